This is an optimization exercise on Yosys and OpenROAD, whose aim is small area, a short achievable clock period and few clock cycles, not a production implementation.
RTL that was checked went through simulation tests only; none was proved equivalent to the original.
The runs stand in the order in which they began. Some may have run side by side, so a run need not build on the results above it, and the first need not be the original design.
Some runs may be left out. An edit can pass the tests and still lose a function that they never use.
Function not checked in runs 1 to 7, 18, 21, 25 and 28: the RTL went through the layout flow alone.

[design/flow/config.mk]
export PLATFORM = sky130hd
export DESIGN_NAME = DMA_AHB_Master
export DESIGN_NICKNAME = DMA_AHB_Master
export VERILOG_FILES = /design/flow/design.v
export SDC_FILE = /design/flow/constraint.sdc
export NUM_CORES = 4
export LEC_CHECK = 0
export CAP_MARGIN = 20
export CORE_MARGIN = 2
export CORE_UTILIZATION = 40
export PLACE_DENSITY = 0.6
export SLEW_MARGIN = 20
[design/flow/constraint.sdc]
create_clock -name core_clock -period 6.0 [get_ports {HCLK}]
set_input_delay 1.2000 -clock core_clock [delete_from_list [all_inputs] [get_ports {HCLK}]]
set_output_delay 1.2000 -clock core_clock [all_outputs]
set_load 0.01 [all_outputs]
[design/flow/design.v]
module DMA_AHB_Master #(
    parameter ADDR_WIDTH = 32,
    parameter DATA_WIDTH = 32,
    parameter BASE_ADDR  = 32'h0000_0000
)(
    input wire HCLK,
    input wire HRESETn,
    input wire [ADDR_WIDTH-1:0] HADDR,
    input wire [1:0] HTRANS,
    input wire HWRITE,
    input wire [DATA_WIDTH-1:0] HWDATA,
    output reg [DATA_WIDTH-1:0] HRDATA,
    output reg [ADDR_WIDTH-1:0] master_HADDR,
    output reg [2:0] master_HBURST,
    output reg master_HMASTLOCK,
    output reg [3:0] master_HPROT,
    output reg [2:0] master_HSIZE,
    output reg [1:0] master_HTRANS,
    output reg [DATA_WIDTH-1:0] master_HWDATA,
    output reg master_HWRITE,
    input wire [DATA_WIDTH-1:0] master_HRDATA,
    input wire master_HREADY,
    input wire master_HRESP
);
    reg [31:2] src_q;
    reg [31:2] dst_q;
    reg [31:0] size_q;
    reg        busy;
    reg        done;
    reg        wr_q;       
    reg [31:2] addr_q;
    reg [31:2] alt_q;
    reg [28:0] left_q;     
    reg [31:0] data_q;
    wire acc   = HTRANS[1];
    wire a_start = (HADDR == BASE_ADDR);
    wire a_src   = (HADDR == BASE_ADDR + 4);
    wire a_dst   = (HADDR == BASE_ADDR + 8);
    wire a_size  = (HADDR == BASE_ADDR + 12);
    wire a_done  = (HADDR == BASE_ADDR + 16);
    wire st    = acc & HWRITE & a_start & HWDATA[0];
    wire frac  = |size_q[1:0];
    wire last  = (left_q == 29'd0) | ((left_q == 29'd1) & ~frac);
    wire fin   = busy & wr_q & master_HREADY & last;
    wire busy_d = st | (busy & ~fin);
    always @(posedge HCLK or negedge HRESETn) begin
        if (!HRESETn) begin
            src_q  <= 30'd0;
            dst_q  <= 30'd0;
            size_q <= 32'd0;
            busy   <= 1'b0;
            done   <= 1'b0;
        end else begin
            if (acc & HWRITE & a_src)  src_q  <= HWDATA[31:2];
            if (acc & HWRITE & a_dst)  dst_q  <= HWDATA[31:2];
            if (acc & HWRITE & a_size) size_q <= HWDATA;
            busy <= busy_d;
            done <= (done & ~st) | fin;
        end
    end
    always @(posedge HCLK) begin
        if (st) begin
            wr_q   <= 1'b0;
            addr_q <= src_q;
            alt_q  <= dst_q;
            left_q <= size_q[30:2];
        end else if (master_HREADY) begin
            wr_q   <= ~wr_q;
            addr_q <= alt_q;
            alt_q  <= addr_q + 30'd1;
            if (wr_q) left_q <= left_q - 29'd1;
        end
        if (~wr_q) data_q <= master_HRDATA;
        HRDATA <= ({32{a_start}} & {31'd0, busy_d})
                | ({32{a_src}}   & {src_q, 2'b00})
                | ({32{a_dst}}   & {dst_q, 2'b00})
                | ({32{a_size}}  & size_q)
                | ({32{a_done}}  & {31'd0, done});
    end
    always @(*) begin
        master_HADDR     = {addr_q, 2'b00};
        master_HBURST    = 3'b000;
        master_HMASTLOCK = 1'b0;
        master_HPROT     = 4'b0000;
        master_HSIZE     = 3'b010;
        master_HTRANS    = {busy, 1'b0};
        master_HWDATA    = data_q;
        master_HWRITE    = wr_q;
    end
endmodule
[design/flow/run.sh]
#!/bin/bash
# synth_recipe.tcl (not shown) runs the flow's synth.tcl, then flattens the netlist and writes it again
# the make line also repeats each setting of config.mk as NAME=value (left out here)
make -C /OpenROAD-flow-scripts/flow DESIGN_CONFIG=/design/flow/config.mk WORK_HOME=/design/flow/orfs CLKGATE_MAP_FILE= SYNTH_SCRIPT=/design/flow/synth_recipe.tcl finish
==> summary.txt, run 1 <==
status=complete, no violations; # Post-CTS Setup Buffers=0; Synth area leaders=edfxtp_1, dfrtp_1, mux2_2; met2 Use GR=between 20% and 30%; htree depth=1; total core area=~26000 sq um; Cell variety after synth=46; Worst Hold Class=register to register; Synth Cell Area=10740 sq um; final hold vios=0; ys async rst share=37.90%; routability cong.=0.7549; CTS tree=yes; Tmin final=approximately 4 ns; fin cells=roughly 1.4k; Synth Flop Type=edfxtp_1; latest clock arrival within the worst-skew pair=between 0.5 and 0.6 ns; Initial DRT Pass Iterations=7; Max-Cap Viols=0; count of final setup violators=0; final core occ=between 50% and 60%; commonest non-fill, non-tap cells in the layout=clkdlybuf4s50_1, edfxtp_1, dfrtp_1; final WL=26490 microns; dpl hpwl=about 17000 microns; port bufs=just under 200; FF+latch count, synth=between 200 and 250; via/cell ratio=about 5.3; first-pass GRT wire length=40410 microns; DRC Markers=0; Layout Skew=~0.012 ns; DIE AREA=~28000 sq um; Period Utilization, post-route=67.52%; GR Util met1=about a quarter; vias in the first global route=around 7.1k; CTS Sinks=about 250; Post-synth EDFFs=121; Mapped Avg Cell Area=13.32 sq um; RSZ-0062 raised after global routing=no; initial antenna violation count=0; critical path launch point type=input pin; CP top delay family=simple AND/OR/NAND/NOR gates; Peak Freq=between 0.2 and 0.25 GHz; vias=7219; clock buffer depth=3; post-synth top area share=between 30 and 40%; Synth warnings=1; Sum Neg Setup Slack=0 ns; Clock transition at path regs=approximately 0.060 ns; Crit. End Element=register; sequential cell area=6646 sq um; Final ANT Viol Nets=0; gr usage total=18.28%; pin count of the biggest net entering global routing=between 90 and 100; Worst Max-Slew Pin Slew=0.8806 ns; met3 Resource Use GR=2.844%; placed instance count=around 1.3k; Seq/Total Area, Yosys=between 60 and 70%; WL per Instance=between 15 and 20 microns; Layout fillers=roughly 2.2k; hold_buf cts=0; Crit path required time=between 6 and 7 ns; WHS=0.4809 ns; total grt overflow=0; multi-input combinational cell area=approximately 3700 sq um; Max stage delay on crit path=approximately 0.85 ns; Slowest cell on crit path=or4_4; NumNets Final=1110; post-synthesis cell count=~800; Cell Chain, Critical Path=clkdlybuf4s50_1, nor4_1, nand4_1, or4_4, nand2b_2, buf_4; area leader, netlist=edfxtp_1; crit-path max FO=60; critical path data arrival time=roughly 4.2 ns; most common cell after layout, fill and taps aside=clkdlybuf4s50_1; root buffer cell=clkbuf_16; die extent in y=roughly 170 microns; IO Count=between 200 and 250; post_cts resized=0; P&R area growth vs syn=28.90%; cts bufs inserted=27; Die Wd=between 150 and 200 microns; ANT cells=0; GRT busiest layer=met2; layout cells sized above 1=17.97%; max_slew headroom=about two fifths; Crit Path Category=input pin to register; fin. max-slew vios=0; First DRT Iteration DRCs=between 600 and 700; row count=59; WP buf/inv=2; Starting Density=about two fifths
[per-stage QoR]
stage               setup slack, ns  area, sq um
global placement              1.460        12990
floorplan                     1.734        10780
global route                  1.736        13840
finish                        1.949        13840
detailed placement            1.340        12990
CTS                           1.919        13840
[synthesized netlist by cell type, drive strengths merged, types with 2 or more instances]
master	count
nand4	15
nand2b	3
a21oi	58
dfxtp	33
and3	6
or4	2
conb	2
or3	2
ha	4
nand3	19
o21ai	2
clkbuf	10
dfrtp	94
nor2	74
nor3b	2
edfxtp	121
a222oi	30
nand2	18
xnor2	28
buf	42
nor4	26
and2	3
nor3	14
mux2	122
inv	36
xor2	27
[sequential cells by signal, summed over array words and instances (netlist names)]
register / flops
dst_q: 30
busy: 1
src_q: 30
data_q: 32
alt_q: 30
done: 1
left_q: 29
HRDATA: 32
wr_q: 1
addr_q: 30
size_q: 32
[kinds of logic after synthesis]
group	synth area share [%]
xor+xnor	4.486
compound gates	5.954
flops	61.90
fa+ha+maj	0.4661
simple gates	9.135
buf+inv	4.253
mux	13.74
other cells	0.06994
[per-layer routing]
metal / vias up / wire (microns) / share of wire, %
met2: 254 / 12140 / 46
met5: - / 0 / 0
met3: 36 / 1643 / 6.2
met1: 3587 / 12140 / 46
met4: 0 / 565 / 2.1
li1: 3342 / - / -
[layout make-up]
type,instances,share of cell area (%)
Sequential cell,248,48.02
Multi-Input combinational cell,482,26.94
Timing Repair Buffer,208,14.90
Clock buffer,39,5.496
Tap cell,335,3.028
Inverter,36,0.9763
Clock inverter,11,0.6418
[worst paths after layout]
kind | to | cells past startpoint | slack, ns | start
max in group asynchronous | size_q[28] | 2 | 4.21 | HRESETn
min reg2reg | done | 1 | 0.48 | done
max reg2reg | left_q[28] | 7 | 3.18 | left_q[0]
max | addr_q[2] | 6 | 1.95 | HADDR[26]
min in group asynchronous | dst_q[18] | 1 | 0.66 | HRESETn
min | done | 1 | 0.48 | done
Power of run 1 is not shown: the default activity estimate is doubtful for this run.
==> run 2, diff against run 1 <==
--- a/design/flow/design.v
+++ b/design/flow/design.v
@@ -59,7 +59,7 @@
         end
     end
     always @(posedge HCLK) begin
-        if (st) begin
+        if (~busy) begin
             wr_q   <= 1'b0;
             addr_q <= src_q;
             alt_q  <= dst_q;
--- a/design/flow/config.mk
+++ b/design/flow/config.mk
@@ -9,4 +9,5 @@
 export CORE_MARGIN = 2
 export CORE_UTILIZATION = 40
 export PLACE_DENSITY = 0.6
+export SETUP_SLACK_MARGIN = 3.0
 export SLEW_MARGIN = 20
==> run 2 against run 1 <==
Net effect:
- maximum frequency grew 24%
- hold slack gained 0.030 ns
- critical path type unchanged
- setup slack gained 0.77 ns
- die area grew 2.0%
- area after synthesis grew 2.1%
- global-route usage grew 3.0 points
- still clean
==> summary.txt, run 2 <==
status=complete, no violations; Peak Freq=about 0.3 GHz; DIE AREA=28740 sq um; post-synthesis cell count=849; root buffer cell=clkbuf_16; count of final setup violators=0; Sum Neg Setup Slack=0 ns; total core area=26950 sq um; htree depth=1; vias=7672; row count=60; Synth Cell Area=~11000 sq um; ys async rst share=a little under two fifths; dpl hpwl=between 15000 and 20000 microns; Die Wd=169.5 microns; Clock transition at path regs=0.06 ns; Crit Path Category=input pin to register; clock buffer depth=3; Layout fillers=roughly 2.2k; RSZ-0062 raised after global routing=yes; max_slew headroom=42.68%; area leader, netlist=edfxtp_1; die extent in y=between 150 and 200 microns; total grt overflow=0; NumNets Final=1181; vias in the first global route=roughly 7.9k; routability cong.=0.7985; fin. max-slew vios=0; final WL=between 30000 and 40000 microns; Post-synth EDFFs=around 120; Max-Cap Viols=0; Synth area leaders=edfxtp_1, dfrtp_1, mux2_2; P&R area growth vs syn=36.98%; pin count of the biggest net entering global routing=a little over 60; critical path launch point type=input pin; final hold vios=0; IO Count=around 210; Seq/Total Area, Yosys=around 61%; CTS tree=yes; first-pass GRT wire length=roughly 47000 microns; Worst Max-Slew Pin Slew=roughly 0.86 ns; latest clock arrival within the worst-skew pair=about 0.54 ns; WL per Instance=approximately 21 microns; final core occ=55.70%; initial antenna violation count=0; crit-path max FO=8; ANT cells=0; layout cells sized above 1=about a quarter; Tmin final=between 3 and 4 ns; Mapped Avg Cell Area=12.91 sq um; commonest non-fill, non-tap cells in the layout=clkdlybuf4s50_1, edfxtp_1, nor2_1; DRC Markers=0; Period Utilization, post-route=54.64%; hold_buf cts=0; top-count cell post-synth=mux2_2; gr usage total=a little over a fifth; port bufs=a little under 200; Initial DRT Pass Iterations=5; CTS Sinks=around 250; Final ANT Viol Nets=0; via/cell ratio=5.339; top cells by count, synth=mux2_2, edfxtp_1, nor2_1; pre-CTS WS=around 1.3 ns; Crit. End Element=register; Cell variety after synth=between 40 and 50; Layout Skew=around 0.015 ns; Worst Hold Class=register to register; Synth warnings=1; Crit path required time=between 6 and 7 ns; cts bufs inserted=28; Starting Density=between 40% and 50%; critical path data arrival time=3.70 ns; FF+latch count, synth=~250; First DRT Iteration DRCs=520; Top Registers=HRDATA (32), data_q (32), size_q (32); most common cell after layout, fill and taps aside=clkdlybuf4s50_1; worst setup margin=around 2.7 ns; Synth Flop Type=edfxtp_1; post-synth top area share=33.15%
## run 2: kinds of logic (layout without fill, tap and decap cells)
logic type | after synthesis | count (layout) | synth area share, %
and+or+nand+nor | 221 | 221 | 9.990
adders and majority gates | 4 | 4 | 0.4567
muxes | 155 | 155 | 15.90
other | 2 | 14 | 0.06853
buffers and inverters | 71 | 306 | 3.493
AOI/OAI and AO/OA | 93 | 93 | 5.046
xor gates and xnor gates | 55 | 55 | 4.395
DFF | 248 | 248 | 60.65
## run 2: worst max-delay path: stages
cell and delay, ns:
buf_6 0.09, or4_4 0.54, nor3_4 0.13, or4b_4 0.53
buf_6 0.15, nor4b_4 0.28, buf_4 0.17, buf_8 0.13
buf_12 0.16, mux2_4 0.31
## run 2: timing repair
action	4_1_cts	5_1_grt
hold endpoints to repair	0	0
setup endpoints to repair	126	92
setup buffers	19	4
resized for setup	132	42
pin swaps	8	10
gates cloned	9	1
## run 2: area by class of cell
| class | count | area, sq um | share of cell area, % |
|---|---|---|---|
| flip-flops and latches | 248 | 6650 | 44.30 |
| clock buffers | 41 | 769.5 | 5.126 |
| repair buffers | 243 | 2639 | 17.58 |
| inverters | 11 | 41.29 | 0.2750 |
| multi-input cells | 542 | 4395 | 29.28 |
| well taps | 341 | 426.7 | 2.842 |
| clock inverters | 11 | 90.09 | 0.6001 |
## run 2: worst paths after layout
check,slack (ns),endpoint,startpoint,cells after the start
setup / recovery,2.72,dst_q[12],HADDR[0],10
min in group asynchronous,0.77,dst_q[7],HRESETn,1
hold / removal,0.51,dst_q[2],dst_q[2],1
hold reg to reg,0.51,dst_q[2],dst_q[2],1
max in group asynchronous,4.19,size_q[12],HRESETn,2
setup reg to reg,3.30,alt_q[31],addr_q[8],5
## run 2: metal layers
| metal | vias up | global-route usage, % | part of all wire [%] |
|---|---|---|---|
| met5 | - | 0 | 0 |
| met4 | 0 | 4.868 | 2.0 |
| met3 | 36 | 2.985 | 5.5 |
| met2 | 276 | 35.47 | 47 |
| met1 | 3838 | 29.53 | 45 |
| li1 | 3522 | - | - |
## run 2: per-stage QoR
stage,hold WS (ns),cell area [sq um],instances
3_3_place_gp,0.4711,13220,1352
5_1_grt,0.5349,15010,1437
6_report,0.5106,15010,1437
3_5_place_dp,0.4754,13220,1352
2_1_floorplan,0.4581,11060,861
4_1_cts,0.5104,14820,1432
Power of run 2 is not shown: the default activity estimate is doubtful for this run.
==> run 3, diff against run 2 <==
--- a/design/flow/config.mk
+++ b/design/flow/config.mk
@@ -5,9 +5,10 @@
 export SDC_FILE = /design/flow/constraint.sdc
 export NUM_CORES = 4
 export LEC_CHECK = 0
+export ABC_CLOCK_PERIOD_IN_PS = 2400
 export CAP_MARGIN = 20
 export CORE_MARGIN = 2
 export CORE_UTILIZATION = 40
 export PLACE_DENSITY = 0.6
-export SETUP_SLACK_MARGIN = 3.0
+export SETUP_SLACK_MARGIN = 3.6
 export SLEW_MARGIN = 20
==> run 3 against run 2 <==
Net effect:
- synthesized cell count unchanged
- first-iteration DRC count increased by 10%
- setup slack improved by 0.045 ns
- critical endpoint is now dst_q[28]
- cell count increased by 4.3%
- sequential cell count unchanged
- clock skew about the same
- via count increased by 4.2%
- sequential share of layout area decreased by 1.4 points
- maximum frequency increased by 1.4%
- design area increased by 3.4%
- critical path type unchanged
- hold slack got worse by 0.018 ns
- clock-buffer cell count increased by 3
==> summary.txt, run 3 <==
row count=60; Starting Density=40.66%; critical path data arrival time=3.65 ns; P&R area growth vs syn=41.65%; count of final setup violators=0; ANT cells=0; NumNets Final=1243; gr usage total=a little over a fifth; Hold Startpoint=dst_q[2]; Crit path required time=roughly 6.4 ns; Peak Freq=a little over 0.3 GHz; port bufs=196; Worst Setup SP=HADDR[0]; Worst Max-Slew Pin Slew=~0.93 ns; WL per Instance=around 22 microns; total grt overflow=0; CTS Sinks=between 200 and 250; Period Utilization, post-route=between 50% and 60%; critical path launch point type=input pin; Tmin final=about 3.2 ns; vias=about 8k; DIE AREA=28740 sq um; cts bufs inserted=28; Layout Skew=between 0.015 and 0.02 ns; DRC Markers=0; post-synthesis cell count=around 850; Sum Neg Setup Slack=0 ns; ys async rst share=around 38%; CTS tree=yes; Die Wd=169.5 microns; reg2reg start=busy; multi-input combinational cell area=roughly 4600 sq um; sequential cell area=6654 sq um; via/cell ratio=~5.3; final WL=33420 microns; max_slew headroom=38.05%; IO Count=about 210; crit-path max FO=7; htree depth=1; Final ANT Viol Nets=0; layout cells sized above 1=a little over a third; final hold vios=0; commonest non-fill, non-tap cells in the layout=edfxtp_1, dfrtp_1, mux2_2; first-pass GRT wire length=approximately 47000 microns; Max-Cap Viols=0; Clock transition at path regs=0.06 ns; dpl hpwl=approximately 18000 microns; Synth warnings=1; RSZ-0062 raised after global routing=yes; latest clock arrival within the worst-skew pair=~0.54 ns; vias in the first global route=~8k; routability cong.=roughly 0.77; Seq/Total Area, Yosys=between 60% and 70%; status=complete, no violations; root buffer cell=clkbuf_16; area leader, netlist=edfxtp_1; die extent in y=about 170 microns; First DRT Iteration DRCs=~570; Cell variety after synth=46; total core area=26950 sq um; Layout fillers=~2.2k; Initial DRT Pass Iterations=4; pin count of the biggest net entering global routing=between 60 and 70; top-count cell post-synth=mux2_2; top cells by count, synth=mux2_2, edfxtp_1, nor2_1; Mapped Avg Cell Area=around 13 sq um; fin. max-slew vios=0; FF+latch count, synth=around 250; Synth Flop Type=edfxtp_1; clock buffer depth=3; Crit Path Category=input pin to register; hold_buf cts=0; Worst Hold Class=register to register; post-synth top area share=around a third; Synth Cell Area=between 10000 and 15000 sq um; Top Registers=HRDATA (32), data_q (32), size_q (32); initial antenna violation count=0; Synth area leaders=edfxtp_1, dfrtp_1, mux2_2; Post-synth EDFFs=121; Crit. End Element=register; most common cell after layout, fill and taps aside=edfxtp_1
-- run 3: cell counts after synthesis --
No cell type changed its count.
-- run 3: cell type report --
cell class | instances | share of cell area [%]
Tap cell | 341 | 2.748
Inverter | 11 | 0.2660
Clock inverter | 8 | 0.3063
Sequential cell | 248 | 42.86
Multi-Input combinational cell | 544 | 29.57
Clock buffer | 44 | 5.424
Timing Repair Buffer | 303 | 18.82
-- run 3: cells by family after synthesis --
logic type,synth area share [%]
AOI/OAI and AO/OA,5.046
muxes,15.90
DFF,60.65
buffers and inverters,3.493
xor gates and xnor gates,4.395
other,0.06853
adders and majority gates,0.4567
and+or+nand+nor,9.990
-- run 3: through the flow --
| stage | setup slack (ns) | hold slack [ns] | util (%) | instance area (sq um) | cells |
|---|---|---|---|---|---|
| 2_1_floorplan | 2.623 | 0.4581 | - | 11080 | 861 |
| 6_report | 2.766 | 0.4925 | 57.60 | 15520 | 1499 |
| 3_3_place_gp | 1.614 | 0.4696 | 48.99 | 13200 | 1349 |
| 5_1_grt | 2.747 | 0.4957 | 57.60 | 15520 | 1499 |
| 4_1_cts | 2.837 | 0.4904 | 55.45 | 14940 | 1473 |
| 3_5_place_dp | 1.573 | 0.4779 | 48.99 | 13200 | 1349 |
-- run 3: metal layers --
layer	GRT usage, %	routed length, microns
met1	29.26	14850
met3	3.498	1977
met5	0	0
met2	36.82	16090
met4	4.794	498
-- run 3: final timing paths --
check | to | slack, ns | depth (start not counted)
max | dst_q[28] | 2.77 | 10
min | dst_q[2] | 0.49 | 1
max reg2reg | HRDATA[0] | 3.29 | 7
min reg2reg | dst_q[2] | 0.49 | 1
max in group asynchronous | busy | 4.16 | 2
min in group asynchronous | src_q[27] | 0.78 | 1
-- run 3: timing repair --
item | in CTS | in global routing
buffers inserted | 66 | 18
pin swaps | 14 | 16
hold endpoints to repair | 0 | 0
endpoints found under the setup margin | 294 | 212
gates cloned | 6 | 8
gates resized for setup | 366 | 115
-- run 3: critical path, cell delays in order --
cell	delay, ns
buf_6	0.09
or4_4	0.53
nor3_4	0.13
or4b_4	0.52
buf_16	0.17
nor4b_4	0.23
buf_6	0.17
buf_4	0.13
buf_12	0.14
mux2_2	0.34
Power of run 3 is not shown: the default activity estimate is doubtful for this run.
==> run 4, diff against run 3 <==
==> design/flow/config.mk (replaced) <==
export PLATFORM = sky130hd
export DESIGN_NAME = DMA_AHB_Master
export DESIGN_NICKNAME = DMA_AHB_Master
export VERILOG_FILES = /design/flow/design.v
export SDC_FILE = /design/flow/constraint.sdc
export NUM_CORES = 4
export LEC_CHECK = 0
export CAP_MARGIN = 20
export CORE_MARGIN = 2
export CORE_UTILIZATION = 40
export PLACE_DENSITY = 0.6
export SETUP_SLACK_MARGIN = 3.8
export SLEW_MARGIN = 20
==> run 4 against run 3 <==
Net effect:
- critical endpoint is now src_q[27]
- largest cell class unchanged
- design area is 2.2% higher
- global-route usage increased by 0.56 points
- first-iteration DRC count decreased by 9.2%
- non-clock buffer count grew 15
- sequential share of layout area decreased by 0.84 points
- routed wire length shrank 0.90%
- via count rose by 0.75%
- still clean
==> summary.txt, run 4 <==
latest clock arrival within the worst-skew pair=0.55 ns; placed cell area=roughly 13000 sq um; Initial DRT Pass Iterations=5; Mapped Avg Cell Area=about 13 sq um; total core area=between 20000 and 30000 sq um; max_slew headroom=45.20%; die extent in y=about 170 microns; Post-synth EDFFs=between 100 and 150; Seq/Total Area, Yosys=just over 60%; met2 Use GR=between 30% and 40%; gr usage total=22.20%; Synth Cell Area=around 11000 sq um; ys async rst share=between 30% and 40%; Starting Density=approximately 41%; fin. max-slew vios=0; pin count of the biggest net entering global routing=57; status=complete, no violations; critical path launch point type=input pin; GR Util met1=approximately 31%; GRT busiest layer=met2; Synth area leaders=edfxtp_1, dfrtp_1, mux2_2; dpl hpwl=17710 microns; area leader, netlist=edfxtp_1; routability cong.=0.8038; met3 Resource Use GR=around 3.7%; post-route cell area=15870 sq um; FF+latch count, synth=~250; P&R area growth vs syn=44.83%; Top Registers=HRDATA (32), data_q (32), size_q (32); commonest non-fill, non-tap cells in the layout=edfxtp_1, dfrtp_1, nor2_1; layout cells sized above 1=between 40 and 50%; clock buffer depth=3; count of final setup violators=0; Layout fillers=around 2.2k; Peak Freq=about 0.30 GHz; total grt overflow=0; Synth Flop Type=edfxtp_1; Tmin final=3.293 ns; htree depth=1; vias in the first global route=8110; Die Wd=roughly 170 microns; Layout Skew=around 0.014 ns; final WL=33120 microns; post-synthesis cell count=849; via/cell ratio=around 5.3; most common cell after layout, fill and taps aside=edfxtp_1; CTS tree=yes; cts bufs inserted=28; Worst Max-Slew Pin Slew=a little over 0.8 ns; IO Count=213; ANT cells=0; Crit Path Category=input pin to register; crit-path max FO=5; top-count cell post-synth=mux2_2; NumNets Final=between 1k and 1.5k; row count=60; Final ANT Viol Nets=0; critical path data arrival time=between 3 and 4 ns; DRC Markers=0; port bufs=around 200; Max-Cap Viols=0; final hold vios=0; vias=8052; CTS Sinks=248; WL per Instance=approximately 22 microns; initial antenna violation count=0; first-pass GRT wire length=about 48000 microns; DIE AREA=approximately 29000 sq um; Crit. End Element=register; Period Utilization, post-route=between 50% and 60%; Clock transition at path regs=0.06 ns; RSZ-0062 raised after global routing=yes; Cell variety after synth=46; top cells by count, synth=mux2_2, edfxtp_1, nor2_1; Synth warnings=1; post-synth top area share=around a third; Sum Neg Setup Slack=0 ns; Worst Hold Class=register to register; Crit path required time=~6.4 ns; hold_buf cts=0; First DRT Iteration DRCs=~520; root buffer cell=clkbuf_16
## run 4: cell counts after synthesis
Identical to the previous run, type by type.
## run 4: worst paths after layout
path,start,to,slack [ns],depth (start not counted)
worst max-delay path,HADDR[27],src_q[27],2.71,11
worst min register to register,dst_q[2],dst_q[2],0.49,1
min in group asynchronous,HRESETn,src_q[25],0.62,1
max in group asynchronous,HRESETn,src_q[7],4.19,2
worst max register to register,busy,HRDATA[0],3.61,7
worst min-delay path,dst_q[2],dst_q[2],0.49,1
## run 4: critical path: stages
cell and delay, ns:
clkdlybuf4s15_1 0.19, nor4_2 0.30, nand4_1 0.20, or4b_4 0.58, buf_12 0.15, buf_4 0.15
nor3_4 0.19, buf_6 0.16, buf_12 0.13, buf_12 0.13, mux2_2 0.33
## run 4: what timing repair did
| item | CTS | global route |
|---|---|---|
| buffers inserted | 80 | 18 |
| pin swaps | 42 | 33 |
| setup endpoints to repair | 338 | 327 |
| gates cloned | 11 | 4 |
| resized for setup | 572 | 100 |
## run 4: through the flow
stage	util [%]	worst slack, ns	hold WS, ns	instances
after floorplan	-	2.623	0.4581	861
after detailed placement	49.10	1.367	0.4799	1350
after global placement	49.10	1.372	0.4680	1350
final	58.90	2.707	0.4885	1515
after global routing	58.90	2.627	0.5128	1515
after CTS	56.72	2.673	0.4936	1493
## run 4: layer usage
layer	wire length, microns	vias up
met1	14680	4068
met4	716	0
met5	0	-
met3	1824	36
li1	-	3690
met2	15900	258
## run 4: logic make-up (layout without fill, tap and decap cells)
kind of cell / Yosys count / count (layout) / share of synthesized area [%]
adders and majority gates: 4 / 4 / 0.4567
other: 2 / 14 / 0.06853
and+or+nand+nor: 221 / 224 / 9.990
buffers and inverters: 71 / 381 / 3.493
xor gates and xnor gates: 55 / 55 / 4.395
DFF: 248 / 248 / 60.65
AOI/OAI and AO/OA: 93 / 93 / 5.046
muxes: 155 / 155 / 15.90
## run 4: final cells by class
class	instances	area, sq um	share of cell area (%)
clock buffer	44	822.0	5.179
multi-input combinational	545	4767	30.03
inverter	11	41.29	0.2601
clock inverter	8	72.57	0.4572
tap	341	426.7	2.688
sequential	248	6670	42.02
timing repair buffer	318	3073	19.36
Power of run 4 is not shown: the default activity estimate is doubtful for this run.
==> run 5, diff against run 4 <==
==> design/flow/flow/run.sh (new file) <==
#!/bin/bash
# Standard ORFS layout, with plain buffers on the ports instead of the
# delay cells buffer_ports picks by default. Synthesis is the standard one.
set -euo pipefail
bash standard.sh synth > synth.log 2>&1
export BUFFER_PORTS_ARGS="-buffer_cell sky130_fd_sc_hd__buf_1"
bash standard.sh > layout.log 2>&1
==> design/flow/standard.sh (new file) <==
#!/bin/bash
# synth_recipe.tcl (not shown) runs the flow's synth.tcl, then flattens the netlist and writes it again
# the make line also repeats each setting of config.mk as NAME=value (left out here)
make -C /OpenROAD-flow-scripts/flow DESIGN_CONFIG=/design/flow/config.mk WORK_HOME=/design/flow/orfs CLKGATE_MAP_FILE= SYNTH_SCRIPT=/design/flow/synth_recipe.tcl "${@:-finish}"
--- a/design/flow/config.mk
+++ b/design/flow/config.mk
@@ -9,5 +9,5 @@
 export CORE_MARGIN = 2
 export CORE_UTILIZATION = 40
 export PLACE_DENSITY = 0.6
-export SETUP_SLACK_MARGIN = 3.8
+export SETUP_SLACK_MARGIN = 3.6
 export SLEW_MARGIN = 20
removed: design/flow/run.sh
==> run 5 against run 4 <==
Net effect:
- synthesized cell count is the same
- hold slack improved by 0.0084 ns
- global-route usage decreased by 1.9 points
- clock-buffer cell count down 13
- register-to-register slack better by 0.11 ns
- still clean
- non-clock buffer count shrank 67
==> summary.txt, run 5 <==
status=complete, no violations; hold path depth=1; fin. max-slew vios=0; gr usage total=approximately a fifth; die extent in y=between 150 and 200 microns; multi-input combinational cell area=approximately 4400 sq um; WL per Instance=around 21 microns; first-pass GRT wire length=around 44000 microns; Reg-to-Reg End=alt_q[31]; Die Wd=169.5 microns; Seq/Total Area, Yosys=60.65%; reg2reg start=addr_q[8]; Layout fillers=approximately 2.3k; RSZ-0062 raised after global routing=yes; hold worst-path end=dst_q[2]; latest clock arrival within the worst-skew pair=approximately 0.55 ns; post-synthesis cell count=849; CTS Sinks=approximately 250; most common cell after layout, fill and taps aside=buf_1; Worst Max-Slew Pin Slew=just under 1 ns; First DRT Iteration DRCs=440; Crit path required time=6.42 ns; Final ANT Viol Nets=0; Initial DRT Pass Iterations=7; Mapped Avg Cell Area=~13 sq um; pin count of the biggest net entering global routing=between 80 and 90; Sum Neg Setup Slack=0 ns; Tmin final=a little over 3 ns; port bufs=about 200; sequential cell area=approximately 6700 sq um; FF+latch count, synth=roughly 250; Synth warnings=1; CP top delay family=simple AND/OR/NAND/NOR gates; Top Registers=HRDATA (32), data_q (32), size_q (32); commonest non-fill, non-tap cells in the layout=buf_1, edfxtp_1, nor2_1; Synth area leaders=edfxtp_1, dfrtp_1, mux2_2; total grt overflow=0; CTS tree=yes; Worst Hold Class=register to register; WP buf/inv=3; IO Count=~210; final hold vios=0; Crit. End Element=register; htree depth=1; initial antenna violation count=1; Slowest cell on crit path=or4b_4; post-synth top area share=around a third; layout cells sized above 1=a little over a quarter; total core area=26950 sq um; top-count cell post-synth=mux2_2; ys async rst share=between 30 and 40%; top cells by count, synth=mux2_2, edfxtp_1, nor2_1; count of final setup violators=0; vias=~7.7k; critical path launch point type=input pin; Max stage delay on crit path=about 0.57 ns; DIE AREA=28740 sq um; cts bufs inserted=28; WHS=around 0.50 ns; clock buffer depth=3; vias in the first global route=around 7.5k; Worst R2R Setup Slack=3.72 ns; critical path data arrival time=about 3.5 ns; Hold Startpoint=dst_q[2]; Peak Freq=about 0.32 GHz; Max-Cap Viols=0; Starting Density=roughly two fifths; root buffer cell=clkbuf_16; Synth Flop Type=edfxtp_1; Worst Setup SP=HADDR[0]; Cell Chain, Critical Path=buf_1, or4_4, nor3_4, or4b_4, nor4b_4, buf_6, buf_12, mux2_2; via/cell ratio=between 5 and 6; Clock transition at path regs=approximately 0.060 ns; Cell variety after synth=between 40 and 50; Worst R2R Path Depth=5; final WL=roughly 30000 microns; P&R area growth vs syn=27.13%; Period Utilization, post-route=51.70%; row count=60; Layout Skew=0.01185 ns; DRC Markers=0; max_slew headroom=between 30% and 40%; routability cong.=0.7806; Post-synth EDFFs=around 120; Synth Cell Area=around 11000 sq um; Crit Path Category=input pin to register; crit-path max FO=15; NumNets Final=between 1k and 1.5k; area leader, netlist=edfxtp_1; dpl hpwl=between 15000 and 20000 microns
-- run 5: cell type report --
class | instances | area share (%)
multi-input cells | 542 | 31.23
clock inverters | 21 | 1.886
clock buffers | 31 | 5.110
inverters | 11 | 0.2964
flip-flops and latches | 248 | 47.74
diodes | 1 | 0.01796
repair buffers | 251 | 10.66
well taps | 341 | 3.062
-- run 5: cell families (layout without fill, tap and decap cells) --
kind of cell,Yosys count,in the layout,share of synthesized area (%)
AND/OR/NAND/NOR,221,221,9.990
multiplexers,155,155,15.90
XOR/XNOR,55,55,4.395
other,2,15,0.06853
flip-flops,248,248,60.65
AO/OA/AOI/OAI,93,93,5.046
adder cells (fa/ha/maj),4,4,0.4567
buffers and inverters,71,314,3.493
-- run 5: through the flow --
| stage | worst slack (ns) | instances | util (%) | area [sq um] |
|---|---|---|---|---|
| finish | 2.898 | 1446 | 51.69 | 13930 |
| global route | 2.821 | 1446 | 51.69 | 13930 |
| CTS | 2.903 | 1430 | 49.99 | 13470 |
| detailed placement | 1.635 | 1348 | 44.46 | 11980 |
| global placement | 1.620 | 1348 | 44.46 | 11980 |
| floorplan | 2.623 | 861 | - | 11080 |
-- run 5: what timing repair did --
item,in CTS,in global routing
hold buffers,0,0
hold endpoints to repair,0,0
endpoints found under the setup margin,175,146
pin swaps,1,2
gates cloned,4,5
resized for setup,45,66
setup buffers,26,9
-- run 5: worst max-delay path by stage --
stage | end | slack, ns | cells past startpoint
after global routing | dst_q[12] | 2.82 | 8
after detailed placement | dst_q[20] | 1.63 | 7
after CTS | dst_q[20] | 2.90 | 8
after global placement | dst_q[18] | 1.62 | 7
final | dst_q[20] | 2.90 | 8
after floorplan | dst_q[10] | 2.62 | 7
-- run 5: metal layers --
metal	global-route usage, %	up-vias	wire [microns]
met5	0	-	0
met4	6.800	0	917
met3	3.382	48	1874
met2	34.43	310	14560
met1	26.59	3808	13190
li1	-	3542	-
Power of run 5 is not shown: the default activity estimate is doubtful for this run.
==> run 6, diff against run 5 <==
--- a/design/flow/design.v
+++ b/design/flow/design.v
@@ -27,18 +27,24 @@
     reg [31:0] size_q;
     reg        busy;
     reg        done;
+    reg [31:0] wdata_q;
+    reg        w_src, w_dst, w_size;
     reg        wr_q;       
     reg [31:2] addr_q;
     reg [31:2] alt_q;
     reg [28:0] left_q;     
     reg [31:0] data_q;
-    wire acc   = HTRANS[1];
-    wire a_start = (HADDR == BASE_ADDR);
-    wire a_src   = (HADDR == BASE_ADDR + 4);
-    wire a_dst   = (HADDR == BASE_ADDR + 8);
-    wire a_size  = (HADDR == BASE_ADDR + 12);
-    wire a_done  = (HADDR == BASE_ADDR + 16);
-    wire st    = acc & HWRITE & a_start & HWDATA[0];
+    wire hit     = ~|HADDR[31:5] & ~|HADDR[1:0];
+    wire a_start = hit & (HADDR[4:2] == 3'd0);
+    wire a_src   = hit & (HADDR[4:2] == 3'd1);
+    wire a_dst   = hit & (HADDR[4:2] == 3'd2);
+    wire a_size  = hit & (HADDR[4:2] == 3'd3);
+    wire a_done  = hit & (HADDR[4:2] == 3'd4);
+    wire wacc    = HTRANS[1] & HWRITE;
+    wire [31:2] src_d  = w_src  ? wdata_q[31:2] : src_q;
+    wire [31:2] dst_d  = w_dst  ? wdata_q[31:2] : dst_q;
+    wire [31:0] size_d = w_size ? wdata_q : size_q;
+    wire st    = wacc & a_start & HWDATA[0];
     wire frac  = |size_q[1:0];
     wire last  = (left_q == 29'd0) | ((left_q == 29'd1) & ~frac);
     wire fin   = busy & wr_q & master_HREADY & last;
@@ -48,22 +54,29 @@
             src_q  <= 30'd0;
             dst_q  <= 30'd0;
             size_q <= 32'd0;
+            w_src  <= 1'b0;
+            w_dst  <= 1'b0;
+            w_size <= 1'b0;
             busy   <= 1'b0;
             done   <= 1'b0;
         end else begin
-            if (acc & HWRITE & a_src)  src_q  <= HWDATA[31:2];
-            if (acc & HWRITE & a_dst)  dst_q  <= HWDATA[31:2];
-            if (acc & HWRITE & a_size) size_q <= HWDATA;
-            busy <= busy_d;
-            done <= (done & ~st) | fin;
+            src_q  <= src_d;
+            dst_q  <= dst_d;
+            size_q <= size_d;
+            w_src  <= wacc & a_src;
+            w_dst  <= wacc & a_dst;
+            w_size <= wacc & a_size;
+            busy   <= busy_d;
+            done   <= (done & ~st) | fin;
         end
     end
     always @(posedge HCLK) begin
+        wdata_q <= HWDATA;
         if (~busy) begin
             wr_q   <= 1'b0;
-            addr_q <= src_q;
-            alt_q  <= dst_q;
-            left_q <= size_q[30:2];
+            addr_q <= src_d;
+            alt_q  <= dst_d;
+            left_q <= size_d[30:2];
         end else if (master_HREADY) begin
             wr_q   <= ~wr_q;
             addr_q <= alt_q;
@@ -72,9 +85,9 @@
         end
         if (~wr_q) data_q <= master_HRDATA;
         HRDATA <= ({32{a_start}} & {31'd0, busy_d})
-                | ({32{a_src}}   & {src_q, 2'b00})
-                | ({32{a_dst}}   & {dst_q, 2'b00})
-                | ({32{a_size}}  & size_q)
+                | ({32{a_src}}   & {src_d, 2'b00})
+                | ({32{a_dst}}   & {dst_d, 2'b00})
+                | ({32{a_size}}  & size_d)
                 | ({32{a_done}}  & {31'd0, done});
     end
     always @(*) begin
--- a/design/flow/config.mk
+++ b/design/flow/config.mk
@@ -7,7 +7,7 @@
 export LEC_CHECK = 0
 export CAP_MARGIN = 20
 export CORE_MARGIN = 2
-export CORE_UTILIZATION = 40
-export PLACE_DENSITY = 0.6
+export CORE_UTILIZATION = 55
+export PLACE_DENSITY = 0.7
 export SETUP_SLACK_MARGIN = 3.6
 export SLEW_MARGIN = 20
==> run 6 against run 5 <==
Net effect:
- first-iteration DRC count is 26% higher
- sequential cell count is 35 higher
- sequential share of layout area is 4.0 points higher
- global-route usage is 5.0 points higher
- clock-buffer cell count is 15 higher
- area after synthesis is 7.5% higher
- maximum frequency is 31% higher
- non-clock buffer count is 1 higher
- via count is 11% higher
- largest cell class unchanged
==> summary.txt, run 6 <==
Tmin final=roughly 2.4 ns; fin. max-slew vios=0; Crit path required time=around 6.4 ns; Worst Hold Class=register to register; most common cell after layout, fill and taps aside=buf_1; Layout Skew=approximately 0.011 ns; CTS tree=yes; first-pass GRT wire length=44150 microns; ys async rst share=approximately 34%; Simple-Gate Fraction of Synth Area=between 10% and 20%; FF+latch count, synth=between 200 and 300; cts bufs inserted=29; gr usage total=25.34%; P&R area growth vs syn=20.77%; Mapped Avg Cell Area=approximately 12 sq um; Crit. End Element=register; hold worst-path end=size_q[1]; total grt overflow=0; Seq/Total Area, Yosys=62.48%; final WL=between 20000 and 30000 microns; Adder-Cell Fraction of Synth Area=less than 1%; die extent in y=between 150 and 200 microns; crit-path max FO=5; Final ANT Viol Nets=0; largest family of logic cells by synthesized area=multiplexers; WL per Instance=around 20 microns; Starting Density=56.06%; First DRT Iteration DRCs=~550; top sig layer=met4; wl on met1=12370 microns; Worst Max-Slew Pin Slew=about 0.96 ns; Synth Flop Type=edfxtp_1; XOR/XNOR Fraction of Synth Area=1.858%; vias=about 8.6k; CTS Sinks=approximately 280; NumNets Final=roughly 1.3k; pin count of the biggest net entering global routing=between 80 and 90; hold path depth=1; DIE AREA=about 23000 sq um; Crit Path Category=register to register; post-synthesis cell count=946; critical path data arrival time=2.77 ns; Sum Neg Setup Slack=0 ns; final hold vios=0; vias in the first global route=around 8.2k; top-count cell post-synth=mux2_2; Worst R2R Path Depth=5; status=complete, no violations; initial antenna violation count=0; row count=53; Synth area leaders=edfxtp_1, dfrtp_1, mux2_2; latest clock arrival within the worst-skew pair=0.54 ns; root buffer cell=clkbuf_16; Synth Cell Area=11780 sq um; multiplexer share of the synthesized area=between 10% and 20%; IO Count=about 210; total core area=21020 sq um; Max-Cap Viols=0; dpl hpwl=approximately 17000 microns; clock buffer depth=3; layout cells sized above 1=22.58%; Synth warnings=1; htree depth=1; Period Utilization, post-route=39.60%; routability cong.=0.8146; met2 WL=approximately 15000 microns; Cell variety after synth=50; max_slew headroom=36.20%; Die Wd=roughly 150 microns; count of final setup violators=0; Initial DRT Pass Iterations=5; Post-synth EDFFs=approximately 120; commonest non-fill, non-tap cells in the layout=buf_1, mux2_2, edfxtp_1; ANT cells=0; Worst R2R Setup Slack=roughly 3.6 ns; Reg-to-Reg End=left_q[27]; port bufs=a little under 200; top cells by count, synth=mux2_2, edfxtp_1, nor2_1; via/cell ratio=just under 6; critical path launch point type=register; met3 WL=about 1700 microns; area leader, netlist=edfxtp_1; complex-gate fraction of the synthesized area=between 7 and 8%; reg2reg start=left_q[9]; Hold Startpoint=wdata_q[1]; RSZ-0062 raised after global routing=yes; DRC Markers=0; Peak Freq=about 0.42 GHz; post-synth top area share=a little under a third; Clock transition at path regs=~0.06 ns
run 6: changes by cell type in the layout (fill, tap and decap cells not counted), moves of 18 or more:
cell,delta
a22oi_1,-27
mux2_2,+36
inv_1,+30
mux2_4,-60
a31oi_1,+18
a21oi_1,-21
buf_4,+20
xnor2_1,-29
dfxtp_1,+32
o32ai_1,+26
nor2_1,+22
run 6: how the worst max path moves through the flow:
stage,startpoint,cells after the start,slack (ns),end
floorplan,HADDR[13],5,3.57,HRDATA[25]
global placement,HADDR[2],5,2.47,HRDATA[18]
detailed placement,HADDR[2],5,2.36,HRDATA[18]
CTS,HADDR[2],5,3.52,HRDATA[17]
global route,left_q[15],4,3.54,left_q[28]
finish,left_q[9],5,3.62,left_q[27]
run 6: final cells by class:
type | instances | area (sq um)
inverter | 40 | 150.1
timing repair buffer | 252 | 1220
clock buffer | 46 | 870.8
multi-input combinational | 571 | 4212
tap | 275 | 344.1
clock inverter | 8 | 66.31
fill | 1561 | 6790
sequential | 283 | 7368
run 6: cells by family after synthesis:
family	Yosys count
AO/OA/AOI/OAI	122
XOR/XNOR	25
adder cells (fa/ha/maj)	4
buffers and inverters	107
flip-flops	283
multiplexers	127
other	2
AND/OR/NAND/NOR	276
run 6: worst max-delay path: stages, from the launching register on:
cell	delay [ns]
edfxtp_1	0.40
or4_4	0.56
buf_4	0.15
or4_4	0.52
or4_1	0.41
a31oi_1	0.16
run 6: stage by stage:
step | hold slack (ns) | utilization [%] | cells | worst slack, ns | cell area, sq um
2_1_floorplan | 0.4495 | - | 958 | 3.570 | 11860
3_3_place_gp | 0.4629 | 60.24 | 1367 | 2.467 | 12660
3_5_place_dp | 0.4657 | 60.31 | 1368 | 2.355 | 12680
4_1_cts | 0.4817 | 66.31 | 1451 | 3.516 | 13940
5_1_grt | 0.5086 | 67.70 | 1475 | 3.540 | 14230
6_report | 0.4794 | 67.70 | 1475 | 3.624 | 14230
run 6: repair_timing:
| item | in CTS | in global routing |
|---|---|---|
| cloned | 2 | 1 |
| setup endpoints to repair | 90 | 59 |
| hold buffers | 0 | 0 |
| setup buffers | 27 | 23 |
| resized for setup | 16 | 25 |
| pin swaps | 5 | 13 |
run 6: layer usage:
metal  GRT usage, %  up-vias
met1          33.86     4273
met3          3.242       69
met4          8.019        0
met5              0        -
met2          43.27      289
li1               -     3935
Power of run 6 is not shown: the default activity estimate is doubtful for this run.
==> run 7, diff against run 6 <==
--- a/design/flow/config.mk
+++ b/design/flow/config.mk
@@ -7,7 +7,7 @@
 export LEC_CHECK = 0
 export CAP_MARGIN = 20
 export CORE_MARGIN = 2
-export CORE_UTILIZATION = 55
-export PLACE_DENSITY = 0.7
+export CORE_UTILIZATION = 40
+export PLACE_DENSITY = 0.6
 export SETUP_SLACK_MARGIN = 3.6
 export SLEW_MARGIN = 20
==> run 7 against run 6 <==
Net effect:
- clock skew up 0.0081 ns
- sequential cell count is the same
- design area up 2.4%
- largest cell class unchanged
==> summary.txt, run 7 <==
vias in the first global route=slightly above 8k; hold_buf cts=0; initial antenna violation count=0; worst setup margin=roughly 3.5 ns; Reg-to-Reg End=left_q[19]; die extent in y=175.6 microns; clock buffer depth=3; Cell variety after synth=50; ys async rst share=approximately a third; cts bufs inserted=31; Worst R2R Path Depth=4; top-count cell post-synth=mux2_2; Clock transition at path regs=~0.06 ns; WL per Instance=19.47 microns; Hold Startpoint=wdata_q[1]; latest clock arrival within the worst-skew pair=0.56 ns; P&R area growth vs syn=23.70%; Synth Flop Type=edfxtp_1; vias=8513; root buffer cell=clkbuf_16; via/cell ratio=~5.4; layout cells sized above 1=between 20% and 30%; port bufs=around 200; first-pass GRT wire length=46840 microns; Mapped Avg Cell Area=roughly 12 sq um; CP top delay family=flip-flops; Layout Skew=~0.019 ns; count of final setup violators=0; Crit path required time=between 4 and 5 ns; reg2reg start=left_q[2]; Slowest cell on crit path=dfrtp_4; IO Count=~210; hold worst-path end=size_q[1]; Initial DRT Pass Iterations=7; final hold vios=0; critical path launch point type=register; total grt overflow=0; Crit Path Category=register to output port; Period Utilization, post-route=a little over two fifths; First DRT Iteration DRCs=about 580; pre-CTS WS=about 2.2 ns; FF+latch count, synth=about 280; top cells by count, synth=mux2_2, edfxtp_1, nor2_1; critical path data arrival time=about 1.3 ns; htree depth=1; DIE AREA=approximately 30000 sq um; most common cell after layout, fill and taps aside=buf_1; fin. max-slew vios=0; row count=62; Starting Density=about 41%; Cell Chain, Critical Path=buf_16, clkbuf_2; area leader, netlist=edfxtp_1; post-route cell area=between 10000 and 15000 sq um; Worst R2R Setup Slack=roughly 3.6 ns; commonest non-fill, non-tap cells in the layout=buf_1, mux2_2, edfxtp_1; Final ANT Viol Nets=0; max_slew headroom=about a third; Synth area leaders=edfxtp_1, dfrtp_1, mux2_2; Max-Cap Viols=0; DRC Markers=0; placed cell area=approximately 13000 sq um; Max stage delay on crit path=~0.5 ns; WP buf/inv=2; RSZ-0062 raised after global routing=yes; routability cong.=a little under 0.8; CTS tree=yes; pin count of the biggest net entering global routing=68; status=complete, no violations; hold path depth=1; crit-path max FO=6; Crit. End Element=output port; Sum Neg Setup Slack=0 ns; Synth warnings=1; Worst Hold Class=register to register; critical path depth in cells=2; final WL=between 30000 and 40000 microns; NumNets Final=between 1k and 1.5k; Die Wd=around 180 microns; Seq/Total Area, Yosys=62.48%; post-synth top area share=roughly 31%; Peak Freq=about 0.40 GHz; Post-synth EDFFs=about 120; Tmin final=about 2.5 ns; Synth Cell Area=about 12000 sq um; dpl hpwl=between 15000 and 20000 microns; CTS Sinks=roughly 280; total core area=between 20000 and 30000 sq um; Worst Max-Slew Pin Slew=about 1.0 ns; gr usage total=between 15 and 20%; post-synthesis cell count=946
[run 7: cell counts after synthesis]
Identical to the previous run, type by type.
[run 7: cell families (layout without fill, tap and decap cells)]
kind of cell	count (synthesis)	after routing	share of synthesized area, %
XOR/XNOR	25	25	1.858
AO/OA/AOI/OAI	122	122	7.220
flip-flops	283	283	62.48
other	2	15	0.06373
AND/OR/NAND/NOR	276	276	11.86
adder cells (fa/ha/maj)	4	4	0.4247
multiplexers	127	127	12.14
buffers and inverters	107	355	3.960
[run 7: layout make-up]
type                    instances  area, sq um
flip-flops and latches        283         7370
multi-input cells             568         4163
clock inverters                10        107.6
inverters                      40        150.1
fillers                      2613        14280
clock buffers                  48        983.4
repair buffers                257         1320
well taps                     384        480.5
diodes                          1        2.502
[run 7: worst max path at each step]
stage	from	endpoint	slack (ns)
final	busy	master_HTRANS[1]	3.49
after global routing	busy	master_HTRANS[1]	3.45
after CTS	busy	master_HTRANS[1]	3.40
after global placement	HADDR[2]	HRDATA[17]	2.19
after floorplan	HADDR[13]	HRDATA[25]	3.57
after detailed placement	HADDR[2]	HRDATA[6]	2.18
[run 7: routing by layer]
metal	vias up	part of all wire, %	track usage, %
li1	3936	-	-
met1	4253	43	26.05
met2	279	49	32.96
met3	45	5.8	3.074
met4	0	2.2	5.028
met5	-	0	0
[run 7: metrics by stage]
stage                     utilization, %  hold slack, ns  cells
final                              50.51          0.4931   1591
after global routing               50.50          0.5126   1590
after CTS                          49.56          0.4949   1571
after detailed placement           44.44          0.4657   1480
after global placement             44.44          0.4786   1480
after floorplan                        -          0.4495    958
[run 7: timing repair]
item / 4_1_cts / 5_1_grt
resized for setup: 24 / 32
setup endpoints to repair: 84 / 61
cloned: 2 / 0
buffers inserted: 31 / 19
pin swaps: 5 / 13
Power of run 7 is not shown: the default activity estimate is doubtful for this run.
==> run 8, diff against run 7 <==
--- a/design/flow/design.v
+++ b/design/flow/design.v
@@ -27,13 +27,12 @@
     reg [31:0] size_q;
     reg        busy;
     reg        done;
-    reg [31:0] wdata_q;
     reg        w_src, w_dst, w_size;
     reg        wr_q;       
     reg [31:2] addr_q;
     reg [31:2] alt_q;
     reg [28:0] left_q;     
-    reg [31:0] data_q;
+    reg [31:0] data_q;     
     wire hit     = ~|HADDR[31:5] & ~|HADDR[1:0];
     wire a_start = hit & (HADDR[4:2] == 3'd0);
     wire a_src   = hit & (HADDR[4:2] == 3'd1);
@@ -41,9 +40,9 @@
     wire a_size  = hit & (HADDR[4:2] == 3'd3);
     wire a_done  = hit & (HADDR[4:2] == 3'd4);
     wire wacc    = HTRANS[1] & HWRITE;
-    wire [31:2] src_d  = w_src  ? wdata_q[31:2] : src_q;
-    wire [31:2] dst_d  = w_dst  ? wdata_q[31:2] : dst_q;
-    wire [31:0] size_d = w_size ? wdata_q : size_q;
+    wire [31:2] src_d  = w_src  ? data_q[31:2] : src_q;
+    wire [31:2] dst_d  = w_dst  ? data_q[31:2] : dst_q;
+    wire [31:0] size_d = w_size ? data_q : size_q;
     wire st    = wacc & a_start & HWDATA[0];
     wire frac  = |size_q[1:0];
     wire last  = (left_q == 29'd0) | ((left_q == 29'd1) & ~frac);
@@ -51,18 +50,12 @@
     wire busy_d = st | (busy & ~fin);
     always @(posedge HCLK or negedge HRESETn) begin
         if (!HRESETn) begin
-            src_q  <= 30'd0;
-            dst_q  <= 30'd0;
-            size_q <= 32'd0;
-            w_src  <= 1'b0;
-            w_dst  <= 1'b0;
-            w_size <= 1'b0;
+            w_src  <= 1'b1;
+            w_dst  <= 1'b1;
+            w_size <= 1'b1;
             busy   <= 1'b0;
             done   <= 1'b0;
         end else begin
-            src_q  <= src_d;
-            dst_q  <= dst_d;
-            size_q <= size_d;
             w_src  <= wacc & a_src;
             w_dst  <= wacc & a_dst;
             w_size <= wacc & a_size;
@@ -70,8 +63,15 @@
             done   <= (done & ~st) | fin;
         end
     end
+    always @(posedge HCLK or negedge HRESETn) begin
+        if (!HRESETn) begin
+            data_q <= 32'd0;
+        end else begin
+            if (~busy) data_q <= HWDATA;
+            else if (~wr_q) data_q <= master_HRDATA;
+        end
+    end
     always @(posedge HCLK) begin
-        wdata_q <= HWDATA;
         if (~busy) begin
             wr_q   <= 1'b0;
             addr_q <= src_d;
@@ -83,7 +83,9 @@
             alt_q  <= addr_q + 30'd1;
             if (wr_q) left_q <= left_q - 29'd1;
         end
-        if (~wr_q) data_q <= master_HRDATA;
+        src_q  <= src_d;
+        dst_q  <= dst_d;
+        size_q <= size_d;
         HRDATA <= ({32{a_start}} & {31'd0, busy_d})
                 | ({32{a_src}}   & {src_d, 2'b00})
                 | ({32{a_dst}}   & {dst_d, 2'b00})
--- a/design/flow/config.mk
+++ b/design/flow/config.mk
@@ -7,7 +7,7 @@
 export LEC_CHECK = 0
 export CAP_MARGIN = 20
 export CORE_MARGIN = 2
-export CORE_UTILIZATION = 40
-export PLACE_DENSITY = 0.6
+export CORE_UTILIZATION = 55
+export PLACE_DENSITY = 0.7
 export SETUP_SLACK_MARGIN = 3.6
 export SLEW_MARGIN = 20
==> run 8 against run 7 <==
Net effect:
- hold slack worse by 0.0045 ns
- sequential share of layout area is 3.8 points lower
- area after synthesis is 7.8% lower
- sequential cell count is 32 lower
- global-route usage is 6.7 points higher
- design area is 10% lower
- cell count is 7.7% lower
- clock skew is 0.0012 ns lower
- die area is 32% lower
- register-to-register slack better by 0.09 ns
- synthesized cell count is 4.0% higher
- highest routed layer unchanged
==> summary.txt, run 8 <==
status=complete, no violations; Tmin final=roughly 2.4 ns; FF+latch count, synth=around 250; DRC Markers=0; routability cong.=approximately 0.8; most common cell after layout, fill and taps aside=buf_1; Cell Chain, Critical Path=buf_1; Initial DRT Pass Iterations=5; Crit. End Element=output port; dpl hpwl=between 15000 and 20000 microns; clock buffer depth=3; vias in the first global route=approximately 7.7k; CTS tree=yes; pre-CTS WS=about 2.9 ns; final WL=27830 microns; First DRT Iteration DRCs=560; vias=8160; DIE AREA=around 21000 sq um; latest clock arrival within the worst-skew pair=~0.54 ns; Worst Max-Slew Pin Slew=roughly 0.94 ns; Peak Freq=around 0.42 GHz; top cells by count, synth=nor2_1, dfxtp_1, mux2_2; NumNets Final=between 1k and 1.5k; Top Registers=HRDATA (32), data_q (32), size_q (32); port bufs=196; ANT cells=0; root buffer cell=clkbuf_16; Starting Density=56.04%; RSZ-0062 raised after global routing=yes; commonest non-fill, non-tap cells in the layout=buf_1, nor2_1, dfxtp_1; multi-input combinational cell area=4654 sq um; htree depth=1; cts bufs inserted=26; post-synthesis cell count=around 980; critical path data arrival time=approximately 1.2 ns; Crit Path Category=register to output port; initial antenna violation count=0; Sum Neg Setup Slack=0 ns; Seq/Total Area, Yosys=~56%; Period Utilization, post-route=roughly two fifths; P&R area growth vs syn=20.33%; Synth warnings=1; Synth Flop Type=dfxtp_1; first-pass GRT wire length=approximately 42000 microns; final hold vios=0; total grt overflow=0; Layout fillers=between 1.5k and 2k; critical path launch point type=register; via/cell ratio=approximately 5.6; Worst Hold Class=register to register; Synth area leaders=edfxtp_1, dfxtp_1, mux2_2; CTS Sinks=around 250; Final ANT Viol Nets=0; layout cells sized above 1=between 20 and 25%; post-synth top area share=between 20% and 30%; sequential cell area=slightly above 6000 sq um; count of final setup violators=0; WL per Instance=between 15 and 20 microns; ys async rst share=14.74%; gr usage total=a little over a quarter; Die Wd=between 100 and 150 microns; Layout Skew=0.01817 ns; worst setup margin=3.594 ns; row count=51; area leader, netlist=edfxtp_1; Slowest cell on crit path=dfxtp_4; Clock transition at path regs=about 0.060 ns; WP buf/inv=1; Post-synth EDFFs=approximately 90; fin. max-slew vios=0; IO Count=213; Crit path required time=roughly 4.8 ns; Synth Cell Area=approximately 11000 sq um; pin count of the biggest net entering global routing=around 100; total core area=19400 sq um; top-count cell post-synth=nor2_1; Cell variety after synth=47; crit-path max FO=11; CP top delay family=flip-flops; die extent in y=~140 microns; max_slew headroom=a little under two fifths; hold_buf cts=0; Max stage delay on crit path=around 0.49 ns; Max-Cap Viols=0; Mapped Avg Cell Area=approximately 11 sq um
-- run 8: per-layer routing --
layer / up-vias / wire length (microns) / global-route usage (%)
met5: - / 0 / 0
met4: 0 / 530 / 7.103
met3: 42 / 1611 / 3.808
met2: 273 / 13540 / 43.93
met1: 3971 / 12150 / 35.64
li1: 3874 / - / -
-- run 8: path summary, 6_finish.rpt --
check	from	to	slack, ns	depth (start not counted)
min reg2reg	src_q[11]	src_q[11]	0.49	1
min in group asynchronous	HRESETn	data_q[21]	0.75	2
max	wr_q	master_HWRITE	3.59	1
max in group asynchronous	HRESETn	busy	4.82	2
min	src_q[11]	src_q[11]	0.49	1
max reg2reg	addr_q[10]	alt_q[20]	3.69	7
-- run 8: logic make-up after synthesis --
family	after synthesis	share of synthesized area, %
AND/OR/NAND/NOR	286	12.14
other	2	0.06909
adder cells (fa/ha/maj)	4	0.4604
flip-flops	251	56.16
XOR/XNOR	49	3.948
multiplexers	155	15.69
AO/OA/AOI/OAI	134	7.355
buffers and inverters	103	4.178
-- run 8: final cells by class --
cell class,instances,area share (%)
tap,265,2.535
inverter,33,0.9470
multi-input combinational,643,35.58
sequential,251,46.74
timing repair buffer,229,8.102
clock inverter,2,0.07653
clock buffer,46,6.017
-- run 8: repair_timing --
| item | in CTS | in global routing |
|---|---|---|
| setup endpoints to repair | 129 | 31 |
| gates cloned | 2 | 0 |
| resized for setup | 12 | 21 |
| pin swaps | 1 | 0 |
| setup buffers | 15 | 9 |
-- run 8: metrics by stage --
step / cell area, sq um / instances / util, % / hold WS, ns
global route: 13080 / 1469 / 67.43 / 0.5029
floorplan: 11170 / 996 / - / 0.4516
global placement: 11920 / 1395 / 61.44 / 0.4578
CTS: 12910 / 1460 / 66.57 / 0.4911
finish: 13080 / 1469 / 67.43 / 0.4886
detailed placement: 11920 / 1395 / 61.44 / 0.4655
Testbench counts for the RTL of run 8, summed over its fixed seeds: cycles 9,069.
Power of run 8 is not shown: the default activity estimate is doubtful for this run.
==> run 9, diff against run 8 <==
--- a/design/flow/config.mk
+++ b/design/flow/config.mk
@@ -8,6 +8,7 @@
 export CAP_MARGIN = 20
 export CORE_MARGIN = 2
 export CORE_UTILIZATION = 55
+export CTS_BUF_LIST = sky130_fd_sc_hd__clkbuf_4 sky130_fd_sc_hd__clkbuf_8
 export PLACE_DENSITY = 0.7
 export SETUP_SLACK_MARGIN = 3.6
 export SLEW_MARGIN = 20
==> run 9 against run 8 <==
Net effect:
- core utilization up 0.72 points
- still clean on timing, DRC and antenna
- critical path depth unchanged
- die area unchanged
- area after synthesis unchanged
==> summary.txt, run 9 <==
final hold vios=0; Tmin final=roughly 2.4 ns; post-synthesis cell count=984; port bufs=between 150 and 200; status=complete, no violations; DIE AREA=20900 sq um; cts bufs inserted=42; Cell Chain, Critical Path=buf_1; pre-CTS WS=2.876 ns; Slowest cell on crit path=dfxtp_4; layout cells sized above 1=23.93%; total grt overflow=0; CTS tree=yes; P&R area growth vs syn=21.60%; Synth Cell Area=around 11000 sq um; Cell variety after synth=47; vias=between 8k and 9k; Post-synth EDFFs=89; Worst Max-Slew Pin Slew=roughly 0.96 ns; pin count of the biggest net entering global routing=~100; Mapped Avg Cell Area=approximately 11 sq um; root buffer cell=clkbuf_8; CP top delay family=flip-flops; final core occ=approximately 68%; ANT cells=0; FF+latch count, synth=between 200 and 300; post-synth top area share=about a quarter; CTS Sinks=251; IO Count=approximately 210; Period Utilization, post-route=39.98%; Crit. End Element=output port; htree depth=2; wl on met1=12220 microns; vias in the first global route=7769; fin. max-slew vios=0; Seq/Total Area, Yosys=between 50% and 60%; row count=around 50; Max-Cap Viols=0; Synth Flop Type=dfxtp_1; most common cell after layout, fill and taps aside=buf_1; WL per Instance=18.37 microns; Starting Density=approximately 56%; Max stage delay on crit path=about 0.48 ns; NumNets Final=around 1.3k; RSZ-0062 raised after global routing=yes; met3 WL=1566 microns; top sig layer=met4; Top Registers=HRDATA (32), data_q (32), size_q (32); clock buffer depth=3; Initial DRT Pass Iterations=4; first-pass GRT wire length=between 40000 and 50000 microns; worst setup margin=3.601 ns; Die Wd=roughly 140 microns; ys async rst share=approximately 15%; area leader, netlist=edfxtp_1; Worst Hold Class=register to register; max_slew headroom=a little over a third; WP buf/inv=1; die extent in y=144.6 microns; commonest non-fill, non-tap cells in the layout=buf_1, nor2_1, dfxtp_1; Synth area leaders=edfxtp_1, dfxtp_1, mux2_2; Clock transition at path regs=0.06 ns; Synth warnings=1; count of final setup violators=0; top-count cell post-synth=nor2_1; First DRT Iteration DRCs=a little under 500; Final ANT Viol Nets=0; Layout Skew=~0.012 ns; total core area=just under 20000 sq um; critical path launch point type=register; met2 WL=~13000 microns; dpl hpwl=between 15000 and 20000 microns; gr usage total=between 20% and 30%; top cells by count, synth=nor2_1, dfxtp_1, mux2_2; routability cong.=~0.80; Crit Path Category=register to output port; final WL=roughly 28000 microns; Sum Neg Setup Slack=0 ns; Peak Freq=roughly 0.42 GHz; via/cell ratio=roughly 5.5; Crit path required time=4.80 ns; critical path data arrival time=1.20 ns; DRC Markers=0; initial antenna violation count=1; latest clock arrival within the worst-skew pair=about 0.54 ns; crit-path max FO=11
run 9: worst paths after layout:
path / start / to / slack (ns) / depth (start not counted)
worst min register to register: size_q[31] / size_q[31] / 0.48 / 1
max in group asynchronous: HRESETn / busy / 4.84 / 2
worst min-delay path: size_q[31] / size_q[31] / 0.48 / 1
worst max-delay path: wr_q / master_HWRITE / 3.60 / 1
worst max register to register: addr_q[9] / alt_q[20] / 3.64 / 7
min in group asynchronous: HRESETn / data_q[28] / 0.73 / 2
run 9: layout make-up:
cell class / instances / area (sq um)
fillers: 1573 / 6180
multi-input cells: 643 / 4631
clock inverters: 2 / 12.51
repair buffers: 237 / 1114
clock buffers: 75 / 888.4
inverters: 33 / 123.9
flip-flops and latches: 251 / 6118
well taps: 265 / 331.6
run 9: kinds of logic after synthesis:
logic type	after synthesis	synth area share [%]
AOI/OAI and AO/OA	134	7.355
xor gates and xnor gates	49	3.948
adders and majority gates	4	0.4604
buffers and inverters	103	4.178
DFF	251	56.16
muxes	155	15.69
other	2	0.06909
and+or+nand+nor	286	12.14
run 9: timing repair:
action	in CTS	in global routing
pin swaps	1	1
setup endpoints to repair	135	35
hold buffers	0	0
buffers inserted	18	14
cloned	2	0
resized for setup	14	16
endpoints found under the hold margin	0	0
run 9: stage by stage:
step,instance area (sq um),hold slack (ns),instances
CTS,13040,0.4799,1492
finish,13220,0.4812,1506
global placement,11920,0.4578,1395
floorplan,11170,0.4516,996
global route,13220,0.4994,1506
detailed placement,11920,0.4655,1395
run 9: metal layers:
| metal | vias up | track usage, % |
|---|---|---|
| li1 | 3935 | - |
| met1 | 4029 | 35.26 |
| met2 | 250 | 42.93 |
| met3 | 42 | 5.132 |
| met4 | 0 | 8.431 |
| met5 | - | 0 |
Power of run 9 is not shown: the default activity estimate is doubtful for this run.
==> run 10, diff against run 9 <==
--- a/design/flow/config.mk
+++ b/design/flow/config.mk
@@ -8,7 +8,6 @@
 export CAP_MARGIN = 20
 export CORE_MARGIN = 2
 export CORE_UTILIZATION = 55
-export CTS_BUF_LIST = sky130_fd_sc_hd__clkbuf_4 sky130_fd_sc_hd__clkbuf_8
 export PLACE_DENSITY = 0.7
-export SETUP_SLACK_MARGIN = 3.6
+export SETUP_SLACK_MARGIN = 4.0
 export SLEW_MARGIN = 20
==> run 10 against run 9 <==
Net effect:
- hold slack worse by 0.0061 ns
- setup slack worse by 0.0024 ns
- die area unchanged
- maximum frequency about the same
- highest routed layer unchanged
==> summary.txt, run 10 <==
status=complete, no violations; Crit path required time=about 4.8 ns; layout cells sized above 1=between 40% and 50%; placed cell area=approximately 12000 sq um; sequential cell area=between 6000 and 7000 sq um; Slowest cell on crit path=edfxtp_1; critical path launch point type=register; XOR/XNOR Fraction of Synth Area=3.948%; top-count cell post-synth=nor2_1; via/cell ratio=between 5 and 6; commonest non-fill, non-tap cells in the layout=nor2_1, buf_4, mux2_2; Layout fillers=1126; reg2reg start=addr_q[12]; Adder-Cell Fraction of Synth Area=0.4604%; pin count of the biggest net entering global routing=74; First DRT Iteration DRCs=about 860; Die Wd=144.6 microns; post-synth top area share=24.59%; count of final setup violators=0; gr usage total=approximately 30%; root buffer cell=clkbuf_16; Worst Hold Class=register to register; Synth Cell Area=~11000 sq um; vias=around 9.5k; multiplexer share of the synthesized area=between 10% and 20%; htree depth=1; final hold vios=0; final core occ=79.84%; final WL=roughly 35000 microns; CTS tree=yes; port bufs=a little under 200; top cells by count, synth=nor2_1, dfxtp_1, mux2_2; die extent in y=144.6 microns; Initial DRT Pass Iterations=6; cts bufs inserted=27; Worst Setup SP=addr_q[5]; NumNets Final=between 1k and 1.5k; WL per Instance=approximately 22 microns; Mapped Avg Cell Area=roughly 11 sq um; FF+latch count, synth=251; RSZ-0062 raised after global routing=yes; first-pass GRT wire length=48010 microns; routability cong.=~0.8; Cell variety after synth=47; most common cell after layout, fill and taps aside=nor2_1; Hold Startpoint=size_q[31]; total core area=19400 sq um; Crit Path Category=register to output port; CTS Sinks=251; Clock transition at path regs=roughly 0.06 ns; Synth warnings=1; IO Count=~210; Worst Max-Slew Pin Slew=between 0.6 and 0.7 ns; Max-Cap Viols=0; P&R area growth vs syn=42.48%; Top Registers=HRDATA (32), data_q (32), size_q (32); critical path data arrival time=between 1 and 1.5 ns; latest clock arrival within the worst-skew pair=0.55 ns; initial antenna violation count=0; Period Utilization, post-route=about two fifths; ys async rst share=roughly 15%; DRC Markers=0; Synth area leaders=edfxtp_1, dfxtp_1, mux2_2; multi-input combinational cell area=around 5300 sq um; Final ANT Viol Nets=0; complex-gate fraction of the synthesized area=7.355%; max_slew headroom=between 50% and 60%; area leader, netlist=edfxtp_1; Simple-Gate Fraction of Synth Area=around an eighth; post-synthesis cell count=984; post-route cell area=around 15000 sq um; Cell Chain, Critical Path=buf_6; crit-path max FO=2; Tmin final=2.401 ns; total grt overflow=0; Crit. End Element=output port; Peak Freq=between 0.4 and 0.5 GHz; DIE AREA=~21000 sq um; dpl hpwl=16320 microns; Seq/Total Area, Yosys=between 50% and 60%; hold_buf cts=0; Starting Density=between 50 and 60%; Sum Neg Setup Slack=0 ns; ANT cells=0; fin. max-slew vios=0; CP top delay family=flip-flops; row count=51; Layout Skew=between 0.01 and 0.015 ns; WP buf/inv=1; Post-synth EDFFs=89; Max stage delay on crit path=0.48 ns; Synth Flop Type=dfxtp_1; largest family of logic cells by synthesized area=multiplexers; vias in the first global route=approximately 8.6k; clock buffer depth=3
==> run 10: cell counts after synthesis <==
No cell type changed its count.
==> run 10: worst paths after layout <==
path	end	slack, ns	cells after the start
worst max-delay path	master_HADDR[5]	3.60	1
worst min-delay path	size_q[31]	0.48	1
worst max register to register	alt_q[28]	3.62	7
worst min register to register	size_q[31]	0.48	1
max in group asynchronous	data_q[15]	4.82	2
min in group asynchronous	data_q[28]	0.73	2
==> run 10: area by class of cell <==
class	count	area share, %
clock buffers	36	4.968
clock inverters	14	0.8401
inverters	33	0.8078
multi-input cells	646	33.99
flip-flops and latches	251	39.72
well taps	265	2.141
repair buffers	377	17.53
==> run 10: cells by family (layout without fill, tap and decap cells) <==
logic type      after synthesis  after routing
fa+ha+maj                     4              4
simple gates                286            290
buf+inv                     103            460
xor+xnor                     49             49
mux                         155            155
compound gates              134            134
flops                       251            251
other cells                   2             14
==> run 10: timing repair <==
item / in CTS / in global routing
endpoints found under the setup margin: 308 / 165
gates cloned: 9 / 1
resized for setup: 187 / 118
buffers inserted: 107 / 60
pin swaps: 39 / 47
==> run 10: per-stage QoR <==
step	instances	hold WS, ns	setup WS [ns]
after floorplan	996	0.4516	3.433
after global placement	1395	0.4583	3.025
after detailed placement	1395	0.4616	3.003
after CTS	1561	0.4751	3.556
after global routing	1622	0.4944	3.593
final	1622	0.4751	3.599
==> run 10: routing by layer <==
metal	routed length, microns	vias up	part of all wire, %	GRT usage, %
met3	2684	131	7.7	5.861
met5	0	-	0	0
met2	16550	495	47	49.14
li1	-	4196	-	-
met1	14140	4685	40	40.92
met4	1672	0	4.8	11.09
Power of run 10 is not shown: the default activity estimate is doubtful for this run.
==> run 11, diff against run 10 <==
--- a/design/flow/config.mk
+++ b/design/flow/config.mk
@@ -8,6 +8,8 @@
 export CAP_MARGIN = 20
 export CORE_MARGIN = 2
 export CORE_UTILIZATION = 55
+export CTS_BUF_LIST = sky130_fd_sc_hd__clkbuf_8
+export CTS_CLUSTER_SIZE = 25
 export PLACE_DENSITY = 0.7
-export SETUP_SLACK_MARGIN = 4.0
+export SETUP_SLACK_MARGIN = 3.6
 export SLEW_MARGIN = 20
==> run 11 against run 10 <==
Net effect:
- design area is 15% lower
- global-route usage fell by 4.1 points
- critical endpoint is now master_HADDR[30]
- register-to-register slack gained 0.05 ns
- non-clock buffer count is 135 lower
- largest cell class unchanged
==> summary.txt, run 11 <==
multi-input combinational cell area=roughly 4600 sq um; Sum Neg Setup Slack=0 ns; DRC Markers=0; Synth Cell Area=approximately 11000 sq um; Synth warnings=1; Clock transition at path regs=roughly 0.060 ns; Mapped Avg Cell Area=11.05 sq um; layout cells sized above 1=22.23%; fin cells=between 1.5k and 2k; Initial DRT Pass Iterations=5; ANT cells=0; total grt overflow=0; wl on met1=between 10000 and 15000 microns; Worst Hold Class=register to register; clock buffer depth=3; Period Utilization, post-route=about two fifths; Final ANT Viol Nets=0; First DRT Iteration DRCs=roughly 530; Tmin final=2.367 ns; sequential cell area=6118 sq um; WP buf/inv=1; DIE AREA=between 20000 and 25000 sq um; met2 WL=between 10000 and 15000 microns; WL per Instance=between 15 and 20 microns; CP top delay family=flip-flops; Worst Max-Slew Pin Slew=roughly 1.0 ns; dpl hpwl=about 16000 microns; final hold vios=0; Crit Path Category=register to output port; final WL=27780 microns; post-synthesis cell count=between 900 and 1k; P&R area growth vs syn=21.02%; vias=8238; commonest non-fill, non-tap cells in the layout=buf_1, nor2_1, dfxtp_1; routability cong.=approximately 0.8; Max-Cap Viols=0; Layout Skew=about 0.015 ns; top-count cell post-synth=nor2_1; root buffer cell=clkbuf_8; top sig layer=met4; Top Registers=HRDATA (32), data_q (32), size_q (32); FF+latch count, synth=between 200 and 300; fin. max-slew vios=0; vias in the first global route=7762; ys async rst share=around 15%; max_slew headroom=around 33%; critical path launch point type=register; Synth Flop Type=dfxtp_1; Peak Freq=around 0.42 GHz; Cell Chain, Critical Path=buf_1; IO Count=approximately 210; Cell variety after synth=47; Crit path required time=4.80 ns; area leader, netlist=edfxtp_1; Die Wd=between 100 and 150 microns; critical path data arrival time=1.17 ns; WHS=~0.48 ns; Starting Density=a little under three fifths; crit-path max FO=3; status=complete, no violations; met3 WL=between 1500 and 2000 microns; cts bufs inserted=42; pin count of the biggest net entering global routing=104; initial antenna violation count=1; top cells by count, synth=nor2_1, dfxtp_1, mux2_2; post-synth top area share=approximately a quarter; Max stage delay on crit path=approximately 0.46 ns; first-pass GRT wire length=41790 microns; CTS tree=yes; placed instance count=1395; CTS Sinks=around 250; total core area=approximately 19000 sq um; port bufs=between 150 and 200; most common cell after layout, fill and taps aside=buf_1; Crit. End Element=output port; latest clock arrival within the worst-skew pair=approximately 0.54 ns; RSZ-0062 raised after global routing=no; Post-synth EDFFs=between 80 and 90; via/cell ratio=between 5 and 6; Slowest cell on crit path=edfxtp_1; gr usage total=between 20% and 30%; Seq/Total Area, Yosys=about 56%; Layout fillers=~1.6k; count of final setup violators=0; Synth area leaders=edfxtp_1, dfxtp_1, mux2_2; die extent in y=about 140 microns; row count=51; htree depth=2; NumNets Final=1320
==> run 11: final timing paths <==
kind,cells after the start,slack [ns],start,to
max,1,3.63,addr_q[30],master_HADDR[30]
min,1,0.48,size_q[31],size_q[31]
max reg2reg,7,3.67,addr_q[9],alt_q[20]
min reg2reg,1,0.48,size_q[31],size_q[31]
max in group asynchronous,2,4.84,HRESETn,busy
min in group asynchronous,2,0.73,HRESETn,data_q[28]
==> run 11: kinds of logic (layout without fill, tap and decap cells) <==
logic type               count (synthesis)  count (layout)  synth area share, %
AND/OR/NAND/NOR                        286             287                12.14
flip-flops                             251             251                56.16
multiplexers                           155             155                15.69
AO/OA/AOI/OAI                          134             134                7.355
buffers and inverters                  103             352                4.178
XOR/XNOR                                49              49                3.948
adder cells (fa/ha/maj)                  4               4               0.4604
other                                    2              14              0.06909
==> run 11: through the flow <==
stage | setup WS (ns) | util, % | cell area (sq um)
6_report | 3.633 | 67.81 | 13160
5_1_grt | 3.591 | 67.81 | 13160
4_1_cts | 3.570 | 66.89 | 12980
3_5_place_dp | 2.876 | 61.44 | 11920
3_3_place_gp | 2.874 | 61.44 | 11920
2_1_floorplan | 3.433 | - | 11170
==> run 11: repair_timing <==
action | in CTS | in global routing
resized for setup | 15 | 13
buffers inserted | 19 | 18
pin swaps | 1 | 1
endpoints found under the setup margin | 135 | 26
endpoints found under the hold margin | 0 | 0
hold buffers | 0 | 0
gates cloned | 2 | 0
==> run 11: final cells by class <==
type | instances | area share (%)
clock buffers | 52 | 5.440
clock inverters | 25 | 0.7514
inverters | 33 | 0.9416
multi-input cells | 643 | 35.09
flip-flops and latches | 251 | 46.51
well taps | 265 | 2.520
repair buffers | 242 | 8.750
==> run 11: routing by layer <==
layer,GRT usage [%],vias to the layer above
li1,-,3939
met1,35.55,3969
met2,42.93,280
met3,5.232,50
met4,8.431,0
met5,0,-
Power of run 11 is not shown: the default activity estimate is doubtful for this run.
==> run 12, diff against run 11 <==
--- a/design/flow/config.mk
+++ b/design/flow/config.mk
@@ -8,8 +8,6 @@
 export CAP_MARGIN = 20
 export CORE_MARGIN = 2
 export CORE_UTILIZATION = 55
-export CTS_BUF_LIST = sky130_fd_sc_hd__clkbuf_8
-export CTS_CLUSTER_SIZE = 25
 export PLACE_DENSITY = 0.7
-export SETUP_SLACK_MARGIN = 3.6
+export SETUP_SLACK_MARGIN = 3.4
 export SLEW_MARGIN = 20
==> run 12 against run 11 <==
Net effect:
- non-clock buffer count shrank 31
- maximum frequency fell by 6.5%
- via count is 2.1% lower
- first-iteration DRC count decreased by 5.9%
- critical endpoint is now master_HWRITE
- largest cell class unchanged
==> summary.txt, run 12 <==
Synth Cell Area=between 10000 and 15000 sq um; pin count of the biggest net entering global routing=around 150; fin. max-slew vios=0; First DRT Iteration DRCs=~500; Sum Neg Setup Slack=0 ns; vias=8064; most common cell after layout, fill and taps aside=buf_1; NumNets Final=about 1.3k; Worst Max-Slew Pin Slew=around 1.0 ns; Worst R2R Setup Slack=~3.6 ns; via/cell ratio=~5.6; latest clock arrival within the worst-skew pair=0.53 ns; critical path data arrival time=between 1 and 1.5 ns; Post-synth EDFFs=a little under 90; area leader, netlist=edfxtp_1; Layout Skew=a little under 0.009 ns; Starting Density=a little under three fifths; total grt overflow=0; crit-path max FO=20; P&R area growth vs syn=17.35%; Period Utilization, post-route=42.20%; vias in the first global route=around 7.6k; ys async rst share=between 10% and 20%; post-synthesis cell count=just under 1k; hold path depth=1; total core area=a little under 20000 sq um; first-pass GRT wire length=between 40000 and 50000 microns; DRC Markers=0; die extent in y=around 140 microns; RSZ-0062 raised after global routing=yes; cts bufs inserted=26; final WL=between 20000 and 30000 microns; WL per Instance=roughly 19 microns; CTS Sinks=251; hold_buf cts=0; port bufs=between 150 and 200; Final ANT Viol Nets=0; initial antenna violation count=0; top-count cell post-synth=nor2_1; Seq/Total Area, Yosys=between 50% and 60%; routability cong.=between 0.8 and 0.9; root buffer cell=clkbuf_16; Synth Flop Type=dfxtp_1; critical path launch point type=register; Mapped Avg Cell Area=11.05 sq um; reg2reg start=addr_q[2]; Initial DRT Pass Iterations=5; Peak Freq=0.3949 GHz; dpl hpwl=approximately 17000 microns; top cells by count, synth=nor2_1, dfxtp_1, mux2_2; max_slew headroom=between 30% and 40%; Die Wd=144.6 microns; layout cells sized above 1=between 10% and 20%; commonest non-fill, non-tap cells in the layout=buf_1, nor2_1, dfxtp_1; Synth area leaders=edfxtp_1, dfxtp_1, mux2_2; WHS=approximately 0.49 ns; sequential cell area=between 6000 and 7000 sq um; Crit Path Category=register to output port; Crit. End Element=output port; clock buffer depth=3; status=complete, no violations; count of final setup violators=0; Worst R2R Path Depth=7; hold worst-path end=src_q[12]; multi-input combinational cell area=4439 sq um; Hold Startpoint=src_q[12]; CTS tree=yes; Synth warnings=1; htree depth=1; row count=51; Crit path required time=approximately 4.8 ns; Layout fillers=around 1.6k; DIE AREA=20900 sq um; Top Registers=HRDATA (32), data_q (32), size_q (32); final hold vios=0; Tmin final=2.532 ns; Reg-to-Reg End=alt_q[20]; Clock transition at path regs=0.06 ns; Worst Hold Class=register to register; ANT cells=0; Cell variety after synth=47; post-synth top area share=about a quarter; FF+latch count, synth=roughly 250; IO Count=213; Max-Cap Viols=0; gr usage total=25.58%
==> run 12: changes by cell type in the layout (fill, tap and decap cells not counted), moves of 7 or more <==
| cell | previous run | this run |
|---|---|---|
| o32ai_2 | 15 | 0 |
| buf_4 | 41 | 10 |
| buf_1 | 188 | 195 |
| inv_1 | 55 | 32 |
| o32ai_1 | 11 | 26 |
| clkbuf_16 | 0 | 28 |
| clkbuf_1 | 0 | 8 |
| clkbuf_8 | 52 | 4 |
==> run 12: repair_timing <==
action                     4_1_cts  5_1_grt
resized for setup                2        4
setup endpoints to repair        4       38
pin swaps                        0        1
buffers inserted                 3        3
==> run 12: kinds of logic (layout without fill, tap and decap cells) <==
family                   Yosys count  after routing  share of synthesized area, %
AND/OR/NAND/NOR                  286            286                         12.14
flip-flops                       251            251                         56.16
multiplexers                     155            155                         15.69
AO/OA/AOI/OAI                    134            134                         7.355
buffers and inverters            103            292                         4.178
XOR/XNOR                          49             49                         3.948
adder cells (fa/ha/maj)            4              4                        0.4604
other                              2             14                       0.06909
==> run 12: cell type report <==
cell class,count,share of cell area [%]
Tap cell,265,2.599
Timing Repair Buffer,211,7.003
Multi-Input combinational cell,642,34.80
Clock inverter,8,0.5493
Inverter,33,0.9711
Sequential cell,251,47.92
Clock buffer,40,6.160
==> run 12: how the worst max path moves through the flow <==
stage,startpoint,endpoint,slack [ns]
2_1_floorplan,HADDR[13],HRDATA[14],3.40
3_3_place_gp,HADDR[2],HRDATA[27],2.96
3_5_place_dp,HADDR[2],HRDATA[20],2.92
4_1_cts,busy,master_HTRANS[1],3.41
5_1_grt,left_q[0],left_q[26],3.39
6_report,wr_q,master_HWRITE,3.47
==> run 12: stage by stage <==
stage | utilization, % | setup slack, ns | instances | area, sq um
after floorplan | - | 3.398 | 996 | 11020
after global placement | 60.87 | 2.962 | 1396 | 11810
after detailed placement | 60.87 | 2.916 | 1396 | 11810
after CTS | 65.54 | 3.412 | 1447 | 12710
after global routing | 65.76 | 3.394 | 1450 | 12760
final | 65.76 | 3.468 | 1450 | 12760
==> run 12: critical path, stage by stage (launching register included) <==
cell     delay, ns
dfxtp_4       0.38
buf_8         0.24
buf_1         0.18
==> run 12: metal layers <==
layer	vias up	part of all wire, %	global-route usage [%]
met5	-	0	0
met4	0	2.4	7.767
met3	47	6.5	4.172
met2	275	47	41.58
met1	3906	44	35.45
li1	3836	-	-
Power of run 12 is not shown: the default activity estimate is doubtful for this run.
==> run 13, diff against run 12 <==
--- a/design/flow/config.mk
+++ b/design/flow/config.mk
@@ -9,5 +9,5 @@
 export CORE_MARGIN = 2
 export CORE_UTILIZATION = 55
 export PLACE_DENSITY = 0.7
-export SETUP_SLACK_MARGIN = 3.4
+export SETUP_SLACK_MARGIN = 3.5
 export SLEW_MARGIN = 20
==> run 13 against run 12 <==
Net effect:
- synthesized cell count unchanged
- first-iteration DRC count up 7.3%
- critical path type unchanged
- area after synthesis unchanged
- cell count up 0.69%
- core utilization up 0.99 points
- global-route usage up 0.51 points
- hold slack better by 0.0023 ns
==> summary.txt, run 13 <==
status=complete, no violations; Crit Path Category=register to output port; gr usage total=26.09%; Cell variety after synth=47; htree depth=1; Slowest cell on crit path=edfxtp_1; Starting Density=a little under three fifths; die extent in y=144.6 microns; FF+latch count, synth=between 200 and 300; latest clock arrival within the worst-skew pair=around 0.54 ns; post-synth top area share=around a quarter; multiplexer share of the synthesized area=between 15 and 20%; post-route cell area=about 13000 sq um; final core occ=66.74%; post-synthesis cell count=984; P&R area growth vs syn=19.11%; Clock transition at path regs=0.06 ns; CP top delay family=flip-flops; Max-Cap Viols=0; pin count of the biggest net entering global routing=73; reg2reg start=addr_q[2]; Synth Cell Area=roughly 11000 sq um; ys async rst share=around 15%; DRC Markers=0; Seq/Total Area, Yosys=between 50% and 60%; first-pass GRT wire length=approximately 42000 microns; total grt overflow=0; First DRT Iteration DRCs=531; initial antenna violation count=0; Adder-Cell Fraction of Synth Area=less than 1%; Worst Hold Class=register to register; port bufs=between 150 and 200; placed instance count=1395; max_slew headroom=between 30 and 40%; WP buf/inv=1; Synth area leaders=edfxtp_1, dfxtp_1, mux2_2; Tmin final=approximately 2.5 ns; placed cell area=around 12000 sq um; Post-synth EDFFs=just under 90; Final ANT Viol Nets=0; top-count cell post-synth=nor2_1; XOR/XNOR Fraction of Synth Area=about 3.9%; Period Utilization, post-route=between 40% and 50%; layout cells sized above 1=17.91%; crit-path max FO=6; Top Registers=HRDATA (32), data_q (32), size_q (32); dpl hpwl=roughly 17000 microns; area leader, netlist=edfxtp_1; Mapped Avg Cell Area=11.05 sq um; commonest non-fill, non-tap cells in the layout=buf_1, nor2_1, dfxtp_1; cts bufs inserted=27; row count=51; Crit. End Element=output port; count of final setup violators=0; CTS Sinks=between 200 and 300; largest family of logic cells by synthesized area=multiplexers; clock buffer depth=3; Simple-Gate Fraction of Synth Area=~12%; NumNets Final=1281; most common cell after layout, fill and taps aside=buf_1; Die Wd=roughly 140 microns; Layout Skew=about 0.014 ns; top cells by count, synth=nor2_1, dfxtp_1, mux2_2; fin. max-slew vios=0; vias=just over 8k; IO Count=between 200 and 250; Synth warnings=1; Initial DRT Pass Iterations=5; ANT cells=0; WL per Instance=around 19 microns; DIE AREA=between 20000 and 25000 sq um; Synth Flop Type=dfxtp_1; Layout fillers=1592; Hold Startpoint=src_q[15]; routability cong.=about 0.84; fin cells=around 1.5k; CTS tree=yes; Cell Chain, Critical Path=buf_1; critical path launch point type=register; Worst Setup SP=addr_q[9]; Worst Max-Slew Pin Slew=about 1 ns; root buffer cell=clkbuf_16; vias in the first global route=7810; total core area=about 19000 sq um; Crit path required time=approximately 4.8 ns; Max stage delay on crit path=between 0.5 and 0.6 ns; Peak Freq=0.4075 GHz; critical path data arrival time=~1.3 ns; RSZ-0062 raised after global routing=yes; Sum Neg Setup Slack=0 ns; final hold vios=0; final WL=27160 microns; complex-gate fraction of the synthesized area=7.355%; via/cell ratio=approximately 5.5
run 13: cell counts after synthesis:
No cell type changed its count.
run 13: layout make-up:
type | instances | area (sq um) | area share (%)
inverters | 33 | 123.9 | 0.9567
well taps | 265 | 331.6 | 2.561
clock inverters | 11 | 86.33 | 0.6668
clock buffers | 39 | 783.3 | 6.049
repair buffers | 219 | 987.2 | 7.625
multi-input cells | 642 | 4523 | 34.93
flip-flops and latches | 251 | 6112 | 47.21
run 13: worst paths after layout:
| check | to | slack (ns) | cells past startpoint |
|---|---|---|---|
| hold reg to reg | src_q[15] | 0.49 | 1 |
| min in group asynchronous | data_q[29] | 0.72 | 2 |
| setup / recovery | master_HADDR[9] | 3.55 | 1 |
| setup reg to reg | alt_q[20] | 3.68 | 7 |
| max in group asynchronous | busy | 4.85 | 2 |
| hold / removal | src_q[15] | 0.49 | 1 |
run 13: cell families (layout without fill, tap and decap cells):
group | Yosys count | count (layout)
and+or+nand+nor | 286 | 286
buffers and inverters | 103 | 302
xor gates and xnor gates | 49 | 49
AOI/OAI and AO/OA | 134 | 134
adders and majority gates | 4 | 4
other | 2 | 14
DFF | 251 | 251
muxes | 155 | 155
run 13: repair_timing:
action / CTS / global route
gates resized for setup: 7 / 5
pin swaps: 1 / 0
setup buffers: 7 / 7
setup endpoints to repair: 64 / 71
hold buffers: 0 / 0
cloned: 1 / 0
run 13: routing by layer:
| layer | global-route usage, % | routed length (microns) | vias to the layer above | share of wire, % |
|---|---|---|---|---|
| met2 | 41.83 | 12580 | 257 | 46 |
| met3 | 3.742 | 1550 | 52 | 5.7 |
| met4 | 8.125 | 744 | 0 | 2.7 |
| met1 | 36.87 | 12290 | 3887 | 45 |
| li1 | - | - | 3852 | - |
| met5 | 0 | 0 | - | 0 |
run 13: worst reg2reg max path, cell delays in order, from the launching register on:
cell      delay [ns]
edfxtp_1        0.47
ha_1            0.27
nand3_1         0.20
nor3_4          0.35
buf_4           0.23
nand3_1         0.13
or3_1           0.37
a31oi_1         0.16
run 13: stage by stage:
| stage | worst slack (ns) | hold WS [ns] |
|---|---|---|
| after CTS | 3.393 | 0.4905 |
| after global routing | 3.478 | 0.4986 |
| after global placement | 2.651 | 0.4602 |
| after floorplan | 3.398 | 0.4516 |
| after detailed placement | 2.684 | 0.4762 |
| final | 3.546 | 0.4892 |
Power of run 13 is not shown: the default activity estimate is doubtful for this run.
==> run 14, diff against run 13 <==
--- a/design/flow/config.mk
+++ b/design/flow/config.mk
@@ -8,6 +8,9 @@
 export CAP_MARGIN = 20
 export CORE_MARGIN = 2
 export CORE_UTILIZATION = 55
+export CTS_BUF_LIST = sky130_fd_sc_hd__clkbuf_16
+export CTS_CLUSTER_DIAMETER = 80
+export CTS_CLUSTER_SIZE = 20
 export PLACE_DENSITY = 0.7
-export SETUP_SLACK_MARGIN = 3.5
+export SETUP_SLACK_MARGIN = 3.6
 export SLEW_MARGIN = 20
==> run 14 against run 13 <==
Net effect:
- setup slack gained 0.078 ns
- core utilization shrank 1.5 points
- design area shrank 2.2%
- clock-buffer cell count shrank 22
- largest cell class unchanged
- register-to-register slack lost 0.02 ns
- critical path type unchanged
- via count shrank 0.17%
- highest routed layer unchanged
- non-clock buffer count grew 2
- synthesized cell count is the same
- maximum frequency grew 3.3%
- die area is the same
- critical path depth is the same
==> summary.txt, run 14 <==
die extent in y=around 140 microns; port bufs=196; top cells by count, synth=nor2_1, dfxtp_1, mux2_2; DIE AREA=20900 sq um; via/cell ratio=~5.6; routability cong.=0.7975; Cell variety after synth=47; fin. max-slew vios=0; First DRT Iteration DRCs=480; final WL=between 20000 and 30000 microns; DRC Markers=0; fin cells=roughly 1.4k; critical path launch point type=register; CP top delay family=flip-flops; first-pass GRT wire length=just over 40000 microns; WHS=about 0.49 ns; count of final setup violators=0; P&R area growth vs syn=16.44%; commonest non-fill, non-tap cells in the layout=buf_1, nor2_1, dfxtp_1; pin count of the biggest net entering global routing=about 100; final core occ=between 60% and 70%; status=complete, no violations; Slowest cell on crit path=edfxtp_1; Synth Cell Area=10870 sq um; Top Registers=HRDATA (32), data_q (32), size_q (32); post-synth top area share=24.59%; Max-Cap Viols=0; NumNets Final=between 1k and 1.5k; Synth area leaders=edfxtp_1, dfxtp_1, mux2_2; CTS tree=yes; Clock transition at path regs=0.08 ns; Crit Path Category=register to output port; Sum Neg Setup Slack=0 ns; ANT cells=0; Initial DRT Pass Iterations=5; root buffer cell=clkbuf_16; layout cells sized above 1=between 10% and 20%; latest clock arrival within the worst-skew pair=a little under 0.5 ns; CTS Sinks=around 250; Period Utilization, post-route=between 30% and 40%; FF+latch count, synth=251; ys async rst share=approximately 15%; WL per Instance=between 15 and 20 microns; RSZ-0062 raised after global routing=yes; Seq/Total Area, Yosys=a little under three fifths; sequential cell area=between 6000 and 7000 sq um; total grt overflow=0; Synth Flop Type=dfxtp_1; Max stage delay on crit path=slightly above 0.5 ns; Starting Density=between 50% and 60%; Tmin final=between 2 and 2.5 ns; clock buffer depth=3; gr usage total=25.15%; max_slew headroom=between 30% and 40%; crit-path max FO=4; area leader, netlist=edfxtp_1; vias=about 8.0k; final hold vios=0; row count=between 50 and 60; Layout Skew=about 0.014 ns; vias in the first global route=approximately 7.4k; Crit. End Element=output port; initial antenna violation count=0; Post-synth EDFFs=just under 90; Final ANT Viol Nets=0; Synth warnings=1; Worst Max-Slew Pin Slew=approximately 0.97 ns; Cell Chain, Critical Path=clkbuf_2; cts bufs inserted=16; multi-input combinational cell area=4623 sq um; Layout fillers=about 1.6k; Worst R2R Setup Slack=between 3 and 4 ns; Peak Freq=between 0.4 and 0.5 GHz; Die Wd=roughly 140 microns; IO Count=roughly 210; Mapped Avg Cell Area=about 11 sq um; WP buf/inv=1; critical path data arrival time=approximately 1.2 ns; total core area=19400 sq um; Worst Hold Class=register to register; most common cell after layout, fill and taps aside=buf_1; placed instance count=1395; top-count cell post-synth=nor2_1; Crit path required time=approximately 4.8 ns; post-synthesis cell count=984; htree depth=1; dpl hpwl=approximately 16000 microns
[run 14: cell counts after synthesis]
Identical to the previous run, type by type.
[run 14: area by class of cell]
cell class / instances / share of cell area (%)
multi-input combinational: 643 / 36.53
tap: 265 / 2.620
clock inverter: 11 / 0.3855
inverter: 33 / 0.9787
clock buffer: 17 / 3.361
timing repair buffer: 221 / 7.829
sequential: 251 / 48.30
[run 14: kinds of logic (layout without fill, tap and decap cells)]
group                      Yosys count  in the layout  share of synthesized area (%)
AOI/OAI and AO/OA                  134            134                          7.355
xor gates and xnor gates            49             49                          3.948
adders and majority gates            4              4                         0.4604
DFF                                251            251                          56.16
and+or+nand+nor                    286            287                          12.14
buffers and inverters              103            282                          4.178
other                                2             14                        0.06909
muxes                              155            155                          15.69
[run 14: final timing paths]
| check | from | endpoint | cells after the start |
|---|---|---|---|
| min in group asynchronous | HRESETn | data_q[1] | 2 |
| worst max-delay path | addr_q[15] | master_HADDR[15] | 1 |
| worst max register to register | addr_q[2] | alt_q[20] | 7 |
| max in group asynchronous | HRESETn | busy | 2 |
| worst min-delay path | size_q[31] | size_q[31] | 1 |
| worst min register to register | size_q[31] | size_q[31] | 1 |
[run 14: metal layers]
metal	global-route usage, %	part of all wire, %	up-vias
met3	3.510	5.6	35
li1	-	-	3824
met4	5.161	1.6	0
met5	0	0	-
met2	41.96	48	253
met1	35.34	45	3922
[run 14: repair_timing]
item / CTS / global route
pin swaps: 1 / 1
buffers inserted: 6 / 10
resized for setup: 13 / 10
gates cloned: 2 / 0
hold buffers: 0 / 0
setup endpoints to repair: 123 / 19
[run 14: through the flow]
stage,setup slack [ns],area [sq um]
final,3.624,12660
after global placement,2.874,11920
after floorplan,3.433,11170
after global routing,3.567,12660
after detailed placement,2.876,11920
after CTS,3.492,12540
Power of run 14 is not shown: the default activity estimate is doubtful for this run.
==> run 15, diff against run 14 <==
--- a/design/flow/config.mk
+++ b/design/flow/config.mk
@@ -9,8 +9,8 @@
 export CORE_MARGIN = 2
 export CORE_UTILIZATION = 55
 export CTS_BUF_LIST = sky130_fd_sc_hd__clkbuf_16
-export CTS_CLUSTER_DIAMETER = 80
-export CTS_CLUSTER_SIZE = 20
+export CTS_CLUSTER_DIAMETER = 120
+export CTS_CLUSTER_SIZE = 30
 export PLACE_DENSITY = 0.7
 export SETUP_SLACK_MARGIN = 3.6
 export SLEW_MARGIN = 20
==> run 15 against run 14 <==
Net effect:
- sequential cell count stayed put
- hold slack better by 0.0030 ns
- global-route usage decreased by 0.23 points
- via count is 0.44% lower
- critical path depth unchanged
- largest cell class unchanged
- design area is 0.59% lower
- cell count shrank 0.49%
- core utilization fell by 0.39 points
- critical path type unchanged
- die area did not move
- first-iteration DRC count rose by 15%
==> summary.txt, run 15 <==
status=complete, no violations; Starting Density=56.04%; Initial DRT Pass Iterations=5; critical path launch point type=register; post-route cell area=approximately 13000 sq um; htree depth=1; Max stage delay on crit path=0.53 ns; gr usage total=between 20% and 30%; Worst R2R Setup Slack=3.67 ns; Clock transition at path regs=~0.12 ns; Sum Neg Setup Slack=0 ns; via/cell ratio=between 5 and 6; Synth area leaders=edfxtp_1, dfxtp_1, mux2_2; ANT cells=0; Top Registers=HRDATA (32), data_q (32), size_q (32); root buffer cell=clkbuf_16; WL per Instance=between 15 and 20 microns; Crit path required time=4.80 ns; final hold vios=0; Reg-to-Reg End=alt_q[28]; pre-CTS WS=between 2 and 3 ns; DIE AREA=20900 sq um; Crit Path Category=register to output port; crit-path max FO=4; total grt overflow=0; Period Utilization, post-route=39.85%; Mapped Avg Cell Area=around 11 sq um; Hold Startpoint=size_q[31]; CTS Sinks=between 200 and 300; latest clock arrival within the worst-skew pair=0.49 ns; commonest non-fill, non-tap cells in the layout=buf_1, nor2_1, dfxtp_1; top-count cell post-synth=nor2_1; RSZ-0062 raised after global routing=yes; port bufs=roughly 200; First DRT Iteration DRCs=550; NumNets Final=roughly 1.3k; worst setup margin=around 3.6 ns; reg2reg start=addr_q[15]; WP buf/inv=1; routability cong.=roughly 0.80; placed cell area=approximately 12000 sq um; P&R area growth vs syn=15.75%; fin. max-slew vios=0; Die Wd=approximately 140 microns; cts bufs inserted=12; Worst Max-Slew Pin Slew=0.9562 ns; row count=51; hold_buf cts=0; Seq/Total Area, Yosys=between 50 and 60%; dpl hpwl=between 15000 and 20000 microns; Final ANT Viol Nets=0; critical path data arrival time=about 1.2 ns; Worst R2R Path Depth=5; Post-synth EDFFs=just under 90; Synth Flop Type=dfxtp_1; Worst Hold Class=register to register; IO Count=between 200 and 250; die extent in y=roughly 140 microns; pin count of the biggest net entering global routing=between 100 and 150; WHS=between 0.4 and 0.5 ns; max_slew headroom=roughly 36%; clock buffer depth=3; CTS tree=yes; vias=~8k; Synth Cell Area=between 10000 and 15000 sq um; area leader, netlist=edfxtp_1; vias in the first global route=roughly 7.3k; critical path depth in cells=1; initial antenna violation count=0; hold worst-path end=size_q[31]; first-pass GRT wire length=between 30000 and 40000 microns; post-synth top area share=24.59%; CP top delay family=flip-flops; Layout Skew=approximately 0.028 ns; top cells by count, synth=nor2_1, dfxtp_1, mux2_2; Max-Cap Viols=0; post-synthesis cell count=around 1000; Slowest cell on crit path=edfxtp_1; total core area=19400 sq um; Peak Freq=0.4183 GHz; layout cells sized above 1=a little under a fifth; Crit. End Element=output port; DRC Markers=0; FF+latch count, synth=251; Synth warnings=1; ys async rst share=about 15%; hold path depth=1; final WL=approximately 27000 microns; Cell Chain, Critical Path=clkbuf_2; Tmin final=2.391 ns; count of final setup violators=0; most common cell after layout, fill and taps aside=buf_1; Cell variety after synth=47
-- run 15: cell counts after synthesis --
No cell type changed its count.
-- run 15: how the worst max path moves through the flow --
stage / start / end / slack, ns
after floorplan: HADDR[18] / HRDATA[14] / 3.43
after global placement: HADDR[2] / HRDATA[8] / 2.87
after detailed placement: HADDR[2] / HRDATA[8] / 2.88
after CTS: wr_q / master_HWRITE / 3.48
after global routing: wr_q / master_HWRITE / 3.57
final: addr_q[15] / master_HADDR[15] / 3.61
-- run 15: cells by family (layout without fill, tap and decap cells) --
group / count (synthesis) / count (layout) / synth area share (%)
simple gates: 286 / 287 / 12.14
flops: 251 / 251 / 56.16
mux: 155 / 155 / 15.69
compound gates: 134 / 134 / 7.355
buf+inv: 103 / 275 / 4.178
xor+xnor: 49 / 49 / 3.948
fa+ha+maj: 4 / 4 / 0.4604
other cells: 2 / 14 / 0.06909
-- run 15: per-layer routing --
metal	part of all wire (%)	global-route usage, %	vias to the layer above
met2	48	41.96	249
met5	0	0	-
met1	45	34.59	3905
met4	1.4	5.008	0
li1	-	-	3818
met3	5.4	3.675	27
-- run 15: area by class of cell --
type | instances | area (sq um)
clock buffer | 13 | 325.3
clock inverter | 7 | 42.54
fill | 1627 | 6817
inverter | 33 | 123.9
multi-input combinational | 643 | 4639
sequential | 251 | 6113
tap | 265 | 331.6
timing repair buffer | 222 | 1006
-- run 15: metrics by stage --
stage | util, % | std cells
after floorplan | - | 996
after CTS | 64.09 | 1424
after global routing | 64.86 | 1434
after detailed placement | 61.44 | 1395
final | 64.86 | 1434
after global placement | 61.44 | 1395
-- run 15: timing repair --
item / 4_1_cts / 5_1_grt
cloned: 2 / 0
endpoints found under the setup margin: 123 / 20
buffers inserted: 7 / 10
resized for setup: 13 / 17
pin swaps: 1 / 1
Power of run 15 is not shown: the default activity estimate is doubtful for this run.
==> run 16, diff against run 15 <==
--- a/design/flow/config.mk
+++ b/design/flow/config.mk
@@ -7,10 +7,10 @@
 export LEC_CHECK = 0
 export CAP_MARGIN = 20
 export CORE_MARGIN = 2
-export CORE_UTILIZATION = 55
+export CORE_UTILIZATION = 65
 export CTS_BUF_LIST = sky130_fd_sc_hd__clkbuf_16
-export CTS_CLUSTER_DIAMETER = 120
-export CTS_CLUSTER_SIZE = 30
-export PLACE_DENSITY = 0.7
+export CTS_CLUSTER_DIAMETER = 100
+export CTS_CLUSTER_SIZE = 25
+export PLACE_DENSITY = 0.8
 export SETUP_SLACK_MARGIN = 3.6
 export SLEW_MARGIN = 20
==> run 16 against run 15 <==
Net effect:
- critical path depth is 4 higher
- sequential cell count stayed put
- setup slack got worse by 0.0085 ns
- via count grew 2.2%
- synthesized cell count unchanged
- die area is 15% lower
- clock-buffer cell count grew 2
- sequential share of layout area fell by 0.077 points
- design area up 0.16%
- maximum frequency shrank 0.35%
==> summary.txt, run 16 <==
layout cells sized above 1=approximately 18%; crit-path max FO=6; Crit. End Element=register; Worst Hold Class=register to register; Synth warnings=1; port bufs=~200; RSZ-0062 raised after global routing=yes; hold path depth=1; Max-Cap Viols=0; ANT cells=0; Worst R2R Setup Slack=3.60 ns; Starting Density=between 60 and 70%; Initial DRT Pass Iterations=5; final core occ=roughly 77%; clock buffer depth=3; Mapped Avg Cell Area=about 11 sq um; Sum Neg Setup Slack=0 ns; post-synth top area share=around a quarter; Post-synth EDFFs=slightly below 90; Synth area leaders=edfxtp_1, dfxtp_1, mux2_2; post-synthesis cell count=between 900 and 1k; final hold vios=0; initial antenna violation count=0; Synth Cell Area=around 11000 sq um; CTS Sinks=251; worst setup margin=roughly 3.6 ns; vias in the first global route=7806; Final ANT Viol Nets=0; First DRT Iteration DRCs=about 560; area leader, netlist=edfxtp_1; pre-CTS WS=a little under 3 ns; Period Utilization, post-route=39.99%; pin count of the biggest net entering global routing=around 170; commonest non-fill, non-tap cells in the layout=buf_1, nor2_1, dfxtp_1; P&R area growth vs syn=15.93%; count of final setup violators=0; total grt overflow=0; Crit Path Category=register to register; max_slew headroom=approximately a third; ys async rst share=14.74%; Reg-to-Reg End=alt_q[26]; Seq/Total Area, Yosys=between 50 and 60%; row count=47; Tmin final=about 2.4 ns; Die Wd=133.3 microns; Synth Flop Type=dfxtp_1; cts bufs inserted=14; dpl hpwl=16120 microns; NumNets Final=about 1.3k; root buffer cell=clkbuf_16; Layout fillers=between 1k and 1.5k; routability cong.=~0.82; latest clock arrival within the worst-skew pair=0.49 ns; status=complete, no violations; hold worst-path end=size_q[31]; total core area=about 16000 sq um; fin. max-slew vios=0; die extent in y=approximately 130 microns; final WL=approximately 27000 microns; Top Registers=HRDATA (32), data_q (32), size_q (32); hold_buf cts=0; top-count cell post-synth=nor2_1; Cell variety after synth=47; DRC Markers=0; Hold Startpoint=size_q[31]; first-pass GRT wire length=41070 microns; reg2reg start=addr_q[9]; Layout Skew=between 0.03 and 0.04 ns; Worst Max-Slew Pin Slew=approximately 1 ns; Peak Freq=about 0.42 GHz; Clock transition at path regs=0.10 ns; Crit path required time=6.18 ns; critical path launch point type=register; IO Count=approximately 210; htree depth=1; DIE AREA=between 15000 and 20000 sq um; gr usage total=a little under 30%; most common cell after layout, fill and taps aside=buf_1; top cells by count, synth=nor2_1, dfxtp_1, mux2_2; CTS tree=yes; Worst R2R Path Depth=5; FF+latch count, synth=251; WL per Instance=around 19 microns; critical path data arrival time=between 2 and 3 ns; vias=8175; via/cell ratio=roughly 5.9
==> run 16: cell counts after synthesis <==
No cell type changed its count.
==> run 16: worst max-delay path by stage <==
| stage | start | endpoint | depth (start not counted) |
|---|---|---|---|
| after floorplan | HADDR[18] | HRDATA[14] | 8 |
| after global placement | HADDR[2] | HRDATA[7] | 6 |
| after detailed placement | HADDR[2] | HRDATA[7] | 6 |
| final | addr_q[9] | alt_q[26] | 5 |
| after CTS | wr_q | master_HWRITE | 2 |
| after global routing | wr_q | master_HWRITE | 2 |
==> run 16: kinds of logic after synthesis <==
group | Yosys count | share of synthesized area, %
AO/OA/AOI/OAI | 134 | 7.355
XOR/XNOR | 49 | 3.948
adder cells (fa/ha/maj) | 4 | 0.4604
buffers and inverters | 103 | 4.178
flip-flops | 251 | 56.16
multiplexers | 155 | 15.69
other | 2 | 0.06909
AND/OR/NAND/NOR | 286 | 12.14
==> run 16: final cells by class <==
cell class / count / area (sq um) / share of cell area, %
inverters: 33 / 123.9 / 0.9829
multi-input cells: 643 / 4664 / 37.01
clock buffers: 15 / 375.4 / 2.979
flip-flops and latches: 251 / 6113 / 48.51
clock inverters: 9 / 60.06 / 0.4766
well taps: 220 / 275.3 / 2.184
repair buffers: 221 / 989.7 / 7.853
==> run 16: what timing repair did <==
action / CTS / global route
setup buffers: 7 / 9
gates cloned: 1 / 1
hold endpoints to repair: 0 / 0
resized for setup: 10 / 20
endpoints found under the setup margin: 62 / 33
pin swaps: 1 / 1
==> run 16: metrics by stage <==
stage,instance area (sq um),hold slack (ns),std cells
2_1_floorplan,11170,0.4516,996
3_3_place_gp,11860,0.4589,1350
3_5_place_dp,11860,0.4659,1350
4_1_cts,12410,0.4899,1382
5_1_grt,12600,0.5151,1392
6_report,12600,0.4927,1392
==> run 16: layer usage <==
layer	up-vias	routed length, microns	track usage, %
met4	0	461	7.624
met5	-	0	0
met3	43	2019	4.833
met1	3988	11270	40.08
met2	330	12930	49.26
li1	3814	-	-
==> run 16: critical path: stages, from the launching register on <==
cell	delay (ns)
edfxtp_1	0.51
nand3_1	0.39
nor4_1	0.67
nand3_1	0.24
xor2_1	0.20
a21oi_1	0.08
Power of run 16 is not shown: the default activity estimate is doubtful for this run.
==> run 17, diff against run 16 <==
--- a/design/flow/config.mk
+++ b/design/flow/config.mk
@@ -7,10 +7,10 @@
 export LEC_CHECK = 0
 export CAP_MARGIN = 20
 export CORE_MARGIN = 2
-export CORE_UTILIZATION = 65
+export CORE_UTILIZATION = 55
 export CTS_BUF_LIST = sky130_fd_sc_hd__clkbuf_16
 export CTS_CLUSTER_DIAMETER = 100
 export CTS_CLUSTER_SIZE = 25
-export PLACE_DENSITY = 0.8
+export PLACE_DENSITY = 0.7
 export SETUP_SLACK_MARGIN = 3.6
 export SLEW_MARGIN = 20
==> run 17 against run 16 <==
Net effect:
- still clean on timing, DRC and antenna
- via count decreased by 1.9%
- clock-buffer cell count unchanged
- first-iteration DRC count decreased by 7.1%
- setup slack improved by 0.014 ns
- area after synthesis unchanged
- design area about the same
- core utilization decreased by 12 points
- critical path type is now register to output port
- highest routed layer unchanged
==> summary.txt, run 17 <==
Mapped Avg Cell Area=11.05 sq um; status=complete, no violations; Initial DRT Pass Iterations=5; hold path depth=1; latest clock arrival within the worst-skew pair=0.48 ns; port bufs=196; vias=8023; Top Registers=HRDATA (32), data_q (32), size_q (32); Worst Max-Slew Pin Slew=between 0.9 and 1 ns; Reg-to-Reg End=alt_q[28]; Sum Neg Setup Slack=0 ns; final hold vios=0; placed cell area=between 10000 and 15000 sq um; Synth warnings=1; Clock transition at path regs=roughly 0.10 ns; total grt overflow=0; NumNets Final=roughly 1.3k; Cell Chain, Critical Path=clkbuf_2; WL per Instance=about 19 microns; via/cell ratio=5.591; post-synthesis cell count=just under 1k; Final ANT Viol Nets=0; Slowest cell on crit path=edfxtp_1; Period Utilization, post-route=39.76%; top-count cell post-synth=nor2_1; total core area=roughly 19000 sq um; reg2reg start=addr_q[15]; max_slew headroom=34.57%; FF+latch count, synth=~250; dpl hpwl=16160 microns; Max stage delay on crit path=approximately 0.52 ns; Worst Hold Class=register to register; critical path data arrival time=between 1 and 1.5 ns; Starting Density=between 50% and 60%; Crit Path Category=register to output port; First DRT Iteration DRCs=roughly 520; vias in the first global route=7341; Seq/Total Area, Yosys=between 50% and 60%; Worst R2R Path Depth=5; Synth Cell Area=10870 sq um; Crit. End Element=output port; critical path depth in cells=1; IO Count=213; Max-Cap Viols=0; most common cell after layout, fill and taps aside=buf_1; crit-path max FO=4; gr usage total=between 20% and 30%; post-route cell area=roughly 13000 sq um; area leader, netlist=edfxtp_1; Hold Startpoint=size_q[31]; layout cells sized above 1=17.95%; Crit path required time=around 4.8 ns; Worst R2R Setup Slack=approximately 3.7 ns; htree depth=1; Die Wd=144.6 microns; critical path launch point type=register; Peak Freq=roughly 0.42 GHz; Synth Flop Type=dfxtp_1; clock buffer depth=3; commonest non-fill, non-tap cells in the layout=buf_1, nor2_1, dfxtp_1; count of final setup violators=0; final WL=approximately 27000 microns; root buffer cell=clkbuf_16; Layout Skew=0.02411 ns; CP top delay family=flip-flops; Synth area leaders=edfxtp_1, dfxtp_1, mux2_2; first-pass GRT wire length=40240 microns; CTS Sinks=~250; initial antenna violation count=0; CTS tree=yes; pin count of the biggest net entering global routing=between 100 and 150; RSZ-0062 raised after global routing=yes; cts bufs inserted=14; Cell variety after synth=47; DIE AREA=around 21000 sq um; ANT cells=0; Post-synth EDFFs=89; row count=between 50 and 60; ys async rst share=14.74%; post-synth top area share=between 20 and 25%; die extent in y=~140 microns; P&R area growth vs syn=15.92%; hold_buf cts=0; top cells by count, synth=nor2_1, dfxtp_1, mux2_2; Tmin final=roughly 2.4 ns; DRC Markers=0; fin. max-slew vios=0; WP buf/inv=1; hold worst-path end=size_q[31]; routability cong.=~0.80
run 17: cell counts after synthesis:
No cell type changed its count.
run 17: timing repair:
action | in CTS | in global routing
cloned | 2 | 0
gates resized for setup | 11 | 12
buffers inserted | 7 | 7
pin swaps | 1 | 0
endpoints found under the setup margin | 122 | 18
run 17: layer usage:
| metal | vias to the layer above | GRT usage, % | routed length [microns] |
|---|---|---|---|
| met3 | 34 | 3.675 | 1488 |
| met4 | 0 | 4.650 | 454 |
| li1 | 3817 | - | - |
| met1 | 3924 | 35.06 | 11900 |
| met2 | 248 | 42.21 | 12960 |
| met5 | - | 0 | 0 |
run 17: through the flow:
stage / std cells / hold slack [ns] / util [%] / worst slack [ns]
after floorplan: 996 / 0.4516 / - / 3.433
after global placement: 1395 / 0.4578 / 61.44 / 2.874
after detailed placement: 1395 / 0.4655 / 61.44 / 2.876
after CTS: 1428 / 0.4894 / 64.42 / 3.496
after global routing: 1435 / 0.5100 / 64.96 / 3.564
final: 1435 / 0.4904 / 64.96 / 3.615
run 17: worst max-delay path by stage:
stage | from | end | slack (ns)
after floorplan | HADDR[18] | HRDATA[14] | 3.43
after global placement | HADDR[2] | HRDATA[8] | 2.87
after detailed placement | HADDR[2] | HRDATA[8] | 2.88
after CTS | wr_q | master_HWRITE | 3.50
after global routing | HADDR[25] | HRDATA[8] | 3.56
final | addr_q[15] | master_HADDR[15] | 3.61
run 17: area by class of cell:
cell class,instances,area [sq um]
sequential,251,6113
tap,265,331.6
timing repair buffer,219,975.9
multi-input combinational,643,4621
inverter,33,123.9
fill,1631,6798
clock buffer,15,375.4
clock inverter,9,60.06
run 17: cell families after synthesis:
| family | count (synthesis) | synth area share (%) |
|---|---|---|
| compound gates | 134 | 7.355 |
| xor+xnor | 49 | 3.948 |
| fa+ha+maj | 4 | 0.4604 |
| buf+inv | 103 | 4.178 |
| flops | 251 | 56.16 |
| mux | 155 | 15.69 |
| other cells | 2 | 0.06909 |
| simple gates | 286 | 12.14 |
Power of run 17 is not shown: the default activity estimate is doubtful for this run.
==> run 18, diff against run 17 <==
--- a/design/flow/design.v
+++ b/design/flow/design.v
@@ -29,6 +29,8 @@
     reg        done;
     reg        w_src, w_dst, w_size;
     reg        wr_q;       
+    reg        wr_o;       
+    reg        busy_o;     
     reg [31:2] addr_q;
     reg [31:2] alt_q;
     reg [28:0] left_q;     
@@ -48,18 +50,31 @@
     wire last  = (left_q == 29'd0) | ((left_q == 29'd1) & ~frac);
     wire fin   = busy & wr_q & master_HREADY & last;
     wire busy_d = st | (busy & ~fin);
+    reg [31:0] rd_word;
+    always @(*) begin
+        case (HADDR[4:2])
+            3'd0:    rd_word = {31'd0, busy_d};
+            3'd1:    rd_word = {src_d, 2'b00};
+            3'd2:    rd_word = {dst_d, 2'b00};
+            3'd3:    rd_word = size_d;
+            3'd4:    rd_word = {31'd0, done};
+            default: rd_word = 32'd0;
+        endcase
+    end
     always @(posedge HCLK or negedge HRESETn) begin
         if (!HRESETn) begin
             w_src  <= 1'b1;
             w_dst  <= 1'b1;
             w_size <= 1'b1;
             busy   <= 1'b0;
+            busy_o <= 1'b0;
             done   <= 1'b0;
         end else begin
             w_src  <= wacc & a_src;
             w_dst  <= wacc & a_dst;
             w_size <= wacc & a_size;
             busy   <= busy_d;
+            busy_o <= st | (busy_o & ~fin);
             done   <= (done & ~st) | fin;
         end
     end
@@ -74,11 +89,13 @@
     always @(posedge HCLK) begin
         if (~busy) begin
             wr_q   <= 1'b0;
+            wr_o   <= 1'b0;
             addr_q <= src_d;
             alt_q  <= dst_d;
             left_q <= size_d[30:2];
         end else if (master_HREADY) begin
             wr_q   <= ~wr_q;
+            wr_o   <= ~wr_o;
             addr_q <= alt_q;
             alt_q  <= addr_q + 30'd1;
             if (wr_q) left_q <= left_q - 29'd1;
@@ -86,11 +103,7 @@
         src_q  <= src_d;
         dst_q  <= dst_d;
         size_q <= size_d;
-        HRDATA <= ({32{a_start}} & {31'd0, busy_d})
-                | ({32{a_src}}   & {src_d, 2'b00})
-                | ({32{a_dst}}   & {dst_d, 2'b00})
-                | ({32{a_size}}  & size_d)
-                | ({32{a_done}}  & {31'd0, done});
+        HRDATA <= hit ? rd_word : 32'd0;
     end
     always @(*) begin
         master_HADDR     = {addr_q, 2'b00};
@@ -98,8 +111,8 @@
         master_HMASTLOCK = 1'b0;
         master_HPROT     = 4'b0000;
         master_HSIZE     = 3'b010;
-        master_HTRANS    = {busy, 1'b0};
+        master_HTRANS    = {busy_o, 1'b0};
         master_HWDATA    = data_q;
-        master_HWRITE    = wr_q;
+        master_HWRITE    = wr_o;
     end
 endmodule
==> run 18 against run 17 <==
Net effect:
- still clean
- core utilization down 1.2 points
- area after synthesis rose by 1.0%
- non-clock buffer count fell by 6
- largest cell class unchanged
==> summary.txt, run 18 <==
Layout fillers=~1.6k; gr usage total=about a quarter; Final ANT Viol Nets=0; Worst R2R Path Depth=6; Hold Startpoint=size_q[31]; initial antenna violation count=0; Crit. End Element=register; Post-synth EDFFs=89; sequential cell area=~6000 sq um; Clock transition at path regs=approximately 0.090 ns; top-count cell post-synth=dfxtp_1; ANT cells=0; routability cong.=0.7851; reg2reg start=busy; max_slew headroom=between 30% and 40%; hold path depth=1; multi-input combinational cell area=approximately 4600 sq um; Starting Density=56.25%; vias in the first global route=7611; NumNets Final=between 1k and 1.5k; Mapped Avg Cell Area=11.56 sq um; post-synth top area share=between 20% and 30%; total grt overflow=0; vias=between 7k and 8k; CTS tree=yes; First DRT Iteration DRCs=429; top cells by count, synth=dfxtp_1, mux2_2, nor2_1; row count=51; dpl hpwl=between 15000 and 20000 microns; Reg-to-Reg End=HRDATA[0]; clock buffer depth=3; area leader, netlist=edfxtp_1; FF+latch count, synth=around 250; pin count of the biggest net entering global routing=91; final hold vios=0; P&R area growth vs syn=13.29%; Period Utilization, post-route=between 40 and 50%; Synth area leaders=edfxtp_1, dfxtp_1, mux2_2; cts bufs inserted=14; final WL=25740 microns; DRC Markers=0; Tmin final=approximately 2.6 ns; worst setup margin=around 3.4 ns; Peak Freq=between 0.3 and 0.4 GHz; Synth warnings=1; layout cells sized above 1=approximately a fifth; crit-path max FO=31; Seq/Total Area, Yosys=a little under three fifths; critical path data arrival time=3.01 ns; Max-Cap Viols=0; Top Registers=HRDATA (32), data_q (32), size_q (32); via/cell ratio=5.592; Crit Path Category=input pin to register; IO Count=around 210; CTS Sinks=roughly 250; total core area=19530 sq um; Synth Flop Type=dfxtp_1; first-pass GRT wire length=between 40000 and 50000 microns; ys async rst share=15.02%; post-synthesis cell count=950; Layout Skew=0.02429 ns; status=complete, no violations; htree depth=1; latest clock arrival within the worst-skew pair=0.49 ns; Cell variety after synth=55; Sum Neg Setup Slack=0 ns; Worst R2R Setup Slack=~3.6 ns; most common cell after layout, fill and taps aside=buf_1; pre-CTS WS=approximately 2.7 ns; count of final setup violators=0; Synth Cell Area=~11000 sq um; die extent in y=between 100 and 150 microns; hold_buf cts=0; DIE AREA=roughly 21000 sq um; RSZ-0062 raised after global routing=yes; port bufs=approximately 200; fin. max-slew vios=0; hold worst-path end=size_q[31]; Worst Hold Class=register to register; WL per Instance=roughly 18 microns; Initial DRT Pass Iterations=5; root buffer cell=clkbuf_16; Worst Max-Slew Pin Slew=~1.0 ns; Crit path required time=around 6.4 ns; commonest non-fill, non-tap cells in the layout=buf_1, dfxtp_1, mux2_2; Die Wd=between 100 and 150 microns; critical path launch point type=input pin
[run 18: changes by cell type after synthesis, sizes merged, moves of 11 or more]
| cell | delta |
|---|---|
| a21oi | +28 |
| xor2 | +14 |
| inv | -29 |
| nor2 | -68 |
| nand2 | +31 |
| xnor2 | -11 |
| o32ai | -26 |
| a22oi | +30 |
[run 18: per-stage QoR]
step           utilization, %  cell area (sq um)  cells  hold WS, ns
3_3_place_gp            60.79              11870   1361       0.4410
3_5_place_dp            60.79              11870   1361       0.4454
4_1_cts                 63.47              12390   1388       0.4679
2_1_floorplan               -              11050    962       0.4336
6_report                63.73              12440   1393       0.4672
5_1_grt                 63.73              12440   1393       0.5039
[run 18: cell type report]
cell class	instances	area share, %
Clock inverter	8	0.3720
Multi-Input combinational cell	635	36.76
Clock buffer	16	3.217
Timing Repair Buffer	213	7.430
Inverter	3	0.09049
Tap cell	265	2.664
Sequential cell	253	49.47
[run 18: routing by layer]
layer	GRT usage, %	up-vias	share of wire [%]
li1	-	3736	-
met1	32.84	3819	45
met2	39.86	202	48
met3	2.987	32	5.0
met4	5.686	0	1.7
met5	0	-	0
[run 18: logic make-up after synthesis]
logic type | count (synthesis) | synth area share, %
AOI/OAI and AO/OA | 161 | 9.261
xor gates and xnor gates | 52 | 4.146
other | 2 | 0.06837
DFF | 253 | 55.99
adders and majority gates | 4 | 0.4557
buffers and inverters | 74 | 3.258
and+or+nand+nor | 249 | 11.30
muxes | 155 | 15.53
[run 18: timing repair]
item	CTS	global route
gates cloned	1	0
resized for setup	8	5
endpoints found under the setup margin	62	47
pin swaps	0	1
buffers inserted	2	5
[run 18: worst max-delay path by stage]
stage / cells after the start / endpoint / from / slack, ns
CTS: 7 / HRDATA[0] / HADDR[15] / 3.41
global placement: 7 / HRDATA[0] / HADDR[15] / 2.78
global route: 7 / HRDATA[0] / HADDR[15] / 3.35
floorplan: 5 / done / HADDR[15] / 3.13
finish: 7 / HRDATA[0] / HADDR[15] / 3.40
detailed placement: 7 / HRDATA[0] / HADDR[15] / 2.74
[run 18: worst max-delay path: stages]
cell	delay [ns]
buf_1	0.08
or4_4	0.52
or4b_4	0.59
nor3_4	0.15
nand2_2	0.09
buf_12	0.21
a31oi_1	0.17
Power of run 18 is not shown: the default activity estimate is doubtful for this run.
==> run 19, diff against run 18 <==
--- a/design/flow/design.v
+++ b/design/flow/design.v
@@ -29,8 +29,6 @@
     reg        done;
     reg        w_src, w_dst, w_size;
     reg        wr_q;       
-    reg        wr_o;       
-    reg        busy_o;     
     reg [31:2] addr_q;
     reg [31:2] alt_q;
     reg [28:0] left_q;     
@@ -67,14 +65,12 @@
             w_dst  <= 1'b1;
             w_size <= 1'b1;
             busy   <= 1'b0;
-            busy_o <= 1'b0;
             done   <= 1'b0;
         end else begin
             w_src  <= wacc & a_src;
             w_dst  <= wacc & a_dst;
             w_size <= wacc & a_size;
             busy   <= busy_d;
-            busy_o <= st | (busy_o & ~fin);
             done   <= (done & ~st) | fin;
         end
     end
@@ -89,13 +85,11 @@
     always @(posedge HCLK) begin
         if (~busy) begin
             wr_q   <= 1'b0;
-            wr_o   <= 1'b0;
             addr_q <= src_d;
             alt_q  <= dst_d;
             left_q <= size_d[30:2];
         end else if (master_HREADY) begin
             wr_q   <= ~wr_q;
-            wr_o   <= ~wr_o;
             addr_q <= alt_q;
             alt_q  <= addr_q + 30'd1;
             if (wr_q) left_q <= left_q - 29'd1;
@@ -111,8 +105,8 @@
         master_HMASTLOCK = 1'b0;
         master_HPROT     = 4'b0000;
         master_HSIZE     = 3'b010;
-        master_HTRANS    = {busy_o, 1'b0};
+        master_HTRANS    = {busy, 1'b0};
         master_HWDATA    = data_q;
-        master_HWRITE    = wr_o;
+        master_HWRITE    = wr_q;
     end
 endmodule
--- a/design/flow/config.mk
+++ b/design/flow/config.mk
@@ -12,5 +12,5 @@
 export CTS_CLUSTER_DIAMETER = 100
 export CTS_CLUSTER_SIZE = 25
 export PLACE_DENSITY = 0.7
-export SETUP_SLACK_MARGIN = 3.6
+export SETUP_SLACK_MARGIN = 3.7
 export SLEW_MARGIN = 20
==> run 19 against run 18 <==
Net effect:
- critical path depth shrank 6
- die area decreased by 1.6%
- area after synthesis decreased by 1.6%
- design area increased by 4.8%
- sequential share of layout area is 2.5 points lower
- largest cell class unchanged
==> summary.txt, run 19 <==
FF+latch count, synth=between 200 and 300; WL per Instance=about 19 microns; Final ANT Viol Nets=0; critical path launch point type=register; die extent in y=between 100 and 150 microns; P&R area growth vs syn=20.68%; IO Count=between 200 and 250; Cell Chain, Critical Path=buf_1; sequential cell area=around 6100 sq um; Worst Hold Class=register to register; dpl hpwl=16710 microns; Layout Skew=0.02974 ns; Worst Setup SP=addr_q[2]; total grt overflow=0; top cells by count, synth=dfxtp_1, mux2_2, a21oi_1; WP buf/inv=1; vias in the first global route=around 8k; first-pass GRT wire length=between 40000 and 50000 microns; Hold Startpoint=size_q[31]; DIE AREA=20780 sq um; CP top delay family=flip-flops; latest clock arrival within the worst-skew pair=between 0.4 and 0.5 ns; max_slew headroom=36.00%; total core area=19400 sq um; Die Wd=about 140 microns; via/cell ratio=about 5.6; Crit path required time=roughly 4.8 ns; Synth warnings=1; count of final setup violators=0; routability cong.=between 0.7 and 0.8; Initial DRT Pass Iterations=5; CTS Sinks=between 200 and 300; ys async rst share=14.74%; post-synth top area share=around a quarter; Synth Cell Area=10800 sq um; Post-synth EDFFs=89; vias=8223; fin. max-slew vios=0; Top Registers=HRDATA (32), data_q (32), size_q (32); NumNets Final=about 1.3k; Max-Cap Viols=0; Starting Density=55.70%; Tmin final=about 2.4 ns; fin cells=approximately 1.5k; CTS tree=yes; Crit. End Element=output port; status=complete, no violations; Peak Freq=~0.42 GHz; root buffer cell=clkbuf_16; final WL=about 28000 microns; Mapped Avg Cell Area=between 10 and 15 sq um; Layout fillers=~1.5k; gr usage total=between 20% and 30%; Slowest cell on crit path=edfxtp_1; pin count of the biggest net entering global routing=84; Worst Max-Slew Pin Slew=roughly 0.96 ns; hold_buf cts=0; Seq/Total Area, Yosys=between 50% and 60%; Max stage delay on crit path=between 0.5 and 0.6 ns; top-count cell post-synth=dfxtp_1; port bufs=~200; crit-path max FO=4; commonest non-fill, non-tap cells in the layout=buf_1, dfxtp_1, mux2_2; post-synthesis cell count=between 900 and 1k; Synth Flop Type=dfxtp_1; critical path data arrival time=about 1.2 ns; Cell variety after synth=47; ANT cells=0; most common cell after layout, fill and taps aside=buf_1; multi-input combinational cell area=about 4500 sq um; Synth area leaders=edfxtp_1, dfxtp_1, mux2_2; placed instance count=approximately 1.4k; Crit Path Category=register to output port; area leader, netlist=edfxtp_1; RSZ-0062 raised after global routing=yes; First DRT Iteration DRCs=576; clock buffer depth=3; initial antenna violation count=2; row count=51; layout cells sized above 1=24.59%; DRC Markers=0; final hold vios=0; reg2reg start=addr_q[4]; Sum Neg Setup Slack=0 ns; htree depth=1; Clock transition at path regs=roughly 0.09 ns; cts bufs inserted=14; Period Utilization, post-route=roughly 40%
[run 19: changes by cell type after synthesis, moves of 4 or more]
cell	delta
a21oi_1	+33
a21oi_2	-30
xnor2_1	+18
xor2_1	-17
nor4_1	+14
a31oi_1	-4
inv_1	+4
nand3_1	-4
nor3_1	+4
or3_1	-4
[run 19: logic make-up (layout without fill, tap and decap cells)]
kind of cell,Yosys count,after routing,share of synthesized area (%)
adder cells (fa/ha/maj),4,4,0.4632
AO/OA/AOI/OAI,158,158,8.211
AND/OR/NAND/NOR,246,247,11.26
multiplexers,156,156,15.89
XOR/XNOR,54,54,4.447
other,2,14,0.06951
buffers and inverters,76,328,3.162
flip-flops,251,251,56.50
[run 19: what timing repair did]
item                                    in CTS  in global routing
setup buffers                               51                 42
gates resized for setup                     25                 34
gates cloned                                 1                  0
endpoints found under the setup margin     108                 58
pin swaps                                    3                  3
[run 19: layout make-up]
type                       count  area share, %
inverter                       7         0.2015
clock buffer                  15          2.879
clock inverter                 9         0.4702
sequential                   251          46.93
tap                          265          2.543
timing repair buffer         297          12.12
multi-input combinational    633          34.85
[run 19: metal layers]
metal  wire length [microns]  global-route usage (%)  part of all wire (%)
met1                   11980                   36.45                    43
met4                     677                   8.329                   2.4
met3                    2156                   4.570                   7.7
met5                      23                       0                 0.082
met2                   13140                   42.33                    47
[run 19: worst paths after layout]
path                            slack (ns)  cells past startpoint         endpoint
worst max register to register        3.68                      6        alt_q[28]
max in group asynchronous             4.78                      2             busy
min in group asynchronous             0.79                      2        data_q[8]
worst min register to register        0.48                      1       size_q[31]
worst min-delay path                  0.48                      1       size_q[31]
worst max-delay path                  3.61                      1  master_HADDR[2]
[run 19: per-stage QoR]
stage	utilization (%)	hold WS (ns)	cell area [sq um]	worst slack [ns]
global route	67.21	0.5060	13040	3.572
floorplan	-	0.4502	10860	3.710
global placement	60.26	0.4605	11690	2.984
detailed placement	60.26	0.4639	11690	2.877
CTS	65.10	0.4875	12630	3.598
finish	67.21	0.4842	13040	3.611
Testbench counts for the RTL of run 19, summed over its fixed seeds: cycles 9,069.
Power of run 19 is not shown: the default activity estimate is doubtful for this run.
==> run 20, diff against run 19 <==
--- a/design/flow/config.mk
+++ b/design/flow/config.mk
@@ -12,5 +12,5 @@
 export CTS_CLUSTER_DIAMETER = 100
 export CTS_CLUSTER_SIZE = 25
 export PLACE_DENSITY = 0.7
-export SETUP_SLACK_MARGIN = 3.7
+export SETUP_SLACK_MARGIN = 3.6
 export SLEW_MARGIN = 20
==> run 20 against run 19 <==
Net effect:
- area after synthesis did not move
- non-clock buffer count down 63
- register-to-register slack better by 0.02 ns
- via count down 4.5%
- hold slack improved by 0.00091 ns
- core utilization shrank 3.1 points
- setup slack improved by 0.0033 ns
- highest routed layer unchanged
- die area unchanged
- critical path depth did not move
- global-route usage decreased by 1.1 points
- sequential share of layout area up 2.2 points
==> summary.txt, run 20 <==
P&R area growth vs syn=15.21%; htree depth=1; post-synthesis cell count=between 900 and 1k; port bufs=196; vias=7851; Crit Path Category=register to output port; wl on met1=11930 microns; post-synth top area share=24.74%; via/cell ratio=roughly 5.6; crit-path max FO=4; Initial DRT Pass Iterations=5; Tmin final=about 2.4 ns; critical path data arrival time=1.19 ns; Post-synth EDFFs=89; FF+latch count, synth=around 250; cts bufs inserted=14; Seq/Total Area, Yosys=around 57%; First DRT Iteration DRCs=a little under 600; worst setup margin=3.614 ns; DIE AREA=between 20000 and 25000 sq um; Worst R2R Path Depth=6; most common cell after layout, fill and taps aside=buf_1; final hold vios=0; hold path depth=1; Starting Density=a little under three fifths; WL per Instance=between 15 and 20 microns; Clock transition at path regs=0.09 ns; NumNets Final=around 1.2k; CTS tree=yes; Peak Freq=0.4191 GHz; Synth warnings=1; Worst Max-Slew Pin Slew=approximately 0.98 ns; Sum Neg Setup Slack=0 ns; ANT cells=0; root buffer cell=clkbuf_16; latest clock arrival within the worst-skew pair=around 0.49 ns; status=complete, no violations; met2 WL=about 12000 microns; max_slew headroom=34.96%; Final ANT Viol Nets=0; pre-CTS WS=around 2.9 ns; Crit. End Element=output port; met3 WL=about 1800 microns; DRC Markers=0; Max stage delay on crit path=0.53 ns; final WL=~27000 microns; Synth Flop Type=dfxtp_1; Synth Cell Area=10800 sq um; first-pass GRT wire length=about 40000 microns; fin. max-slew vios=0; layout cells sized above 1=roughly 18%; total grt overflow=0; WP buf/inv=1; top sig layer=met5; RSZ-0062 raised after global routing=yes; Period Utilization, post-route=39.77%; Crit path required time=roughly 4.8 ns; Mapped Avg Cell Area=about 11 sq um; dpl hpwl=~17000 microns; Synth area leaders=edfxtp_1, dfxtp_1, mux2_2; CP top delay family=flip-flops; Layout Skew=~0.032 ns; Top Registers=HRDATA (32), data_q (32), size_q (32); row count=between 50 and 60; vias in the first global route=roughly 7.5k; CTS Sinks=approximately 250; commonest non-fill, non-tap cells in the layout=buf_1, dfxtp_1, mux2_2; gr usage total=approximately 25%; initial antenna violation count=1; ys async rst share=~15%; routability cong.=slightly below 0.8; top cells by count, synth=dfxtp_1, mux2_2, a21oi_1; clock buffer depth=3; die extent in y=~140 microns; Worst Hold Class=register to register; IO Count=213; pin count of the biggest net entering global routing=84; Slowest cell on crit path=edfxtp_1; Max-Cap Viols=0; total core area=19400 sq um; Cell variety after synth=between 40 and 50; count of final setup violators=0; area leader, netlist=edfxtp_1; Die Wd=~140 microns; top-count cell post-synth=dfxtp_1; critical path depth in cells=1; Cell Chain, Critical Path=buf_1; critical path launch point type=register
run 20: final timing paths:
path | end | slack [ns] | from
max | master_HADDR[2] | 3.61 | addr_q[2]
min | size_q[31] | 0.49 | size_q[31]
max reg2reg | left_q[21] | 3.70 | left_q[6]
min reg2reg | size_q[31] | 0.49 | size_q[31]
max in group asynchronous | busy | 4.79 | HRESETn
min in group asynchronous | data_q[8] | 0.78 | HRESETn
run 20: logic make-up (layout without fill, tap and decap cells):
| kind of cell | Yosys count | after routing | share of synthesized area [%] |
|---|---|---|---|
| muxes | 156 | 156 | 15.89 |
| buffers and inverters | 76 | 265 | 3.162 |
| other | 2 | 14 | 0.06951 |
| AOI/OAI and AO/OA | 158 | 158 | 8.211 |
| adders and majority gates | 4 | 4 | 0.4632 |
| and+or+nand+nor | 246 | 246 | 11.26 |
| DFF | 251 | 251 | 56.50 |
| xor gates and xnor gates | 54 | 54 | 4.447 |
run 20: per-stage QoR:
| step | hold slack, ns | std cells | instance area [sq um] | utilization [%] |
|---|---|---|---|---|
| after global placement | 0.4605 | 1359 | 11690 | 60.26 |
| after CTS | 0.4875 | 1393 | 12250 | 63.16 |
| after floorplan | 0.4502 | 959 | 10860 | - |
| after global routing | 0.5060 | 1413 | 12450 | 64.16 |
| final | 0.4851 | 1413 | 12450 | 64.16 |
| after detailed placement | 0.4639 | 1359 | 11690 | 60.26 |
run 20: repair_timing:
action / 4_1_cts / 5_1_grt
setup buffers: 10 / 20
endpoints found under the setup margin: 50 / 48
hold buffers: 0 / 0
hold endpoints to repair: 0 / 0
gates resized for setup: 6 / 8
pin swaps: 1 / 2
run 20: area by class of cell:
class / count / area [sq um]
fillers: 1561 / 6952
inverters: 7 / 26.28
multi-input cells: 632 / 4493
flip-flops and latches: 251 / 6113
clock buffers: 15 / 375.4
repair buffers: 234 / 1046
well taps: 265 / 331.6
clock inverters: 9 / 61.31
run 20: routing by layer:
layer	track usage, %	up-vias
li1	-	3763
met1	35.72	3751
met2	40.48	290
met3	3.907	45
met4	7.001	2
met5	0	-
Power of run 20 is not shown: the default activity estimate is doubtful for this run.
==> run 21, diff against run 20 <==
--- a/design/flow/design.v
+++ b/design/flow/design.v
@@ -29,6 +29,7 @@
     reg        done;
     reg        w_src, w_dst, w_size;
     reg        wr_q;       
+    reg        first_q;    
     reg [31:2] addr_q;
     reg [31:2] alt_q;
     reg [28:0] left_q;     
@@ -84,14 +85,16 @@
     end
     always @(posedge HCLK) begin
         if (~busy) begin
-            wr_q   <= 1'b0;
-            addr_q <= src_d;
-            alt_q  <= dst_d;
-            left_q <= size_d[30:2];
+            wr_q    <= 1'b0;
+            first_q <= 1'b1;
+            addr_q  <= src_d;
+            alt_q   <= dst_d;
+            left_q  <= size_d[30:2];
         end else if (master_HREADY) begin
-            wr_q   <= ~wr_q;
-            addr_q <= alt_q;
-            alt_q  <= addr_q + 30'd1;
+            wr_q    <= ~wr_q;
+            first_q <= 1'b0;
+            addr_q  <= alt_q + {29'd0, ~first_q};
+            alt_q   <= addr_q;
             if (wr_q) left_q <= left_q - 29'd1;
         end
         src_q  <= src_d;
==> run 21 against run 20 <==
Net effect:
- still clean
- clock skew is 0.0053 ns lower
- cell count is 1.9% lower
- design area is 1.9% lower
- non-clock buffer count is 23 lower
- hold slack better by 0.0099 ns
- maximum frequency is 3.8% lower
- core utilization is 1.0 points lower
- first-iteration DRC count is 26% lower
- clock-buffer cell count stayed put
==> summary.txt, run 21 <==
Worst R2R Setup Slack=roughly 3.5 ns; dpl hpwl=16080 microns; total grt overflow=0; CTS Sinks=approximately 250; top-count cell post-synth=dfxtp_1; IO Count=about 210; critical path launch point type=register; CTS tree=yes; Top Registers=HRDATA (32), data_q (32), size_q (32); hold path depth=1; P&R area growth vs syn=13.46%; NumNets Final=between 1k and 1.5k; post-synth top area share=around a quarter; port bufs=196; Mapped Avg Cell Area=between 10 and 15 sq um; initial antenna violation count=0; Final ANT Viol Nets=0; area leader, netlist=edfxtp_1; First DRT Iteration DRCs=around 440; count of final setup violators=0; Crit path required time=slightly above 6 ns; WL per Instance=around 19 microns; vias=a little under 8k; Max-Cap Viols=0; most common cell after layout, fill and taps aside=buf_1; Synth Flop Type=dfxtp_1; status=complete, no violations; total core area=between 15000 and 20000 sq um; layout cells sized above 1=roughly 17%; htree depth=1; Post-synth EDFFs=slightly below 90; ANT cells=0; reg2reg start=left_q[12]; first-pass GRT wire length=around 40000 microns; hold_buf cts=0; DRC Markers=0; critical path data arrival time=~2.7 ns; pin count of the biggest net entering global routing=approximately 110; Tmin final=about 2.5 ns; Worst R2R Path Depth=6; max_slew headroom=32.24%; commonest non-fill, non-tap cells in the layout=buf_1, dfxtp_1, mux2_2; hold worst-path end=dst_q[5]; final hold vios=0; Hold Startpoint=dst_q[5]; FF+latch count, synth=~250; final WL=25910 microns; Peak Freq=roughly 0.4 GHz; Sum Neg Setup Slack=0 ns; Synth warnings=1; Worst Max-Slew Pin Slew=1.016 ns; Synth Cell Area=between 10000 and 15000 sq um; row count=just over 50; Period Utilization, post-route=41.34%; Initial DRT Pass Iterations=5; die extent in y=roughly 140 microns; post-synthesis cell count=~940; Cell variety after synth=between 40 and 50; Seq/Total Area, Yosys=around 57%; Layout Skew=approximately 0.027 ns; WHS=between 0.4 and 0.5 ns; Worst Setup SP=left_q[12]; crit-path max FO=6; DIE AREA=around 21000 sq um; Crit Path Category=register to register; Reg-to-Reg End=left_q[25]; root buffer cell=clkbuf_16; Starting Density=about 56%; vias in the first global route=7514; cts bufs inserted=14; Worst Hold Class=register to register; via/cell ratio=around 5.6; clock buffer depth=3; Synth area leaders=edfxtp_1, dfxtp_1, mux2_2; RSZ-0062 raised after global routing=yes; fin. max-slew vios=0; routability cong.=0.8117; latest clock arrival within the worst-skew pair=0.48 ns; Clock transition at path regs=0.10 ns; Crit. End Element=register; Die Wd=about 140 microns; top cells by count, synth=dfxtp_1, mux2_2, a21oi_1; ys async rst share=between 10% and 20%; gr usage total=around a quarter
==> run 21: cell count changes after synthesis, moves of 2 or more <==
| cell | previous run | this run |
|---|---|---|
| xor2_1 | 14 | 34 |
| xnor2_1 | 39 | 21 |
| nor4_1 | 26 | 10 |
| nand3_1 | 13 | 23 |
| and3_1 | 7 | 15 |
| inv_1 | 7 | 3 |
| nand4_1 | 10 | 6 |
| nor2_1 | 100 | 104 |
| nor3_1 | 16 | 13 |
| and2_1 | 2 | 0 |
| or3_1 | 1 | 3 |
| or4_1 | 2 | 0 |
==> run 21: worst max path at each step <==
stage               depth (start not counted)         end
finish                                      6  left_q[25]
global placement                            6   HRDATA[4]
CTS                                         6  left_q[25]
floorplan                                   7  left_q[25]
global route                                6  left_q[21]
detailed placement                          6   HRDATA[4]
==> run 21: layout make-up <==
class | count | area [sq um]
repair buffers | 211 | 853.3
well taps | 265 | 331.6
multi-input cells | 630 | 4442
inverters | 4 | 17.52
flip-flops and latches | 252 | 6131
clock inverters | 9 | 60.06
fillers | 1595 | 7124
clock buffers | 15 | 375.4
==> run 21: routing by layer <==
layer	up-vias	wire length, microns	GRT usage (%)
met5	-	0	0
met3	33	1216	3.532
met1	3795	11850	34.96
li1	3670	-	-
met4	0	435	5.779
met2	201	12410	40.83
==> run 21: cell families after synthesis <==
group / count (synthesis) / synth area share, %
compound gates: 158 / 8.139
xor+xnor: 55 / 4.476
fa+ha+maj: 5 / 0.5813
buf+inv: 74 / 3.174
flops: 252 / 56.91
mux: 156 / 15.95
other cells: 2 / 0.06979
simple gates: 241 / 10.70
==> run 21: critical path: stages, from the launching register on <==
cell and delay, ns:
edfxtp_1 0.42, or4_4 0.55, or3_4 0.38, or3_4 0.44
nor3b_4 0.19, xnor2_1 0.15, a21oi_1 0.09
==> run 21: timing repair <==
item	CTS	global route
gates resized for setup	12	12
setup endpoints to repair	108	82
setup buffers	4	3
hold endpoints to repair	0	0
gates cloned	1	0
pin swaps	8	1
==> run 21: through the flow <==
| stage | util, % | setup slack (ns) | instance area [sq um] | cells |
|---|---|---|---|---|
| final | 63.15 | 3.519 | 12210 | 1386 |
| after global placement | 60.18 | 2.883 | 11630 | 1354 |
| after floorplan | - | 3.599 | 10810 | 955 |
| after detailed placement | 60.18 | 2.796 | 11630 | 1354 |
| after CTS | 62.82 | 3.533 | 12150 | 1383 |
| after global routing | 63.15 | 3.472 | 12210 | 1386 |
Power of run 21 is not shown: the default activity estimate is doubtful for this run.
==> run 22, diff against run 21 <==
--- a/design/flow/design.v
+++ b/design/flow/design.v
@@ -30,6 +30,8 @@
     reg        w_src, w_dst, w_size;
     reg        wr_q;       
     reg        first_q;    
+    reg        wr_o;       
+    reg        busy_o;     
     reg [31:2] addr_q;
     reg [31:2] alt_q;
     reg [28:0] left_q;     
@@ -66,12 +68,14 @@
             w_dst  <= 1'b1;
             w_size <= 1'b1;
             busy   <= 1'b0;
+            busy_o <= 1'b0;
             done   <= 1'b0;
         end else begin
             w_src  <= wacc & a_src;
             w_dst  <= wacc & a_dst;
             w_size <= wacc & a_size;
             busy   <= busy_d;
+            busy_o <= st | (busy_o & ~fin);
             done   <= (done & ~st) | fin;
         end
     end
@@ -86,12 +90,14 @@
     always @(posedge HCLK) begin
         if (~busy) begin
             wr_q    <= 1'b0;
+            wr_o    <= 1'b0;
             first_q <= 1'b1;
             addr_q  <= src_d;
             alt_q   <= dst_d;
             left_q  <= size_d[30:2];
         end else if (master_HREADY) begin
             wr_q    <= ~wr_q;
+            wr_o    <= ~wr_o;
             first_q <= 1'b0;
             addr_q  <= alt_q + {29'd0, ~first_q};
             alt_q   <= addr_q;
@@ -108,8 +114,8 @@
         master_HMASTLOCK = 1'b0;
         master_HPROT     = 4'b0000;
         master_HSIZE     = 3'b010;
-        master_HTRANS    = {busy, 1'b0};
+        master_HTRANS    = {busy_o, 1'b0};
         master_HWDATA    = data_q;
-        master_HWRITE    = wr_q;
+        master_HWRITE    = wr_o;
     end
 endmodule
--- a/design/flow/config.mk
+++ b/design/flow/config.mk
@@ -12,5 +12,5 @@
 export CTS_CLUSTER_DIAMETER = 100
 export CTS_CLUSTER_SIZE = 25
 export PLACE_DENSITY = 0.7
-export SETUP_SLACK_MARGIN = 3.6
+export SETUP_SLACK_MARGIN = 3.7
 export SLEW_MARGIN = 20
==> run 22 against run 21 <==
Net effect:
- sequential cell count rose by 2
- die area rose by 2.3%
- synthesized cell count rose by 1.9%
- critical path depth fell by 5
- setup slack improved by 0.17 ns
- core utilization rose by 2.1 points
- global-route usage fell by 0.80 points
- design area rose by 4.7%
==> summary.txt, run 22 <==
status=complete, no violations; complex-gate fraction of the synthesized area=under 10%; max_slew headroom=35.70%; Synth warnings=1; latest clock arrival within the worst-skew pair=~0.5 ns; post-synth top area share=between 20% and 30%; XOR/XNOR Fraction of Synth Area=under 10%; total grt overflow=0; Cell Chain, Critical Path=clkbuf_2; critical path data arrival time=between 1 and 1.5 ns; Worst Hold Class=register to register; Final ANT Viol Nets=0; DIE AREA=about 21000 sq um; multi-input combinational cell area=4705 sq um; Synth area leaders=edfxtp_1, dfxtp_1, mux2_2; post-synthesis cell count=between 900 and 1k; IO Count=213; via/cell ratio=approximately 5.5; commonest non-fill, non-tap cells in the layout=buf_1, dfxtp_1, mux2_2; dpl hpwl=16710 microns; top cells by count, synth=dfxtp_1, mux2_2, a21oi_1; Clock transition at path regs=around 0.1 ns; DRC Markers=0; Post-synth EDFFs=just under 90; Layout fillers=1595; crit-path max FO=2; RSZ-0062 raised after global routing=yes; First DRT Iteration DRCs=about 550; P&R area growth vs syn=16.07%; Starting Density=between 50% and 60%; ANT cells=0; Layout Skew=around 0.027 ns; met3 Resource Use GR=around 3.2%; Initial DRT Pass Iterations=5; die extent in y=about 150 microns; final hold vios=0; critical path launch point type=register; final WL=~26000 microns; Crit path required time=4.80 ns; placed instance count=approximately 1.4k; Die Wd=around 150 microns; Synth Cell Area=about 11000 sq um; Simple-Gate Fraction of Synth Area=a little under an eighth; Slowest cell on crit path=edfxtp_1; Worst Max-Slew Pin Slew=~0.96 ns; Sum Neg Setup Slack=0 ns; row count=51; fin cells=roughly 1.4k; initial antenna violation count=0; met2 Use GR=just under 40%; Seq/Total Area, Yosys=roughly 56%; htree depth=1; vias=~7.9k; Max stage delay on crit path=0.46 ns; fin. max-slew vios=0; Cell variety after synth=54; sequential cell area=6178 sq um; cts bufs inserted=14; Period Utilization, post-route=between 30% and 40%; CTS Sinks=roughly 250; routability cong.=just over 0.8; largest family of logic cells by synthesized area=multiplexers; multiplexer share of the synthesized area=between 10% and 20%; Worst Setup SP=addr_q[14]; CTS tree=yes; port bufs=196; Hold Startpoint=first_q; layout cells sized above 1=between 20% and 30%; WL per Instance=between 15 and 20 microns; Synth Flop Type=dfxtp_1; Crit. End Element=output port; clock buffer depth=3; first-pass GRT wire length=about 40000 microns; GR Util met1=between 30% and 40%; Adder-Cell Fraction of Synth Area=0.5679%; FF+latch count, synth=around 250; gr usage total=24.01%; Mapped Avg Cell Area=roughly 11 sq um; WP buf/inv=1; ys async rst share=between 10% and 20%; GRT busiest layer=met2; Peak Freq=~0.43 GHz; Max-Cap Viols=0; most common cell after layout, fill and taps aside=buf_1; Crit Path Category=register to output port; final core occ=65.27%; pin count of the biggest net entering global routing=81; area leader, netlist=edfxtp_1; Tmin final=2.313 ns; count of final setup violators=0; root buffer cell=clkbuf_16; Top Registers=HRDATA (32), data_q (32), size_q (32); NumNets Final=about 1.3k; top-count cell post-synth=dfxtp_1; total core area=between 15000 and 20000 sq um; reg2reg start=w_size; CP top delay family=flip-flops; vias in the first global route=~7.6k
## run 22: cell count changes after synthesis, sizes merged, moves of 5 or more
cell	before	now
and3	15	3
xor2	34	21
and2	1	6
nand3	23	17
xnor2	21	33
nand4	6	14
a21oi	120	115
nor4	12	21
nand2	49	54
## run 22: timing repair
action                                  4_1_cts  5_1_grt
endpoints found under the hold margin         0        0
endpoints found under the setup margin       93      110
buffers inserted                             14       20
pin swaps                                     0        0
hold buffers                                  0        0
resized for setup                             9       30
## run 22: final cells by class
| cell class | instances | share of cell area [%] |
|---|---|---|
| timing repair buffer | 238 | 8.748 |
| inverter | 5 | 0.1468 |
| clock inverter | 9 | 0.4697 |
| clock buffer | 15 | 2.935 |
| multi-input combinational | 645 | 36.79 |
| sequential | 254 | 48.32 |
| tap | 265 | 2.593 |
## run 22: stage by stage
step                      hold slack, ns  instance area [sq um]  worst slack (ns)
after floorplan                   0.4416                  11190             3.617
after global placement            0.4529                  11950             2.643
after detailed placement          0.4639                  11960             2.925
after CTS                         0.4849                  12520             3.683
after global routing              0.5070                  12790             3.660
final                             0.4826                  12790             3.687
## run 22: kinds of logic (layout without fill, tap and decap cells)
kind of cell               Yosys count  after routing
muxes                              157            157
adders and majority gates            5              5
and+or+nand+nor                    257            257
DFF                                254            254
AOI/OAI and AO/OA                  158            158
other                                2             14
xor gates and xnor gates            54             54
buffers and inverters               74            267
## run 22: final timing paths
check,to,slack (ns),cells past startpoint
worst min-delay path,first_q,0.48,2
max in group asynchronous,busy,4.79,2
worst max-delay path,master_HADDR[14],3.69,1
worst max register to register,left_q[15],3.82,3
worst min register to register,first_q,0.48,2
min in group asynchronous,data_q[3],0.77,2
## run 22: metal layers
metal,up-vias,routed length (microns)
met5,-,0
met4,0,333
met3,22,1229
met2,203,12510
met1,3863,12080
li1,3817,-
Testbench counts for the RTL of run 22, summed over its fixed seeds: cycles 9,069.
Power of run 22 is not shown: the default activity estimate is doubtful for this run.
==> run 23, diff against run 22 <==
--- a/design/flow/config.mk
+++ b/design/flow/config.mk
@@ -12,5 +12,5 @@
 export CTS_CLUSTER_DIAMETER = 100
 export CTS_CLUSTER_SIZE = 25
 export PLACE_DENSITY = 0.7
-export SETUP_SLACK_MARGIN = 3.7
+export SETUP_SLACK_MARGIN = 3.8
 export SLEW_MARGIN = 20
==> run 23 against run 22 <==
Net effect:
- highest routed layer unchanged
- routed wire length increased by 5.3%
- sequential share of layout area is 1.5 points lower
- sequential cell count is the same
- critical path depth did not move
==> summary.txt, run 23 <==
fin cells=about 1.5k; Synth Cell Area=11020 sq um; die extent in y=around 150 microns; Post-synth EDFFs=between 80 and 90; placed instance count=1373; most common cell after layout, fill and taps aside=buf_1; fin. max-slew vios=0; routability cong.=just under 0.8; Worst Setup SP=addr_q[26]; CTS tree=yes; Crit. End Element=output port; post-synthesis cell count=961; Slowest cell on crit path=edfxtp_1; gr usage total=between 20 and 25%; DRC Markers=0; Max-Cap Viols=0; layout cells sized above 1=around 30%; final WL=about 28000 microns; sequential cell area=just over 6000 sq um; Synth area leaders=edfxtp_1, dfxtp_1, mux2_2; Seq/Total Area, Yosys=between 50% and 60%; Layout fillers=between 1.5k and 2k; Synth Flop Type=dfxtp_1; ys async rst share=14.96%; crit-path max FO=2; Cell variety after synth=54; top cells by count, synth=dfxtp_1, mux2_2, a21oi_1; pin count of the biggest net entering global routing=97; Die Wd=145.5 microns; First DRT Iteration DRCs=about 520; first-pass GRT wire length=41550 microns; Initial DRT Pass Iterations=5; Cell Chain, Critical Path=clkbuf_2; area leader, netlist=edfxtp_1; row count=between 50 and 60; initial antenna violation count=0; Top Registers=HRDATA (32), data_q (32), size_q (32); total core area=just under 20000 sq um; Reg-to-Reg End=left_q[25]; Peak Freq=roughly 0.43 GHz; placed cell area=around 12000 sq um; post-synth top area share=around a quarter; Max stage delay on crit path=about 0.45 ns; Worst Max-Slew Pin Slew=1.003 ns; Clock transition at path regs=roughly 0.1 ns; Mapped Avg Cell Area=about 11 sq um; WP buf/inv=1; Starting Density=56.24%; Worst R2R Setup Slack=approximately 3.8 ns; Synth warnings=1; CP top delay family=flip-flops; Tmin final=roughly 2.3 ns; htree depth=1; max_slew headroom=about a third; Crit path required time=between 4 and 5 ns; CTS Sinks=between 200 and 300; port bufs=slightly below 200; post-route cell area=roughly 13000 sq um; critical path launch point type=register; count of final setup violators=0; ANT cells=0; critical path data arrival time=approximately 1.1 ns; hold_buf cts=0; root buffer cell=clkbuf_16; Crit Path Category=register to output port; reg2reg start=left_q[5]; Worst Hold Class=register to register; DIE AREA=about 21000 sq um; WL per Instance=~19 microns; cts bufs inserted=14; dpl hpwl=approximately 17000 microns; critical path depth in cells=1; Period Utilization, post-route=38.38%; vias in the first global route=7703; final core occ=a little under 70%; Final ANT Viol Nets=0; Layout Skew=about 0.022 ns; total grt overflow=0; final hold vios=0; via/cell ratio=~5.5; FF+latch count, synth=about 250; worst setup path end=master_HADDR[26]; vias=~8k; P&R area growth vs syn=19.98%; latest clock arrival within the worst-skew pair=around 0.5 ns; Worst R2R Path Depth=5; Sum Neg Setup Slack=0 ns; commonest non-fill, non-tap cells in the layout=buf_1, mux2_2, dfxtp_1; top-count cell post-synth=dfxtp_1; NumNets Final=about 1.3k; clock buffer depth=3; multi-input combinational cell area=around 4800 sq um; IO Count=213; RSZ-0062 raised after global routing=yes; status=complete, no violations
==> run 23: cell count changes in the layout (fill, tap and decap cells not counted), moves of 3 or more <==
cell      previous run  this run
a21oi_2             19        28
clkbuf_2            10        51
buf_1              181       127
buf_2                1         8
buf_4               38        58
buf_6                7        11
a21oi_1             96        85
nand2_1             54        51
dfxtp_2              1         4
dfxtp_1            126       123
==> run 23: cell families (layout without fill, tap and decap cells) <==
family	after synthesis	count (layout)	share of synthesized area, %
and+or+nand+nor	257	258	11.86
DFF	254	254	56.00
xor gates and xnor gates	54	54	4.293
buffers and inverters	74	289	3.407
muxes	157	157	15.68
AOI/OAI and AO/OA	158	158	8.120
adders and majority gates	5	5	0.5679
other	2	14	0.06817
==> run 23: per-stage QoR <==
step	setup slack (ns)	hold WS, ns
after floorplan	3.618	0.4416
after global placement	2.984	0.4540
after detailed placement	2.954	0.4648
after CTS	3.678	0.4896
after global routing	3.663	0.4999
final	3.697	0.4884
==> run 23: metal layers <==
metal  wire, microns  part of all wire, %  GRT usage [%]  vias to the layer above
met5               0                    0              0                        -
met4             392                  1.4          5.000                        0
met3            1166                  4.2          2.257                       27
met2           13480                   49          40.28                      195
met1           12510                   45          35.02                     3958
li1                -                    -              -                     3866
==> run 23: final cells by class <==
class	instances	share of cell area, %
clock buffers	15	2.840
clock inverters	9	0.4544
inverters	5	0.1420
multi-input cells	646	36.37
flip-flops and latches	254	46.82
well taps	265	2.509
repair buffers	260	10.87
==> run 23: what timing repair did <==
action                     in CTS  in global routing
setup buffers                  37                 16
pin swaps                       0                  7
gates cloned                    1                  3
setup endpoints to repair     136                188
gates resized for setup        34                 96
==> run 23: worst min path at each step <==
stage / from / endpoint / slack [ns] / cells after the start
2_1_floorplan: first_q / first_q / 0.44 / 2
4_1_cts: size_q[31] / size_q[31] / 0.49 / 1
3_5_place_dp: size_q[31] / size_q[31] / 0.46 / 1
5_1_grt: size_q[31] / size_q[31] / 0.50 / 1
3_3_place_gp: first_q / first_q / 0.45 / 2
6_report: first_q / first_q / 0.49 / 2
Power of run 23 is not shown: the default activity estimate is doubtful for this run.
==> run 24, diff against run 23 <==
--- a/design/flow/config.mk
+++ b/design/flow/config.mk
@@ -12,5 +12,5 @@
 export CTS_CLUSTER_DIAMETER = 100
 export CTS_CLUSTER_SIZE = 25
 export PLACE_DENSITY = 0.7
-export SETUP_SLACK_MARGIN = 3.8
+export SETUP_SLACK_MARGIN = 3.6
 export SLEW_MARGIN = 20
==> run 24 against run 23 <==
Net effect:
- core utilization decreased by 4.2 points
- via count decreased by 2.1%
- first-iteration DRC count decreased by 8.4%
- synthesized cell count unchanged
- register-to-register slack got worse by 0.03 ns
- area after synthesis unchanged
- highest routed layer unchanged
==> summary.txt, run 24 <==
status=complete, no violations; Layout Skew=about 0.028 ns; P&R area growth vs syn=12.45%; IO Count=approximately 210; vias in the first global route=7767; total core area=about 20000 sq um; Die Wd=roughly 150 microns; Tmin final=roughly 2.3 ns; Starting Density=about 56%; Clock transition at path regs=about 0.10 ns; via/cell ratio=5.637; vias=between 7k and 8k; Initial DRT Pass Iterations=5; htree depth=1; DIE AREA=21180 sq um; post-route cell area=approximately 12000 sq um; placed instance count=roughly 1.4k; root buffer cell=clkbuf_16; commonest non-fill, non-tap cells in the layout=buf_1, dfxtp_1, mux2_2; Slowest cell on crit path=dfrtp_1; row count=approximately 50; total grt overflow=0; critical path data arrival time=1.14 ns; post-synthesis cell count=961; Worst Max-Slew Pin Slew=approximately 1.0 ns; CTS Sinks=254; latest clock arrival within the worst-skew pair=0.49 ns; RSZ-0062 raised after global routing=no; area leader, netlist=edfxtp_1; top cells by count, synth=dfxtp_1, mux2_2, a21oi_1; clock buffer depth=3; port bufs=approximately 200; initial antenna violation count=0; layout cells sized above 1=16.33%; fin cells=1398; die extent in y=approximately 150 microns; crit-path max FO=5; Synth Cell Area=about 11000 sq um; Top Registers=HRDATA (32), data_q (32), size_q (32); Cell Chain, Critical Path=buf_1; WP buf/inv=1; first-pass GRT wire length=between 40000 and 50000 microns; CP top delay family=flip-flops; Crit Path Category=register to output port; FF+latch count, synth=254; Mapped Avg Cell Area=11.46 sq um; Final ANT Viol Nets=0; Max-Cap Viols=0; dpl hpwl=16840 microns; ys async rst share=14.96%; top-count cell post-synth=dfxtp_1; NumNets Final=1233; WL per Instance=approximately 19 microns; Synth warnings=1; First DRT Iteration DRCs=480; ANT cells=0; Synth area leaders=edfxtp_1, dfxtp_1, mux2_2; pin count of the biggest net entering global routing=between 200 and 250; placed cell area=approximately 12000 sq um; critical path launch point type=register; count of final setup violators=0; DRC Markers=0; Cell variety after synth=between 50 and 60; Seq/Total Area, Yosys=between 50 and 60%; cts bufs inserted=14; final WL=between 20000 and 30000 microns; Period Utilization, post-route=a little under 40%; Peak Freq=~0.43 GHz; most common cell after layout, fill and taps aside=buf_1; Max stage delay on crit path=approximately 0.48 ns; Worst Hold Class=register to register; routability cong.=a little under 0.8; hold_buf cts=0; Crit. End Element=output port; Synth Flop Type=dfxtp_1; CTS tree=yes; Crit path required time=around 4.8 ns; final hold vios=0; Post-synth EDFFs=89; gr usage total=24.84%; post-synth top area share=roughly a quarter; fin. max-slew vios=0; max_slew headroom=around a third; Sum Neg Setup Slack=0 ns
==> run 24: cell counts after synthesis <==
Identical to the previous run, type by type.
==> run 24: final timing paths <==
check | from | end | slack [ns] | cells past startpoint
max | data_q[5] | master_HWDATA[5] | 3.66 | 1
min | first_q | first_q | 0.48 | 2
max reg2reg | left_q[0] | left_q[24] | 3.79 | 7
min reg2reg | first_q | first_q | 0.48 | 2
max in group asynchronous | HRESETn | busy | 4.79 | 2
min in group asynchronous | HRESETn | data_q[3] | 0.77 | 2
==> run 24: what timing repair did <==
action	4_1_cts	5_1_grt
buffers inserted	1	0
pin swaps	2	0
cloned	1	0
resized for setup	5	7
setup endpoints to repair	37	34
==> run 24: cells by family (layout without fill, tap and decap cells) <==
kind of cell	count (synthesis)	in the layout	share of synthesized area, %
simple gates	257	258	11.86
flops	254	254	56.00
buf+inv	74	233	3.407
mux	157	157	15.68
compound gates	158	158	8.120
xor+xnor	54	54	4.293
other cells	2	14	0.06817
fa+ha+maj	5	5	0.5679
==> run 24: stage by stage <==
stage | worst slack, ns | utilization, % | hold slack [ns]
2_1_floorplan | 3.601 | - | 0.4416
3_3_place_gp | 2.900 | 60.60 | 0.4530
3_5_place_dp | 2.855 | 60.60 | 0.4646
4_1_cts | 3.623 | 63.03 | 0.4807
5_1_grt | 3.601 | 63.24 | 0.5018
6_report | 3.655 | 63.24 | 0.4764
==> run 24: layout make-up <==
| class | instances | area [sq um] |
|---|---|---|
| Fill cell | 1658 | 7202 |
| Clock buffer | 15 | 375.4 |
| Multi-Input combinational cell | 646 | 4617 |
| Tap cell | 265 | 331.6 |
| Clock inverter | 9 | 60.06 |
| Timing Repair Buffer | 204 | 809.5 |
| Inverter | 5 | 18.77 |
| Sequential cell | 254 | 6176 |
==> run 24: per-layer routing <==
metal / global-route usage [%] / part of all wire [%] / vias to the layer above
met5: 0 / 0 / -
met4: 4.951 / 1.3 / 0
met3: 2.665 / 4.1 / 28
met2: 42.32 / 49 / 198
met1: 34.78 / 46 / 3905
li1: - / - / 3749
==> run 24: worst register-to-register path, delay by kind of cell (launching register included) <==
kind,cells,cell delay (ns)
flops,1,0.49
simple gates,3,0.89
compound gates,1,0.08
buf+inv,1,0.12
xor+xnor,1,0.16
fa+ha+maj,1,0.20
Power of run 24 is not shown: the default activity estimate is doubtful for this run.
==> run 25, diff against run 24 <==
--- a/design/flow/design.v
+++ b/design/flow/design.v
@@ -43,9 +43,9 @@
     wire a_size  = hit & (HADDR[4:2] == 3'd3);
     wire a_done  = hit & (HADDR[4:2] == 3'd4);
     wire wacc    = HTRANS[1] & HWRITE;
-    wire [31:2] src_d  = w_src  ? data_q[31:2] : src_q;
-    wire [31:2] dst_d  = w_dst  ? data_q[31:2] : dst_q;
-    wire [31:0] size_d = w_size ? data_q : size_q;
+    wire [31:2] src_d  = w_src  ? HRDATA[31:2] : src_q;
+    wire [31:2] dst_d  = w_dst  ? HRDATA[31:2] : dst_q;
+    wire [31:0] size_d = w_size ? HRDATA : size_q;
     wire st    = wacc & a_start & HWDATA[0];
     wire frac  = |size_q[1:0];
     wire last  = (left_q == 29'd0) | ((left_q == 29'd1) & ~frac);
@@ -81,10 +81,9 @@
     end
     always @(posedge HCLK or negedge HRESETn) begin
         if (!HRESETn) begin
-            data_q <= 32'd0;
+            HRDATA <= 32'd0;
         end else begin
-            if (~busy) data_q <= HWDATA;
-            else if (~wr_q) data_q <= master_HRDATA;
+            HRDATA <= HWRITE ? HWDATA : hit ? rd_word : 32'd0;
         end
     end
     always @(posedge HCLK) begin
@@ -106,7 +105,7 @@
         src_q  <= src_d;
         dst_q  <= dst_d;
         size_q <= size_d;
-        HRDATA <= hit ? rd_word : 32'd0;
+        if (busy & ~wr_q) data_q <= master_HRDATA;
     end
     always @(*) begin
         master_HADDR     = {addr_q, 2'b00};
==> run 25 against run 24 <==
Net effect:
- sequential cell count unchanged
- design area up 0.76%
- via count up 0.82%
- maximum frequency down 0.53%
- first-iteration DRC count up 18%
- register-to-register slack worse by 0.13 ns
- critical path depth unchanged
- critical endpoint is now master_HADDR[30]
- synthesized cell count down 4.0%
- clock skew up 0.0011 ns
- still clean
- setup slack worse by 0.013 ns
- highest routed layer unchanged
- clock-buffer cell count unchanged
==> summary.txt, run 25 <==
critical path depth in cells=1; Layout fillers=~1.7k; commonest non-fill, non-tap cells in the layout=buf_1, mux2_2, edfxtp_1; via/cell ratio=between 5 and 6; port bufs=about 200; Crit. End Element=output port; DRC Markers=0; NumNets Final=around 1.2k; total core area=19590 sq um; Slowest cell on crit path=edfxtp_1; Die Wd=145.9 microns; layout cells sized above 1=16.67%; Crit path required time=4.80 ns; Peak Freq=0.4243 GHz; area leader, netlist=edfxtp_1; crit-path max FO=2; final hold vios=0; Layout Skew=roughly 0.029 ns; vias=7945; Worst R2R Path Depth=4; fin cells=1369; clock buffer depth=3; reg2reg start=left_q[22]; Sum Neg Setup Slack=0 ns; ANT cells=0; Max stage delay on crit path=roughly 0.5 ns; critical path launch point type=register; count of final setup violators=0; Cell variety after synth=roughly 60; latest clock arrival within the worst-skew pair=roughly 0.5 ns; Seq/Total Area, Yosys=between 50% and 60%; Synth warnings=1; status=complete, no violations; IO Count=between 200 and 250; top cells by count, synth=mux2_2, edfxtp_1, dfxtp_1; pin count of the biggest net entering global routing=76; Top Registers=HRDATA (32), data_q (32), size_q (32); post-route cell area=12480 sq um; cts bufs inserted=14; top-count cell post-synth=mux2_2; Worst Hold Class=register to register; dpl hpwl=~17000 microns; Worst Max-Slew Pin Slew=around 1 ns; Max-Cap Viols=0; RSZ-0062 raised after global routing=yes; WL per Instance=19.50 microns; die extent in y=between 100 and 150 microns; Worst R2R Setup Slack=3.66 ns; Final ANT Viol Nets=0; post-synthesis cell count=between 900 and 1k; DIE AREA=21280 sq um; fin. max-slew vios=0; placed cell area=around 12000 sq um; WP buf/inv=1; Initial DRT Pass Iterations=8; Hold Startpoint=first_q; row count=slightly above 50; critical path data arrival time=between 1 and 1.5 ns; gr usage total=around a quarter; Synth area leaders=edfxtp_1, dfxtp_1, mux2_2; max_slew headroom=approximately a third; Mapped Avg Cell Area=12.00 sq um; FF+latch count, synth=254; first-pass GRT wire length=around 41000 microns; final WL=roughly 27000 microns; Clock transition at path regs=approximately 0.10 ns; P&R area growth vs syn=12.74%; Tmin final=between 2 and 2.5 ns; final core occ=between 60% and 70%; Synth Flop Type=edfxtp_1; CTS Sinks=around 250; ys async rst share=about 15%; First DRT Iteration DRCs=~570; post-synth top area share=between 30% and 40%; CP top delay family=flip-flops; CTS tree=yes; Cell Chain, Critical Path=buf_1; Synth Cell Area=between 10000 and 15000 sq um; most common cell after layout, fill and taps aside=buf_1; Period Utilization, post-route=39.29%; Reg-to-Reg End=busy; htree depth=1; vias in the first global route=7711; placed instance count=1338; routability cong.=0.7939; worst setup path end=master_HADDR[30]; Starting Density=roughly 57%; initial antenna violation count=0; Post-synth EDFFs=around 120; root buffer cell=clkbuf_16; Worst Setup SP=addr_q[30]; Crit Path Category=register to output port; total grt overflow=0
## run 25: how the worst min path moves through the flow
stage / endpoint / slack [ns] / cells after the start
final: first_q / 0.48 / 2
after global routing: dst_q[3] / 0.51 / 1
after CTS: first_q / 0.48 / 2
after detailed placement: done / 0.46 / 1
after global placement: first_q / 0.45 / 2
after floorplan: first_q / 0.44 / 2
## run 25: worst reg2reg max path: stages (launching register included)
cell and delay [ns]:
edfxtp_1 0.45, or4_1 0.61, or3_1 0.40, or4_1 0.59, o2bb2ai_1 0.16
## run 25: cells by family (layout without fill, tap and decap cells)
kind of cell / after synthesis / count (layout) / share of synthesized area, %
other: 2 / 14 / 0.06783
DFF: 254 / 254 / 58.62
adders and majority gates: 5 / 5 / 0.5650
buffers and inverters: 79 / 247 / 3.266
muxes: 124 / 124 / 12.60
and+or+nand+nor: 278 / 279 / 13.49
xor gates and xnor gates: 22 / 22 / 1.740
AOI/OAI and AO/OA: 159 / 159 / 9.651
## run 25: final cells by class
class / instances / area, sq um / share of cell area (%)
flip-flops and latches: 254 / 6497 / 52.05
multi-input cells: 603 / 4319 / 34.60
repair buffers: 212 / 862.1 / 6.907
inverters: 11 / 45.04 / 0.3609
clock buffers: 15 / 375.4 / 3.007
clock inverters: 9 / 51.30 / 0.4110
well taps: 265 / 331.6 / 2.656
## run 25: routing by layer
metal	global-route usage, %	wire length, microns
met3	3.072	1310
met2	41.77	12980
met4	5.637	559
met5	0	0
met1	32.97	11850
## run 25: stage by stage
step / hold WS, ns / setup slack (ns)
final: 0.4773 / 3.643
after global routing: 0.5051 / 3.550
after CTS: 0.4828 / 3.626
after detailed placement: 0.4650 / 2.822
after global placement: 0.4521 / 2.888
after floorplan: 0.4416 / 3.763
## run 25: repair_timing
item / in CTS / in global routing
setup endpoints to repair: 49 / 44
setup buffers: 3 / 3
gates resized for setup: 3 / 4
hold buffers: 0 / 0
endpoints found under the hold margin: 0 / 0
cloned: 1 / 0
pin swaps: 2 / 0
Power of run 25 is not shown: the default activity estimate is doubtful for this run.
==> run 26, diff against run 25 <==
--- a/design/flow/design.v
+++ b/design/flow/design.v
@@ -43,9 +43,9 @@
     wire a_size  = hit & (HADDR[4:2] == 3'd3);
     wire a_done  = hit & (HADDR[4:2] == 3'd4);
     wire wacc    = HTRANS[1] & HWRITE;
-    wire [31:2] src_d  = w_src  ? HRDATA[31:2] : src_q;
-    wire [31:2] dst_d  = w_dst  ? HRDATA[31:2] : dst_q;
-    wire [31:0] size_d = w_size ? HRDATA : size_q;
+    wire [31:2] src_d  = w_src  ? data_q[31:2] : src_q;
+    wire [31:2] dst_d  = w_dst  ? data_q[31:2] : dst_q;
+    wire [31:0] size_d = w_size ? data_q : size_q;
     wire st    = wacc & a_start & HWDATA[0];
     wire frac  = |size_q[1:0];
     wire last  = (left_q == 29'd0) | ((left_q == 29'd1) & ~frac);
@@ -81,9 +81,10 @@
     end
     always @(posedge HCLK or negedge HRESETn) begin
         if (!HRESETn) begin
-            HRDATA <= 32'd0;
+            data_q <= 32'd0;
         end else begin
-            HRDATA <= HWRITE ? HWDATA : hit ? rd_word : 32'd0;
+            if (~busy) data_q <= HWDATA;
+            else if (~wr_q) data_q <= master_HRDATA;
         end
     end
     always @(posedge HCLK) begin
@@ -105,7 +106,7 @@
         src_q  <= src_d;
         dst_q  <= dst_d;
         size_q <= size_d;
-        if (busy & ~wr_q) data_q <= master_HRDATA;
+        HRDATA <= hit ? rd_word : 32'd0;
     end
     always @(*) begin
         master_HADDR     = {addr_q, 2'b00};
--- a/design/flow/config.mk
+++ b/design/flow/config.mk
@@ -11,6 +11,6 @@
 export CTS_BUF_LIST = sky130_fd_sc_hd__clkbuf_16
 export CTS_CLUSTER_DIAMETER = 100
 export CTS_CLUSTER_SIZE = 25
-export PLACE_DENSITY = 0.7
+export PLACE_DENSITY = 0.6
 export SETUP_SLACK_MARGIN = 3.6
 export SLEW_MARGIN = 20
==> run 26 against run 25 <==
Net effect:
- setup slack improved by 0.019 ns
- register-to-register slack improved by 0.03 ns
- maximum frequency rose by 0.81%
==> summary.txt, run 26 <==
DIE AREA=21180 sq um; NumNets Final=1234; Synth area leaders=edfxtp_1, dfxtp_1, mux2_2; Tmin final=approximately 2.3 ns; reg2reg start=first_q; ANT cells=0; hold path depth=2; routability cong.=~0.75; post-synthesis cell count=roughly 960; vias=approximately 7.9k; Synth Cell Area=between 10000 and 15000 sq um; root buffer cell=clkbuf_16; fin. max-slew vios=0; Max-Cap Viols=0; Simple-Gate Fraction of Synth Area=around an eighth; pin count of the biggest net entering global routing=90; CP top delay family=simple AND/OR/NAND/NOR gates; WP buf/inv=2; area leader, netlist=edfxtp_1; largest family of logic cells by synthesized area=multiplexers; Hold Startpoint=busy_o; total core area=between 15000 and 20000 sq um; initial antenna violation count=0; WL per Instance=19.16 microns; commonest non-fill, non-tap cells in the layout=buf_1, dfxtp_1, mux2_2; Clock transition at path regs=~0.10 ns; top-count cell post-synth=dfxtp_1; crit-path max FO=4; complex-gate fraction of the synthesized area=approximately 8.1%; layout cells sized above 1=~16%; Layout Skew=between 0.02 and 0.03 ns; Seq/Total Area, Yosys=roughly 56%; latest clock arrival within the worst-skew pair=between 0.4 and 0.5 ns; multiplexer share of the synthesized area=15.68%; htree depth=1; max_slew headroom=around 32%; Worst R2R Setup Slack=around 3.7 ns; Crit Path Category=input pin to register; Slowest cell on crit path=nor4_2; Mapped Avg Cell Area=11.46 sq um; die extent in y=~150 microns; IO Count=213; Worst Max-Slew Pin Slew=approximately 1 ns; status=complete, no violations; total grt overflow=0; RSZ-0062 raised after global routing=no; hold worst-path end=busy_o; dpl hpwl=~17000 microns; Top Registers=HRDATA (32), data_q (32), size_q (32); Worst R2R Path Depth=7; Cell Chain, Critical Path=buf_1, nor4_2, nand2_1, nor4_4, buf_4, nand4_1, a21bo_2; post-synth top area share=between 20% and 30%; Die Wd=145.5 microns; Layout fillers=about 1.7k; DRC Markers=0; critical path launch point type=input pin; Final ANT Viol Nets=0; count of final setup violators=0; Crit path required time=~6.4 ns; clock buffer depth=3; Worst Hold Class=register to register; Starting Density=a little under three fifths; critical path data arrival time=2.72 ns; final WL=about 27000 microns; most common cell after layout, fill and taps aside=buf_1; Cell variety after synth=54; CTS tree=yes; Adder-Cell Fraction of Synth Area=less than 1%; XOR/XNOR Fraction of Synth Area=under 10%; row count=51; port bufs=around 200; First DRT Iteration DRCs=approximately 540; Post-synth EDFFs=89; first-pass GRT wire length=41970 microns; Peak Freq=about 0.43 GHz; Crit. End Element=register; vias in the first global route=~7.6k; top cells by count, synth=dfxtp_1, mux2_2, a21oi_1; FF+latch count, synth=254; Period Utilization, post-route=approximately 40%; cts bufs inserted=14; Synth warnings=1; Initial DRT Pass Iterations=5; Sum Neg Setup Slack=0 ns; CTS Sinks=about 250; via/cell ratio=between 5 and 6; hold_buf cts=0; Max stage delay on crit path=about 0.33 ns; ys async rst share=14.96%; gr usage total=24.69%; Synth Flop Type=dfxtp_1; final hold vios=0; P&R area growth vs syn=12.15%; Reg-to-Reg End=addr_q[16]
run 26: cell types whose count changed in the layout (fill, tap and decap cells not counted), moves of 26 or more:
cell	previous run	this run
xnor2_1	7	33
dfxtp_1	95	126
mux2i_1	1	32
edfxtp_1	121	89
o21ai_0	36	2
a21oi_1	24	114
nor2_1	65	101
a22oi_1	0	30
nor2b_1	31	3
a221oi_1	30	0
run 26: cell families (layout without fill, tap and decap cells):
family,count (synthesis),count (layout)
and+or+nand+nor,257,258
other,2,14
DFF,254,254
buffers and inverters,74,234
xor gates and xnor gates,54,54
AOI/OAI and AO/OA,158,158
muxes,157,157
adders and majority gates,5,5
run 26: layout make-up:
type | instances | area, sq um | area share (%)
Inverter | 5 | 18.77 | 0.1519
Clock inverter | 9 | 60.06 | 0.4861
Tap cell | 265 | 331.6 | 2.684
Sequential cell | 254 | 6176 | 49.98
Multi-Input combinational cell | 646 | 4586 | 37.11
Clock buffer | 15 | 375.4 | 3.038
Timing Repair Buffer | 205 | 808.3 | 6.542
run 26: what timing repair did:
| action | CTS | global route |
|---|---|---|
| endpoints found under the setup margin | 31 | 37 |
| buffers inserted | 1 | 0 |
| resized for setup | 4 | 5 |
| gates cloned | 1 | 0 |
| pin swaps | 2 | 0 |
run 26: how the worst max path moves through the flow:
stage / start / endpoint / cells past startpoint / slack, ns
6_report: HADDR[5] / done / 7 / 3.66
5_1_grt: HADDR[5] / done / 7 / 3.59
4_1_cts: data_q[11] / master_HWDATA[11] / 1 / 3.64
3_5_place_dp: HADDR[9] / HRDATA[24] / 6 / 2.82
3_3_place_gp: HADDR[14] / HRDATA[0] / 6 / 2.85
2_1_floorplan: HADDR[27] / done / 5 / 3.60
run 26: stage by stage:
step,hold slack [ns],instances,area [sq um],setup WS (ns),utilization [%]
global placement,0.4576,1373,11870,2.854,60.57
floorplan,0.4416,973,11080,3.601,-
global route,0.5104,1399,12360,3.590,63.07
detailed placement,0.4622,1373,11870,2.821,60.57
finish,0.4876,1399,12360,3.662,63.07
CTS,0.4863,1399,12330,3.637,62.96
run 26: worst min-delay path, stage by stage (launching register included):
cell and delay (ns):
dfrtp_1 0.36, nand2_1 0.05, nand2_1 0.05
run 26: layer usage:
layer	vias up	global-route usage (%)	share of wire, %
met5	-	0	0
met4	0	4.608	1.9
met3	33	2.727	4.0
met2	217	40.21	46
met1	3857	36.25	48
li1	3743	-	-
Testbench counts for the RTL of run 26, summed over its fixed seeds: cycles 9,069.
Power of run 26 is not shown: the default activity estimate is doubtful for this run.
==> run 27, diff against run 26 <==
--- a/design/flow/config.mk
+++ b/design/flow/config.mk
@@ -11,6 +11,6 @@
 export CTS_BUF_LIST = sky130_fd_sc_hd__clkbuf_16
 export CTS_CLUSTER_DIAMETER = 100
 export CTS_CLUSTER_SIZE = 25
-export PLACE_DENSITY = 0.6
+export PLACE_DENSITY = 0.8
 export SETUP_SLACK_MARGIN = 3.6
 export SLEW_MARGIN = 20
==> run 27 against run 26 <==
Net effect:
- still clean
- die area is the same
- via count about the same
- clock skew increased by 0.00062 ns
- global-route usage decreased by 0.73 points
- non-clock buffer count stayed put
- sequential share of layout area grew 0.10 points
- area after synthesis stayed put
- critical path depth shrank 6
- first-iteration DRC count grew 1.1%
- setup slack worse by 0.027 ns
- synthesized cell count stayed put
- critical endpoint is now master_HWDATA[6]
- largest cell class unchanged
- highest routed layer unchanged
==> summary.txt, run 27 <==
met2 Use GR=between 40% and 50%; Peak Freq=approximately 0.42 GHz; pin count of the biggest net entering global routing=65; Seq/Total Area, Yosys=a little under three fifths; count of final setup violators=0; RSZ-0062 raised after global routing=no; die extent in y=145.5 microns; Sum Neg Setup Slack=0 ns; top-count cell post-synth=dfxtp_1; Synth warnings=1; CTS Sinks=approximately 250; hold_buf cts=0; CTS tree=yes; ys async rst share=between 10 and 15%; final WL=between 20000 and 30000 microns; area leader, netlist=edfxtp_1; GRT busiest layer=met2; vias in the first global route=slightly below 8k; Post-synth EDFFs=between 80 and 90; Period Utilization, post-route=39.42%; DIE AREA=21180 sq um; Synth area leaders=edfxtp_1, dfxtp_1, mux2_2; Die Wd=between 100 and 150 microns; met3 Resource Use GR=about 3.5%; initial antenna violation count=0; ANT cells=0; clock buffer depth=3; first-pass GRT wire length=around 41000 microns; critical path data arrival time=around 1.2 ns; Slowest cell on crit path=dfrtp_1; Synth Flop Type=dfxtp_1; Crit path required time=4.80 ns; layout cells sized above 1=between 10% and 20%; Cell variety after synth=54; Crit. End Element=output port; Clock transition at path regs=0.10 ns; IO Count=approximately 210; htree depth=1; gr usage total=a little under a quarter; routability cong.=about 0.84; Tmin final=between 2 and 2.5 ns; row count=51; GR Util met1=31.88%; First DRT Iteration DRCs=542; NumNets Final=about 1.2k; total core area=approximately 20000 sq um; FF+latch count, synth=around 250; WL per Instance=between 15 and 20 microns; crit-path max FO=5; Starting Density=56.24%; Max stage delay on crit path=~0.47 ns; Synth Cell Area=around 11000 sq um; Mapped Avg Cell Area=roughly 11 sq um; Crit Path Category=register to output port; Worst Max-Slew Pin Slew=a little under 1 ns; vias=just under 8k; latest clock arrival within the worst-skew pair=between 0.5 and 0.6 ns; critical path launch point type=register; port bufs=roughly 200; DRC Markers=0; root buffer cell=clkbuf_16; via/cell ratio=between 5 and 6; cts bufs inserted=14; WP buf/inv=1; dpl hpwl=about 17000 microns; Worst Hold Class=register to register; most common cell after layout, fill and taps aside=buf_1; P&R area growth vs syn=11.93%; top cells by count, synth=dfxtp_1, mux2_2, a21oi_1; commonest non-fill, non-tap cells in the layout=buf_1, dfxtp_1, mux2_2; CP top delay family=flip-flops; status=complete, no violations; max_slew headroom=about a third; Top Registers=HRDATA (32), data_q (32), size_q (32); Cell Chain, Critical Path=buf_1; final hold vios=0; post-synthesis cell count=961; Max-Cap Viols=0; Layout Skew=0.02653 ns; Final ANT Viol Nets=0; total grt overflow=0; Initial DRT Pass Iterations=5; fin. max-slew vios=0; post-synth top area share=around 24%
-- run 27: kinds of logic (layout without fill, tap and decap cells) --
family	count (synthesis)	after routing	synth area share, %
flip-flops	254	254	56.00
AND/OR/NAND/NOR	257	257	11.86
multiplexers	157	157	15.68
AO/OA/AOI/OAI	158	158	8.120
adder cells (fa/ha/maj)	5	5	0.5679
XOR/XNOR	54	54	4.293
other	2	14	0.06817
buffers and inverters	74	234	3.407
-- run 27: timing repair --
action,CTS,global route
endpoints found under the setup margin,3,29
resized for setup,1,5
buffers inserted,0,0
pin swaps,0,0
-- run 27: through the flow --
stage / util (%) / cell area [sq um] / hold WS, ns / instances / setup WS [ns]
detailed placement: 60.60 / 11870 / 0.4658 / 1374 / 3.225
floorplan: - / 11080 / 0.4416 / 973 / 3.601
global placement: 60.60 / 11870 / 0.4568 / 1374 / 3.257
finish: 62.94 / 12330 / 0.4869 / 1398 / 3.635
CTS: 62.81 / 12300 / 0.4888 / 1398 / 3.601
global route: 62.94 / 12330 / 0.5093 / 1398 / 3.604
-- run 27: metal layers --
| metal | up-vias | share of wire [%] |
|---|---|---|
| met5 | - | 0 |
| met1 | 3811 | 43 |
| met4 | 0 | 2.1 |
| met3 | 39 | 5.3 |
| met2 | 250 | 50 |
| li1 | 3744 | - |
-- run 27: layout make-up --
cell class / count / area (sq um)
Fill cell: 1593 / 7259
Sequential cell: 254 / 6176
Multi-Input combinational cell: 645 / 4569
Timing Repair Buffer: 205 / 808.3
Clock buffer: 14 / 350.3
Tap cell: 265 / 331.6
Clock inverter: 10 / 76.32
Inverter: 5 / 18.77
-- run 27: final timing paths --
path	slack, ns	depth (start not counted)	start	to
worst max-delay path	3.63	1	data_q[6]	master_HWDATA[6]
worst min-delay path	0.49	1	size_q[31]	size_q[31]
worst max register to register	3.77	5	left_q[2]	left_q[27]
worst min register to register	0.49	1	size_q[31]	size_q[31]
max in group asynchronous	4.82	2	HRESETn	busy
min in group asynchronous	0.75	2	HRESETn	data_q[3]
Power of run 27 is not shown: the default activity estimate is doubtful for this run.
==> run 28, diff against run 27 <==
--- a/design/flow/design.v
+++ b/design/flow/design.v
@@ -27,7 +27,6 @@
     reg [31:0] size_q;
     reg        busy;
     reg        done;
-    reg        w_src, w_dst, w_size;
     reg        wr_q;       
     reg        first_q;    
     reg        wr_o;       
@@ -41,11 +40,7 @@
     wire a_src   = hit & (HADDR[4:2] == 3'd1);
     wire a_dst   = hit & (HADDR[4:2] == 3'd2);
     wire a_size  = hit & (HADDR[4:2] == 3'd3);
-    wire a_done  = hit & (HADDR[4:2] == 3'd4);
     wire wacc    = HTRANS[1] & HWRITE;
-    wire [31:2] src_d  = w_src  ? data_q[31:2] : src_q;
-    wire [31:2] dst_d  = w_dst  ? data_q[31:2] : dst_q;
-    wire [31:0] size_d = w_size ? data_q : size_q;
     wire st    = wacc & a_start & HWDATA[0];
     wire frac  = |size_q[1:0];
     wire last  = (left_q == 29'd0) | ((left_q == 29'd1) & ~frac);
@@ -55,36 +50,28 @@
     always @(*) begin
         case (HADDR[4:2])
             3'd0:    rd_word = {31'd0, busy_d};
-            3'd1:    rd_word = {src_d, 2'b00};
-            3'd2:    rd_word = {dst_d, 2'b00};
-            3'd3:    rd_word = size_d;
+            3'd1:    rd_word = {src_q, 2'b00};
+            3'd2:    rd_word = {dst_q, 2'b00};
+            3'd3:    rd_word = size_q;
             3'd4:    rd_word = {31'd0, done};
             default: rd_word = 32'd0;
         endcase
     end
     always @(posedge HCLK or negedge HRESETn) begin
         if (!HRESETn) begin
-            w_src  <= 1'b1;
-            w_dst  <= 1'b1;
-            w_size <= 1'b1;
+            src_q  <= 30'd0;
+            dst_q  <= 30'd0;
+            size_q <= 32'd0;
             busy   <= 1'b0;
             busy_o <= 1'b0;
             done   <= 1'b0;
         end else begin
-            w_src  <= wacc & a_src;
-            w_dst  <= wacc & a_dst;
-            w_size <= wacc & a_size;
+            if (wacc & a_src)  src_q  <= HWDATA[31:2];
+            if (wacc & a_dst)  dst_q  <= HWDATA[31:2];
+            if (wacc & a_size) size_q <= HWDATA;
             busy   <= busy_d;
             busy_o <= st | (busy_o & ~fin);
             done   <= (done & ~st) | fin;
-        end
-    end
-    always @(posedge HCLK or negedge HRESETn) begin
-        if (!HRESETn) begin
-            data_q <= 32'd0;
-        end else begin
-            if (~busy) data_q <= HWDATA;
-            else if (~wr_q) data_q <= master_HRDATA;
         end
     end
     always @(posedge HCLK) begin
@@ -92,9 +79,9 @@
             wr_q    <= 1'b0;
             wr_o    <= 1'b0;
             first_q <= 1'b1;
-            addr_q  <= src_d;
-            alt_q   <= dst_d;
-            left_q  <= size_d[30:2];
+            addr_q  <= src_q;
+            alt_q   <= dst_q;
+            left_q  <= size_q[30:2];
         end else if (master_HREADY) begin
             wr_q    <= ~wr_q;
             wr_o    <= ~wr_o;
@@ -103,9 +90,7 @@
             alt_q   <= addr_q;
             if (wr_q) left_q <= left_q - 29'd1;
         end
-        src_q  <= src_d;
-        dst_q  <= dst_d;
-        size_q <= size_d;
+        if (busy & ~wr_q) data_q <= master_HRDATA;
         HRDATA <= hit ? rd_word : 32'd0;
     end
     always @(*) begin
--- a/design/flow/config.mk
+++ b/design/flow/config.mk
@@ -11,6 +11,6 @@
 export CTS_BUF_LIST = sky130_fd_sc_hd__clkbuf_16
 export CTS_CLUSTER_DIAMETER = 100
 export CTS_CLUSTER_SIZE = 25
-export PLACE_DENSITY = 0.8
+export PLACE_DENSITY = 0.7
 export SETUP_SLACK_MARGIN = 3.6
 export SLEW_MARGIN = 20
==> run 28 against run 27 <==
Net effect:
- design area increased by 10%
- die area increased by 0.32%
- synthesized cell count decreased by 11%
- non-clock buffer count increased by 36
- clock-buffer cell count increased by 1
- largest cell class unchanged
==> summary.txt, run 28 <==
CTS Sinks=approximately 250; IO Count=about 210; via/cell ratio=~5.7; Synth area leaders=edfxtp_1, dfrtp_1, mux2_2; Slowest cell on crit path=or4_4; commonest non-fill, non-tap cells in the layout=buf_1, edfxtp_1, dfrtp_1; max_slew headroom=43.21%; met2 WL=between 10000 and 15000 microns; htree depth=1; row count=51; layout cells sized above 1=between 20 and 25%; fin. max-slew vios=0; Period Utilization, post-route=between 40% and 50%; Cell variety after synth=50; final WL=~29000 microns; met3 WL=~2000 microns; Mapped Avg Cell Area=~13 sq um; clock buffer depth=3; FF+latch count, synth=approximately 250; Final ANT Viol Nets=0; CP top delay family=simple AND/OR/NAND/NOR gates; Die Wd=about 150 microns; total grt overflow=0; Peak Freq=around 0.35 GHz; final hold vios=0; top sig layer=met4; gr usage total=25.83%; wl on met1=approximately 12000 microns; Sum Neg Setup Slack=0 ns; CTS tree=yes; DRC Markers=0; Layout Skew=~0.038 ns; Worst Setup SP=HADDR[17]; post-synthesis cell count=approximately 850; crit-path max FO=8; Post-synth EDFFs=121; count of final setup violators=0; vias=about 7.7k; First DRT Iteration DRCs=~620; dpl hpwl=roughly 17000 microns; WHS=~0.52 ns; top-count cell post-synth=edfxtp_1; die extent in y=approximately 150 microns; critical path launch point type=input pin; top cells by count, synth=edfxtp_1, mux2_2, nor2_1; most common cell after layout, fill and taps aside=buf_1; Clock transition at path regs=0.10 ns; Worst Max-Slew Pin Slew=0.8453 ns; Most common cell on crit path=buf_12; port bufs=between 150 and 200; Synth Cell Area=about 11000 sq um; root buffer cell=clkbuf_16; initial antenna violation count=0; Seq/Total Area, Yosys=60.72%; pin count of the biggest net entering global routing=just under 90; status=complete, no violations; ys async rst share=37.85%; first-pass GRT wire length=about 43000 microns; Top Registers=HRDATA (32), data_q (32), size_q (32); Crit path required time=between 6 and 7 ns; Layout fillers=between 1k and 1.5k; ANT cells=0; Tmin final=2.856 ns; critical path data arrival time=3.23 ns; routability cong.=about 0.79; Max-Cap Viols=0; P&R area growth vs syn=23.25%; Hold Startpoint=size_q[31]; Crit. End Element=register; WP buf/inv=4; total core area=between 15000 and 20000 sq um; WL per Instance=between 20 and 25 microns; Synth Flop Type=edfxtp_1; vias in the first global route=around 7.5k; Initial DRT Pass Iterations=5; RSZ-0062 raised after global routing=yes; cts bufs inserted=14; Starting Density=between 50% and 60%; Worst Hold Class=register to register; area leader, netlist=edfxtp_1; DIE AREA=21250 sq um; Cell Chain, Critical Path=buf_1, or4_4, nor2_4, nand4_4, buf_12, nor3b_4, buf_6, buf_12, mux2_4; latest clock arrival within the worst-skew pair=about 0.49 ns; Crit Path Category=input pin to register; Max stage delay on crit path=0.54 ns; reg2reg start=left_q[5]; hold_buf cts=0; NumNets Final=1175; post-synth top area share=about a third; Synth warnings=1
-- run 28: through the flow --
step                util (%)  area, sq um  std cells  setup WS (ns)
CTS                    67.77        13280       1329          3.131
floorplan                  -        11330        865          3.009
global placement       62.15        12180       1279          1.610
detailed placement     62.15        12180       1279          1.598
finish                 69.54        13620       1340          3.144
global route           69.54        13620       1340          3.081
-- run 28: final timing paths --
| kind | endpoint | slack [ns] | cells past startpoint |
|---|---|---|---|
| max in group asynchronous | dst_q[23] | 4.10 | 2 |
| worst max-delay path | src_q[25] | 3.14 | 9 |
| worst max register to register | HRDATA[0] | 3.61 | 5 |
| min in group asynchronous | src_q[8] | 0.77 | 1 |
| worst min register to register | size_q[31] | 0.52 | 1 |
| worst min-delay path | size_q[31] | 0.52 | 1 |
-- run 28: cell type report --
class	count	area [sq um]	area share, %
clock buffers	15	375.4	2.755
clock inverters	9	60.06	0.4409
inverters	6	22.52	0.1653
multi-input cells	553	4656	34.18
flip-flops and latches	251	6715	49.29
well taps	265	331.6	2.434
repair buffers	241	1463	10.74
-- run 28: logic make-up after synthesis --
logic type | count (synthesis) | synth area share, %
flip-flops | 251 | 60.72
XOR/XNOR | 56 | 4.437
multiplexers | 154 | 15.69
AO/OA/AOI/OAI | 96 | 5.162
buffers and inverters | 65 | 3.056
AND/OR/NAND/NOR | 224 | 10.30
adder cells (fa/ha/maj) | 5 | 0.5660
other | 2 | 0.06794
-- run 28: routing by layer --
| layer | vias up | GRT usage (%) |
|---|---|---|
| met3 | 42 | 4.639 |
| met4 | 0 | 7.941 |
| met2 | 312 | 42.15 |
| li1 | 3508 | - |
| met5 | - | 0 |
| met1 | 3792 | 35.55 |
-- run 28: repair_timing --
action                                  in CTS  in global routing
setup buffers                               16                  7
hold endpoints to repair                     0                  0
pin swaps                                   19                  8
cloned                                      10                  4
gates resized for setup                     85                 46
endpoints found under the setup margin     227                177
Power of run 28 is not shown: the default activity estimate is doubtful for this run.
==> run 29, diff against run 28 <==
==> design/flow/design.v: back to that of run 22 <==
--- a/design/flow/config.mk
+++ b/design/flow/config.mk
@@ -11,6 +11,7 @@
 export CTS_BUF_LIST = sky130_fd_sc_hd__clkbuf_16
 export CTS_CLUSTER_DIAMETER = 100
 export CTS_CLUSTER_SIZE = 25
-export PLACE_DENSITY = 0.7
+export PLACE_DENSITY = 0.8
 export SETUP_SLACK_MARGIN = 3.6
 export SLEW_MARGIN = 20
+export TNS_END_PERCENT = 0
==> run 29 against run 28 <==
Net effect:
- still clean
- via count increased by 2.0%
- global-route usage down 1.3 points
- critical path depth fell by 8
- clock-buffer cell count shrank 1
- cell count rose by 4.3%
- register-to-register slack improved by 0.13 ns
- non-clock buffer count is 37 lower
- sequential share of layout area grew 0.81 points
- core utilization decreased by 6.6 points
- critical path type is now register to output port
- critical endpoint is now master_HWDATA[11]
- highest routed layer unchanged
==> summary.txt, run 29 <==
P&R area growth vs syn=11.86%; Worst R2R Setup Slack=approximately 3.7 ns; DRC Markers=0; Initial DRT Pass Iterations=5; via/cell ratio=around 5.6; FF+latch count, synth=~250; Adder-Cell Fraction of Synth Area=less than 1%; latest clock arrival within the worst-skew pair=~0.5 ns; first-pass GRT wire length=approximately 42000 microns; Simple-Gate Fraction of Synth Area=between 10% and 20%; Die Wd=between 100 and 150 microns; commonest non-fill, non-tap cells in the layout=buf_1, dfxtp_1, mux2_2; htree depth=1; top cells by count, synth=dfxtp_1, mux2_2, a21oi_1; Cell Chain, Critical Path=buf_1; Sum Neg Setup Slack=0 ns; clock buffer depth=3; Layout Skew=between 0.02 and 0.03 ns; Seq/Total Area, Yosys=between 50 and 60%; max_slew headroom=approximately 33%; Top Registers=HRDATA (32), data_q (32), size_q (32); layout cells sized above 1=15.64%; vias=between 7k and 8k; crit-path max FO=5; complex-gate fraction of the synthesized area=~8%; total grt overflow=0; post-synth top area share=between 20% and 30%; First DRT Iteration DRCs=around 530; top-count cell post-synth=dfxtp_1; Synth Flop Type=dfxtp_1; Clock transition at path regs=around 0.10 ns; Final ANT Viol Nets=0; routability cong.=roughly 0.8; post-synthesis cell count=961; Cell variety after synth=54; root buffer cell=clkbuf_16; Max-Cap Viols=0; row count=51; Crit Path Category=register to output port; Tmin final=approximately 2.4 ns; Worst Max-Slew Pin Slew=~1.0 ns; XOR/XNOR Fraction of Synth Area=4.293%; Synth area leaders=edfxtp_1, dfxtp_1, mux2_2; die extent in y=between 100 and 150 microns; Period Utilization, post-route=about two fifths; WP buf/inv=1; area leader, netlist=edfxtp_1; cts bufs inserted=14; Worst Hold Class=register to register; Layout fillers=between 1.5k and 2k; IO Count=approximately 210; CTS Sinks=between 200 and 300; CTS tree=yes; gr usage total=between 20% and 30%; initial antenna violation count=0; pin count of the biggest net entering global routing=about 130; most common cell after layout, fill and taps aside=buf_1; final hold vios=0; critical path launch point type=register; ys async rst share=around 15%; Starting Density=a little under three fifths; total core area=around 20000 sq um; status=complete, no violations; dpl hpwl=about 17000 microns; ANT cells=0; RSZ-0062 raised after global routing=yes; Crit. End Element=output port; NumNets Final=1232; fin. max-slew vios=0; Synth Cell Area=~11000 sq um; Post-synth EDFFs=roughly 90; critical path data arrival time=1.20 ns; Peak Freq=0.4167 GHz; Max stage delay on crit path=about 0.51 ns; Synth warnings=1; final WL=between 20000 and 30000 microns; DIE AREA=21180 sq um; Mapped Avg Cell Area=~11 sq um; WL per Instance=18.72 microns; CP top delay family=flip-flops; Slowest cell on crit path=dfrtp_1; hold_buf cts=0; Crit path required time=around 4.8 ns; count of final setup violators=0; largest family of logic cells by synthesized area=multiplexers; vias in the first global route=around 7.8k; port bufs=just under 200; multiplexer share of the synthesized area=15.68%
run 29: changes by cell type in the layout (fill, tap and decap cells not counted), sizes merged, moves of 19 or more:
cell / delta
buf: -31
nand2: +38
mux2i: +32
edfxtp: -32
mux2: -29
dfxtp: +92
xnor2: +19
a21oi: +57
xor2: -21
dfrtp: -60
run 29: final timing paths:
kind	from	endpoint	cells after the start
worst min register to register	busy_o	busy_o	2
max in group asynchronous	HRESETn	busy	2
worst max-delay path	data_q[11]	master_HWDATA[11]	1
min in group asynchronous	HRESETn	data_q[3]	2
worst max register to register	busy	alt_q[17]	2
worst min-delay path	busy_o	busy_o	2
run 29: per-layer routing:
metal | vias up | wire, microns | global-route usage [%]
met5 | - | 0 | 0
met4 | 0 | 710 | 7.941
met3 | 50 | 1325 | 3.448
met2 | 221 | 12780 | 41.82
met1 | 3799 | 11330 | 32.46
li1 | 3737 | - | -
run 29: timing repair:
| item | 4_1_cts | 5_1_grt |
|---|---|---|
| buffers inserted | 0 | 0 |
| pin swaps | 0 | 0 |
| resized for setup | 1 | 3 |
| setup endpoints to repair | 5 | 64 |
run 29: kinds of logic after synthesis:
logic type | count (synthesis)
AND/OR/NAND/NOR | 257
flip-flops | 254
AO/OA/AOI/OAI | 158
multiplexers | 157
buffers and inverters | 74
XOR/XNOR | 54
adder cells (fa/ha/maj) | 5
other | 2
run 29: metrics by stage:
step	utilization (%)	hold slack, ns	instance area [sq um]	worst slack [ns]	std cells
4_1_cts	62.81	0.4888	12300	3.612	1397
3_3_place_gp	60.60	0.4574	11870	3.246	1373
2_1_floorplan	-	0.4416	11070	3.592	973
5_1_grt	62.90	0.5076	12320	3.561	1397
6_report	62.90	0.4866	12320	3.600	1397
3_5_place_dp	60.60	0.4655	11870	3.144	1373
run 29: final cells by class:
| class | count | area [sq um] | share of cell area [%] |
|---|---|---|---|
| timing repair buffer | 204 | 813.3 | 6.600 |
| inverter | 5 | 18.77 | 0.1523 |
| clock inverter | 10 | 76.32 | 0.6194 |
| sequential | 254 | 6175 | 50.11 |
| clock buffer | 14 | 350.3 | 2.843 |
| tap | 265 | 331.6 | 2.691 |
| multi-input combinational | 645 | 4558 | 36.99 |
Testbench counts for the RTL of run 29, summed over its fixed seeds: cycles 9,069.
Power of run 29 is not shown: the default activity estimate is doubtful for this run.
==> run 30, diff against run 29 <==
--- a/design/flow/config.mk
+++ b/design/flow/config.mk
@@ -14,4 +14,4 @@
 export PLACE_DENSITY = 0.8
 export SETUP_SLACK_MARGIN = 3.6
 export SLEW_MARGIN = 20
-export TNS_END_PERCENT = 0
+export TNS_END_PERCENT = 20
==> run 30 against run 29 <==
Net effect:
- sequential share of layout area barely moved
- global-route usage fell by 0.55 points
- area after synthesis did not move
- clock-buffer cell count did not move
- critical path depth did not move
- clock skew fell by 0.0023 ns
- register-to-register slack improved by 0.03 ns
- die area did not move
- non-clock buffer count rose by 1
- still clean
==> summary.txt, run 30 <==
status=complete, no violations; total core area=19590 sq um; pre-CTS WS=approximately 3.2 ns; port bufs=196; Seq/Total Area, Yosys=about 56%; total grt overflow=0; Final ANT Viol Nets=0; post-synthesis cell count=roughly 960; top sig layer=met4; Worst Max-Slew Pin Slew=0.9836 ns; dpl hpwl=~17000 microns; DIE AREA=around 21000 sq um; count of final setup violators=0; Peak Freq=0.4173 GHz; htree depth=1; Crit Path Category=register to output port; root buffer cell=clkbuf_16; critical path data arrival time=between 1 and 1.5 ns; WL per Instance=between 15 and 20 microns; pin count of the biggest net entering global routing=65; worst setup margin=3.604 ns; row count=51; ys async rst share=between 10% and 20%; Max stage delay on crit path=approximately 0.5 ns; wl on met1=~11000 microns; hold_buf cts=0; Reg-to-Reg End=left_q[27]; max_slew headroom=between 30% and 40%; Synth Flop Type=dfxtp_1; DRC Markers=0; via/cell ratio=5.611; critical path launch point type=register; layout cells sized above 1=between 10% and 20%; cts bufs inserted=14; WP buf/inv=1; Layout Skew=approximately 0.027 ns; area leader, netlist=edfxtp_1; routability cong.=about 0.84; Synth Cell Area=11020 sq um; Initial DRT Pass Iterations=5; fin. max-slew vios=0; Worst R2R Path Depth=5; Max-Cap Viols=0; Hold Startpoint=size_q[31]; gr usage total=around a quarter; vias=between 7k and 8k; final WL=approximately 26000 microns; Tmin final=roughly 2.4 ns; # Post-CTS Setup Buffers=0; Synth area leaders=edfxtp_1, dfxtp_1, mux2_2; hold path depth=1; post-synth top area share=24.26%; FF+latch count, synth=between 200 and 300; final hold vios=0; top cells by count, synth=dfxtp_1, mux2_2, a21oi_1; Layout fillers=around 1.6k; Mapped Avg Cell Area=between 10 and 15 sq um; Sum Neg Setup Slack=0 ns; clock buffer depth=3; First DRT Iteration DRCs=542; ANT cells=0; Period Utilization, post-route=between 30% and 40%; latest clock arrival within the worst-skew pair=roughly 0.51 ns; top-count cell post-synth=dfxtp_1; Worst Hold Class=register to register; post_cts resized=1; commonest non-fill, non-tap cells in the layout=buf_1, dfxtp_1, mux2_2; critical path depth in cells=1; hold worst-path end=size_q[31]; NumNets Final=1233; Slowest cell on crit path=dfrtp_1; RSZ-0062 raised after global routing=yes; Worst Setup SP=data_q[11]; Crit path required time=between 4 and 5 ns; initial antenna violation count=0; Starting Density=between 50% and 60%; Clock transition at path regs=around 0.1 ns; Crit. End Element=output port; Cell variety after synth=54; Die Wd=about 150 microns; Worst R2R Setup Slack=roughly 3.8 ns; met3 WL=roughly 1400 microns; reg2reg start=left_q[2]; P&R area growth vs syn=11.91%; IO Count=around 210; CTS tree=yes; Synth warnings=1; met2 WL=roughly 13000 microns; die extent in y=about 150 microns; Top Registers=HRDATA (32), data_q (32), size_q (32); vias in the first global route=~7.7k; most common cell after layout, fill and taps aside=buf_1; final core occ=between 60% and 70%; Cell Chain, Critical Path=buf_1; Post-synth EDFFs=between 80 and 90; first-pass GRT wire length=roughly 41000 microns; CTS Sinks=254; crit-path max FO=5; CP top delay family=flip-flops
[run 30: changes by cell type in the layout (fill, tap and decap cells not counted)]
cell / delta
buf_12: -1
buf_4: +2
nand2b_2: -1
nand2b_4: +1
nor4_1: -1
nor4_2: +1
[run 30: how the worst max path moves through the flow]
stage,to,slack (ns)
final,master_HWDATA[11],3.60
after global routing,master_HWDATA[11],3.58
after CTS,master_HWDATA[11],3.60
after detailed placement,HRDATA[13],3.22
after global placement,HRDATA[13],3.26
after floorplan,done,3.60
[run 30: cell type report]
cell class	count	area, sq um	share of cell area [%]
clock inverters	10	76.32	0.6190
multi-input cells	645	4569	37.06
inverters	5	18.77	0.1522
flip-flops and latches	254	6175	50.08
repair buffers	205	808.3	6.556
well taps	265	331.6	2.689
clock buffers	14	350.3	2.841
[run 30: layer usage]
layer / up-vias / track usage (%)
met2: 246 / 41.28
met3: 39 / 3.480
met4: 0 / 6.422
li1: 3744 / -
met1: 3815 / 31.88
met5: - / 0
[run 30: logic make-up after synthesis]
kind of cell	synth area share (%)
adder cells (fa/ha/maj)	0.5679
XOR/XNOR	4.293
other	0.06817
AND/OR/NAND/NOR	11.86
multiplexers	15.68
buffers and inverters	3.407
AO/OA/AOI/OAI	8.120
flip-flops	56.00
[run 30: stage by stage]
stage | hold WS, ns | cells | area, sq um
floorplan | 0.4416 | 973 | 11080
global placement | 0.4568 | 1374 | 11870
CTS | 0.4888 | 1398 | 12300
global route | 0.5093 | 1398 | 12330
finish | 0.4869 | 1398 | 12330
detailed placement | 0.4658 | 1374 | 11870
Power of run 30 is not shown: the default activity estimate is doubtful for this run.

separate check: timing with driven ports:
How much do the figures lean on ideal ports? The routed layouts below were timed once more, with nothing changed but the port constraints.
Step 1 sets driving cells, clkbuf_16 on the clock port and buf_2 on the other inputs (assumed; they add their load-dependent delay and slew).
Step 2 moves the port delays by t, midway between the first and last clock arrival at a register: inputs arrive t later, outputs are due t later. That takes back most of the time a late clock gives input paths.
a / b / c = no drivers / after step 1 / after step 2; a / b = the first two.
| run | t, ns | setup WS [ns] | latest minus earliest clock arrival (ns) |
|---|---|---|---|
| run 1 | 0.581 | 1.949 / 1.972 / 1.391 | 0.014 / 0.014 |
| run 2 | 0.582 | 2.722 / 2.734 / 2.152 | 0.019 / 0.020 |
| run 3 | 0.578 | 2.766 / 2.779 / 2.201 | 0.016 / 0.016 |
| run 4 | 0.593 | 2.707 / 2.727 / 2.134 | 0.019 / 0.018 |
| run 5 | 0.589 | 2.898 / 2.927 / 2.338 | 0.013 / 0.013 |
| run 6 | 0.585 | 3.624 / 3.585 / 3.081 | 0.012 / 0.012 |
| run 7 | 0.605 | 3.490 / 3.440 / 3.116 | 0.021 / 0.020 |
| run 8 | 0.577 | 3.594 / 3.543 / 3.174 | 0.020 / 0.019 |
| run 9 | 0.576 | 3.601 / 3.559 / 3.185 | 0.015 / 0.016 |
| run 10 | 0.590 | 3.599 / 3.546 / 3.151 | 0.016 / 0.016 |
| run 11 | 0.577 | 3.633 / 3.589 / 3.137 | 0.017 / 0.017 |
| run 12 | 0.571 | 3.468 / 3.420 / 3.017 | 0.010 / 0.010 |
| run 13 | 0.577 | 3.546 / 3.499 / 3.082 | 0.015 / 0.015 |
| run 14 | 0.530 | 3.624 / 3.578 / 3.148 | 0.016 / 0.017 |
| run 15 | 0.520 | 3.609 / 3.564 / 3.200 | 0.027 / 0.028 |
| run 16 | 0.524 | 3.601 / 3.555 / 3.195 | 0.032 / 0.033 |
| run 17 | 0.518 | 3.615 / 3.571 / 3.152 | 0.027 / 0.027 |
| run 18 | 0.522 | 3.403 / 3.428 / 2.906 | 0.025 / 0.025 |
| run 19 | 0.517 | 3.611 / 3.567 / 3.262 | 0.031 / 0.032 |
| run 20 | 0.516 | 3.614 / 3.571 / 3.272 | 0.034 / 0.033 |
| run 21 | 0.516 | 3.519 / 3.519 / 3.201 | 0.028 / 0.028 |
| run 22 | 0.524 | 3.687 / 3.641 / 3.322 | 0.028 / 0.028 |
| run 23 | 0.520 | 3.697 / 3.654 / 3.282 | 0.022 / 0.022 |
| run 24 | 0.519 | 3.655 / 3.612 / 3.185 | 0.028 / 0.028 |
| run 25 | 0.530 | 3.643 / 3.597 / 3.162 | 0.029 / 0.029 |
| run 26 | 0.522 | 3.662 / 3.627 / 3.164 | 0.026 / 0.026 |
| run 27 | 0.542 | 3.635 / 3.587 / 3.267 | 0.027 / 0.027 |
| run 28 | 0.521 | 3.144 / 3.161 / 2.640 | 0.037 / 0.038 |
| run 29 | 0.536 | 3.600 / 3.554 / 3.131 | 0.030 / 0.029 |
| run 30 | 0.542 | 3.604 / 3.556 / 3.267 | 0.027 / 0.027 |
After both steps setup and hold are still met in every run listed. For run 4, which loses most, drivers alone change the setup slack by +0.020 ns; drivers and shift together by -0.573 ns.
